From an optimization exercise on the open Yosys and OpenROAD flow, aimed at small area and a short achievable clock period; shortcuts taken in it are not production practice. At most, simulation tests tie the RTL to the original design; equivalence was not proved. Runs are listed by start time; runs that overlapped did not see each other's results, and the first one shown may already differ from the original design. Some runs may be left out. An edit can pass the tests and still lose a function that they never use. For runs 3 to 13, 19 and 20, only the layout was checked, not whether the RTL still works. Power is estimated from default activity; no workload was simulated.

File: flow/run.sh
#!/bin/bash
# synth_recipe.tcl (not shown) runs the flow's synth.tcl, then flattens the netlist and writes it again
# the make line also repeats each setting of config.mk as NAME=value (left out here)
make -C /OpenROAD-flow-scripts/flow DESIGN_CONFIG=/design/flow/config.mk WORK_HOME=/design/flow/orfs CLKGATE_MAP_FILE= SYNTH_SCRIPT=/design/flow/synth_recipe.tcl finish
File: flow/config.mk
export PLATFORM = sky130hd
export DESIGN_NAME = bist_top
export DESIGN_NICKNAME = bist_top
export VERILOG_FILES = /design/flow/design.v
export SDC_FILE = /design/flow/constraint.sdc
export NUM_CORES = 4
export LEC_CHECK = 0
export CAP_MARGIN = 20
export CORE_MARGIN = 2
export CORE_UTILIZATION = 40
export SLEW_MARGIN = 20
File: flow/constraint.sdc
create_clock -name core_clock -period 6.0 [get_ports {clk}]
set_input_delay 1.2000 -clock core_clock [delete_from_list [all_inputs] [get_ports {clk}]]
set_output_delay 1.2000 -clock core_clock [all_outputs]
set_load 0.01 [all_outputs]
File: flow/design.v
module decoder (
    input  logic [2:0] q,            
    output logic [7:0] data_t        
);
    always_comb begin
        case (q)
            3'b000: data_t = 8'b10101010;
            3'b001: data_t = 8'b01010101;
            3'b010: data_t = 8'b11110000;
            3'b011: data_t = 8'b00001111;
            3'b100: data_t = 8'b00000000;
            3'b101: data_t = 8'b11111111;
            3'b110: data_t = 8'b11001100;
            default: data_t = 8'b00110011;
        endcase
    end
endmodule
module multiplexer #(
    parameter WIDTH = 8   
)(
    input  logic [WIDTH-1:0] normal_in,   
    input  logic [WIDTH-1:0] bist_in,     
    input  logic             NbarT,       
    output logic [WIDTH-1:0] out          
);
    always_comb begin
        if (NbarT)
            out = bist_in;
        else
            out = normal_in;
    end
endmodule
module comparator(
    input  logic [7:0] data_t,        
    input  logic [7:0] ramout,        
    output logic       gt,            
    output logic       eq,            
    output logic       lt             
);
    always_comb begin
        gt = 0;
        eq = 0;
        lt = 0;
        if(data_t > ramout)
            gt = 1;
        else if (data_t < ramout)
            lt = 1;
        else
            eq = 1;
    end
endmodule
module counter #(
    parameter length = 10
)
(
    input logic clk,
    input logic cen,        
    input logic ld,         
    input logic u_d,        
    input logic [length-1:0] d_in,       
    output logic [length-1:0] q,         
    output logic cout        
);
    always_ff @(posedge clk) begin
        if (cen) begin
            if (ld) begin
                q <= d_in;
                cout <= 0;
            end else begin
                if (u_d) begin
                    {cout, q} <= q + 1;
                end else begin
                    {cout, q} <= q - 1;
                    cout <= (q == 0);  
                end
            end
        end
    end
endmodule
module controller
(
    input logic start,       
    input logic rst,         
    input logic clk,         
    input logic cout,        
    output logic NbarT,      
    output logic ld          
);
    typedef enum logic {RESET, TEST} state_t;
    state_t current_state, next_state;
    always_ff @(posedge clk or posedge rst) begin
        if(rst)
            current_state <= RESET;
        else
            current_state <= next_state;
    end
    always_comb begin
        case(current_state)
            RESET: begin
                if (start)
                    next_state = TEST;
                else
                    next_state = RESET;
            end
            TEST: begin
                if(cout)
                    next_state = RESET;
                else
                    next_state = TEST;
            end
            default: next_state = RESET;
        endcase
    end
    always_comb begin
        case(current_state)
            RESET: begin
                NbarT = 0;
                ld = 1;
            end
            TEST: begin
                NbarT = 1;
                ld = 0;
            end
            default: begin
                NbarT = 0;
                ld = 0;
            end
        endcase
    end
endmodule
module single_port_ram(
    input logic [5:0] ramaddr,   
    input logic [7:0] ramin,     
    input logic rwbar,           
    input logic clk,             
    input logic cs,              
    output logic [7:0] ramout    
);
    logic [7:0] ram [0:63];       
    logic [5:0] addr_reg;
    always_ff@(posedge clk) begin
        if(cs) begin
            addr_reg <= ramaddr;
            if(!rwbar) begin
                ram[ramaddr] <= ramin;
            end
        end
    end
    always_comb begin
        if(!cs || !rwbar)begin
            ramout = 8'b0;
        end
        else begin 
            ramout = ram[addr_reg];
        end
    end
endmodule
module bist_top #(
    parameter size   = 6,   
    parameter length = 8    
)(
    input  logic               start,        
    input  logic               rst,
    input  logic               clk,
    input  logic               csin,         
    input  logic               rwbarin,      
    input  logic               opr,          
    input  logic [size-1:0]    address,      
    input  logic [length-1:0]  datain,       
    output logic [length-1:0]  dataout,      
    output logic               fail          
);
    logic               cout, NbarT, ld, counter_en;
    logic [9:0]         q;
    logic [2:0]         decoder_sel;
    logic [size-1:0]    addr_bist, addr_mux_out;
    logic [length-1:0]  data_bist, data_mux_out, ramout;
    logic               rw_mux, eq, gt, lt;
    controller ctrl (
        .start(start),
        .rst(rst),
        .clk(clk),
        .cout(cout),
        .NbarT(NbarT),
        .ld(ld)
    );
    counter #(.length(10)) counter_inst (
        .d_in(10'd0),
        .clk(clk),
        .ld(ld),
        .u_d(1'b1),        
        .cen(counter_en),
        .q(q),
        .cout(cout)
    );
    assign counter_en = NbarT | ld;
    assign decoder_sel = q[2:0];          
    assign addr_bist = q[size-1:0];       
    decoder decoder_inst (
        .q(decoder_sel),
        .data_t(data_bist)
    );
    multiplexer #(.WIDTH(size)) mux_addr (
        .normal_in(address),
        .bist_in(addr_bist),
        .NbarT(NbarT),
        .out(addr_mux_out)
    );
    multiplexer #(.WIDTH(length)) mux_data (
        .normal_in(datain),
        .bist_in(data_bist),
        .NbarT(NbarT),
        .out(data_mux_out)
    );
    assign rw_mux = (NbarT) ? q[6] : rwbarin;
    logic cs;
    assign cs = (NbarT) ? 1'b1 : csin;
    single_port_ram sram_inst (
        .ramaddr(addr_mux_out),
        .ramin(data_mux_out),
        .rwbar(rw_mux),
        .clk(clk),
        .cs(cs),
        .ramout(ramout)
    );
    assign dataout = ramout;
    comparator cmp_inst (
        .data_t(data_bist),
        .ramout(ramout),
        .eq(eq),
        .gt(gt),
        .lt(lt)
    );
    always_comb begin
        if (NbarT && opr) begin
            fail = (!eq) && ((rwbarin && NbarT) || (q[6] && NbarT));
        end else begin
            fail = 1'b0;
        end
    end
endmodule
==> impl_metrics.ini, run 1 <==
[clock_network]
cts_setup_buffers = 0
cts_tree = done
cts_buffer_depth = 3
cts_hold_buf = 0
clkSinkCount = 536
h-tree-depth = 2
worstSkewPairLatency_ps = 590
ctsResizeCount = 0
path_clk_slew_ps = 60
cts_buffers = 53
clockRootBuffer = clkbuf_16

[sta]
hold_viol = 0
setup_viol = 0
slew_viol_final = 0
maxSlewHeadroom_pct = 30.66
setup_tns_ps = 0
period_minus_slack_ps = 5664
max_freq_mhz = 176.5
tightest_slew_ps = 1036
fin_worst_skew_ps = 13.48
fin_crit_sh_pct = 94.41
rsz0062_at_grt = false
hold-worst-slack_ps = 407.4

[drt]
drc = 0
totalWireLength_mm = 49.04
wl_per_cell_um = 25.82
drt_first_iter_violations = 1112
viasPerCell = 5.653
antenna_left = 0
drtPass1Iterations = 5
num_vias = 10735

[logic_synthesis]
synth.yosys.seq_area_share_pct = 73.03
synth-edff-count = 518
avgSynthCellArea_sq_um = 19.76
async_flop_share_pct = 0.1866
ys.flop_type = edfxtp_1
postSynthCellCount = 1103
synthesis.area_sq_um = 21800
ys_ff_latch = 536
ys_warn_count = 8
ys_types = 61

[finish]
layout_commonest_cell = edfxtp_1
final_cell_mix = 518 x edfxtp_1, 97 x nor2_1, 86 x mux4_2
area_growth_syn_to_layout_pct = 12.29
final_cell_area_sq_um = 24480
nets = 1195
antenna-diode-count = 0
utilization_pct = 45.48
drive_above_1_share_pct = 17.62
largest_register_ff_count = 512

[placement]
place_area_sq_um = 22820
hpwl_mm = 30.29
io_buffers = 28
routabilityCongestion = 0.8771

[job]
cap_violations = 0

[floorplan]
fp.dieW_um = 237.4
dieArea_sq_um = 56380
rows = 85
ios = 29
initial_utilization_pct = 40.51
core_area_sq_um = 53810
die_y_um = 237.4

[outcome]
status = timing/DRC/antenna clean

[worst_setup_path]
crit_path_end = fail
cp.required_ps = 4800
reg2reg_slack_ps = 2630
timing.rr.start = ctrl.current_state
r2r_end = sram_inst.ram[32][2]
criticalPathCategory = reg -> out
critical_path.max_fanout = 31
end_kind = output port
crit_path_start_kind = flip-flop
r2r_cells = 6
cp_data_arrival_time_ps = 4460

[global_route]
overflow = 0
grt_max_degree = 65
grt_pass1_wl_mm = 71.70
grt_pass1_vias = 10652
antenna_found_initial = 0
grt_usage_pct = 17.48

[power_and_ir_drop]
p_leak_uw = 0.007856
power.density_nw_per_um2 = 489.5
vdd_drop_max_mv = 0.3261

[hold_path]
hold_class = reg -> reg
==> per-layer routing <==
metal	up-vias	GRT usage, %	part of all wire, %
met3	81	2.915	6.1
li1	4637	-	-
met5	-	0	0
met2	366	27.79	47
met4	0	4.974	2.5
met1	5651	25.04	44
==> cells by family (layout without fill, tap and decap cells) <==
logic type      count (synthesis)  count (layout)  synth area share [%]
fa+ha+maj                      14              14                0.8036
simple gates                  223             223                 4.816
mux                           172             172                 16.04
compound gates                 86              86                 2.709
xor+xnor                        6               6                0.2411
flops                         536             536                 73.03
buf+inv                        66             166                 2.353
==> worst min path at each step <==
stage | depth (start not counted) | from | endpoint | slack (ps)
6_report | 1 | counter_inst.cout | ctrl.current_state | 410
5_1_grt | 1 | counter_inst.cout | ctrl.current_state | 430
4_1_cts | 1 | counter_inst.cout | ctrl.current_state | 410
3_5_place_dp | 1 | counter_inst.cout | ctrl.current_state | 400
3_3_place_gp | 1 | counter_inst.cout | ctrl.current_state | 400
2_1_floorplan | 1 | counter_inst.cout | ctrl.current_state | 390
==> power breakdown <==
part           switching, uW  total [uW]  internal [uW]
logic                   2270        3480           1210
clock network           1370        3200           1830
registers                234        5300           5070
total                   3870       12000           8110
==> stage by stage <==
step | setup WS (ps) | power [uW] | std cells
final | 335.7 | 11980 | 1899
after global routing | 158.6 | 12480 | 1899
after CTS | 265.3 | 12090 | 1899
after detailed placement | 477.1 | 8893 | 1802
after global placement | 419.8 | 8802 | 1802
after floorplan | 1735 | 7518 | 1103
==> cells in the mapped netlist (5+ instances only) <==
library cell,instances,share of area (%)
xnor2_1,6,0.24
nand4_1,7,0.20
nand2b_1,10,0.29
nand2_1,40,0.69
o22ai_1,7,0.20
nor2b_1,16,0.46
a211oi_1,13,0.45
buf_4,12,0.41
a21oi_1,25,0.57
mux4_1,42,5.1
mux2i_1,31,1.4
nor3_1,7,0.16
edfxtp_1,518,71
inv_1,15,0.26
or3_1,5,0.14
a22oi_1,5,0.17
and2_1,8,0.23
mux2_2,13,0.67
mux4_2,86,8.9
nand3_1,17,0.39
o21ai_0,8,0.18
buf_2,9,0.21
ha_1,14,0.80
buf_6,15,0.77
nor2_1,97,1.7
dfxtp_1,17,1.6
==> worst max-delay path: stages, from the launching register on <==
cell and delay (ps):
dfxtp_4 790, buf_12 280, buf_12 220, mux4_1 580, mux2i_1 260, a21oi_1 200
nand3_2 180, o41a_1 190, ha_1 240, nand4_1 80, nor2_1 50, a21oi_1 180
clkdlybuf4s50_1 580
==> area by class of cell <==
class	instances	area, sq um
Clock buffer	64	1368
Clock inverter	33	285.3
Fill cell	4489	29340
Inverter	15	56.30
Multi-Input combinational cell	501	5403
Sequential cell	536	15930
Tap cell	696	870.8
Timing Repair Buffer	54	563.0
==> run 2, diff against run 1 <==
==> flow/design.v (replaced) <==
module bist_top #(
    parameter size   = 6,   
    parameter length = 8    
)(
    input  logic               start,
    input  logic               rst,
    input  logic               clk,
    input  logic               csin,
    input  logic               rwbarin,
    input  logic               opr,
    input  logic [size-1:0]    address,
    input  logic [length-1:0]  datain,
    output logic [length-1:0]  dataout,
    output logic               fail
);
    logic       test;
    logic [9:0] q;
    logic       cout;
    always_ff @(posedge clk or posedge rst) begin
        if (rst)
            test <= 1'b0;
        else if (test)
            test <= !cout;
        else
            test <= start;
    end
    always_ff @(posedge clk) begin
        if (!test)
            {cout, q} <= 11'd0;
        else
            {cout, q} <= {1'b0, q} + 11'd1;
    end
    function automatic logic [7:0] pat(input logic [2:0] s);
        case (s)
            3'd0: pat = 8'hAA;
            3'd1: pat = 8'h55;
            3'd2: pat = 8'hF0;
            3'd3: pat = 8'h0F;
            3'd4: pat = 8'h00;
            3'd5: pat = 8'hFF;
            3'd6: pat = 8'hCC;
            default: pat = 8'h33;
        endcase
    endfunction
    logic [7:0] ptn;
    assign ptn = pat(q[2:0]);
    logic             cs, rw;
    logic [size-1:0]  addr;
    logic [length-1:0] wdata;
    assign cs    = test | csin;
    assign rw    = test ? q[6] : rwbarin;
    assign addr  = test ? q[size-1:0] : address;
    assign wdata = test ? ptn : datain;
    logic [length-1:0] ram [0:63];
    always_ff @(posedge clk) begin
        if (cs && !rw)
            ram[addr] <= wdata;
    end
    logic [length-1:0] rdata;
    always_ff @(posedge clk) begin
        if (cs)
            rdata <= rw ? ram[addr] : wdata;
    end
    assign dataout = (cs && rw) ? rdata : 8'h00;
    logic mm_rd, mm_wr;
    assign mm_rd = (rdata != ptn);         
    assign mm_wr = (q[2:0] != 3'd4);       
    assign fail  = test && opr && (q[6] ? mm_rd : (rwbarin && mm_wr));
endmodule
==> impl_metrics.ini, run 2 <==
[outcome]
status = timing/DRC/antenna clean

[placement]
place_ws_ps = 908.2
hpwl_mm = 38.62
io_buffers = 28
routabilityCongestion = 0.8705

[power_and_ir_drop]
internal_power_uw = 8112
switching_share_pct = 35.92
power.density_nw_per_um2 = 516.9
switchingPower_uw = 4548
p_leak_uw = 0.007899
p_seq_share_pct = 41.1
vdd_drop_max_mv = 0.2926
comb_power_share_pct = 33.3
pwr-share-clk_pct = 25.6

[logic_synthesis]
postSynthCellCount = 1372
ys_ff_latch = 532
yosys.area_share.adder_pct = 0.2940
ys_warn_count = 1
ys.flop_type = edfxtp_1
synth_top_family_by_area = compound AO/OA/AOI/OAI gates
avgSynthCellArea_sq_um = 15.51
ys_types = 69
ys_top_cells_by_area = edfxtp_1 73%, mux2i_1 2.6%, nand2_1 2.3%
yosys.area.top_type_share_pct = 73.39
synth_compound_area_share_pct = 11.50
muxShareOfSynthArea_pct = 4.916
synth-edff-count = 520
yosys.area_share.simple_pct = 6.140
synthXorXnorAreaFrac_pct = 0.5352
yosys.area.top_type = edfxtp_1
synth.yosys.seq_area_share_pct = 74.55
synth_most_common_cell = edfxtp_1
synthesis.area_sq_um = 21280
async_flop_share_pct = 0.1880
synthTopCellsByCount = 520 x edfxtp_1, 131 x nand2_1, 108 x nor2_1

[worst_setup_path]
r2r_end = rdata[3]
criticalPathCategory = reg -> out
end_kind = output port
cp.required_ps = 4800
reg2reg_slack_ps = 1950
r2r_cells = 8
timing.rr.start = test
cp_data_arrival_time_ps = 3630
critical_path.max_fanout = 14
crit_path_start_kind = flip-flop

[sta]
tightest_slew_ps = 1154
hold-worst-slack_ps = 466.1
slew_viol_final = 0
setup_ws_ps = 1173
fin_worst_skew_ps = 23.20
max_freq_mhz = 207.2
setup_tns_ps = 0
period_minus_slack_ps = 4827
maxSlewHeadroom_pct = 23.09
fin_crit_sh_pct = 80.45
rsz0062_at_grt = false
hold_viol = 0
setup_viol = 0

[finish]
antenna-diode-count = 0
layout_commonest_cell = edfxtp_1
final_cell_mix = 520 x edfxtp_1, 131 x nand2_1, 106 x nor2_1
drive_above_1_share_pct = 14.67
largest_register_ff_count = 512
regMostFlops = ram
nets = 1483
area_growth_syn_to_layout_pct = 15.12

[drt]
drc = 0
totalWireLength_mm = 62.22
viasPerCell = 5.986
antenna_left = 0
num_vias = 13098
drtPass1Iterations = 6
wl_per_cell_um = 28.44
drt_first_iter_violations = 1976

[clock_network]
cts_setup_buffers = 0
cts_tree = done
cts_hold_buf = 0
h-tree-depth = 2
clkSinkCount = 532
clockRootBuffer = clkbuf_16
cts_buffers = 55
ctsResizeCount = 0
path_clk_slew_ps = 60
cts_buffer_depth = 3
worstSkewPairLatency_ps = 610

[job]
cap_violations = 0

[global_route]
grt_usage_pct = 22.30
antenna_found_initial = 0
grt_pass1_vias = 12917
overflow = 0
grt_max_degree = 85
grt_pass1_wl_mm = 90.60

[floorplan]
fp.dieW_um = 234.6
initial_utilization_pct = 40.49
ios = 29
dieArea_sq_um = 55050
core_area_sq_um = 52550
die_y_um = 234.6
rows = 84

[hold_path]
hold_start = q[9]
whs_path_depth = 2
hold_class = reg -> reg
holdPathEnd = cout
[run 2: cell count changes after synthesis, sizes merged, moves of 20 or more]
| cell | change |
|---|---|
| o21ai | +25 |
| mux2i | +25 |
| a221oi | +22 |
| mux2 | +20 |
| a222oi | +27 |
| a221o | +20 |
| a21oi | +50 |
| clkbuf | +35 |
| nand2 | +92 |
| a22oi | +23 |
| mux4 | -124 |
[run 2: worst max-delay path by stage]
stage                     from         to  slack, ps
floorplan                 q[2]  ram[0][4]       2320
global placement    address[0]   rdata[3]        910
detailed placement  address[0]   rdata[6]        910
CTS                       q[2]       fail       1150
global route              q[2]       fail        940
finish                    q[2]       fail       1170
[run 2: metrics by stage]
step / util (%) / cells / cell area (sq um) / total power [uW]
finish: 46.61 / 2188 / 24490 / 12660
global route: 46.61 / 2188 / 24490 / 13060
CTS: 46.55 / 2187 / 24460 / 12610
detailed placement: 43.35 / 2088 / 22780 / 9406
global placement: 43.35 / 2088 / 22780 / 9352
floorplan: - / 1372 / 21280 / 7555
[run 2: cell type report]
cell class                      instances  area, sq um
Clock buffer                           70         1475
Inverter                                8        30.03
Multi-Input combinational cell        747         5112
Tap cell                              688        860.8
Sequential cell                       532        15860
Fill cell                            4573        28060
Timing Repair Buffer                  114        945.9
Clock inverter                         29        206.4
[run 2: critical path, cell delays in order, from the launching register on]
cell	delay (ps)
dfxtp_1	650
inv_1	180
ha_1	290
or2_2	320
a21oi_1	340
xor2_1	190
nand4_1	100
nor4_1	300
a311oi_1	140
clkdlybuf4s50_1	500
[run 2: metal layers]
layer	vias up	GRT usage, %	wire length (um)
li1	5630	-	-
met1	6593	31.25	25780
met2	744	33.76	27840
met3	131	5.334	6196
met4	0	8.573	2409
met5	-	0	0
[run 2: cell families after synthesis]
group,Yosys count
xor+xnor,13
flops,532
mux,93
simple gates,307
buf+inv,93
fa+ha+maj,5
compound gates,329
[run 2: power by group through the flow]
stage	registers [uW]	clock network, uW	logic, uW
after floorplan	5260	0	2300
after global placement	5270	0	4080
after detailed placement	5280	0	4130
after CTS	5200	3270	4140
after global routing	5220	3420	4430
final	5200	3240	4220
==> run 3, diff against run 2 <==
==> flow/design.v (replaced) <==
module dec3n (
    input  logic [2:0] a,
    input  logic       en,
    output logic [7:0] yn
);
    always_comb
        for (int i = 0; i < 8; i++)
            yn[i] = !(en && (a == i));
endmodule
module wsel (
    input  logic rn,
    input  logic cn,
    output logic y
);
    assign y = !(rn || cn);
endmodule
module aoi3 (
    input  logic [2:0] d,
    input  logic [2:0] s,
    output logic       yn
);
    assign yn = !(|(d & s));
endmodule
module rdbit64 (
    input  logic [63:0] d,
    input  logic [63:0] s,
    output logic        y
);
    logic [21:0] n;
    genvar g;
    generate
        for (g = 0; g < 21; g++) begin : g_aoi
            aoi3 u (.d(d[3*g+2:3*g]), .s(s[3*g+2:3*g]), .yn(n[g]));
        end
    endgenerate
    assign n[21] = !(d[63] && s[63]);
    assign y = !(&n);
endmodule
module dgate (
    input  logic a, b, c, d,
    output logic y
);
    assign y = (a && b && c) || d;
endmodule
module fgate (
    input  logic a, b, c, d,
    output logic y
);
    assign y = (a && b && c) || (a && d);
endmodule
module bist_top #(
    parameter size   = 6,   
    parameter length = 8    
)(
    input  logic               start,
    input  logic               rst,
    input  logic               clk,
    input  logic               csin,
    input  logic               rwbarin,
    input  logic               opr,
    input  logic [size-1:0]    address,
    input  logic [length-1:0]  datain,
    output logic [length-1:0]  dataout,
    output logic               fail
);
    function automatic logic [7:0] pat(input logic [2:0] s);
        case (s)
            3'd0: pat = 8'hAA;
            3'd1: pat = 8'h55;
            3'd2: pat = 8'hF0;
            3'd3: pat = 8'h0F;
            3'd4: pat = 8'h00;
            3'd5: pat = 8'hFF;
            3'd6: pat = 8'hCC;
            default: pat = 8'h33;
        endcase
    endfunction
    logic       test;
    logic [9:0] q;
    logic       cout;
    logic       test_nx;
    logic [9:0] q_nx;
    logic       cout_nx;
    assign test_nx = test ? !cout : start;
    assign {cout_nx, q_nx} = test ? {1'b0, q} + 11'd1 : 11'd0;
    always_ff @(posedge clk or posedge rst) begin
        if (rst)
            test <= 1'b0;
        else
            test <= test_nx;
    end
    always_ff @(posedge clk) begin
        {cout, q} <= {cout_nx, q_nx};
    end
    logic [7:0] ptn;
    assign ptn = pat(q[2:0]);
    logic              cs, rw, we;
    logic [size-1:0]   addr;
    logic [length-1:0] wdata;
    assign cs    = test | csin;
    assign rw    = test ? q[6] : rwbarin;
    assign we    = cs & !rw;
    assign addr  = test ? q[size-1:0] : address;
    assign wdata = test ? ptn : datain;
    logic [7:0]  row_n, col_n, wrow_n;
    dec3n u_drow  (.a(addr[5:3]), .en(1'b1), .yn(row_n));
    dec3n u_dcol  (.a(addr[2:0]), .en(1'b1), .yn(col_n));
    dec3n u_dwrow (.a(addr[5:3]), .en(we),   .yn(wrow_n));
    logic [63:0] rsel, wsel_w;
    genvar gw;
    generate
        for (gw = 0; gw < 64; gw++) begin : g_sel
            wsel u_r (.rn(row_n[gw/8]),  .cn(col_n[gw%8]), .y(rsel[gw]));
            wsel u_w (.rn(wrow_n[gw/8]), .cn(col_n[gw%8]), .y(wsel_w[gw]));
        end
    endgenerate
    logic [length-1:0] ram [0:63];
    always_ff @(posedge clk) begin
        for (int w = 0; w < 64; w++)
            if (wsel_w[w])
                ram[w] <= wdata;
    end
    logic [length-1:0] rd_word;
    genvar gb, gx;
    generate
        for (gb = 0; gb < length; gb++) begin : g_rd
            logic [63:0] col;
            for (gx = 0; gx < 64; gx++) begin : g_w
                assign col[gx] = ram[gx][gb];
            end
            rdbit64 u_rd (.d(col), .s(rsel), .y(rd_word[gb]));
        end
    endgenerate
    logic [length-1:0] rdata;
    always_ff @(posedge clk) begin
        if (cs)
            rdata <= rw ? rd_word : wdata;
    end
    logic rd_t, fa, fb;
    logic [7:0] rdata_t;
    assign rdata_t = q[6] ? rd_word : ptn;     
    always_ff @(posedge clk or posedge rst) begin
        if (rst) begin
            rd_t <= 1'b0;
            fa   <= 1'b0;
            fb   <= 1'b0;
        end else begin
            rd_t <= test_nx && q_nx[6];
            fa   <= test && !cout && q_nx[6] && (rdata_t != pat(q_nx[2:0]));
            fb   <= test_nx && !q_nx[6] && (q_nx[2:0] != 3'd4);
        end
    end
    genvar go;
    generate
        for (go = 0; go < length; go++) begin : g_out
            logic idle_d, test_d;
            assign idle_d = rdata[go] && !test;
            assign test_d = rdata[go] && rd_t;
            dgate u_d (.a(csin), .b(rwbarin), .c(idle_d), .d(test_d), .y(dataout[go]));
        end
    endgenerate
    fgate u_f (.a(opr), .b(rwbarin), .c(fb), .d(fa), .y(fail));
endmodule
--- a/flow/config.mk
+++ b/flow/config.mk
@@ -8,4 +8,6 @@
 export CAP_MARGIN = 20
 export CORE_MARGIN = 2
 export CORE_UTILIZATION = 40
+export CTS_BUF_LIST = sky130_fd_sc_hd__clkbuf_4 sky130_fd_sc_hd__clkbuf_8
 export SLEW_MARGIN = 20
+export SYNTH_HIERARCHICAL = 1
==> impl_metrics.ini, run 3 <==
[outcome]
status = timing/DRC/antenna clean

[sta]
slew_viol_final = 0
maxSlewHeadroom_pct = 24.84
period_minus_slack_ps = 4691
setup_tns_ps = 0
setup_viol = 0
tightest_slew_ps = 1124
rsz0062_at_grt = false
max_freq_mhz = 213.2
fin_crit_sh_pct = 78.19
hold_viol = 0
fin_worst_skew_ps = 34.08

[worst_setup_path]
cp_num_buf_inv = 2
crit_chain = clkdlybuf4s50_1 -> mux2_2 -> nand4bb_1 -> nor2_1 -> a222oi_1 -> nand4_1 -> a211oi_1 -> buf_4 -> nand2_1 -> o22ai_2 -> xor2_1 -> o2111ai_1 -> a211oi_1 -> a31oi_1
slowest_stage = a222oi_1
crit_top_cell = a211oi_1
cp_data_arrival_time_ps = 5220
criticalPathCategory = in -> reg
critPathMaxStageDelay_ps = 610
cp_top_family = compound AO/OA/AOI/OAI gates
crit_path_start_kind = input pin
end_kind = flip-flop
cp.required_ps = 6530
critical_path.max_fanout = 16

[global_route]
antenna_found_initial = 1
grt_pass1_wl_mm = 75.24
grt_pass1_vias = 11917
grt_usage_pct = 19.16
overflow = 0
grt_max_degree = 66

[logic_synthesis]
ys_types = 57
ys_warn_count = 9
ys_top_cells_by_area = edfxtp_1 78%, a222oi_1 8.4%, nor2_1 2.9%
synth.yosys.seq_area_share_pct = 79.23
synthTopCellsByCount = 520 x edfxtp_1, 168 x a222oi_1, 154 x nor2_1
ys_ff_latch = 535
yosys.area.top_type_share_pct = 77.64
avgSynthCellArea_sq_um = 17.97
ys.flop_type = edfxtp_1
postSynthCellCount = 1119
yosys.area.top_type = edfxtp_1
synthesis.area_sq_um = 20110
synth-edff-count = 520
synth_most_common_cell = edfxtp_1
async_flop_share_pct = 0.7477

[drt]
antenna_left = 0
wl_per_cell_um = 25.31
viasPerCell = 5.978
wl_met1_mm = 20.34
top_layer = met4
totalWireLength_mm = 50.33
num_vias = 11891
drtPass1Iterations = 10
routed-wl-met3_mm = 4.563
wl_met2_mm = 23.89
drt_first_iter_violations = 1903
drc = 0

[floorplan]
initial_utilization_pct = 40.34
core_area_sq_um = 49860
die_y_um = 228.2
rows = 82
dieArea_sq_um = 52090
ios = 29
fp.dieW_um = 228.2

[clock_network]
clkSinkCount = 535
cts_tree = done
cts_setup_buffers = 0
h-tree-depth = 3
cts_buffers = 83
ctsResizeCount = 0
path_clk_slew_ps = 60
cts_buffer_depth = 3
clockRootBuffer = clkbuf_8
worstSkewPairLatency_ps = 660
cts_hold_buf = 0

[finish]
regMostFlops = ram
largest_register_ff_count = 512
final_cell_area_sq_um = 23090
finalNonFillerCells = 1989
final_cell_mix = 520 x edfxtp_1, 168 x a222oi_1, 154 x nor2_1
drive_above_1_share_pct = 13.91
multi_input_area_sq_um = 4156
area_growth_syn_to_layout_pct = 14.79
layout_commonest_cell = edfxtp_1
seqCellArea_sq_um = 15940
nets = 1288
fill_cells = 4319

[hold_path]
hold_class = reg -> reg

[placement]
routabilityCongestion = 0.8693
place_area_sq_um = 21430
placed_cells = 1846
hpwl_mm = 31.52
io_buffers = 28

[power_and_ir_drop]
vdd_drop_max_mv = 0.2027
p_leak_uw = 0.007220
power.density_nw_per_um2 = 445.2

[job]
cap_violations = 0
-- run 3: cell count changes in the layout (fill, tap and decap cells not counted), sizes merged, moves of 20 or more --
cell and change:
mux2i -56, a221o -20, a21oi -65, a222oi +141
a221oi -21, nand2 -105, a22oi -28, o21ai -29
nor2 +45, nand4 +33, o2bb2ai -22, buf -63
clkbuf +36
-- run 3: through the flow --
stage                     utilization, %  setup WS, ps  total power, uW  hold slack [ps]
after CTS                          46.30          1465            10360            473.9
after global placement             42.99         808.6             7265            461.5
final                              46.30          1309            10280            470.8
after detailed placement           42.99         765.4             7323            465.8
after floorplan                        -          2177             6393            436.3
after global routing               46.30          1173            10680            494.3
-- run 3: path summary, 6_finish.rpt --
kind / endpoint / start / slack (ps) / depth (start not counted)
max in group asynchronous: test / rst / 5090 / 2
setup reg to reg: fa / test / 1660 / 12
hold / removal: cout / q[9] / 470 / 2
hold reg to reg: cout / q[9] / 470 / 2
setup / recovery: fa / address[4] / 1310 / 14
min in group asynchronous: fa / rst / 730 / 2
-- run 3: cell type report --
type | count | area share (%)
Sequential cell | 535 | 69.02
Inverter | 13 | 0.2113
Antenna cell | 1 | 0.01084
Clock buffer | 106 | 5.831
Clock inverter | 36 | 1.322
Tap cell | 672 | 3.642
Multi-Input combinational cell | 575 | 18.00
Timing Repair Buffer | 51 | 1.962
-- run 3: layer usage --
metal  track usage, %  vias to the layer above
met1            25.33                     5999
met2            30.95                      650
met5                0                        -
li1                 -                     5153
met3            4.063                       89
met4            7.843                        0
-- run 3: kinds of logic (layout without fill, tap and decap cells) --
family                   count (synthesis)  count (layout)  synth area share [%]
adder cells (fa/ha/maj)                  9               9                0.5599
multiplexers                            18              18                 1.026
flip-flops                             535             535                 79.23
other                                    1              17               0.01864
XOR/XNOR                                14              14                0.6097
buffers and inverters                   24             206                0.7651
AO/OA/AOI/OAI                          222             222                 10.51
AND/OR/NAND/NOR                        296             296                 7.285
-- run 3: worst reg2reg max path: stages, from the launching register on --
cell and delay, ps:
dfrtp_1 520, mux2_2 520, nand4_1 490, nor2_1 280, a222oi_1 470, nand4_1 310, nor4_1 450, nand2_1 240
o22ai_2 200, xor2_1 160, o2111ai_1 140, a211oi_1 300, a31oi_1 150
-- run 3: Yosys stat by module, one instance, submodules excluded --
module | flops+latches | cells inside | area [sq um] | times used
bist_top | 535 | 717 | 17230 | 1
dec3n | 0 | 8 | 76.32 | 3
rdbit64 | 0 | 9 | 51.30 | 8
fgate | 0 | 2 | 11.26 | 1
aoi3 | 0 | 1 | 10.01 | 168
dgate | 0 | 1 | 8.758 | 8
wsel | 0 | 1 | 3.754 | 128
-- run 3: power by group --
group / switching, uW / leakage, uW / internal [uW]
clock: 1360 / 0.000858 / 1680
sequential: 65.9 / 0.00481 / 5050
combinational: 1640 / 0.00155 / 486
total: 3060 / 0.00722 / 7220
==> run 4, diff against run 3 <==
--- a/flow/config.mk
+++ b/flow/config.mk
@@ -9,5 +9,6 @@
 export CORE_MARGIN = 2
 export CORE_UTILIZATION = 40
 export CTS_BUF_LIST = sky130_fd_sc_hd__clkbuf_4 sky130_fd_sc_hd__clkbuf_8
+export SETUP_SLACK_MARGIN = 3.2
 export SLEW_MARGIN = 20
 export SYNTH_HIERARCHICAL = 1
==> impl_metrics.ini, run 4 <==
[outcome]
status = timing/DRC/antenna clean

[logic_synthesis]
synth_most_common_cell = edfxtp_1
ys.flop_type = edfxtp_1
async_flop_share_pct = 0.7477
muxShareOfSynthArea_pct = 1.026
yosys.area.top_type_share_pct = 77.64
synth_compound_area_share_pct = 10.51
ys_warn_count = 9
ys_top_cells_by_area = edfxtp_1 78%, a222oi_1 8.4%, nor2_1 2.9%
synthesis.area_sq_um = 20110
ys_types = 57
synth-edff-count = 520
synthXorXnorAreaFrac_pct = 0.6096
synth.yosys.seq_area_share_pct = 79.23
postSynthCellCount = 1119
yosys.area_share.adder_pct = 0.5599
synthTopCellsByCount = 520 x edfxtp_1, 168 x a222oi_1, 154 x nor2_1
avgSynthCellArea_sq_um = 17.97
yosys.area.top_type = edfxtp_1
ys_ff_latch = 535
synth_top_family_by_area = compound AO/OA/AOI/OAI gates
yosys.area_share.simple_pct = 7.285

[sta]
setup_viol = 0
hold-worst-slack_ps = 497.7
tightest_slew_ps = 1065
period_minus_slack_ps = 3744
setup_tns_ps = 0
max_freq_mhz = 267.1
fin_crit_sh_pct = 62.40
fin_worst_skew_ps = 60.00
slew_viol_final = 0
hold_viol = 0
maxSlewHeadroom_pct = 29.00
rsz0062_at_grt = true

[placement]
io_buffers = 28
hpwl_mm = 32.24
place_area_sq_um = 21550
routabilityCongestion = 0.8439

[finish]
drive_above_1_share_pct = 34.58
area_growth_syn_to_layout_pct = 28.44
antenna-diode-count = 0
final_cell_mix = 520 x edfxtp_1, 168 x a222oi_1, 100 x buf_4
nets = 1438
layout_commonest_cell = edfxtp_1
largest_register_ff_count = 512
regMostFlops = ram
final_cell_area_sq_um = 25830
fill_cells = 3999

[hold_path]
hold_class = reg -> reg

[worst_setup_path]
critical_path.max_fanout = 8
end_kind = flip-flop
criticalPathCategory = in -> reg
cp_data_arrival_time_ps = 4270
crit_path_start_kind = input pin
cp.required_ps = 6520

[power_and_ir_drop]
vdd_drop_max_mv = 0.3112
power.density_nw_per_um2 = 426.6
p_leak_uw = 0.008340

[drt]
viasPerCell = 6.036
drc = 0
totalWireLength_mm = 57.50
drt_first_iter_violations = 2238
wl_per_cell_um = 26.82
drtPass1Iterations = 13
num_vias = 12941
antenna_left = 0

[floorplan]
core_area_sq_um = 49860
initial_utilization_pct = 40.34
dieArea_sq_um = 52090
die_y_um = 228.2
ios = 29
rows = 82
fp.dieW_um = 228.2

[global_route]
grt_usage_pct = 21.43
grt_pass1_vias = 12678
grt_max_degree = 66
overflow = 0
grt_pass1_wl_mm = 82.32
antenna_found_initial = 0

[clock_network]
path_clk_slew_ps = 60
worstSkewPairLatency_ps = 680
cts_buffer_depth = 3
cts_buffers = 85
clockRootBuffer = clkbuf_8
cts_hold_buf = 0
cts_tree = done
h-tree-depth = 3
clkSinkCount = 535

[job]
cap_violations = 0
-- run 4: per-module statistics from Yosys, one instance, submodules excluded --
module / flip-flops and latches / cells / copies in the design
bist_top: 535 / 717 / 1
rdbit64: 0 / 9 / 8
aoi3: 0 / 1 / 168
fgate: 0 / 2 / 1
dec3n: 0 / 8 / 3
dgate: 0 / 1 / 8
wsel: 0 / 1 / 128
-- run 4: through the flow --
| stage | power [uW] | cells | utilization, % | worst slack, ps |
|---|---|---|---|---|
| 2_1_floorplan | 6397 | 1134 | - | 2259 |
| 3_3_place_gp | 7282 | 1849 | 43.21 | 649.6 |
| 3_5_place_dp | 7320 | 1849 | 43.21 | 593.6 |
| 4_1_cts | 10770 | 2094 | 50.07 | 2420 |
| 5_1_grt | 11370 | 2144 | 51.81 | 2192 |
| 6_report | 11020 | 2144 | 51.81 | 2256 |
-- run 4: worst max-delay path: stages --
cell and delay, ps:
buf_4 140, mux2_4 350, nand4_1 160, buf_4 200
buf_4 160, nor2_4 70, a222oi_1 410, nand4_1 330
nor4_4 320, nand2_1 140, nor2b_1 120, a21oi_1 60
xnor2_1 170, o2111ai_1 140, a211oi_1 200, a31oi_1 110
-- run 4: area by class of cell --
cell class | count | area [sq um] | area share [%]
Inverter | 13 | 48.80 | 0.1889
Clock inverter | 38 | 203.9 | 0.7895
Clock buffer | 112 | 1391 | 5.386
Tap cell | 672 | 840.8 | 3.255
Multi-Input combinational cell | 582 | 5355 | 20.73
Sequential cell | 535 | 15940 | 61.70
Timing Repair Buffer | 192 | 2053 | 7.948
-- run 4: cells by family (layout without fill, tap and decap cells) --
logic type,Yosys count,count (layout)
buf+inv,24,355
flops,535,535
xor+xnor,14,14
simple gates,296,296
fa+ha+maj,9,9
mux,18,22
other cells,1,16
compound gates,222,225
-- run 4: final timing paths --
check	from	to	slack, ps	depth (start not counted)
max	address[3]	fa	2260	16
min	q[9]	cout	500	2
max reg2reg	test	fa	2310	13
min reg2reg	q[9]	cout	500	2
max in group asynchronous	rst	test	5070	2
min in group asynchronous	rst	fa	750	2
-- run 4: what timing repair did --
item                                    CTS  global route
buffers inserted                         86            47
endpoints found under the setup margin  743           750
pin swaps                                94            48
gates resized for setup                 293            90
cloned                                    9             2
-- run 4: routing by layer --
metal	GRT usage [%]	part of all wire, %
met1	29.29	40
met3	5.887	10
met5	0	0
met4	9.048	3.3
met2	32.38	46
-- run 4: report_power, final --
group          switching (uW)  internal, uW  leakage (uW)
clock network            1390          1550      0.000853
registers                90.6          5040       0.00481
logic                    2010           941       0.00268
total                    3480          7540       0.00834
==> run 5, diff against run 4 <==
==> flow/design.v (replaced) <==
module predec3n (
    input  logic [2:0] a,
    input  logic [2:0] a_n,
    input  logic       en_a,
    input  logic [7:0] qd,
    output logic [7:0] yn
);
    genvar j;
    generate
        for (j = 0; j < 8; j++) begin : g_j
            g_a41oi u (.a(en_a),
                       .b(j[2] ? a[2] : a_n[2]),
                       .c(j[1] ? a[1] : a_n[1]),
                       .d(j[0] ? a[0] : a_n[0]),
                       .e(qd[j]), .y(yn[j]));
        end
    endgenerate
endmodule
module rdbit (
    input  logic [63:0] d,
    input  logic [63:0] rsel,
    input  logic        wbit,
    input  logic        wsel_d,
    output logic        y
);
    logic [21:0] p;
    logic [5:0]  s;
    logic [2:0]  t;
    genvar k;
    generate
        for (k = 0; k < 21; k++) begin : g_p
            g_aoi222 u (.a0(d[3*k]),   .b0(rsel[3*k]),
                        .a1(d[3*k+1]), .b1(rsel[3*k+1]),
                        .a2(d[3*k+2]), .b2(rsel[3*k+2]), .y(p[k]));
        end
    endgenerate
    g_aoi22 u_p21 (.a0(d[63]), .b0(rsel[63]), .a1(wbit), .b1(wsel_d), .y(p[21]));
    g_nand4 u_s0 (.a(p[0]),  .b(p[1]),  .c(p[2]),  .d(p[3]),  .y(s[0]));
    g_nand4 u_s1 (.a(p[4]),  .b(p[5]),  .c(p[6]),  .d(p[7]),  .y(s[1]));
    g_nand4 u_s2 (.a(p[8]),  .b(p[9]),  .c(p[10]), .d(p[11]), .y(s[2]));
    g_nand4 u_s3 (.a(p[12]), .b(p[13]), .c(p[14]), .d(p[15]), .y(s[3]));
    g_nand3 u_s4 (.a(p[16]), .b(p[17]), .c(p[18]), .y(s[4]));
    g_nand3 u_s5 (.a(p[19]), .b(p[20]), .c(p[21]), .y(s[5]));
    g_nor2  u_t0 (.a(s[0]), .b(s[1]), .y(t[0]));
    g_nor2  u_t1 (.a(s[2]), .b(s[3]), .y(t[1]));
    g_nor2  u_t2 (.a(s[4]), .b(s[5]), .y(t[2]));
    g_nand3 u_y  (.a(t[0]), .b(t[1]), .c(t[2]), .y(y));
endmodule
module g_inv   (input logic a, output logic y);                   assign y = !a;                          endmodule
module g_or2   (input logic a, b, output logic y);                assign y = a || b;                      endmodule
module g_nor2  (input logic a, b, output logic y);                assign y = !(a || b);                   endmodule
module g_nor3  (input logic a, b, c, output logic y);             assign y = !(a || b || c);              endmodule
module g_nand3 (input logic a, b, c, output logic y);             assign y = !(a && b && c);              endmodule
module g_nand4 (input logic a, b, c, d, output logic y);          assign y = !(a && b && c && d);         endmodule
module g_xnor2 (input logic a, b, output logic y);                assign y = !(a ^ b);                    endmodule
module g_aoi22 (input logic a0, b0, a1, b1, output logic y);      assign y = !((a0 && b0) || (a1 && b1)); endmodule
module g_aoi222 (input logic a0, b0, a1, b1, a2, b2, output logic y);
    assign y = !((a0 && b0) || (a1 && b1) || (a2 && b2));
endmodule
module g_a41oi (input logic a, b, c, d, e, output logic y);       assign y = !((a && b && c && d) || e);  endmodule
module g_a31o  (input logic a, b, c, d, output logic y);          assign y = (a && b && c) || d;          endmodule
module g_a32o  (input logic a, b, c, d, e, output logic y);       assign y = (a && b && c) || (d && e);   endmodule
module bist_top #(
    parameter size   = 6,   
    parameter length = 8    
)(
    input  logic               start,
    input  logic               rst,
    input  logic               clk,
    input  logic               csin,
    input  logic               rwbarin,
    input  logic               opr,
    input  logic [size-1:0]    address,
    input  logic [length-1:0]  datain,
    output logic [length-1:0]  dataout,
    output logic               fail
);
    function automatic logic [7:0] pat(input logic [2:0] s);
        case (s)
            3'd0: pat = 8'hAA;
            3'd1: pat = 8'h55;
            3'd2: pat = 8'hF0;
            3'd3: pat = 8'h0F;
            3'd4: pat = 8'h00;
            3'd5: pat = 8'hFF;
            3'd6: pat = 8'hCC;
            default: pat = 8'h33;
        endcase
    endfunction
    logic       test;
    logic [9:0] q;
    logic       cout;
    logic       test_nx;
    logic [9:0] q_nx;
    logic       cout_nx;
    assign test_nx = test ? !cout : start;
    assign {cout_nx, q_nx} = test ? {1'b0, q} + 11'd1 : 11'd0;
    always_ff @(posedge clk or posedge rst) begin
        if (rst)
            test <= 1'b0;
        else
            test <= test_nx;
    end
    always_ff @(posedge clk) begin
        {cout, q} <= {cout_nx, q_nx};
    end
    logic [7:0] ptn;
    assign ptn = pat(q[2:0]);
    logic              cs, we;
    logic [length-1:0] wdata;
    assign cs    = test | csin;
    assign we    = test ? !q[6] : (csin && !rwbarin);
    assign wdata = test ? ptn : datain;
    logic       ntest, en_rd, en_wr;
    logic [5:0] address_n;
    logic [7:0] qd_rrow, qd_wrow, qd_col, rrow_n, wrow_n, col_n;
    assign ntest = !test;
    assign en_rd = ntest && rwbarin;
    assign en_wr = ntest && csin && !rwbarin;
    always_comb
        for (int j = 0; j < 8; j++) begin
            qd_rrow[j] = test &&  q[6] && (q[5:3] == j);
            qd_wrow[j] = test && !q[6] && (q[5:3] == j);
            qd_col[j]  = test && (q[2:0] == j);
        end
    genvar ga;
    generate
        for (ga = 0; ga < size; ga++) begin : g_ainv
            g_inv u (.a(address[ga]), .y(address_n[ga]));
        end
    endgenerate
    predec3n u_prrow (.a(address[5:3]), .a_n(address_n[5:3]), .en_a(en_rd), .qd(qd_rrow), .yn(rrow_n));
    predec3n u_pwrow (.a(address[5:3]), .a_n(address_n[5:3]), .en_a(en_wr), .qd(qd_wrow), .yn(wrow_n));
    predec3n u_pcol  (.a(address[2:0]), .a_n(address_n[2:0]), .en_a(ntest), .qd(qd_col),  .yn(col_n));
    genvar gw;
    logic [63:0] rsel, wsel;
    generate
        for (gw = 0; gw < 64; gw++) begin : g_sel
            g_nor2 u_r (.a(rrow_n[gw/8]), .b(col_n[gw%8]), .y(rsel[gw]));
            g_nor2 u_w (.a(wrow_n[gw/8]), .b(col_n[gw%8]), .y(wsel[gw]));
        end
    endgenerate
    logic [length-1:0] ram [0:63];
    always_ff @(posedge clk) begin
        for (int w = 0; w < 64; w++)
            if (wsel[w])
                ram[w] <= wdata;
    end
    logic [length-1:0] rd;
    genvar gb, gx;
    generate
        for (gb = 0; gb < length; gb++) begin : g_rd
            logic [63:0] col;
            for (gx = 0; gx < 64; gx++) begin : g_w
                assign col[gx] = ram[gx][gb];
            end
            rdbit u_rd (.d(col), .rsel(rsel), .wbit(wdata[gb]), .wsel_d(we), .y(rd[gb]));
        end
    endgenerate
    logic [length-1:0] rdata;
    always_ff @(posedge clk) begin
        if (cs)
            rdata <= rd;
    end
    logic [7:0] ptn_nx, mism_n;
    logic       chk_n, fa_lo_d, fa_hi_d;
    assign ptn_nx = pat(q_nx[2:0]);
    assign chk_n  = !(test && !cout && q_nx[6]);
    generate
        for (gb = 0; gb < length; gb++) begin : g_cmp
            g_xnor2 u (.a(rd[gb]), .b(ptn_nx[gb]), .y(mism_n[gb]));
        end
    endgenerate
    g_a41oi u_falo (.a(mism_n[0]), .b(mism_n[1]), .c(mism_n[2]), .d(mism_n[3]), .e(chk_n), .y(fa_lo_d));
    g_a41oi u_fahi (.a(mism_n[4]), .b(mism_n[5]), .c(mism_n[6]), .d(mism_n[7]), .e(chk_n), .y(fa_hi_d));
    logic rd_t, fa_lo, fa_hi, fb;
    always_ff @(posedge clk or posedge rst) begin
        if (rst) begin
            rd_t  <= 1'b0;
            fa_lo <= 1'b0;
            fa_hi <= 1'b0;
            fb    <= 1'b0;
        end else begin
            rd_t  <= test_nx && q_nx[6];
            fa_lo <= fa_lo_d;
            fa_hi <= fa_hi_d;
            fb    <= test_nx && !q_nx[6] && (q_nx[2:0] != 3'd4);
        end
    end
    genvar go;
    generate
        for (go = 0; go < length; go++) begin : g_out
            logic idle_d, test_d;
            assign idle_d = rdata[go] && ntest;
            assign test_d = rdata[go] && rd_t;
            g_a31o u (.a(csin), .b(rwbarin), .c(idle_d), .d(test_d), .y(dataout[go]));
        end
    endgenerate
    logic fa;
    assign fa = fa_lo || fa_hi;
    g_a32o u_fail (.a(opr), .b(rwbarin), .c(fb), .d(opr), .e(fa), .y(fail));
endmodule
--- a/flow/config.mk
+++ b/flow/config.mk
@@ -8,7 +8,5 @@
 export CAP_MARGIN = 20
 export CORE_MARGIN = 2
 export CORE_UTILIZATION = 40
-export CTS_BUF_LIST = sky130_fd_sc_hd__clkbuf_4 sky130_fd_sc_hd__clkbuf_8
-export SETUP_SLACK_MARGIN = 3.2
 export SLEW_MARGIN = 20
 export SYNTH_HIERARCHICAL = 1
==> impl_metrics.ini, run 5 <==
[job]
cap_violations = 0

[floorplan]
ios = 29
fp.dieW_um = 228.6
initial_utilization_pct = 40.39
dieArea_sq_um = 52260
rows = 82
die_y_um = 228.6
core_area_sq_um = 49970

[logic_synthesis]
async_flop_share_pct = 0.9328
ys_top_cells_by_area = edfxtp_1 77%, a222oi_1 8.3%, nor2_1 3.4%
ys.flop_type = edfxtp_1
yosys.area.top_type = edfxtp_1
ys_ff_latch = 536
postSynthCellCount = 1132
synthTopCellsByCount = 520 x edfxtp_1, 182 x nor2_1, 168 x a222oi_1
yosys.area.top_type_share_pct = 77.38
avgSynthCellArea_sq_um = 17.83
ys_warn_count = 8
synth.yosys.seq_area_share_pct = 79.09
synth_most_common_cell = edfxtp_1
synth-edff-count = 520
synthesis.area_sq_um = 20180
ys_types = 44

[finish]
final_cell_area_sq_um = 23150
drive_above_1_share_pct = 11.92
final_cell_mix = 520 x edfxtp_1, 182 x nor2_1, 168 x a222oi_1
utilization_pct = 46.34
area_growth_syn_to_layout_pct = 14.73
layout_commonest_cell = edfxtp_1
antenna-diode-count = 0
regMostFlops = ram
nets = 1254
largest_register_ff_count = 512

[drt]
drtPass1Iterations = 11
antenna_left = 0
drc = 0
wl_per_cell_um = 27.01
num_vias = 11965
totalWireLength_mm = 52.38
viasPerCell = 6.171
drt_first_iter_violations = 2104

[placement]
place_area_sq_um = 21500
routabilityCongestion = 0.9327
place_ws_ps = 925.2
io_buffers = 28
hpwl_mm = 33.13

[clock_network]
clockRootBuffer = clkbuf_16
h-tree-depth = 2
cts_buffers = 53
ctsResizeCount = 0
worstSkewPairLatency_ps = 600
cts_setup_buffers = 0
cts_hold_buf = 0
cts_tree = done
path_clk_slew_ps = 70
clkSinkCount = 536
cts_buffer_depth = 3

[worst_setup_path]
criticalPathCategory = reg -> reg
crit_path_start_kind = flip-flop
cp_num_buf_inv = 3
crit_path_end = fa_hi
cp_data_arrival_time_ps = 5070
critical_path.max_fanout = 40
cp.depth = 11
cp-startpoint = test
end_kind = flip-flop
r2r_end = fa_hi
cp_top_family = compound AO/OA/AOI/OAI gates
critPathMaxStageDelay_ps = 910
r2r_cells = 11
crit_chain = buf_4 -> inv_1 -> a41oi_2 -> buf_4 -> nor2_1 -> a222oi_1 -> nand4_1 -> nor2_1 -> nand3_1 -> xnor2_1 -> a41oi_2
cp.required_ps = 6470
reg2reg_slack_ps = 1400
slowest_stage = a41oi_2
timing.rr.start = test

[sta]
maxSlewHeadroom_pct = 30.52
tightest_slew_ps = 1040
fin_crit_sh_pct = 76.65
setup_viol = 0
max_freq_mhz = 217.4
setup_ws_ps = 1401
rsz0062_at_grt = false
slew_viol_final = 0
period_minus_slack_ps = 4599
setup_tns_ps = 0
fin_worst_skew_ps = 18.61
hold_viol = 0

[global_route]
grt_pass1_vias = 11560
antenna_found_initial = 0
grt_max_degree = 66
grt_pass1_wl_mm = 77.54
overflow = 0
grt_usage_pct = 19.93

[outcome]
status = timing/DRC/antenna clean

[power_and_ir_drop]
power.density_nw_per_um2 = 445.7
vdd_drop_max_mv = 0.3892
p_leak_uw = 0.007066

[hold_path]
hold_class = reg -> reg
run 5: cell types whose count changed in the layout (fill, tap and decap cells not counted), moves of 17 or more:
cell / previous run / this run
buf_12: 27 / 1
nand3_1: 12 / 31
nor2_2: 34 / 0
clkbuf_8: 89 / 0
buf_6: 32 / 0
nor2_1: 37 / 182
clkbuf_16: 2 / 55
nor2_4: 83 / 0
mux2_4: 17 / 0
buf_4: 100 / 19
clkbuf_4: 24 / 0
a41oi_2: 1 / 26
clkdlybuf4s50_1: 10 / 28
run 5: where the power goes:
group / switching [uW] / internal (uW)
Combinational: 1590 / 403
Clock: 1400 / 1720
Sequential: 95.9 / 5110
Total: 3080 / 7240
run 5: Yosys stat by module (local to each module, per instance), excerpt:
| module | cells | cell area, sq um |
|---|---|---|
| bist_top | 699 | 16910 |
| g_a31o | 1 | 8.758 |
| g_a32o | 1 | 10.01 |
| g_a41oi | 1 | 16.27 |
| g_aoi222 | 1 | 10.01 |
| g_inv | 1 | 3.754 |
| g_nand3 | 1 | 5.005 |
| g_nand4 | 1 | 6.256 |
| g_xnor2 | 1 | 8.758 |
run 5: layer usage:
| metal | vias up | part of all wire [%] | track usage (%) |
|---|---|---|---|
| met5 | - | 0 | 0 |
| met4 | 0 | 3.1 | 7.394 |
| met3 | 91 | 8.5 | 3.743 |
| met2 | 643 | 47 | 31.12 |
| met1 | 6113 | 41 | 27.94 |
| li1 | 5118 | - | - |
run 5: layout make-up:
cell class	instances	area, sq um
fill	4258	26810
sequential	536	15960
multi-input combinational	570	4194
clock buffer	57	1384
tap	672	840.8
timing repair buffer	48	442.9
clock inverter	40	269.0
inverter	16	60.06
run 5: tightest hold or removal path, stage by stage, from the launching register on:
cell and delay, ps:
dfxtp_1 330, nand3_1 70, nor2_1 30
run 5: stage by stage:
step | total power, uW | instances | hold slack (ps)
4_1_cts | 10400 | 1939 | 464.2
2_1_floorplan | 6319 | 1132 | 432.7
6_report | 10320 | 1939 | 466.6
3_3_place_gp | 7269 | 1842 | 451.5
3_5_place_dp | 7297 | 1842 | 449.8
5_1_grt | 10700 | 1939 | 490.7
run 5: cell families after synthesis:
group | share of synthesized area, %
multiplexers | 0.05580
buffers and inverters | 0.5332
AO/OA/AOI/OAI | 12.20
flip-flops | 79.09
AND/OR/NAND/NOR | 6.913
adder cells (fa/ha/maj) | 0.5580
XOR/XNOR | 0.6510
run 5: how the worst min path moves through the flow:
stage	start	endpoint	slack, ps	depth (start not counted)
detailed placement	q[9]	cout	450	2
global route	q[9]	cout	490	2
finish	q[9]	cout	470	2
global placement	q[9]	cout	450	2
floorplan	cout	rd_t	430	1
CTS	q[9]	cout	460	2
==> run 6, diff against run 5 <==
--- a/flow/config.mk
+++ b/flow/config.mk
@@ -7,6 +7,10 @@
 export LEC_CHECK = 0
 export CAP_MARGIN = 20
 export CORE_MARGIN = 2
-export CORE_UTILIZATION = 40
+export CORE_UTILIZATION = 60
+export CTS_BUF_LIST = sky130_fd_sc_hd__clkbuf_8
+export CTS_CLUSTER_DIAMETER = 80
+export CTS_CLUSTER_SIZE = 18
+export SETUP_SLACK_MARGIN = 2.8
 export SLEW_MARGIN = 20
 export SYNTH_HIERARCHICAL = 1
==> impl_metrics.ini, run 6 <==
[outcome]
status = timing/DRC/antenna clean

[sta]
slew_viol_final = 0
period_minus_slack_ps = 3303
hold_viol = 0
max_freq_mhz = 302.8
maxSlewHeadroom_pct = 29.04
fin_worst_skew_ps = 17.45
rsz0062_at_grt = true
setup_tns_ps = 0
setup_viol = 0
tightest_slew_ps = 1062
fin_crit_sh_pct = 55.05

[finish]
drive_above_1_share_pct = 24.54
nets = 1324
fill_cells = 2249
regMostFlops = ram
largest_register_ff_count = 512
area_growth_syn_to_layout_pct = 15.28
utilization_pct = 69.73
final_cell_mix = 520 x edfxtp_1, 168 x a222oi_1, 110 x nor2_1
layout_commonest_cell = edfxtp_1

[logic_synthesis]
synthXorXnorAreaFrac_pct = 0.6510
synthTopCellsByCount = 520 x edfxtp_1, 182 x nor2_1, 168 x a222oi_1
postSynthCellCount = 1132
synth-edff-count = 520
yosys.area.top_type_share_pct = 77.38
synthesis.area_sq_um = 20180
ys_types = 44
avgSynthCellArea_sq_um = 17.83
ys.flop_type = edfxtp_1
yosys.area.top_type = edfxtp_1
ys_ff_latch = 536
synth_compound_area_share_pct = 12.20
async_flop_share_pct = 0.9328
yosys.area_share.adder_pct = 0.5580
synth.yosys.seq_area_share_pct = 79.09
ys_top_cells_by_area = edfxtp_1 77%, a222oi_1 8.3%, nor2_1 3.4%
synth_top_family_by_area = compound AO/OA/AOI/OAI gates
synth_most_common_cell = edfxtp_1
ys_warn_count = 8
yosys.area_share.simple_pct = 6.913
muxShareOfSynthArea_pct = 0.05580

[drt]
drtPass1Iterations = 10
num_vias = 12356
drc = 0
antenna_left = 0
wl_per_cell_um = 30.39
viasPerCell = 7.032
drt_first_iter_violations = 1894
totalWireLength_mm = 53.40

[clock_network]
cts_tree = done
clkSinkCount = 536
h-tree-depth = 2
cts_hold_buf = 0
clockRootBuffer = clkbuf_8
cts_buffers = 35
path_clk_slew_ps = 110
worstSkewPairLatency_ps = 580
cts_buffer_depth = 3

[power_and_ir_drop]
power.density_nw_per_um2 = 393.9
vdd_drop_max_mv = 0.4375
p_leak_uw = 0.007247

[global_route]
grt_pass1_vias = 11804
grt_usage_pct = 30.42
grt_use_met2_pct = 45.84
grt_pass1_wl_mm = 77.83
antenna_found_initial = 2
top_usage_layer = met2
grt_use_met3_pct = 6.548
grt_max_degree = 66
grtUsageMet1_pct = 45.33
overflow = 0

[floorplan]
die_y_um = 187.4
core_area_sq_um = 33360
initial_utilization_pct = 60.49
ios = 29
rows = 67
fp.dieW_um = 187.4
dieArea_sq_um = 35120

[placement]
io_buffers = 28
hpwl_mm = 32.22
routabilityCongestion = 0.8593

[worst_setup_path]
criticalPathCategory = in -> reg
slowest_stage = nor2_1
cp_num_buf_inv = 1
critPathMaxStageDelay_ps = 760
cp_top_family = simple AND/OR/NAND/NOR gates
end_kind = flip-flop
cp_data_arrival_time_ps = 3510
crit_chain = buf_2 -> nor3b_4 -> a41oi_2 -> nor2_1
cp.required_ps = 6200
crit_path_start_kind = input pin
critical_path.max_fanout = 10

[job]
cap_violations = 0

[hold_path]
hold_class = reg -> reg
[run 6: where the power goes]
part / switching (uW) / internal [uW]
Sequential: 89.8 / 5110
Combinational: 1710 / 623
Clock: 1070 / 559
Total: 2870 / 6290
[run 6: path summary, 6_finish.rpt]
| path | startpoint | depth (start not counted) | endpoint | slack [ps] |
|---|---|---|---|---|
| setup / recovery | csin | 4 | ram[57][2] | 2700 |
| hold / removal | q[9] | 2 | cout | 480 |
| setup reg to reg | test | 11 | fa_hi | 2710 |
| hold reg to reg | q[9] | 2 | cout | 480 |
| max in group asynchronous | rst | 2 | test | 4900 |
| min in group asynchronous | rst | 2 | fa_lo | 850 |
[run 6: final cells by class]
| cell class | instances | area [sq um] | area share [%] |
|---|---|---|---|
| inverters | 16 | 75.07 | 0.3227 |
| clock inverters | 14 | 61.31 | 0.2635 |
| well taps | 448 | 560.5 | 2.410 |
| repair buffers | 136 | 1370 | 5.889 |
| multi-input cells | 570 | 4722 | 20.30 |
| flip-flops and latches | 536 | 15980 | 68.68 |
| clock buffers | 36 | 495.5 | 2.130 |
| diodes | 1 | 2.502 | 0.01076 |
[run 6: layer usage]
| layer | vias up | wire, um |
|---|---|---|
| met1 | 6252 | 20820 |
| met2 | 784 | 24490 |
| li1 | 5219 | - |
| met4 | 0 | 1763 |
| met5 | - | 0 |
| met3 | 101 | 6322 |
[run 6: worst reg2reg max path: stages, from the launching register on]
cell      delay [ps]
dfrtp_4          530
buf_4            160
and3_1           200
a41oi_2          150
buf_4            360
nor2_1           280
a222oi_1         660
nand4_1          260
nor2_2           170
nand3_2          120
xnor2_2          150
a41oi_2          180
[run 6: modules after synthesis, one instance, submodules excluded, excerpt]
module / flops+latches / cells
bist_top: 536 / 699
g_a31o: 0 / 1
g_a32o: 0 / 1
g_a41oi: 0 / 1
g_aoi22: 0 / 1
g_aoi222: 0 / 1
g_inv: 0 / 1
g_nand3: 0 / 1
g_nand4: 0 / 1
g_xnor2: 0 / 1
[run 6: cells by family after synthesis]
group / after synthesis
AOI/OAI and AO/OA: 239
xor gates and xnor gates: 15
adders and majority gates: 9
buffers and inverters: 26
DFF: 536
muxes: 1
and+or+nand+nor: 306
[run 6: what timing repair did]
item	in CTS	in global routing
pin swaps	68	42
buffers inserted	73	11
hold endpoints to repair	0	0
endpoints found under the setup margin	531	111
resized for setup	195	47
[run 6: per-stage QoR]
stage | power, uW | instance area [sq um] | std cells | hold WS, ps | setup slack, ps
global route | 9465 | 23260 | 1757 | 526.9 | 2619
floorplan | 6286 | 20220 | 1132 | 432.7 | 2837
finish | 9163 | 23260 | 1757 | 482.5 | 2697
CTS | 9056 | 23000 | 1745 | 472.7 | 2656
global placement | 7195 | 21240 | 1622 | 466.0 | 1145
detailed placement | 7245 | 21240 | 1622 | 465.8 | 1168
==> run 7, diff against run 6 <==
--- a/flow/config.mk
+++ b/flow/config.mk
@@ -11,6 +11,5 @@
 export CTS_BUF_LIST = sky130_fd_sc_hd__clkbuf_8
 export CTS_CLUSTER_DIAMETER = 80
 export CTS_CLUSTER_SIZE = 18
-export SETUP_SLACK_MARGIN = 2.8
 export SLEW_MARGIN = 20
 export SYNTH_HIERARCHICAL = 1
==> impl_metrics.ini, run 7 <==
[outcome]
status = timing/DRC/antenna clean

[logic_synthesis]
yosys.area_share.simple_pct = 6.913
synth_top_family_by_area = compound AO/OA/AOI/OAI gates
yosys.area.top_type_share_pct = 77.38
yosys.area_share.adder_pct = 0.5580
ys.flop_type = edfxtp_1
synth_most_common_cell = edfxtp_1
ys_warn_count = 8
synthXorXnorAreaFrac_pct = 0.6510
async_flop_share_pct = 0.9328
ys_types = 44
synthesis.area_sq_um = 20180
synth_compound_area_share_pct = 12.20
synth.yosys.seq_area_share_pct = 79.09
synthTopCellsByCount = 520 x edfxtp_1, 182 x nor2_1, 168 x a222oi_1
postSynthCellCount = 1132
muxShareOfSynthArea_pct = 0.05580
ys_top_cells_by_area = edfxtp_1 77%, a222oi_1 8.3%, nor2_1 3.4%
synth-edff-count = 520
ys_ff_latch = 536
avgSynthCellArea_sq_um = 17.83
yosys.area.top_type = edfxtp_1

[drt]
num_vias = 11761
totalWireLength_mm = 49.37
drt_first_iter_violations = 2339
wl_per_cell_um = 29.40
drc = 0
drtPass1Iterations = 12
viasPerCell = 7.005
antenna_left = 0

[global_route]
antenna_found_initial = 0
grt_max_degree = 65
grt_usage_pct = 28.14
grtUsageMet1_pct = 45.41
top_usage_layer = met1
grt_use_met2_pct = 40.79
grt_use_met3_pct = 5.141
grt_pass1_vias = 11068
grt_pass1_wl_mm = 72.33
overflow = 0

[worst_setup_path]
cp-startpoint = address[1]
criticalPathCategory = in -> reg
crit_chain = clkdlybuf4s50_1 -> inv_1 -> a41oi_2 -> nor2_1 -> a222oi_1 -> nand4_1 -> nor2_1 -> nand3_1 -> xnor2_1 -> a41oi_2
cp.depth = 10
timing.rr.start = q[1]
critPathMaxStageDelay_ps = 900
crit_path_start_kind = input pin
critical_path.max_fanout = 10
r2r_cells = 12
cp_data_arrival_time_ps = 4980
cp_top_family = compound AO/OA/AOI/OAI gates
cp.required_ps = 6470
slowest_stage = a41oi_2
end_kind = flip-flop
cp_num_buf_inv = 2

[finish]
largest_register_ff_count = 512
regMostFlops = ram
seqCellArea_sq_um = 15960
antenna-diode-count = 0
drive_above_1_share_pct = 9.667
fill_cells = 2373
final_cell_mix = 520 x edfxtp_1, 182 x nor2_1, 168 x a222oi_1
nets = 1248
area_growth_syn_to_layout_pct = 8.327
layout_commonest_cell = edfxtp_1
multi_input_area_sq_um = 4194

[clock_network]
path_clk_slew_ps = 120
cts_hold_buf = 0
cts_buffers = 35
clkSinkCount = 536
cts_buffer_depth = 3
worstSkewPairLatency_ps = 590
cts_tree = done
h-tree-depth = 2
ctsResizeCount = 0
clockRootBuffer = clkbuf_8
cts_setup_buffers = 0

[placement]
hpwl_mm = 31.72
place_ws_ps = 894.4
io_buffers = 28
routabilityCongestion = 0.8408

[floorplan]
die_y_um = 187.4
initial_utilization_pct = 60.49
core_area_sq_um = 33360
fp.dieW_um = 187.4
rows = 67
dieArea_sq_um = 35120
ios = 29

[sta]
maxSlewHeadroom_pct = 29.77
tightest_slew_ps = 1053
fin_crit_sh_pct = 75.20
max_freq_mhz = 221.6
fin_worst_skew_ps = 15.75
rsz0062_at_grt = false
setup_ws_ps = 1488
slew_viol_final = 0
setup_tns_ps = 0
period_minus_slack_ps = 4512
setup_viol = 0
hold_viol = 0

[power_and_ir_drop]
power.density_nw_per_um2 = 403.0
p_leak_uw = 0.006650
vdd_drop_max_mv = 0.4573

[hold_path]
hold_class = reg -> reg
whs_path_depth = 2
hold_start = q[9]

[job]
cap_violations = 0
run 7: metal layers:
metal  part of all wire (%)  vias to the layer above
met5                      0                        -
met4                    1.7                        0
met3                     11                       56
met2                     45                      662
met1                     43                     5993
li1                       -                     5050
run 7: area by class of cell:
cell class | instances | share of cell area (%)
repair buffers | 60 | 2.381
multi-input cells | 570 | 19.18
inverters | 16 | 0.2747
well taps | 448 | 2.564
clock inverters | 14 | 0.3777
clock buffers | 35 | 2.204
flip-flops and latches | 536 | 73.01
run 7: path summary, 6_finish.rpt:
kind	slack [ps]	to
setup / recovery	1490	fa_lo
hold / removal	480	cout
setup reg to reg	1810	fa_lo
hold reg to reg	480	cout
max in group asynchronous	4950	test
min in group asynchronous	820	fa_lo
run 7: through the flow:
stage / utilization [%] / cells / cell area (sq um) / hold WS [ps] / power, uW
after floorplan: - / 1132 / 20180 / 432.7 / 6319
after global routing: 65.52 / 1679 / 21860 / 517.7 / 9120
after CTS: 65.52 / 1679 / 21860 / 476.5 / 8835
after global placement: 63.83 / 1630 / 21300 / 450.0 / 7205
final: 65.52 / 1679 / 21860 / 481.3 / 8809
after detailed placement: 63.83 / 1630 / 21300 / 456.7 / 7242
run 7: logic make-up after synthesis:
kind of cell | after synthesis
xor+xnor | 15
simple gates | 306
mux | 1
fa+ha+maj | 9
buf+inv | 26
compound gates | 239
flops | 536
run 7: worst reg2reg max path: cells and delay by family (launching register included):
family          cells  cell delay, ps
buf+inv             1             100
compound gates      3            1540
simple gates        6            1440
fa+ha+maj           1             310
flops               1             470
xor+xnor            1             210
run 7: where the power goes:
group / internal [uW] / switching [uW] / total, uW
sequential: 5100 / 100 / 5200
clock: 586 / 1060 / 1640
combinational: 423 / 1540 / 1960
run 7: per-module statistics from Yosys (local to each module, per instance), a selection:
module	cells inside	copies in the design
bist_top	699	1
g_a41oi	1	26
g_aoi22	1	8
g_a32o	1	1
g_aoi222	1	168
g_a31o	1	8
g_xnor2	1	8
g_nand4	1	32
g_nand3	1	24
g_inv	1	6
g_nor2	1	152
==> run 8, diff against run 7 <==
--- a/flow/design.v
+++ b/flow/design.v
@@ -58,6 +58,8 @@
     assign y = !((a0 && b0) || (a1 && b1) || (a2 && b2));
 endmodule
 module g_a41oi (input logic a, b, c, d, e, output logic y);       assign y = !((a && b && c && d) || e);  endmodule
+module g_and2  (input logic a, b, output logic y);                assign y = a && b;                      endmodule
+module g_a21o  (input logic a, b, c, output logic y);             assign y = (a && b) || c;               endmodule
 module g_a31o  (input logic a, b, c, d, output logic y);          assign y = (a && b && c) || d;          endmodule
 module g_a32o  (input logic a, b, c, d, e, output logic y);       assign y = (a && b && c) || (d && e);   endmodule
 module bist_top #(
@@ -187,13 +189,15 @@
             fb    <= test_nx && !q_nx[6] && (q_nx[2:0] != 3'd4);
         end
     end
+    logic idle_rd;
+    g_and2 u_ird (.a(csin), .b(rwbarin), .y(idle_rd));
     genvar go;
     generate
         for (go = 0; go < length; go++) begin : g_out
             logic idle_d, test_d;
             assign idle_d = rdata[go] && ntest;
             assign test_d = rdata[go] && rd_t;
-            g_a31o u (.a(csin), .b(rwbarin), .c(idle_d), .d(test_d), .y(dataout[go]));
+            g_a21o u (.a(idle_rd), .b(idle_d), .c(test_d), .y(dataout[go]));
         end
     endgenerate
     logic fa;
--- a/flow/config.mk
+++ b/flow/config.mk
@@ -10,6 +10,7 @@
 export CORE_UTILIZATION = 60
 export CTS_BUF_LIST = sky130_fd_sc_hd__clkbuf_8
 export CTS_CLUSTER_DIAMETER = 80
-export CTS_CLUSTER_SIZE = 18
+export CTS_CLUSTER_SIZE = 14
+export SETUP_SLACK_MARGIN = 3.5
 export SLEW_MARGIN = 20
 export SYNTH_HIERARCHICAL = 1
==> impl_metrics.ini, run 8 <==
[outcome]
status = timing/DRC/antenna clean

[sta]
fin_crit_sh_pct = 54.19
fin_worst_skew_ps = 41.34
maxSlewHeadroom_pct = 29.97
setup_ws_ps = 2749
slew_viol_final = 0
tightest_slew_ps = 1048
max_freq_mhz = 307.6
setup_tns_ps = 0
hold-worst-slack_ps = 467.5
setup_viol = 0
period_minus_slack_ps = 3251
rsz0062_at_grt = true
hold_viol = 0

[finish]
utilization_pct = 74.71
final_cell_mix = 520 x edfxtp_1, 168 x a222oi_1, 112 x buf_4
antenna-diode-count = 0
area_growth_syn_to_layout_pct = 23.55
finalNonFillerCells = 1842
regMostFlops = ram
drive_above_1_share_pct = 33.57
largest_register_ff_count = 512
fill_cells = 1995
nets = 1405
layout_commonest_cell = edfxtp_1

[clock_network]
cts_tree = done
clockRootBuffer = clkbuf_8
cts_buffers = 44
worstSkewPairLatency_ps = 650
clkSinkCount = 536
cts_buffer_depth = 3
path_clk_slew_ps = 110
h-tree-depth = 2

[worst_setup_path]
r2r_cells = 13
crit_chain = buf_12 -> clkinvlp_4 -> buf_6 -> a41oi_4 -> buf_12 -> buf_6 -> nor2_2 -> a222oi_1 -> nand4_1 -> nor2_2 -> nand3_2 -> xnor2_2 -> a41oi_2
crit_path_start_kind = input pin
reg2reg_slack_ps = 2750
crit_path_end = fa_hi
cp_data_arrival_time_ps = 3780
cp.depth = 13
criticalPathCategory = in -> reg
end_kind = flip-flop
cp_num_buf_inv = 5
slowest_stage = a222oi_1
r2r_end = fa_hi
critPathMaxStageDelay_ps = 630
cp_top_family = compound AO/OA/AOI/OAI gates
cp-startpoint = address[1]
cp.required_ps = 6530
timing.rr.start = q[0]
critical_path.max_fanout = 8

[logic_synthesis]
synth-edff-count = 520
yosys.area.top_type_share_pct = 77.39
synthXorXnorAreaFrac_pct = 0.6511
avgSynthCellArea_sq_um = 17.81
async_flop_share_pct = 0.9328
yosys.area.top_type = edfxtp_1
synth_compound_area_share_pct = 12.15
synthesis.area_sq_um = 20180
yosys.area_share.simple_pct = 6.945
yosys.area_share.adder_pct = 0.5581
synth.yosys.seq_area_share_pct = 79.10
muxShareOfSynthArea_pct = 0.05581
synth_top_family_by_area = compound AO/OA/AOI/OAI gates
synth_most_common_cell = edfxtp_1
ys_top_cells_by_area = edfxtp_1 77%, a222oi_1 8.3%, nor2_1 3.4%
postSynthCellCount = 1133
ys_ff_latch = 536
ys_warn_count = 8
ys.flop_type = edfxtp_1
ys_types = 43
synthTopCellsByCount = 520 x edfxtp_1, 182 x nor2_1, 168 x a222oi_1

[hold_path]
hold_class = reg -> reg
whs_path_depth = 1

[power_and_ir_drop]
vdd_drop_max_mv = 0.5488
power.density_nw_per_um2 = 391.8
p_leak_uw = 0.007879

[global_route]
grt_pass1_wl_mm = 80.09
grt_usage_pct = 31.19
grt_pass1_vias = 12254
overflow = 0
grt_max_degree = 66
antenna_found_initial = 0

[floorplan]
initial_utilization_pct = 60.47
dieArea_sq_um = 35110
core_area_sq_um = 33360
die_y_um = 187.4
fp.dieW_um = 187.4
rows = 67
ios = 29

[placement]
place_ws_ps = 775.0
placed_cells = 1616
routabilityCongestion = 0.8444
hpwl_mm = 30.89
io_buffers = 28

[drt]
num_vias = 12745
totalWireLength_mm = 54.72
antenna_left = 0
drt_first_iter_violations = 2105
drc = 0
drtPass1Iterations = 11
viasPerCell = 6.919
wl_per_cell_um = 29.71

[job]
cap_violations = 0
run 8: Yosys stat by module, one instance, submodules excluded, excerpt:
module / area, sq um / cells inside
g_nand4: 6.256 / 1
g_inv: 3.754 / 1
g_and2: 6.256 / 1
g_a21o: 7.507 / 1
g_nand3: 5.005 / 1
g_nor2: 3.754 / 1
g_aoi222: 10.01 / 1
bist_top: 16910 / 699
g_a41oi: 16.27 / 1
g_xnor2: 8.758 / 1
g_a32o: 10.01 / 1
g_aoi22: 12.51 / 1
run 8: timing repair:
action                                  in CTS  in global routing
gates resized for setup                    346                 72
buffers inserted                           115                 44
pin swaps                                   93                 60
endpoints found under the setup margin     570                371
cloned                                       3                  0
hold buffers                                 0                  0
run 8: area by class of cell:
class | count | area, sq um | area share, %
Clock inverter | 19 | 86.33 | 0.3463
Clock buffer | 45 | 619.3 | 2.485
Sequential cell | 536 | 15970 | 64.08
Multi-Input combinational cell | 572 | 5385 | 21.60
Tap cell | 448 | 560.5 | 2.249
Timing Repair Buffer | 206 | 2216 | 8.889
Inverter | 16 | 86.33 | 0.3463
run 8: metal layers:
layer,global-route usage (%),vias to the layer above,wire length (um)
li1,-,5388,-
met1,46.85,6531,22150
met2,47.47,753,25550
met3,5.310,73,5537
met4,10.12,0,1481
met5,0,-,0
run 8: per-stage QoR:
step / cell area [sq um] / power (uW)
6_report: 24930 / 9768
5_1_grt: 24930 / 10060
4_1_cts: 24130 / 9540
3_5_place_dp: 21330 / 7224
3_3_place_gp: 21330 / 7188
2_1_floorplan: 20410 / 6337
run 8: cell families after synthesis:
logic type / after synthesis
flip-flops: 536
adder cells (fa/ha/maj): 9
buffers and inverters: 26
XOR/XNOR: 15
AO/OA/AOI/OAI: 239
multiplexers: 1
AND/OR/NAND/NOR: 307
run 8: how the worst min path moves through the flow:
stage / start / to / slack (ps)
2_1_floorplan: cout / rd_t / 430
3_3_place_gp: q[9] / cout / 450
3_5_place_dp: q[9] / cout / 450
4_1_cts: q[9] / cout / 470
5_1_grt: q[9] / cout / 490
6_report: cout / rd_t / 470
run 8: power by group:
part,internal [uW],switching [uW]
clock network,693,1140
registers,5110,101
logic,830,1900
total,6630,3140
==> run 9, diff against run 8 <==
--- a/flow/config.mk
+++ b/flow/config.mk
@@ -11,6 +11,6 @@
 export CTS_BUF_LIST = sky130_fd_sc_hd__clkbuf_8
 export CTS_CLUSTER_DIAMETER = 80
 export CTS_CLUSTER_SIZE = 14
-export SETUP_SLACK_MARGIN = 3.5
+export SETUP_SLACK_MARGIN = 3.0
 export SLEW_MARGIN = 20
 export SYNTH_HIERARCHICAL = 1
==> impl_metrics.ini, run 9 <==
[sta]
setup_viol = 0
slew_viol_final = 0
maxSlewHeadroom_pct = 31.62
hold_viol = 0
max_freq_mhz = 309.0
fin_crit_sh_pct = 53.94
fin_worst_skew_ps = 28.46
setup_ws_ps = 2764
rsz0062_at_grt = true
setup_tns_ps = 0
tightest_slew_ps = 1024
period_minus_slack_ps = 3236

[floorplan]
fp.dieW_um = 187.4
dieArea_sq_um = 35110
core_area_sq_um = 33360
ios = 29
die_y_um = 187.4
initial_utilization_pct = 60.47
rows = 67

[logic_synthesis]
synthesis.area_sq_um = 20180
ys.flop_type = edfxtp_1
avgSynthCellArea_sq_um = 17.81
ys_top_cells_by_area = edfxtp_1 77%, a222oi_1 8.3%, nor2_1 3.4%
yosys.area.top_type = edfxtp_1
async_flop_share_pct = 0.9328
synthTopCellsByCount = 520 x edfxtp_1, 182 x nor2_1, 168 x a222oi_1
ys_types = 43
synth_most_common_cell = edfxtp_1
ys_warn_count = 8
postSynthCellCount = 1133
synth.yosys.seq_area_share_pct = 79.10
yosys.area.top_type_share_pct = 77.39
synth-edff-count = 520
ys_ff_latch = 536

[finish]
regMostFlops = ram
drive_above_1_share_pct = 27.93
fill_cells = 2122
nets = 1359
final_cell_mix = 520 x edfxtp_1, 168 x a222oi_1, 91 x nor2_1
layout_commonest_cell = edfxtp_1
utilization_pct = 71.81
area_growth_syn_to_layout_pct = 18.75
largest_register_ff_count = 512
antenna-diode-count = 0

[worst_setup_path]
critical_path.max_fanout = 8
r2r_cells = 13
cp_data_arrival_time_ps = 3710
cp.required_ps = 6470
timing.rr.start = q[0]
criticalPathCategory = in -> reg
reg2reg_slack_ps = 2780
r2r_end = fa_hi
end_kind = flip-flop
crit_path_start_kind = input pin

[clock_network]
cts_buffers = 44
clockRootBuffer = clkbuf_8
cts_buffer_depth = 3
path_clk_slew_ps = 100
worstSkewPairLatency_ps = 620
cts_hold_buf = 0
h-tree-depth = 2
cts_tree = done
clkSinkCount = 536

[power_and_ir_drop]
vdd_drop_max_mv = 0.4550
p_leak_uw = 0.007579
power.density_nw_per_um2 = 403.1
total_power_uw = 9658

[placement]
routabilityCongestion = 0.9106
io_buffers = 28
place_ws_ps = 846.5
hpwl_mm = 32.28

[global_route]
overflow = 0
grt_pass1_vias = 11939
grt_pass1_wl_mm = 78.47
grt_usage_pct = 30.52
grt_max_degree = 66
antenna_found_initial = 0

[hold_path]
hold_start = q[9]
hold_class = reg -> reg
holdPathEnd = cout
whs_path_depth = 2

[drt]
drt_first_iter_violations = 2312
viasPerCell = 7.017
totalWireLength_mm = 54.51
drtPass1Iterations = 14
drc = 0
wl_per_cell_um = 30.39
antenna_left = 0
num_vias = 12589

[outcome]
status = timing/DRC/antenna clean

[job]
cap_violations = 0
[run 9: cell counts after synthesis]
Identical to the previous run, type by type.
[run 9: worst max-delay path by stage]
stage	start	to	depth (start not counted)
finish	address[2]	fa_hi	12
detailed placement	address[1]	fa_hi	10
global placement	address[0]	fa_hi	11
CTS	address[2]	fa_hi	12
floorplan	datain[2]	fa_lo	8
global route	q[0]	fa_lo	13
[run 9: critical path, cell delays in order]
cell        delay [ps]
buf_12              80
clkinvlp_4         170
a41oi_4            280
buf_12             160
buf_8              130
nor2_4              60
a222oi_1           560
nand4_1            360
nor2_1             210
nand3_2            130
xnor2_2            210
a41oi_2            140
[run 9: what timing repair did]
item,in CTS,in global routing
setup endpoints to repair,531,25
buffers inserted,83,29
pin swaps,57,61
gates cloned,0,2
gates resized for setup,241,81
[run 9: where the power goes]
group          switching [uW]  internal (uW)
combinational            1840            784
sequential                107           5110
clock                    1140            680
total                    3080           6570
[run 9: metal layers]
layer / up-vias / track usage (%) / wire length [um]
li1: 5283 / - / -
met2: 806 / 48.50 / 25960
met5: - / 0 / 0
met4: 0 / 8.752 / 1665
met1: 6392 / 44.84 / 21320
met3: 108 / 4.597 / 5571
[run 9: cell type report]
cell class	count	area (sq um)	share of cell area, %
timing repair buffer	161	1754	7.322
clock inverter	18	83.83	0.3499
tap	448	560.5	2.340
clock buffer	44	605.6	2.528
multi-input combinational	571	4891	20.41
sequential	536	15970	66.67
inverter	16	90.09	0.3760
[run 9: cell families (layout without fill, tap and decap cells)]
logic type	after synthesis	in the layout	synth area share [%]
DFF	536	536	79.10
AOI/OAI and AO/OA	239	239	12.15
buffers and inverters	26	239	0.5333
muxes	1	1	0.05581
and+or+nand+nor	307	307	6.945
adders and majority gates	9	9	0.5581
xor gates and xnor gates	15	15	0.6511
[run 9: modules after synthesis (local to each module, per instance), a selection]
module | flip-flops and latches | cell area [sq um] | times used
bist_top | 536 | 16910 | 1
g_a41oi | 0 | 16.27 | 26
g_aoi22 | 0 | 12.51 | 8
g_a32o | 0 | 10.01 | 1
g_xnor2 | 0 | 8.758 | 8
g_a21o | 0 | 7.507 | 8
g_nand4 | 0 | 6.256 | 32
g_and2 | 0 | 6.256 | 1
g_nand3 | 0 | 5.005 | 24
g_nor2 | 0 | 3.754 | 152
g_inv | 0 | 3.754 | 6
[run 9: stage by stage]
step,std cells,cell area (sq um),hold slack [ps]
after CTS,1763,23340,478.5
after global placement,1618,21300,454.5
final,1794,23960,479.5
after global routing,1794,23960,526.0
after floorplan,1133,20310,432.7
after detailed placement,1618,21300,453.2
==> run 10, diff against run 9 <==
==> flow/flow/run.sh (new file) <==
#!/bin/bash
# Layout flow: the standard synthesis and layout (standard.sh), with all
# signal ports constrained to one edge of the die (io.tcl) and the port
# buffers made from buf_4 cells. Each step's full output goes to its own log.
set -euo pipefail
work=$(pwd)
bash standard.sh synth > "$work/synth.log" 2>&1
bash standard.sh \
    IO_CONSTRAINTS="$work/flow/io.tcl" \
    "BUFFER_PORTS_ARGS=-buffer_cell sky130_fd_sc_hd__buf_4" \
    finish > "$work/layout.log" 2>&1
==> flow/flow/io.tcl (new file) <==
# All ports on the right edge of the die, kept together.
set_io_pin_constraint -group -region right:* -pin_names {
    clk rst start csin rwbarin opr
    address[0] address[1] address[2] address[3] address[4] address[5]
    datain[0] datain[1] datain[2] datain[3] datain[4] datain[5] datain[6] datain[7]
    dataout[0] dataout[1] dataout[2] dataout[3] dataout[4] dataout[5] dataout[6] dataout[7]
    fail
}
==> flow/standard.sh (new file) <==
#!/bin/bash
# synth_recipe.tcl (not shown) runs the flow's synth.tcl, then flattens the netlist and writes it again
# the make line also repeats each setting of config.mk as NAME=value (left out here)
make -C /OpenROAD-flow-scripts/flow DESIGN_CONFIG=/design/flow/config.mk WORK_HOME=/design/flow/orfs CLKGATE_MAP_FILE= SYNTH_SCRIPT=/design/flow/synth_recipe.tcl "${@:-finish}"
removed: flow/run.sh
==> impl_metrics.ini, run 10 <==
[placement]
hpwl_mm = 30.70
routabilityCongestion = 0.8920
io_buffers = 28
place_ws_ps = 1563
placed_cells = 1614

[drt]
wl_per_cell_um = 29.01
drt_first_iter_violations = 2060
drtPass1Iterations = 10
num_vias = 12223
antenna_left = 0
drc = 0
viasPerCell = 6.859
totalWireLength_mm = 51.70

[power_and_ir_drop]
p_leak_uw = 0.007534
total_power_uw = 9570
vdd_drop_max_mv = 0.4020
power.density_nw_per_um2 = 402.8

[logic_synthesis]
avgSynthCellArea_sq_um = 17.81
synth-edff-count = 520
ys_warn_count = 8
yosys.area.top_type_share_pct = 77.39
synthTopCellsByCount = 520 x edfxtp_1, 182 x nor2_1, 168 x a222oi_1
async_flop_share_pct = 0.9328
synth_most_common_cell = edfxtp_1
postSynthCellCount = 1133
synth.yosys.seq_area_share_pct = 79.10
yosys.area.top_type = edfxtp_1
ys_types = 43
synthesis.area_sq_um = 20180
ys.flop_type = edfxtp_1
ys_top_cells_by_area = edfxtp_1 77%, a222oi_1 8.3%, nor2_1 3.4%
ys_ff_latch = 536

[clock_network]
clkSinkCount = 536
cts_buffer_depth = 3
h-tree-depth = 2
worstSkewPairLatency_ps = 660
cts_buffers = 44
cts_tree = done
path_clk_slew_ps = 90
clockRootBuffer = clkbuf_8

[finish]
drive_above_1_share_pct = 28.11
regMostFlops = ram
finalNonFillerCells = 1782
utilization_pct = 71.22
nets = 1347
layout_commonest_cell = edfxtp_1
antenna-diode-count = 0
area_growth_syn_to_layout_pct = 17.77
largest_register_ff_count = 512
final_cell_mix = 520 x edfxtp_1, 168 x a222oi_1, 101 x buf_4
fill_cells = 2168

[hold_path]
hold_class = reg -> reg
whs_path_depth = 2

[sta]
fin_worst_skew_ps = 51.08
maxSlewHeadroom_pct = 32.90
rsz0062_at_grt = true
max_freq_mhz = 310.1
hold_viol = 0
period_minus_slack_ps = 3225
setup_ws_ps = 2775
setup_viol = 0
fin_crit_sh_pct = 53.74
slew_viol_final = 0
setup_tns_ps = 0
tightest_slew_ps = 1004

[floorplan]
fp.dieW_um = 187.4
initial_utilization_pct = 60.47
dieArea_sq_um = 35110
rows = 67
die_y_um = 187.4
ios = 29
core_area_sq_um = 33360

[worst_setup_path]
criticalPathCategory = in -> reg
cp.required_ps = 6490
end_kind = flip-flop
crit_chain = buf_8 -> clkinvlp_4 -> buf_4 -> a41oi_4 -> buf_12 -> buf_4 -> nor2_1 -> a222oi_1 -> nand4_1 -> nor2_2 -> nand3_2 -> xnor2_2 -> a41oi_2
slowest_stage = a222oi_1
crit_top_cell = buf_4
r2r_cells = 13
crit_path_start_kind = input pin
critPathMaxStageDelay_ps = 340
critical_path.max_fanout = 8
cp_data_arrival_time_ps = 3720

[outcome]
status = timing/DRC/antenna clean

[job]
cap_violations = 0

[global_route]
overflow = 0
grt_max_degree = 66
grt_pass1_vias = 11671
grt_pass1_wl_mm = 75.40
grt_usage_pct = 29.23
antenna_found_initial = 0
run 10: worst max-delay path, delay by kind of cell:
kind            cells  cell delay, ps
xor+xnor            1             190
compound gates      3             720
simple gates        4             770
buf+inv             5             830
run 10: layout make-up:
cell class,instances,area [sq um],area share (%)
flip-flops and latches,536,15970,67.23
multi-input cells,571,4902,20.63
repair buffers,149,1528,6.429
clock buffers,45,619.3,2.607
well taps,448,560.5,2.359
clock inverters,17,88.84,0.3739
inverters,16,88.84,0.3739
run 10: path summary, 6_finish.rpt:
path / endpoint / slack (ps) / from
min in group asynchronous: fa_lo / 530 / rst
max reg2reg: fa_hi / 2830 / q[0]
max in group asynchronous: test / 5210 / rst
max: fa_hi / 2780 / address[0]
min reg2reg: cout / 480 / q[9]
min: cout / 480 / q[9]
run 10: timing repair:
action / CTS / global route
pin swaps: 85 / 60
gates resized for setup: 171 / 51
endpoints found under the setup margin: 223 / 445
hold buffers: 0 / 0
cloned: 1 / 0
buffers inserted: 71 / 34
run 10: power by group:
part	internal, uW	leakage (uW)	switching [uW]
clock	695	0.000416	1120
sequential	5110	0.00483	118
combinational	756	0.00229	1770
total	6570	0.00753	3000
run 10: kinds of logic (layout without fill, tap and decap cells):
family	count (synthesis)	after routing	synth area share, %
muxes	1	1	0.05581
xor gates and xnor gates	15	15	0.6511
and+or+nand+nor	307	307	6.945
DFF	536	536	79.10
adders and majority gates	9	9	0.5581
AOI/OAI and AO/OA	239	239	12.15
buffers and inverters	26	227	0.5333
run 10: metal layers:
layer	track usage, %	part of all wire (%)	up-vias
met5	0	0	-
met4	6.511	2.2	0
met3	6.548	9.9	82
met2	44.01	46	677
li1	-	-	5259
met1	44.55	42	6205
run 10: Yosys stat by module (local to each module, per instance), a selection:
module / cell area [sq um] / cells inside / flip-flops and latches
g_xnor2: 8.758 / 1 / 0
g_a41oi: 16.27 / 1 / 0
g_nor2: 3.754 / 1 / 0
g_inv: 3.754 / 1 / 0
bist_top: 16910 / 699 / 536
g_aoi222: 10.01 / 1 / 0
g_nand3: 5.005 / 1 / 0
g_nand4: 6.256 / 1 / 0
g_aoi22: 12.51 / 1 / 0
g_and2: 6.256 / 1 / 0
g_a32o: 10.01 / 1 / 0
run 10: metrics by stage:
step                hold WS [ps]  instance area, sq um
detailed placement         448.6                 21180
CTS                        470.1                 23290
floorplan                  432.7                 20310
global route               492.5                 23760
global placement           452.9                 21180
finish                     476.8                 23760
==> run 11, diff against run 10 <==
--- a/flow/design.v
+++ b/flow/design.v
@@ -16,6 +16,13 @@
         end
     endgenerate
 endmodule
+module ao8 (
+    input  logic [7:0] d,
+    input  logic [7:0] s,
+    output logic       y
+);
+    assign y = |(d & s);
+endmodule
 module rdbit (
     input  logic [63:0] d,
     input  logic [63:0] rsel,
@@ -23,32 +30,25 @@
     input  logic        wsel_d,
     output logic        y
 );
-    logic [21:0] p;
-    logic [5:0]  s;
-    logic [2:0]  t;
+    logic [7:0] s;
+    logic [2:0] t;
+    logic       byp_n;
     genvar k;
     generate
-        for (k = 0; k < 21; k++) begin : g_p
-            g_aoi222 u (.a0(d[3*k]),   .b0(rsel[3*k]),
-                        .a1(d[3*k+1]), .b1(rsel[3*k+1]),
-                        .a2(d[3*k+2]), .b2(rsel[3*k+2]), .y(p[k]));
-        end
-    endgenerate
-    g_aoi22 u_p21 (.a0(d[63]), .b0(rsel[63]), .a1(wbit), .b1(wsel_d), .y(p[21]));
-    g_nand4 u_s0 (.a(p[0]),  .b(p[1]),  .c(p[2]),  .d(p[3]),  .y(s[0]));
-    g_nand4 u_s1 (.a(p[4]),  .b(p[5]),  .c(p[6]),  .d(p[7]),  .y(s[1]));
-    g_nand4 u_s2 (.a(p[8]),  .b(p[9]),  .c(p[10]), .d(p[11]), .y(s[2]));
-    g_nand4 u_s3 (.a(p[12]), .b(p[13]), .c(p[14]), .d(p[15]), .y(s[3]));
-    g_nand3 u_s4 (.a(p[16]), .b(p[17]), .c(p[18]), .y(s[4]));
-    g_nand3 u_s5 (.a(p[19]), .b(p[20]), .c(p[21]), .y(s[5]));
-    g_nor2  u_t0 (.a(s[0]), .b(s[1]), .y(t[0]));
-    g_nor2  u_t1 (.a(s[2]), .b(s[3]), .y(t[1]));
-    g_nor2  u_t2 (.a(s[4]), .b(s[5]), .y(t[2]));
-    g_nand3 u_y  (.a(t[0]), .b(t[1]), .c(t[2]), .y(y));
+        for (k = 0; k < 8; k++) begin : g_s
+            ao8 u (.d(d[8*k+7:8*k]), .s(rsel[8*k+7:8*k]), .y(s[k]));
+        end
+    endgenerate
+    g_nor3  u_t0 (.a(s[0]), .b(s[1]), .c(s[2]), .y(t[0]));
+    g_nor3  u_t1 (.a(s[3]), .b(s[4]), .c(s[5]), .y(t[1]));
+    g_nor2  u_t2 (.a(s[6]), .b(s[7]), .y(t[2]));
+    g_nand2 u_b  (.a(wbit), .b(wsel_d), .y(byp_n));
+    g_nand4 u_y  (.a(t[0]), .b(t[1]), .c(t[2]), .d(byp_n), .y(y));
 endmodule
 module g_inv   (input logic a, output logic y);                   assign y = !a;                          endmodule
 module g_or2   (input logic a, b, output logic y);                assign y = a || b;                      endmodule
 module g_nor2  (input logic a, b, output logic y);                assign y = !(a || b);                   endmodule
+module g_nand2 (input logic a, b, output logic y);                assign y = !(a && b);                   endmodule
 module g_nor3  (input logic a, b, c, output logic y);             assign y = !(a || b || c);              endmodule
 module g_nand3 (input logic a, b, c, output logic y);             assign y = !(a && b && c);              endmodule
 module g_nand4 (input logic a, b, c, d, output logic y);          assign y = !(a && b && c && d);         endmodule
==> flow/run.sh (new file) <==
#!/bin/bash
# synth_recipe.tcl (not shown) runs the flow's synth.tcl, then flattens the netlist and writes it again
# the make line also repeats each setting of config.mk as NAME=value (left out here)
make -C /OpenROAD-flow-scripts/flow DESIGN_CONFIG=/design/flow/config.mk WORK_HOME=/design/flow/orfs CLKGATE_MAP_FILE= SYNTH_SCRIPT=/design/flow/synth_recipe.tcl finish
removed: flow/flow/run.sh
removed: flow/flow/io.tcl
removed: flow/standard.sh
==> impl_metrics.ini, run 11 <==
[floorplan]
core_area_sq_um = 33620
initial_utilization_pct = 61.21
rows = 67
ios = 29
die_y_um = 189.2
fp.dieW_um = 189.2
dieArea_sq_um = 35790

[placement]
placed_cells = 1720
place_ws_ps = 1084
hpwl_mm = 32.47
io_buffers = 28
routabilityCongestion = 0.9066

[power_and_ir_drop]
comb_power_share_pct = 25.7
internal_power_uw = 6522
p_leak_uw = 0.007425
switchingPower_uw = 2997
switching_share_pct = 31.49
total_power_uw = 9519
p_seq_share_pct = 54.8
power.density_nw_per_um2 = 392.1
vdd_drop_max_mv = 0.2974
pwr-share-clk_pct = 19.5

[logic_synthesis]
synth-edff-count = 520
ys_top_cells_by_area = edfxtp_1 76%, a22oi_1 9.3%, nor2_1 3.0%
yosys.area.top_type = edfxtp_1
yosys.area.top_type_share_pct = 75.88
ys_warn_count = 8
synth_most_common_cell = edfxtp_1
synthesis.area_sq_um = 20580
synth.yosys.seq_area_share_pct = 77.56
ys.flop_type = edfxtp_1
ys_ff_latch = 536
async_flop_share_pct = 0.9328
postSynthCellCount = 1237
synthTopCellsByCount = 520 x edfxtp_1, 256 x a22oi_1, 166 x nor2_1
avgSynthCellArea_sq_um = 16.63
ys_types = 43

[worst_setup_path]
cp.required_ps = 4800
r2r_end = fa_hi
criticalPathCategory = in -> out
cp-startpoint = csin
crit_path_start_kind = input pin
timing.rr.start = test
reg2reg_slack_ps = 3010
critical_path.max_fanout = 7
crit_path_end = dataout[6]
cp_data_arrival_time_ps = 1890
r2r_cells = 11
end_kind = output port

[job]
cap_violations = 0

[sta]
max_freq_mhz = 323.8
fin_worst_skew_ps = 45.52
rsz0062_at_grt = true
hold_viol = 0
setup_tns_ps = 0
fin_crit_sh_pct = 51.47
maxSlewHeadroom_pct = 40.82
slew_viol_final = 0
tightest_slew_ps = 887.7
setup_ws_ps = 2912
setup_viol = 0
period_minus_slack_ps = 3088

[finish]
finalNonFillerCells = 1873
largest_register_ff_count = 512
layout_commonest_cell = edfxtp_1
drive_above_1_share_pct = 27.81
nets = 1435
area_growth_syn_to_layout_pct = 17.99
final_cell_mix = 520 x edfxtp_1, 203 x a22oi_1, 74 x nor2_2
regMostFlops = ram

[clock_network]
cts_buffer_depth = 3
h-tree-depth = 2
path_clk_slew_ps = 110
clkSinkCount = 536
cts_hold_buf = 0
clockRootBuffer = clkbuf_8
cts_tree = done
cts_buffers = 44
worstSkewPairLatency_ps = 630

[drt]
drc = 0
viasPerCell = 6.684
drt_first_iter_violations = 1642
wl_per_cell_um = 28.28
antenna_left = 0
totalWireLength_mm = 52.97
drtPass1Iterations = 7
num_vias = 12520

[outcome]
status = timing/DRC/antenna clean

[hold_path]
hold_class = reg -> reg

[global_route]
overflow = 0
grt_pass1_wl_mm = 74.64
antenna_found_initial = 0
grt_max_degree = 46
grt_pass1_vias = 11795
grt_usage_pct = 28.63
==> run 11: worst min-delay path by stage <==
| stage | start | to | slack (ps) | cells after the start |
|---|---|---|---|---|
| detailed placement | q[9] | cout | 460 | 2 |
| global placement | q[9] | cout | 460 | 2 |
| finish | cout | rd_t | 490 | 1 |
| CTS | q[9] | cout | 480 | 2 |
| floorplan | cout | rd_t | 430 | 1 |
| global route | q[9] | cout | 520 | 2 |
==> run 11: cell families after synthesis <==
kind of cell    share of synthesized area [%]
flops                                   77.56
simple gates                            8.075
compound gates                          12.60
buf+inv                                0.5229
xor+xnor                               0.6385
fa+ha+maj                              0.5473
mux                                   0.05472
==> run 11: layout make-up <==
class | count | area [sq um]
Tap cell | 448 | 560.5
Inverter | 16 | 82.58
Multi-Input combinational cell | 675 | 5431
Sequential cell | 536 | 15970
Clock buffer | 45 | 619.3
Timing Repair Buffer | 133 | 1499
Antenna cell | 1 | 2.502
Clock inverter | 19 | 110.1
Fill cell | 2100 | 9338
==> run 11: metal layers <==
metal  vias up  share of wire [%]  global-route usage (%)
met4         0                2.8                   7.752
met3        90                8.4                   4.708
met2       644                 46                   43.36
li1       5432                  -                       -
met5         -                  0                       0
met1      6354                 43                   43.81
==> run 11: Yosys stat by module (local to each module, per instance), a selection <==
module / cell area (sq um) / copies in the design
g_a41oi: 16.27 / 26
g_and2: 6.256 / 1
g_nand2: 3.754 / 8
g_nand4: 6.256 / 8
g_xnor2: 8.758 / 8
g_a21o: 7.507 / 8
g_inv: 3.754 / 6
g_nor2: 3.754 / 136
g_nor3: 10.01 / 16
g_a32o: 10.01 / 1
ao8: 36.28 / 64
bist_top: 16910 / 1
==> run 11: worst max-delay path: stages <==
cell and delay, ps:
buf_2 130, and2_4 170, buf_6 110, a21o_1 150, buf_2 130
==> run 11: timing repair <==
action	4_1_cts	5_1_grt
setup buffers	40	42
pin swaps	33	65
endpoints found under the setup margin	531	480
cloned	0	5
gates resized for setup	172	158
==> run 11: per-stage QoR <==
stage	hold WS (ps)	utilization [%]	area, sq um
3_3_place_gp	459.4	64.44	21660
4_1_cts	478.6	68.88	23150
3_5_place_dp	458.2	64.44	21660
5_1_grt	515.2	72.21	24280
6_report	488.2	72.22	24280
2_1_floorplan	432.7	-	20710
==> run 11: power groups by stage <==
| stage | clock [uW] | sequential (uW) | combinational, uW |
|---|---|---|---|
| after floorplan | 0 | 5250 | 1000 |
| after global routing | 2030 | 5230 | 2570 |
| after CTS | 1890 | 5210 | 2100 |
| after detailed placement | 0 | 5290 | 1930 |
| final | 1860 | 5210 | 2450 |
| after global placement | 0 | 5290 | 1880 |
==> run 12, diff against run 11 <==
==> flow/flow/run.sh (new file) <==
#!/bin/bash
# Layout flow: the standard synthesis and layout (standard.sh), with all
# signal ports constrained to one edge of the die (io.tcl) and the port
# buffers made from buf_4 cells. Each step's full output goes to its own log.
set -euo pipefail
work=$(pwd)
bash standard.sh synth > "$work/synth.log" 2>&1
bash standard.sh \
    IO_CONSTRAINTS="$work/flow/io.tcl" \
    "BUFFER_PORTS_ARGS=-buffer_cell sky130_fd_sc_hd__buf_4" \
    finish > "$work/layout.log" 2>&1
==> flow/flow/io.tcl (new file) <==
# All ports on the right edge of the die, kept together.
set_io_pin_constraint -group -region right:* -pin_names {
    clk rst start csin rwbarin opr
    address[0] address[1] address[2] address[3] address[4] address[5]
    datain[0] datain[1] datain[2] datain[3] datain[4] datain[5] datain[6] datain[7]
    dataout[0] dataout[1] dataout[2] dataout[3] dataout[4] dataout[5] dataout[6] dataout[7]
    fail
}
==> flow/standard.sh (new file) <==
#!/bin/bash
# synth_recipe.tcl (not shown) runs the flow's synth.tcl, then flattens the netlist and writes it again
# the make line also repeats each setting of config.mk as NAME=value (left out here)
make -C /OpenROAD-flow-scripts/flow DESIGN_CONFIG=/design/flow/config.mk WORK_HOME=/design/flow/orfs CLKGATE_MAP_FILE= SYNTH_SCRIPT=/design/flow/synth_recipe.tcl "${@:-finish}"
--- a/flow/config.mk
+++ b/flow/config.mk
@@ -11,6 +11,6 @@
 export CTS_BUF_LIST = sky130_fd_sc_hd__clkbuf_8
 export CTS_CLUSTER_DIAMETER = 80
 export CTS_CLUSTER_SIZE = 14
-export SETUP_SLACK_MARGIN = 3.0
+export SETUP_SLACK_MARGIN = 3.3
 export SLEW_MARGIN = 20
 export SYNTH_HIERARCHICAL = 1
removed: flow/run.sh
==> impl_metrics.ini, run 12 <==
[placement]
routabilityCongestion = 0.8685
hpwl_mm = 32.44
placed_cells = 1718
io_buffers = 28

[global_route]
grt_usage_pct = 31.21
grt_pass1_vias = 12519
grt_pass1_wl_mm = 81.42
grt_use_met2_pct = 46.93
grt_use_met3_pct = 5.987
grtUsageMet1_pct = 47.17
grt_max_degree = 61
antenna_found_initial = 0
top_usage_layer = met1
overflow = 0

[sta]
slew_viol_final = 0
setup_tns_ps = 0
tightest_slew_ps = 1062
hold_viol = 0
period_minus_slack_ps = 3142
rsz0062_at_grt = true
maxSlewHeadroom_pct = 29.18
max_freq_mhz = 318.3
fin_crit_sh_pct = 52.37
fin_worst_skew_ps = 40.18
setup_viol = 0

[drt]
drc = 0
drtPass1Iterations = 6
wl_per_cell_um = 29.45
totalWireLength_mm = 56.45
drt_first_iter_violations = 1682
num_vias = 12979
viasPerCell = 6.770
antenna_left = 0

[logic_synthesis]
synthesis.area_sq_um = 20580
muxShareOfSynthArea_pct = 0.05472
yosys.area.top_type = edfxtp_1
synth_compound_area_share_pct = 12.60
ys_warn_count = 8
synthTopCellsByCount = 520 x edfxtp_1, 256 x a22oi_1, 166 x nor2_1
ys.flop_type = edfxtp_1
yosys.area_share.adder_pct = 0.5472
synth_top_family_by_area = compound AO/OA/AOI/OAI gates
ys_types = 43
yosys.area.top_type_share_pct = 75.88
async_flop_share_pct = 0.9328
synth.yosys.seq_area_share_pct = 77.56
synth_most_common_cell = edfxtp_1
postSynthCellCount = 1237
synth-edff-count = 520
yosys.area_share.simple_pct = 8.075
ys_ff_latch = 536
synthXorXnorAreaFrac_pct = 0.6385
ys_top_cells_by_area = edfxtp_1 76%, a22oi_1 9.3%, nor2_1 3.0%
avgSynthCellArea_sq_um = 16.63

[clock_network]
h-tree-depth = 2
clkSinkCount = 536
cts_buffers = 44
cts_buffer_depth = 3
clockRootBuffer = clkbuf_8
cts_tree = done
path_clk_slew_ps = 110
worstSkewPairLatency_ps = 620

[floorplan]
dieArea_sq_um = 35790
die_y_um = 189.2
rows = 67
initial_utilization_pct = 61.21
core_area_sq_um = 33620
ios = 29
fp.dieW_um = 189.2

[power_and_ir_drop]
comb_power_share_pct = 27.3
p_leak_uw = 0.007770
vdd_drop_max_mv = 0.5596
switchingPower_uw = 3144
p_seq_share_pct = 53.6
switching_share_pct = 32.26
internal_power_uw = 6602
pwr-share-clk_pct = 19.0
power.density_nw_per_um2 = 387.6

[finish]
drive_above_1_share_pct = 35.06
nets = 1482
fill_cells = 1990
antenna-diode-count = 0
largest_register_ff_count = 512
layout_commonest_cell = edfxtp_1
regMostFlops = ram
area_growth_syn_to_layout_pct = 22.19
finalNonFillerCells = 1917
final_cell_mix = 520 x edfxtp_1, 184 x a22oi_1, 113 x buf_4

[worst_setup_path]
crit_chain = buf_12 -> clkinvlp_4 -> buf_4 -> a41oi_4 -> buf_6 -> buf_4 -> nor2_4 -> a22oi_1 -> nand4_1 -> nor3_2 -> nand4_1 -> xnor2_1 -> a41oi_2
end_kind = flip-flop
critical_path.max_fanout = 8
cp_num_buf_inv = 5
cp_data_arrival_time_ps = 3610
crit_path_start_kind = input pin
criticalPathCategory = in -> reg
cp-startpoint = address[2]
timing.rr.start = test
critPathMaxStageDelay_ps = 320
slowest_stage = nor3_2
cp_top_family = simple AND/OR/NAND/NOR gates
cp.required_ps = 6460

[hold_path]
hold_class = reg -> reg
hold_start = q[9]

[outcome]
status = timing/DRC/antenna clean

[job]
cap_violations = 0
-- run 12: routing by layer --
layer | routed length [um] | share of wire, %
met2 | 25550 | 45
met4 | 1751 | 3.1
met1 | 23350 | 41
met3 | 5803 | 10
met5 | 0 | 0
-- run 12: tightest hold or removal path: stages (launching register included) --
cell     delay (ps)
dfxtp_1         340
nand3_1          60
nor2_1           30
-- run 12: cell type report --
class | count | area, sq um | share of cell area [%]
tap | 448 | 560.5 | 2.229
sequential | 536 | 15970 | 63.53
timing repair buffer | 178 | 1996 | 7.937
clock buffer | 44 | 605.6 | 2.408
multi-input combinational | 677 | 5816 | 23.13
clock inverter | 18 | 107.6 | 0.4279
inverter | 16 | 86.33 | 0.3434
-- run 12: path summary, 6_finish.rpt --
check / end / slack [ps] / depth (start not counted)
max in group asynchronous: test / 5190 / 2
max reg2reg: fa_hi / 2870 / 14
min: cout / 460 / 2
max: fa_hi / 2860 / 13
min in group asynchronous: rd_t / 540 / 2
min reg2reg: cout / 460 / 2
-- run 12: timing repair --
action | 4_1_cts | 5_1_grt
endpoints found under the setup margin | 627 | 623
hold endpoints to repair | 0 | 0
setup buffers | 107 | 22
hold buffers | 0 | 0
pin swaps | 91 | 53
cloned | 7 | 1
resized for setup | 278 | 64
-- run 12: cells by family after synthesis --
logic type | count (synthesis)
xor gates and xnor gates | 15
AOI/OAI and AO/OA | 319
and+or+nand+nor | 331
buffers and inverters | 26
muxes | 1
adders and majority gates | 9
DFF | 536
-- run 12: per-stage QoR --
stage | util [%] | total power [uW] | hold slack, ps | setup WS [ps] | cell area [sq um]
after floorplan | - | 6265 | 432.7 | 3027 | 20810
after global placement | 64.45 | 7148 | 447.4 | 1715 | 21670
after global routing | 74.80 | 10030 | 487.3 | 2750 | 25140
after CTS | 73.45 | 9512 | 461.6 | 2985 | 24690
after detailed placement | 64.45 | 7199 | 454.0 | 1635 | 21670
final | 74.80 | 9745 | 464.8 | 2858 | 25140
-- run 12: power groups by stage --
stage | Combinational (uW) | Clock (uW) | Sequential [uW]
global placement | 1870 | 0 | 5270
CTS | 2430 | 1870 | 5210
floorplan | 1020 | 0 | 5250
detailed placement | 1920 | 0 | 5280
finish | 2660 | 1860 | 5230
global route | 2770 | 2010 | 5240
-- run 12: Yosys stat by module (local to each module, per instance), a selection --
module    copies in the design  flip-flops and latches  cell area, sq um
g_inv                        6                       0             3.754
g_a32o                       1                       0             10.01
g_and2                       1                       0             6.256
g_a21o                       8                       0             7.507
ao8                         64                       0             36.28
g_nor3                      16                       0             10.01
bist_top                     1                     536             16910
g_nor2                     136                       0             3.754
g_a41oi                     26                       0             16.27
g_xnor2                      8                       0             8.758
g_nand4                      8                       0             6.256
g_nand2                      8                       0             3.754
==> run 13, diff against run 12 <==
--- a/flow/config.mk
+++ b/flow/config.mk
@@ -11,6 +11,6 @@
 export CTS_BUF_LIST = sky130_fd_sc_hd__clkbuf_8
 export CTS_CLUSTER_DIAMETER = 80
 export CTS_CLUSTER_SIZE = 14
-export SETUP_SLACK_MARGIN = 3.3
+export SETUP_SLACK_MARGIN = 3.0
 export SLEW_MARGIN = 20
 export SYNTH_HIERARCHICAL = 1
==> impl_metrics.ini, run 13 <==
[finish]
finalNonFillerCells = 1889
largest_register_ff_count = 512
antenna-diode-count = 0
final_cell_mix = 520 x edfxtp_1, 174 x a22oi_1, 88 x nor2_2
layout_commonest_cell = edfxtp_1
utilization_pct = 73.65
area_growth_syn_to_layout_pct = 20.32
drive_above_1_share_pct = 33.80
regMostFlops = ram
nets = 1452

[global_route]
grt_pass1_wl_mm = 77.29
antenna_found_initial = 0
overflow = 0
grt_pass1_vias = 11818
grt_usage_pct = 29.95
grt_max_degree = 66

[drt]
antenna_left = 0
viasPerCell = 6.713
totalWireLength_mm = 54.34
drt_first_iter_violations = 1494
drc = 0
drtPass1Iterations = 6
wl_per_cell_um = 28.77
num_vias = 12680

[power_and_ir_drop]
p_leak_uw = 0.007557
comb_power_share_pct = 26.2
power.density_nw_per_um2 = 384.7
vdd_drop_max_mv = 0.3860
switchingPower_uw = 3028
internal_power_uw = 6496
p_seq_share_pct = 54.9
switching_share_pct = 31.79
pwr-share-clk_pct = 19.0

[logic_synthesis]
yosys.area.top_type = edfxtp_1
ys_types = 43
yosys.area.top_type_share_pct = 75.88
synth-edff-count = 520
synthesis.area_sq_um = 20580
synth_most_common_cell = edfxtp_1
postSynthCellCount = 1237
ys.flop_type = edfxtp_1
ys_ff_latch = 536
ys_warn_count = 8
synthTopCellsByCount = 520 x edfxtp_1, 256 x a22oi_1, 166 x nor2_1
ys_top_cells_by_area = edfxtp_1 76%, a22oi_1 9.3%, nor2_1 3.0%
async_flop_share_pct = 0.9328
avgSynthCellArea_sq_um = 16.63
synth.yosys.seq_area_share_pct = 77.56

[worst_setup_path]
critPathMaxStageDelay_ps = 350
timing.rr.start = test
cp.depth = 13
reg2reg_slack_ps = 2910
crit_path_start_kind = input pin
criticalPathCategory = in -> reg
critical_path.max_fanout = 8
crit_chain = buf_8 -> clkinvlp_4 -> buf_6 -> a41oi_4 -> buf_12 -> buf_12 -> nor2_4 -> a22oi_1 -> nand4_1 -> nor3_2 -> nand4_1 -> xnor2_1 -> a41oi_2
crit_path_end = fa_hi
cp_top_family = simple AND/OR/NAND/NOR gates
cp_data_arrival_time_ps = 3610
end_kind = flip-flop
r2r_end = fa_hi
slowest_stage = nor3_2
cp-startpoint = address[2]
cp.required_ps = 6510
r2r_cells = 14
cp_num_buf_inv = 5

[clock_network]
worstSkewPairLatency_ps = 650
cts_buffers = 44
cts_buffer_depth = 3
cts_tree = done
path_clk_slew_ps = 100
h-tree-depth = 2
clockRootBuffer = clkbuf_8
clkSinkCount = 536
cts_hold_buf = 0

[floorplan]
die_y_um = 189.2
ios = 29
dieArea_sq_um = 35790
core_area_sq_um = 33620
initial_utilization_pct = 61.21
rows = 67
fp.dieW_um = 189.2

[sta]
period_minus_slack_ps = 3095
rsz0062_at_grt = true
max_freq_mhz = 323.1
slew_viol_final = 0
maxSlewHeadroom_pct = 43.28
hold_viol = 0
tightest_slew_ps = 850.9
setup_tns_ps = 0
fin_crit_sh_pct = 51.58
setup_viol = 0
fin_worst_skew_ps = 50.77

[hold_path]
hold_class = in -> async

[placement]
hpwl_mm = 32.96
placed_cells = 1719
routabilityCongestion = 0.8856
io_buffers = 28

[job]
cap_violations = 0

[outcome]
status = timing/DRC/antenna clean
==> run 13: cell types whose count changed in the layout (fill, tap and decap cells not counted), sizes merged <==
cell / before / now
bufbuf: 4 / 1
bufinv: 1 / 0
clkinvlp: 8 / 7
inv: 24 / 28
a21oi: 9 / 8
clkbuf: 44 / 46
buf: 174 / 147
clkinv: 1 / 0
==> run 13: final cells by class <==
class / count / area (sq um)
clock buffers: 45 / 619.3
multi-input cells: 676 / 5774
fillers: 2061 / 8857
repair buffers: 149 / 1665
flip-flops and latches: 536 / 15970
clock inverters: 19 / 78.83
well taps: 448 / 560.5
inverters: 16 / 86.33
==> run 13: worst min-delay path by stage <==
stage,end,slack (ps),startpoint
2_1_floorplan,rd_t,430,cout
3_3_place_gp,cout,470,q[9]
3_5_place_dp,cout,470,q[9]
4_1_cts,fb,460,rst
5_1_grt,fa_hi,480,rst
6_report,fb,470,rst
==> run 13: per-layer routing <==
layer	share of wire, %	routed length (um)	GRT usage [%]	vias up
met2	47	25310	45.01	685
met4	3.5	1908	10.40	0
met5	0	0	0	-
met1	41	22290	44.14	6404
met3	8.9	4826	6.413	119
li1	-	-	-	5472
==> run 13: kinds of logic after synthesis <==
group	synth area share, %
XOR/XNOR	0.6385
multiplexers	0.05472
AO/OA/AOI/OAI	12.60
adder cells (fa/ha/maj)	0.5473
buffers and inverters	0.5229
AND/OR/NAND/NOR	8.075
flip-flops	77.56
==> run 13: power by group through the flow <==
| stage | sequential, uW | clock, uW | combinational (uW) |
|---|---|---|---|
| 6_report | 5230 | 1810 | 2490 |
| 5_1_grt | 5240 | 1980 | 2620 |
| 4_1_cts | 5200 | 1840 | 2170 |
| 3_5_place_dp | 5290 | 0 | 1930 |
| 3_3_place_gp | 5290 | 0 | 1890 |
| 2_1_floorplan | 5250 | 0 | 1000 |
==> run 13: what timing repair did <==
action,CTS,global route
setup endpoints to repair,227,525
cloned,2,1
resized for setup,135,222
pin swaps,34,95
setup buffers,56,47
==> run 13: per-module statistics from Yosys (local to each module, per instance), a selection <==
module / flops+latches / area (sq um) / times used
g_and2: 0 / 6.256 / 1
g_a32o: 0 / 10.01 / 1
g_nor2: 0 / 3.754 / 136
bist_top: 536 / 16910 / 1
g_nand2: 0 / 3.754 / 8
ao8: 0 / 36.28 / 64
g_a41oi: 0 / 16.27 / 26
g_xnor2: 0 / 8.758 / 8
g_a21o: 0 / 7.507 / 8
g_nand4: 0 / 6.256 / 8
g_nor3: 0 / 10.01 / 16
g_inv: 0 / 3.754 / 6
==> run 13: through the flow <==
| step | total power, uW | hold slack [ps] | setup slack [ps] | cell area [sq um] |
|---|---|---|---|---|
| 5_1_grt | 9842 | 477.6 | 2854 | 24760 |
| 3_5_place_dp | 7214 | 465.3 | 1768 | 21580 |
| 4_1_cts | 9217 | 457.3 | 2938 | 23440 |
| 6_report | 9524 | 471.2 | 2905 | 24760 |
| 3_3_place_gp | 7176 | 466.5 | 1863 | 21580 |
| 2_1_floorplan | 6252 | 432.7 | 2926 | 20710 |
==> run 14, diff against run 13 <==
--- a/flow/design.v
+++ b/flow/design.v
@@ -26,24 +26,20 @@
 module rdbit (
     input  logic [63:0] d,
     input  logic [63:0] rsel,
-    input  logic        wbit,
-    input  logic        wsel_d,
     output logic        y
 );
     logic [7:0] s;
-    logic [2:0] t;
-    logic       byp_n;
+    logic [3:0] t;
     genvar k;
     generate
         for (k = 0; k < 8; k++) begin : g_s
             ao8 u (.d(d[8*k+7:8*k]), .s(rsel[8*k+7:8*k]), .y(s[k]));
         end
-    endgenerate
-    g_nor3  u_t0 (.a(s[0]), .b(s[1]), .c(s[2]), .y(t[0]));
-    g_nor3  u_t1 (.a(s[3]), .b(s[4]), .c(s[5]), .y(t[1]));
-    g_nor2  u_t2 (.a(s[6]), .b(s[7]), .y(t[2]));
-    g_nand2 u_b  (.a(wbit), .b(wsel_d), .y(byp_n));
-    g_nand4 u_y  (.a(t[0]), .b(t[1]), .c(t[2]), .d(byp_n), .y(y));
+        for (k = 0; k < 4; k++) begin : g_t
+            g_nor2 u (.a(s[2*k]), .b(s[2*k+1]), .y(t[k]));
+        end
+    endgenerate
+    g_nand4 u_y (.a(t[0]), .b(t[1]), .c(t[2]), .d(t[3]), .y(y));
 endmodule
 module g_inv   (input logic a, output logic y);                   assign y = !a;                          endmodule
 module g_or2   (input logic a, b, output logic y);                assign y = a || b;                      endmodule
@@ -60,6 +56,7 @@
 module g_a41oi (input logic a, b, c, d, e, output logic y);       assign y = !((a && b && c && d) || e);  endmodule
 module g_and2  (input logic a, b, output logic y);                assign y = a && b;                      endmodule
 module g_a21o  (input logic a, b, c, output logic y);             assign y = (a && b) || c;               endmodule
+module g_o21ai (input logic a, b, c, output logic y);             assign y = !((a || b) && c);            endmodule
 module g_a31o  (input logic a, b, c, d, output logic y);          assign y = (a && b && c) || d;          endmodule
 module g_a32o  (input logic a, b, c, d, e, output logic y);       assign y = (a && b && c) || (d && e);   endmodule
 module bist_top #(
@@ -113,15 +110,14 @@
     assign cs    = test | csin;
     assign we    = test ? !q[6] : (csin && !rwbarin);
     assign wdata = test ? ptn : datain;
-    logic       ntest, en_rd, en_wr;
+    logic       ntest, en_wr;
     logic [5:0] address_n;
     logic [7:0] qd_rrow, qd_wrow, qd_col, rrow_n, wrow_n, col_n;
     assign ntest = !test;
-    assign en_rd = ntest && rwbarin;
     assign en_wr = ntest && csin && !rwbarin;
     always_comb
         for (int j = 0; j < 8; j++) begin
-            qd_rrow[j] = test &&  q[6] && (q[5:3] == j);
+            qd_rrow[j] = test && (q[5:3] == j);
             qd_wrow[j] = test && !q[6] && (q[5:3] == j);
             qd_col[j]  = test && (q[2:0] == j);
         end
@@ -131,7 +127,7 @@
             g_inv u (.a(address[ga]), .y(address_n[ga]));
         end
     endgenerate
-    predec3n u_prrow (.a(address[5:3]), .a_n(address_n[5:3]), .en_a(en_rd), .qd(qd_rrow), .yn(rrow_n));
+    predec3n u_prrow (.a(address[5:3]), .a_n(address_n[5:3]), .en_a(ntest), .qd(qd_rrow), .yn(rrow_n));
     predec3n u_pwrow (.a(address[5:3]), .a_n(address_n[5:3]), .en_a(en_wr), .qd(qd_wrow), .yn(wrow_n));
     predec3n u_pcol  (.a(address[2:0]), .a_n(address_n[2:0]), .en_a(ntest), .qd(qd_col),  .yn(col_n));
     genvar gw;
@@ -156,18 +152,18 @@
             for (gx = 0; gx < 64; gx++) begin : g_w
                 assign col[gx] = ram[gx][gb];
             end
-            rdbit u_rd (.d(col), .rsel(rsel), .wbit(wdata[gb]), .wsel_d(we), .y(rd[gb]));
+            rdbit u_rd (.d(col), .rsel(rsel), .y(rd[gb]));
         end
     endgenerate
     logic [length-1:0] rdata;
     always_ff @(posedge clk) begin
         if (cs)
-            rdata <= rd;
+            rdata <= we ? wdata : rd;
     end
     logic [7:0] ptn_nx, mism_n;
     logic       chk_n, fa_lo_d, fa_hi_d;
     assign ptn_nx = pat(q_nx[2:0]);
-    assign chk_n  = !(test && !cout && q_nx[6]);
+    assign chk_n  = !(test && !cout && q[6] && q_nx[6]);
     generate
         for (gb = 0; gb < length; gb++) begin : g_cmp
             g_xnor2 u (.a(rd[gb]), .b(ptn_nx[gb]), .y(mism_n[gb]));
@@ -175,32 +171,34 @@
     endgenerate
     g_a41oi u_falo (.a(mism_n[0]), .b(mism_n[1]), .c(mism_n[2]), .d(mism_n[3]), .e(chk_n), .y(fa_lo_d));
     g_a41oi u_fahi (.a(mism_n[4]), .b(mism_n[5]), .c(mism_n[6]), .d(mism_n[7]), .e(chk_n), .y(fa_hi_d));
-    logic rd_t, fa_lo, fa_hi, fb;
+    logic rd_t, fa_lo, fa_hi, fa_t, fb;
     always_ff @(posedge clk or posedge rst) begin
         if (rst) begin
             rd_t  <= 1'b0;
             fa_lo <= 1'b0;
             fa_hi <= 1'b0;
+            fa_t  <= 1'b0;
             fb    <= 1'b0;
         end else begin
             rd_t  <= test_nx && q_nx[6];
             fa_lo <= fa_lo_d;
             fa_hi <= fa_hi_d;
+            fa_t  <= test && !cout && !q[6] && q_nx[6];
             fb    <= test_nx && !q_nx[6] && (q_nx[2:0] != 3'd4);
         end
     end
-    logic idle_rd;
-    g_and2 u_ird (.a(csin), .b(rwbarin), .y(idle_rd));
+    logic idle_rd_n;
+    g_nand2 u_ird (.a(csin), .b(rwbarin), .y(idle_rd_n));
     genvar go;
     generate
         for (go = 0; go < length; go++) begin : g_out
-            logic idle_d, test_d;
-            assign idle_d = rdata[go] && ntest;
-            assign test_d = rdata[go] && rd_t;
-            g_a21o u (.a(idle_rd), .b(idle_d), .c(test_d), .y(dataout[go]));
+            logic idle_dn, test_dn;
+            assign idle_dn = !(rdata[go] && ntest);
+            assign test_dn = !(rdata[go] && rd_t);
+            g_o21ai u (.a(idle_rd_n), .b(idle_dn), .c(test_dn), .y(dataout[go]));
         end
     endgenerate
     logic fa;
-    assign fa = fa_lo || fa_hi;
+    assign fa = fa_lo || fa_hi || fa_t;
     g_a32o u_fail (.a(opr), .b(rwbarin), .c(fb), .d(opr), .e(fa), .y(fail));
 endmodule
==> impl_metrics.ini, run 14 <==
[floorplan]
initial_utilization_pct = 61.07
rows = 67
dieArea_sq_um = 35710
core_area_sq_um = 33620
ios = 29
die_y_um = 189.0
fp.dieW_um = 189.0

[finish]
regMostFlops = ram
drive_above_1_share_pct = 35.50
utilization_pct = 73.31
area_growth_syn_to_layout_pct = 20.04
finalNonFillerCells = 1882
antenna-diode-count = 0
layout_commonest_cell = edfxtp_1
final_cell_mix = 520 x edfxtp_1, 140 x a22oi_1, 116 x a22oi_2
nets = 1445
largest_register_ff_count = 512

[hold_path]
whs_path_depth = 2
hold_class = reg -> reg

[global_route]
grt_max_degree = 65
grt_usage_pct = 29.58
overflow = 0
grt_pass1_vias = 12057
antenna_found_initial = 0
grt_pass1_wl_mm = 77.49

[clock_network]
path_clk_slew_ps = 100
clockRootBuffer = clkbuf_8
h-tree-depth = 2
cts_buffers = 44
clkSinkCount = 537
worstSkewPairLatency_ps = 590
cts_buffer_depth = 3
cts_tree = done

[logic_synthesis]
ys_types = 46
synth_most_common_cell = edfxtp_1
synth-edff-count = 520
yosys.area.top_type_share_pct = 76.07
postSynthCellCount = 1247
synth.yosys.seq_area_share_pct = 77.87
muxShareOfSynthArea_pct = 0.4388
synthesis.area_sq_um = 20530
ys_warn_count = 8
yosys.area_share.adder_pct = 0.5485
yosys.area_share.simple_pct = 7.320
synth_top_family_by_area = compound AO/OA/AOI/OAI gates
synthTopCellsByCount = 520 x edfxtp_1, 256 x a22oi_1, 184 x nor2_1
async_flop_share_pct = 1.117
synth_compound_area_share_pct = 12.67
ys.flop_type = edfxtp_1
ys_top_cells_by_area = edfxtp_1 76%, a22oi_1 9.4%, nor2_1 3.4%
yosys.area.top_type = edfxtp_1
avgSynthCellArea_sq_um = 16.46
synthXorXnorAreaFrac_pct = 0.5973
ys_ff_latch = 537

[sta]
period_minus_slack_ps = 3082
fin_crit_sh_pct = 51.36
rsz0062_at_grt = true
maxSlewHeadroom_pct = 27.79
max_freq_mhz = 324.5
tightest_slew_ps = 1083
setup_viol = 0
hold_viol = 0
setup_tns_ps = 0
fin_worst_skew_ps = 32.09
slew_viol_final = 0

[worst_setup_path]
cp.required_ps = 6350
criticalPathCategory = reg -> reg
critical_path.max_fanout = 8
crit_path_start_kind = flip-flop
cp_data_arrival_time_ps = 3430
r2r_cells = 13
end_kind = flip-flop

[placement]
io_buffers = 28
placed_cells = 1725
routabilityCongestion = 0.9222
hpwl_mm = 32.20

[power_and_ir_drop]
p_leak_uw = 0.007421
vdd_drop_max_mv = 0.3313
power.density_nw_per_um2 = 408.3

[drt]
wl_per_cell_um = 28.74
drtPass1Iterations = 7
antenna_left = 0
drc = 0
totalWireLength_mm = 54.09
drt_first_iter_violations = 1501
num_vias = 12712
viasPerCell = 6.755

[job]
cap_violations = 0

[outcome]
status = timing/DRC/antenna clean
-- run 14: cell count changes in the layout (fill, tap and decap cells not counted), moves of 10 or more --
| cell | previous run | this run |
|---|---|---|
| a22oi_1 | 174 | 140 |
| a22oi_2 | 82 | 116 |
| buf_6 | 33 | 10 |
| nor2_2 | 88 | 108 |
| nor3_2 | 16 | 0 |
| nor2_4 | 36 | 24 |
| buf_4 | 82 | 93 |
| nand2_1 | 17 | 28 |
| nor2_1 | 42 | 52 |
-- run 14: repair_timing --
action | CTS | global route
hold buffers | 0 | 0
pin swaps | 39 | 93
buffers inserted | 56 | 34
cloned | 0 | 3
gates resized for setup | 141 | 218
hold endpoints to repair | 0 | 0
endpoints found under the setup margin | 508 | 531
-- run 14: Yosys stat by module (local to each module, per instance), excerpt --
module    flip-flops and latches  cells  copies in the design  cell area, sq um
g_nand4                        0      1                     8             6.256
g_a41oi                        0      1                    26             16.27
g_nor2                         0      1                   160             3.754
bist_top                     537    709                     1             16990
ao8                            0      5                    64             36.28
g_inv                          0      1                     6             3.754
g_nand2                        0      1                     1             3.754
g_a32o                         0      1                     1             10.01
g_o21ai                        0      1                     8             5.005
-- run 14: path summary, 6_finish.rpt --
kind                       start  endpoint  slack (ps)
max in group asynchronous    rst      test        5190
max                         test  rdata[0]        2920
min in group asynchronous    rst      test         550
max reg2reg                 test  rdata[0]        2920
min reg2reg                 q[9]      cout         480
min                         q[9]      cout         480
-- run 14: routing by layer --
| layer | track usage (%) | up-vias | wire length, um |
|---|---|---|---|
| li1 | - | 5464 | - |
| met1 | 44.40 | 6462 | 22450 |
| met2 | 45.46 | 683 | 25360 |
| met3 | 5.171 | 103 | 4743 |
| met4 | 8.173 | 0 | 1536 |
| met5 | 0 | - | 0 |
-- run 14: worst max-delay path, stage by stage (launching register included) --
cell	delay (ps)
dfrtp_2	400
buf_12	130
clkinvlp_4	190
buf_12	200
buf_12	140
a41oi_4	280
buf_12	160
buf_12	150
nor2_4	90
a22oi_2	190
nand4_1	230
nor2_4	210
nand4_1	150
mux2_2	290
-- run 14: through the flow --
step                total power (uW)  area (sq um)  hold slack, ps  setup slack, ps
global route                   10380         24640           486.7             2850
floorplan                       6570         20660           426.7             3009
CTS                             9732         23420           471.9             2857
detailed placement              7697         21530           450.0             1775
global placement                7661         21530           444.4             1818
finish                         10060         24640           476.7             2918
-- run 14: layout make-up --
type,count,area [sq um]
sequential,537,16000
fill,2097,8974
multi-input combinational,681,5838
timing repair buffer,136,1455
clock buffer,45,619.3
tap,448,560.5
clock inverter,19,86.33
inverter,16,86.33
-- run 14: cell families (layout without fill, tap and decap cells) --
kind of cell             count (synthesis)  in the layout
AO/OA/AOI/OAI                          320            320
multiplexers                             8              8
flip-flops                             537            537
XOR/XNOR                                14             14
AND/OR/NAND/NOR                        330            330
adder cells (fa/ha/maj)                  9              9
buffers and inverters                   29            216
-- run 14: power breakdown --
part	switching [uW]	leakage [uW]	internal [uW]	total (uW)
Combinational	2130	0.00217	856	2980
Clock	1120	0.000415	693	1810
Sequential	133	0.00484	5140	5270
Total	3380	0.00742	6690	10100
==> run 15, diff against run 14 <==
==> flow/run.sh (new file) <==
#!/bin/bash
# synth_recipe.tcl (not shown) runs the flow's synth.tcl, then flattens the netlist and writes it again
# the make line also repeats each setting of config.mk as NAME=value (left out here)
make -C /OpenROAD-flow-scripts/flow DESIGN_CONFIG=/design/flow/config.mk WORK_HOME=/design/flow/orfs CLKGATE_MAP_FILE= SYNTH_SCRIPT=/design/flow/synth_recipe.tcl finish
removed: flow/flow/run.sh
removed: flow/flow/io.tcl
removed: flow/standard.sh
==> impl_metrics.ini, run 15 <==
[outcome]
status = timing/DRC/antenna clean

[global_route]
antenna_found_initial = 0
grtUsageMet1_pct = 46.23
top_usage_layer = met1
grt_max_degree = 66
overflow = 0
grt_usage_pct = 30.94
grt_use_met2_pct = 46.18
grt_pass1_wl_mm = 79.63
grt_pass1_vias = 12050
grt_use_met3_pct = 5.264

[worst_setup_path]
critPathMaxStageDelay_ps = 280
crit_path_start_kind = input pin
criticalPathCategory = in -> reg
slowest_stage = mux2_2
cp_data_arrival_time_ps = 3420
end_kind = flip-flop
crit_chain = buf_6 -> clkinvlp_4 -> buf_4 -> a41oi_4 -> buf_12 -> buf_4 -> nor2_1 -> a22oi_1 -> nand4_1 -> nor2_2 -> nand4_1 -> mux2_2
r2r_cells = 11
cp.required_ps = 6370
critical_path.max_fanout = 8

[finish]
final_cell_mix = 520 x edfxtp_1, 176 x a22oi_1, 112 x nor2_1
largest_register_ff_count = 512
nets = 1445
utilization_pct = 72.44
multi_input_area_sq_um = 5448
seqCellArea_sq_um = 16000
fill_cells = 2091
regMostFlops = ram
drive_above_1_share_pct = 27.86
layout_commonest_cell = edfxtp_1
antenna-diode-count = 0
area_growth_syn_to_layout_pct = 18.62

[clock_network]
clkSinkCount = 537
cts_buffer_depth = 3
clockRootBuffer = clkbuf_8
cts_buffers = 44
path_clk_slew_ps = 100
cts_tree = done
worstSkewPairLatency_ps = 650
h-tree-depth = 2

[sta]
tightest_slew_ps = 1139
fin_crit_sh_pct = 50.72
setup_tns_ps = 0
slew_viol_final = 0
rsz0062_at_grt = true
hold_viol = 0
period_minus_slack_ps = 3043
maxSlewHeadroom_pct = 24.04
max_freq_mhz = 328.6
setup_viol = 0
fin_worst_skew_ps = 51.12

[logic_synthesis]
ys_top_cells_by_area = edfxtp_1 76%, a22oi_1 9.4%, nor2_1 3.4%
postSynthCellCount = 1247
synthTopCellsByCount = 520 x edfxtp_1, 256 x a22oi_1, 184 x nor2_1
ys_types = 46
synthesis.area_sq_um = 20530
avgSynthCellArea_sq_um = 16.46
ys.flop_type = edfxtp_1
yosys.area.top_type_share_pct = 76.07
synth.yosys.seq_area_share_pct = 77.87
synth-edff-count = 520
yosys.area.top_type = edfxtp_1
ys_ff_latch = 537
ys_warn_count = 8
async_flop_share_pct = 1.117
synth_most_common_cell = edfxtp_1

[drt]
drt_first_iter_violations = 1791
viasPerCell = 6.829
totalWireLength_mm = 55.45
wl_per_cell_um = 29.49
drtPass1Iterations = 6
num_vias = 12838
drc = 0
antenna_left = 0

[floorplan]
core_area_sq_um = 33620
rows = 67
fp.dieW_um = 189.0
die_y_um = 189.0
dieArea_sq_um = 35710
ios = 29
initial_utilization_pct = 61.07

[power_and_ir_drop]
vdd_drop_max_mv = 0.5524
p_leak_uw = 0.007379
power.density_nw_per_um2 = 411.7

[hold_path]
whs_path_depth = 2
hold_class = reg -> reg

[placement]
hpwl_mm = 32.65
io_buffers = 28
routabilityCongestion = 0.9075

[job]
cap_violations = 0
[run 15: changes by cell type in the layout (fill, tap and decap cells not counted), moves of 4 or more]
cell | previous run | this run
o21ai_4 | 0 | 5
a22oi_2 | 116 | 80
buf_4 | 93 | 68
buf_6 | 10 | 19
mux2_4 | 5 | 1
mux2_2 | 3 | 7
clkdlybuf4s50_1 | 0 | 10
nor2_4 | 24 | 13
a22oi_1 | 140 | 176
nand2_4 | 5 | 0
nor2_2 | 108 | 59
nor2_1 | 52 | 112
o21ai_2 | 8 | 3
[run 15: stage by stage]
| step | setup WS [ps] | instances | cell area, sq um | hold WS, ps | power [uW] |
|---|---|---|---|---|---|
| global route | 2912 | 1880 | 24350 | 502.8 | 10330 |
| finish | 2957 | 1880 | 24350 | 470.2 | 10020 |
| CTS | 2935 | 1857 | 23690 | 468.3 | 9830 |
| global placement | 856.3 | 1722 | 21570 | 445.9 | 7641 |
| floorplan | 3009 | 1247 | 20660 | 426.7 | 6570 |
| detailed placement | 823.4 | 1722 | 21570 | 443.1 | 7673 |
[run 15: what timing repair did]
item / CTS / global route
pin swaps: 42 / 56
setup buffers: 71 / 21
gates resized for setup: 229 / 109
endpoints found under the setup margin: 531 / 19
cloned: 2 / 2
hold buffers: 0 / 0
[run 15: critical path, delay by kind of cell]
family | cells | cell delay [ps]
mux | 1 | 280
simple gates | 4 | 740
compound gates | 2 | 400
buf+inv | 5 | 790
[run 15: Yosys stat by module, one instance, submodules excluded, a selection]
module	cells inside	copies in the design
g_xnor2	1	8
bist_top	709	1
g_o21ai	1	8
g_nand2	1	1
g_a41oi	1	26
g_nand4	1	8
g_inv	1	6
[run 15: power by group]
group          switching (uW)  internal (uW)  leakage (uW)  total [uW]
clock network            1130            696      0.000416        1830
registers                 120           5140       0.00484        5260
logic                    2100            837       0.00212        2930
[run 15: path summary, 6_finish.rpt]
kind	slack, ps	end	start
max	2960	rdata[1]	address[1]
min	470	cout	q[9]
max reg2reg	3020	rdata[1]	q[0]
min reg2reg	470	cout	q[9]
max in group asynchronous	4960	test	rst
min in group asynchronous	770	fa_hi	rst
[run 15: logic make-up (layout without fill, tap and decap cells)]
group           after synthesis  in the layout  synth area share [%]
flops                       537            537                 77.87
fa+ha+maj                     9              9                0.5486
compound gates              320            320                 12.67
buf+inv                      29            214                0.5607
mux                           8              8                0.4389
xor+xnor                     14             14                0.5973
simple gates                330            330                 7.320
[run 15: cell type report]
class / instances / share of cell area [%]
flip-flops and latches: 537 / 65.71
multi-input cells: 681 / 22.37
repair buffers: 135 / 6.253
clock buffers: 45 / 2.543
well taps: 448 / 2.302
inverters: 16 / 0.4213
clock inverters: 17 / 0.3648
repair inverters: 1 / 0.03597
[run 15: routing by layer]
metal	up-vias	routed length, um
met4	0	2079
met3	142	5816
met2	787	25450
met1	6449	22100
met5	-	0
li1	5460	-
==> run 16, diff against run 15 <==
--- a/flow/config.mk
+++ b/flow/config.mk
@@ -7,10 +7,11 @@
 export LEC_CHECK = 0
 export CAP_MARGIN = 20
 export CORE_MARGIN = 2
-export CORE_UTILIZATION = 60
+export CORE_UTILIZATION = 70
 export CTS_BUF_LIST = sky130_fd_sc_hd__clkbuf_8
 export CTS_CLUSTER_DIAMETER = 80
 export CTS_CLUSTER_SIZE = 14
+export PLACE_DENSITY = 0.78
 export SETUP_SLACK_MARGIN = 3.0
 export SLEW_MARGIN = 20
 export SYNTH_HIERARCHICAL = 1
==> impl_metrics.ini, run 16 <==
[global_route]
top_usage_layer = met2
grtUsageMet1_pct = 50.85
overflow = 0
grt_pass1_vias = 12527
grt_usage_pct = 35.03
grt_use_met3_pct = 6.602
grt_use_met2_pct = 54.40
antenna_found_initial = 0
grt_max_degree = 66
grt_pass1_wl_mm = 78.83

[logic_synthesis]
synth_most_common_cell = edfxtp_1
synthTopCellsByCount = 520 x edfxtp_1, 256 x a22oi_1, 184 x nor2_1
synth.yosys.seq_area_share_pct = 77.87
avgSynthCellArea_sq_um = 16.46
synthesis.area_sq_um = 20530
ys_top_cells_by_area = edfxtp_1 76%, a22oi_1 9.4%, nor2_1 3.4%
ys.flop_type = edfxtp_1
synth-edff-count = 520
yosys.area.top_type_share_pct = 76.07
ys_ff_latch = 537
ys_types = 46
postSynthCellCount = 1247
ys_warn_count = 8
yosys.area.top_type = edfxtp_1
async_flop_share_pct = 1.117

[job]
cap_violations = 0

[clock_network]
h-tree-depth = 2
cts_tree = done
worstSkewPairLatency_ps = 610
clockRootBuffer = clkbuf_8
cts_hold_buf = 0
path_clk_slew_ps = 100
cts_buffers = 44
clkSinkCount = 537
cts_buffer_depth = 3

[finish]
final_cell_mix = 520 x edfxtp_1, 151 x a22oi_1, 105 x a22oi_2
regMostFlops = ram
antenna-diode-count = 0
layout_commonest_cell = edfxtp_1
area_growth_syn_to_layout_pct = 19.22
fill_cells = 1224
final_cell_area_sq_um = 24470
nets = 1443
largest_register_ff_count = 512
drive_above_1_share_pct = 30.46

[power_and_ir_drop]
vdd_drop_max_mv = 0.3490
total_power_uw = 10100
power.density_nw_per_um2 = 412.7
p_leak_uw = 0.007421

[drt]
drc = 0
wl_per_cell_um = 30.81
antenna_left = 0
totalWireLength_mm = 56.23
drt_first_iter_violations = 2208
viasPerCell = 7.353
drtPass1Iterations = 6
num_vias = 13419

[worst_setup_path]
timing.rr.start = q[1]
reg2reg_slack_ps = 2660
cp.required_ps = 6480
cp_data_arrival_time_ps = 3820
crit_path_start_kind = flip-flop
r2r_cells = 14
criticalPathCategory = reg -> reg
end_kind = flip-flop
r2r_end = fa_lo
critical_path.max_fanout = 8

[sta]
slew_viol_final = 0
setup_tns_ps = 0
period_minus_slack_ps = 3342
maxSlewHeadroom_pct = 22.19
tightest_slew_ps = 1167
rsz0062_at_grt = true
hold_viol = 0
fin_worst_skew_ps = 19.56
fin_crit_sh_pct = 55.70
setup_viol = 0
max_freq_mhz = 299.2

[hold_path]
hold_start = q[8]
holdPathEnd = q[8]
whs_path_depth = 2
hold_class = reg -> reg

[floorplan]
die_y_um = 175.3
fp.dieW_um = 175.3
dieArea_sq_um = 30710
rows = 62
ios = 29
initial_utilization_pct = 71.33
core_area_sq_um = 28780

[placement]
place_area_sq_um = 21530
hpwl_mm = 31.75
routabilityCongestion = 0.9125
io_buffers = 28

[outcome]
status = timing/DRC/antenna clean
run 16: cell counts after synthesis:
No cell type changed its count.
run 16: layer usage:
layer / share of wire [%] / vias to the layer above / routed length, um
met1: 35 / 6609 / 19860
met5: 0 / - / 0
met4: 5.2 / 0 / 2918
met2: 46 / 1132 / 26110
li1: - / 5460 / -
met3: 13 / 218 / 7349
run 16: cell families after synthesis:
family,Yosys count,share of synthesized area (%)
XOR/XNOR,14,0.5973
buffers and inverters,29,0.5607
multiplexers,8,0.4389
adder cells (fa/ha/maj),9,0.5486
flip-flops,537,77.87
AO/OA/AOI/OAI,320,12.67
AND/OR/NAND/NOR,330,7.320
run 16: cell type report:
type                            instances  area [sq um]  share of cell area, %
Clock inverter                         28         120.1                 0.4908
Clock buffer                           45         619.3                  2.531
Inverter                               16         98.84                 0.4039
Timing Repair Buffer                  134          1493                  6.099
Sequential cell                       537         15990                  65.34
Tap cell                              384         480.5                  1.963
Multi-Input combinational cell        681          5670                  23.17
run 16: timing repair:
item	CTS	global route
hold endpoints to repair	0	0
pin swaps	52	77
resized for setup	243	161
endpoints found under the setup margin	595	34
setup buffers	63	22
gates cloned	1	2
run 16: how the worst max path moves through the flow:
stage	start	end	slack, ps	cells after the start
5_1_grt	q[1]	fa_hi	2620	14
6_report	q[1]	fa_lo	2660	14
3_3_place_gp	address[2]	rdata[4]	1140	10
3_5_place_dp	address[1]	rdata[6]	1050	9
2_1_floorplan	address[1]	rdata[2]	3010	8
4_1_cts	test	dataout[5]	2880	6
run 16: worst max-delay path: stages (launching register included):
cell and delay, ps:
dfxtp_2 360, inv_1 100, ha_2 310, nand2_2 130, nor2_1 540, a41oi_4 160
buf_12 220, buf_4 160, nor2_2 360, a22oi_1 180, nand4_1 190, nor2_2 80
nand4_1 130, xnor2_1 150, a41oi_2 140
run 16: where the power goes:
| group | total, uW | internal (uW) | switching [uW] |
|---|---|---|---|
| registers | 5250 | 5130 | 113 |
| clock network | 1860 | 701 | 1160 |
| logic | 3000 | 831 | 2170 |
| total | 10100 | 6670 | 3430 |
run 16: stage by stage:
step                hold WS, ps  instances  worst slack (ps)  util, %
CTS                       473.3       1800              2878    81.95
floorplan                 426.7       1247              3009        -
detailed placement        471.0       1663              1051    74.82
finish                    527.5       1825              2658    85.04
global route              551.7       1825              2615    85.04
global placement          453.8       1663              1140    74.82
run 16: Yosys stat by module (local to each module, per instance), excerpt:
module | area (sq um) | cells | flops+latches
g_nor2 | 3.754 | 1 | 0
bist_top | 16990 | 709 | 537
g_a32o | 10.01 | 1 | 0
g_inv | 3.754 | 1 | 0
g_xnor2 | 8.758 | 1 | 0
g_nand4 | 6.256 | 1 | 0
g_nand2 | 3.754 | 1 | 0
ao8 | 36.28 | 5 | 0
g_a41oi | 16.27 | 1 | 0
g_o21ai | 5.005 | 1 | 0
==> run 17, diff against run 16 <==
--- a/flow/config.mk
+++ b/flow/config.mk
@@ -7,11 +7,10 @@
 export LEC_CHECK = 0
 export CAP_MARGIN = 20
 export CORE_MARGIN = 2
-export CORE_UTILIZATION = 70
+export CORE_UTILIZATION = 50
 export CTS_BUF_LIST = sky130_fd_sc_hd__clkbuf_8
 export CTS_CLUSTER_DIAMETER = 80
 export CTS_CLUSTER_SIZE = 14
-export PLACE_DENSITY = 0.78
 export SETUP_SLACK_MARGIN = 3.0
 export SLEW_MARGIN = 20
 export SYNTH_HIERARCHICAL = 1
==> impl_metrics.ini, run 17 <==
[power_and_ir_drop]
power.density_nw_per_um2 = 413.9
p_seq_share_pct = 52.4
pwr-share-clk_pct = 18.2
switchingPower_uw = 3314
vdd_drop_max_mv = 0.3606
internal_power_uw = 6678
p_leak_uw = 0.007259
comb_power_share_pct = 29.4
switching_share_pct = 33.17

[drt]
totalWireLength_mm = 53.78
viasPerCell = 6.311
num_vias = 12281
antenna_left = 0
drc = 0
drt_first_iter_violations = 1287
drtPass1Iterations = 5
wl_per_cell_um = 27.63

[worst_setup_path]
critPathMaxStageDelay_ps = 390
end_kind = flip-flop
critical_path.max_fanout = 9
crit_chain = inv_1 -> ha_4 -> and3_1 -> a41oi_4 -> buf_12 -> nor2_2 -> a22oi_1 -> nand4_1 -> nor2_2 -> nand4_1 -> mux2_2
cp_num_buf_inv = 2
crit_path_start_kind = flip-flop
slowest_stage = dfxtp_4
criticalPathCategory = reg -> reg
cp_top_family = simple AND/OR/NAND/NOR gates
cp_data_arrival_time_ps = 3470
cp.required_ps = 6390

[global_route]
grt_max_degree = 66
grt_usage_pct = 24.92
grt_pass1_vias = 11792
overflow = 0
antenna_found_initial = 0
grt_pass1_wl_mm = 77.02

[logic_synthesis]
async_flop_share_pct = 1.117
postSynthCellCount = 1247
synthesis.area_sq_um = 20530
ys_warn_count = 8
yosys.area.top_type = edfxtp_1
ys_top_cells_by_area = edfxtp_1 76%, a22oi_1 9.4%, nor2_1 3.4%
ys.flop_type = edfxtp_1
synthTopCellsByCount = 520 x edfxtp_1, 256 x a22oi_1, 184 x nor2_1
synth-edff-count = 520
yosys.area.top_type_share_pct = 76.07
synth_most_common_cell = edfxtp_1
ys_ff_latch = 537
ys_types = 46
synth.yosys.seq_area_share_pct = 77.87
avgSynthCellArea_sq_um = 16.46

[hold_path]
hold_class = reg -> reg

[finish]
final_cell_area_sq_um = 24140
regMostFlops = ram
final_cell_mix = 520 x edfxtp_1, 213 x a22oi_1, 89 x nor2_2
antenna-diode-count = 0
drive_above_1_share_pct = 26.24
area_growth_syn_to_layout_pct = 17.59
nets = 1426
layout_commonest_cell = edfxtp_1
largest_register_ff_count = 512

[sta]
setup_viol = 0
tightest_slew_ps = 1128
rsz0062_at_grt = true
setup_tns_ps = 0
fin_worst_skew_ps = 19.28
max_freq_mhz = 324.4
hold_viol = 0
fin_crit_sh_pct = 51.38
slew_viol_final = 0
period_minus_slack_ps = 3083
maxSlewHeadroom_pct = 24.78

[placement]
io_buffers = 28
place_area_sq_um = 21680
hpwl_mm = 32.64
routabilityCongestion = 0.8499

[clock_network]
cts_buffer_depth = 3
worstSkewPairLatency_ps = 630
cts_tree = done
cts_hold_buf = 0
cts_buffers = 44
path_clk_slew_ps = 100
h-tree-depth = 2
clockRootBuffer = clkbuf_8
clkSinkCount = 537

[floorplan]
fp.dieW_um = 206.6
ios = 29
rows = 74
dieArea_sq_um = 42690
initial_utilization_pct = 50.50
core_area_sq_um = 40650
die_y_um = 206.6

[outcome]
status = timing/DRC/antenna clean

[job]
cap_violations = 0
==> run 17: cell counts after synthesis <==
No cell type changed its count.
==> run 17: timing repair <==
action | CTS | global route
setup buffers | 52 | 18
pin swaps | 36 | 43
setup endpoints to repair | 531 | 312
gates resized for setup | 193 | 130
gates cloned | 1 | 4
==> run 17: path summary, 6_finish.rpt <==
check                                 to  cells after the start  start  slack [ps]
worst max-delay path            rdata[6]                     11   q[0]        2920
worst min-delay path                cout                      2   q[9]         470
worst max register to register  rdata[6]                     11   q[0]        2920
worst min register to register      cout                      2   q[9]         470
max in group asynchronous           test                      2    rst        4990
min in group asynchronous           rd_t                      2    rst         790
==> run 17: metrics by stage <==
step | hold WS, ps | instances | setup slack, ps | total power, uW | util [%]
floorplan | 426.7 | 1247 | 3009 | 6570 | -
global placement | 452.8 | 1806 | 899.1 | 7633 | 53.34
detailed placement | 454.3 | 1806 | 925.1 | 7676 | 53.34
CTS | 464.0 | 1922 | 2937 | 9716 | 57.44
global route | 523.2 | 1946 | 2888 | 10350 | 59.39
finish | 468.4 | 1946 | 2917 | 9992 | 59.39
==> run 17: kinds of logic (layout without fill, tap and decap cells) <==
family / count (synthesis) / in the layout / synth area share (%)
compound gates: 320 / 320 / 12.67
xor+xnor: 14 / 14 / 0.5973
fa+ha+maj: 9 / 9 / 0.5486
buf+inv: 29 / 196 / 0.5607
flops: 537 / 537 / 77.87
mux: 8 / 8 / 0.4389
simple gates: 330 / 330 / 7.320
==> run 17: worst min-delay path, cell delays in order (launching register included) <==
cell	delay (ps)
dfxtp_1	330
nand2_1	60
nor3_1	50
==> run 17: power by group through the flow <==
stage	sequential, uW	clock, uW	combinational [uW]
2_1_floorplan	5290	0	1280
5_1_grt	5260	1990	3100
3_3_place_gp	5300	0	2330
6_report	5240	1820	2940
4_1_cts	5220	1870	2630
3_5_place_dp	5310	0	2370
==> run 17: cell type report <==
type                       instances  area (sq um)
fill                            3000         16510
sequential                       537         16000
multi-input combinational        681          5353
timing repair buffer             116          1320
tap                              532         665.6
clock buffer                      45         619.3
inverter                          16         102.6
clock inverter                    18         72.57
timing repair inverter             1         8.758
==> run 17: routing by layer <==
metal	wire length, um	track usage (%)	part of all wire (%)	vias up
met5	0	0	0	-
met4	1401	6.327	2.6	0
met3	4162	4.710	7.7	86
met2	25610	39.82	48	469
met1	22600	35.61	42	6303
li1	-	-	-	5423
==> run 17: Yosys stat by module, one instance, submodules excluded, excerpt <==
module / area [sq um] / flip-flops and latches / cells inside
ao8: 36.28 / 0 / 5
g_a32o: 10.01 / 0 / 1
g_inv: 3.754 / 0 / 1
g_nand2: 3.754 / 0 / 1
g_nand4: 6.256 / 0 / 1
g_nor2: 3.754 / 0 / 1
g_o21ai: 5.005 / 0 / 1
==> run 18, diff against run 17 <==
--- a/flow/config.mk
+++ b/flow/config.mk
@@ -7,10 +7,10 @@
 export LEC_CHECK = 0
 export CAP_MARGIN = 20
 export CORE_MARGIN = 2
-export CORE_UTILIZATION = 50
+export CORE_UTILIZATION = 55
 export CTS_BUF_LIST = sky130_fd_sc_hd__clkbuf_8
 export CTS_CLUSTER_DIAMETER = 80
-export CTS_CLUSTER_SIZE = 14
+export CTS_CLUSTER_SIZE = 16
 export SETUP_SLACK_MARGIN = 3.0
 export SLEW_MARGIN = 20
 export SYNTH_HIERARCHICAL = 1
==> impl_metrics.ini, run 18 <==
[logic_synthesis]
yosys.area.top_type = edfxtp_1
ys.flop_type = edfxtp_1
synth_most_common_cell = edfxtp_1
synthTopCellsByCount = 520 x edfxtp_1, 256 x a22oi_1, 184 x nor2_1
synth-edff-count = 520
ys_warn_count = 8
synthesis.area_sq_um = 20530
ys_ff_latch = 537
synth.yosys.seq_area_share_pct = 77.87
postSynthCellCount = 1247
yosys.area.top_type_share_pct = 76.07
avgSynthCellArea_sq_um = 16.46
async_flop_share_pct = 1.117
ys_top_cells_by_area = edfxtp_1 76%, a22oi_1 9.4%, nor2_1 3.4%
ys_types = 46

[worst_setup_path]
critPathMaxStageDelay_ps = 720
criticalPathCategory = in -> reg
reg2reg_slack_ps = 2960
end_kind = flip-flop
slowest_stage = nor2_1
crit_path_start_kind = input pin
critical_path.max_fanout = 9
cp.required_ps = 6230
cp_data_arrival_time_ps = 3340
crit_chain = buf_12 -> buf_6 -> nor3b_4 -> a41oi_2 -> nor2_1

[outcome]
status = timing/DRC/antenna clean

[floorplan]
die_y_um = 197.2
fp.dieW_um = 197.2
ios = 29
dieArea_sq_um = 38890
initial_utilization_pct = 55.94
rows = 70
core_area_sq_um = 36700

[power_and_ir_drop]
vdd_drop_max_mv = 0.3117
p_leak_uw = 0.007285
power.density_nw_per_um2 = 405.8
switchingPower_uw = 3316
switching_share_pct = 33.52
internal_power_uw = 6576
pwr-share-clk_pct = 17.4
p_seq_share_pct = 52.9
comb_power_share_pct = 29.6

[finish]
area_growth_syn_to_layout_pct = 18.75
largest_register_ff_count = 512
layout_commonest_cell = edfxtp_1
antenna-diode-count = 0
nets = 1433
regMostFlops = ram
final_cell_mix = 520 x edfxtp_1, 167 x a22oi_1, 89 x a22oi_2
fill_cells = 2530
drive_above_1_share_pct = 30.37

[drt]
antenna_left = 0
drt_first_iter_violations = 1303
drtPass1Iterations = 6
viasPerCell = 6.627
totalWireLength_mm = 54.58
drc = 0
num_vias = 12505
wl_per_cell_um = 28.92

[clock_network]
cts_buffer_depth = 3
cts_tree = done
clockRootBuffer = clkbuf_8
path_clk_slew_ps = 110
cts_buffers = 39
worstSkewPairLatency_ps = 610
h-tree-depth = 2
clkSinkCount = 537

[global_route]
grt_max_degree = 66
antenna_found_initial = 0
grt_pass1_wl_mm = 79.01
overflow = 0
grt_usage_pct = 28.20
grt_pass1_vias = 12142

[sta]
period_minus_slack_ps = 3110
setup_tns_ps = 0
hold_viol = 0
maxSlewHeadroom_pct = 33.57
fin_crit_sh_pct = 51.83
tightest_slew_ps = 996.4
fin_worst_skew_ps = 22.21
setup_viol = 0
rsz0062_at_grt = true
setup_ws_ps = 2890
max_freq_mhz = 321.6
slew_viol_final = 0

[placement]
place_ws_ps = 1050
io_buffers = 28
hpwl_mm = 33.78
routabilityCongestion = 0.8642

[job]
cap_violations = 0

[hold_path]
hold_class = reg -> reg
[run 18: critical path: cells and delay by family]
kind                   cells  cell delay (ps)
AOI/OAI and AO/OA          1              580
and+or+nand+nor            2             1310
buffers and inverters      2              230
[run 18: timing repair]
action / in CTS / in global routing
buffers inserted: 67 / 14
pin swaps: 56 / 66
endpoints found under the setup margin: 534 / 267
hold buffers: 0 / 0
gates cloned: 2 / 0
gates resized for setup: 232 / 165
[run 18: cell families after synthesis]
kind of cell	count (synthesis)	share of synthesized area [%]
fa+ha+maj	9	0.5486
compound gates	320	12.67
buf+inv	29	0.5607
simple gates	330	7.320
mux	8	0.4389
xor+xnor	14	0.5973
flops	537	77.87
[run 18: area by class of cell]
type	count	area (sq um)	area share (%)
repair buffers	128	1413	5.794
flip-flops and latches	537	16000	65.62
multi-input cells	681	5640	23.14
inverters	16	112.6	0.4619
well taps	468	585.6	2.402
repair inverters	1	8.758	0.03593
clock inverters	16	71.32	0.2925
clock buffers	40	550.5	2.258
[run 18: path summary, 6_finish.rpt]
kind                         start         end  cells past startpoint
setup / recovery           rwbarin  ram[31][5]                      5
hold / removal                q[9]        cout                      2
setup reg to reg              test  ram[31][5]                      5
hold reg to reg               q[9]        cout                      2
max in group asynchronous      rst        rd_t                      2
min in group asynchronous      rst          fb                      2
[run 18: power groups by stage]
| stage | combinational [uW] | clock, uW | sequential, uW |
|---|---|---|---|
| global route | 3090 | 1880 | 5260 |
| global placement | 2400 | 0 | 5300 |
| CTS | 2780 | 1750 | 5220 |
| detailed placement | 2450 | 0 | 5300 |
| floorplan | 1280 | 0 | 5290 |
| finish | 2930 | 1720 | 5240 |
[run 18: Yosys stat by module, one instance, submodules excluded, excerpt]
module    flops+latches  area [sq um]  cells inside
g_a32o                0         10.01             1
g_a41oi               0         16.27             1
g_nand4               0         6.256             1
g_nor2                0         3.754             1
bist_top            537         16990           709
g_inv                 0         3.754             1
[run 18: routing by layer]
metal	up-vias	wire length [um]	global-route usage [%]	share of wire, %
met5	-	0	0	0
met4	0	1577	8.883	2.9
met3	96	4228	4.798	7.7
met2	534	25600	43.69	47
met1	6445	23170	41.39	42
li1	5430	-	-	-
[run 18: per-stage QoR]
stage	util, %	std cells	power, uW	hold slack, ps	area (sq um)
finish	66.43	1887	9892	478.8	24380
global route	66.43	1887	10230	503.5	24380
CTS	64.32	1873	9757	477.5	23610
detailed placement	59.04	1748	7755	461.9	21660
global placement	58.96	1747	7696	462.9	21640
floorplan	-	1247	6570	426.7	20660
==> run 19, diff against run 18 <==
--- a/flow/design.v
+++ b/flow/design.v
@@ -187,15 +187,13 @@
             fb    <= test_nx && !q_nx[6] && (q_nx[2:0] != 3'd4);
         end
     end
-    logic idle_rd_n;
-    g_nand2 u_ird (.a(csin), .b(rwbarin), .y(idle_rd_n));
     genvar go;
     generate
         for (go = 0; go < length; go++) begin : g_out
-            logic idle_dn, test_dn;
-            assign idle_dn = !(rdata[go] && ntest);
-            assign test_dn = !(rdata[go] && rd_t);
-            g_o21ai u (.a(idle_rd_n), .b(idle_dn), .c(test_dn), .y(dataout[go]));
+            logic idle_d, test_d;
+            assign idle_d = rdata[go] && ntest;
+            assign test_d = rdata[go] && rd_t;
+            g_a31o u (.a(csin), .b(rwbarin), .c(idle_d), .d(test_d), .y(dataout[go]));
         end
     endgenerate
     logic fa;
--- a/flow/config.mk
+++ b/flow/config.mk
@@ -7,10 +7,10 @@
 export LEC_CHECK = 0
 export CAP_MARGIN = 20
 export CORE_MARGIN = 2
-export CORE_UTILIZATION = 55
+export CORE_UTILIZATION = 60
 export CTS_BUF_LIST = sky130_fd_sc_hd__clkbuf_8
 export CTS_CLUSTER_DIAMETER = 80
-export CTS_CLUSTER_SIZE = 16
+export CTS_CLUSTER_SIZE = 14
 export SETUP_SLACK_MARGIN = 3.0
 export SLEW_MARGIN = 20
 export SYNTH_HIERARCHICAL = 1
==> impl_metrics.ini, run 19 <==
[outcome]
status = timing/DRC/antenna clean

[sta]
fin_crit_sh_pct = 51.36
setup_ws_ps = 2919
tightest_slew_ps = 1166
rsz0062_at_grt = true
setup_tns_ps = 0
fin_worst_skew_ps = 31.82
hold_viol = 0
maxSlewHeadroom_pct = 22.11
setup_viol = 0
period_minus_slack_ps = 3081
max_freq_mhz = 324.5
slew_viol_final = 0

[drt]
drc = 0
drtPass1Iterations = 5
wl_per_cell_um = 28.53
viasPerCell = 6.810
num_vias = 12659
drt_first_iter_violations = 1440
antenna_left = 0
totalWireLength_mm = 53.04

[clock_network]
h-tree-depth = 2
cts_buffers = 44
worstSkewPairLatency_ps = 610
cts_tree = done
clkSinkCount = 537
path_clk_slew_ps = 100
cts_hold_buf = 0
clockRootBuffer = clkbuf_8
cts_buffer_depth = 3

[worst_setup_path]
criticalPathCategory = in -> reg
crit_path_start_kind = input pin
cp_data_arrival_time_ps = 3460
crit_chain = buf_12 -> clkinvlp_4 -> buf_6 -> a41oi_4 -> buf_6 -> nor2_4 -> a22oi_2 -> nand4_1 -> nor2_4 -> nand4_1 -> mux2_4
cp_top_family = simple AND/OR/NAND/NOR gates
critPathMaxStageDelay_ps = 380
cp_num_buf_inv = 4
end_kind = flip-flop
slowest_stage = a41oi_4
critical_path.max_fanout = 8
cp.required_ps = 6380

[logic_synthesis]
postSynthCellCount = 1245
yosys.area.top_type = edfxtp_1
async_flop_share_pct = 1.117
synth-edff-count = 520
ys_types = 46
synthTopCellsByCount = 520 x edfxtp_1, 256 x a22oi_1, 184 x nor2_1
yosys.area.top_type_share_pct = 75.83
ys_warn_count = 8
synth_most_common_cell = edfxtp_1
ys_top_cells_by_area = edfxtp_1 76%, a22oi_1 9.3%, nor2_1 3.4%
synth.yosys.seq_area_share_pct = 77.63
ys_ff_latch = 537
synthesis.area_sq_um = 20590
ys.flop_type = edfxtp_1
avgSynthCellArea_sq_um = 16.54

[finish]
largest_register_ff_count = 512
final_cell_mix = 520 x edfxtp_1, 147 x a22oi_1, 109 x a22oi_2
drive_above_1_share_pct = 29.98
area_growth_syn_to_layout_pct = 18.00
regMostFlops = ram
nets = 1423
layout_commonest_cell = edfxtp_1
antenna-diode-count = 0

[floorplan]
rows = 67
fp.dieW_um = 189.3
ios = 29
core_area_sq_um = 33700
initial_utilization_pct = 61.10
dieArea_sq_um = 35820
die_y_um = 189.3

[global_route]
grt_max_degree = 66
grt_pass1_wl_mm = 76.40
grt_usage_pct = 29.13
overflow = 0
antenna_found_initial = 0
grt_pass1_vias = 11999

[placement]
io_buffers = 28
hpwl_mm = 31.93
routabilityCongestion = 0.8724
place_ws_ps = 1055

[power_and_ir_drop]
p_leak_uw = 0.007281
power.density_nw_per_um2 = 410.1
vdd_drop_max_mv = 0.6002

[job]
cap_violations = 0

[hold_path]
hold_class = reg -> reg
## run 19: changes by cell type after synthesis
cell      before  now
buf_1          1    0
nor2b_1        1    9
buf_2          5    6
and2_1         0    8
o21ai_1        8    0
nand2_1       34   17
clkbuf_1       7    6
a31o_1         0    8
## run 19: repair_timing
item                                    4_1_cts  5_1_grt
gates cloned                                  1        1
setup buffers                                45       22
pin swaps                                    53       81
endpoints found under the setup margin      531       54
resized for setup                           226      150
## run 19: per-module statistics from Yosys, one instance, submodules excluded, a selection
| module | cells | area (sq um) |
|---|---|---|
| g_a32o | 1 | 10.01 |
| g_a31o | 1 | 8.758 |
| g_inv | 1 | 3.754 |
| bist_top | 708 | 17020 |
| g_nand4 | 1 | 6.256 |
| g_a41oi | 1 | 16.27 |
| ao8 | 5 | 36.28 |
| g_xnor2 | 1 | 8.758 |
| g_nor2 | 1 | 3.754 |
## run 19: stage by stage
stage / hold WS, ps / total power [uW] / instances / area, sq um / utilization, %
floorplan: 426.7 / 6575 / 1245 / 20690 / -
global placement: 444.1 / 7640 / 1725 / 21660 / 64.27
detailed placement: 444.1 / 7666 / 1725 / 21660 / 64.27
CTS: 463.1 / 9666 / 1834 / 23440 / 69.56
global route: 491.0 / 10280 / 1859 / 24300 / 72.10
finish: 462.2 / 9966 / 1859 / 24300 / 72.10
## run 19: report_power, final
part	internal (uW)	total [uW]	switching, uW
clock	680	1800	1120
combinational	850	2930	2080
sequential	5130	5240	107
## run 19: logic make-up after synthesis
kind of cell,Yosys count,share of synthesized area (%)
simple gates,329,7.474
compound gates,320,12.77
fa+ha+maj,9,0.5469
flops,537,77.63
buf+inv,28,0.5469
mux,8,0.4375
xor+xnor,14,0.5955
## run 19: final cells by class
| type | instances | area [sq um] |
|---|---|---|
| flip-flops and latches | 537 | 16000 |
| fillers | 2113 | 9402 |
| multi-input cells | 680 | 5700 |
| repair buffers | 115 | 1257 |
| clock buffers | 44 | 605.6 |
| well taps | 448 | 560.5 |
| inverters | 16 | 90.09 |
| clock inverters | 19 | 86.33 |
## run 19: worst paths after layout
check,start,end,slack (ps),cells past startpoint
setup / recovery,address[1],rdata[0],2920,11
hold / removal,q[9],cout,460,2
setup reg to reg,test,rdata[0],2930,12
hold reg to reg,q[9],cout,460,2
max in group asynchronous,rst,test,4940,2
min in group asynchronous,rst,fb,830,2
## run 19: metal layers
layer,vias to the layer above,part of all wire [%],GRT usage [%]
met5,-,0,0
met1,6465,41,43.67
met3,99,8.5,3.967
met2,672,48,45.75
li1,5423,-,-
met4,0,2.7,8.020
## run 19: worst reg2reg max path, delay by kind of cell (launching register included)
kind                   cells  cell delay, ps
AO/OA/AOI/OAI              2             610
buffers and inverters      5             780
flip-flops                 1             410
multiplexers               1             300
AND/OR/NAND/NOR            4             740
==> run 20, diff against run 19 <==
--- a/flow/design.v
+++ b/flow/design.v
@@ -26,10 +26,14 @@
 module rdbit (
     input  logic [63:0] d,
     input  logic [63:0] rsel,
+    input  logic        wbit,
+    input  logic        byp,
+    output logic        y_rd,
     output logic        y
 );
     logic [7:0] s;
     logic [3:0] t;
+    logic       all_t, byp_n;
     genvar k;
     generate
         for (k = 0; k < 8; k++) begin : g_s
@@ -39,7 +43,10 @@
             g_nor2 u (.a(s[2*k]), .b(s[2*k+1]), .y(t[k]));
         end
     endgenerate
-    g_nand4 u_y (.a(t[0]), .b(t[1]), .c(t[2]), .d(t[3]), .y(y));
+    g_nand4 u_rd  (.a(t[0]), .b(t[1]), .c(t[2]), .d(t[3]), .y(y_rd));
+    g_and4  u_all (.a(t[0]), .b(t[1]), .c(t[2]), .d(t[3]), .y(all_t));
+    g_nand2 u_b   (.a(wbit), .b(byp), .y(byp_n));
+    g_nand2 u_y   (.a(all_t), .b(byp_n), .y(y));
 endmodule
 module g_inv   (input logic a, output logic y);                   assign y = !a;                          endmodule
 module g_or2   (input logic a, b, output logic y);                assign y = a || b;                      endmodule
@@ -47,6 +54,7 @@
 module g_nand2 (input logic a, b, output logic y);                assign y = !(a && b);                   endmodule
 module g_nor3  (input logic a, b, c, output logic y);             assign y = !(a || b || c);              endmodule
 module g_nand3 (input logic a, b, c, output logic y);             assign y = !(a && b && c);              endmodule
+module g_and4  (input logic a, b, c, d, output logic y);          assign y = a && b && c && d;            endmodule
 module g_nand4 (input logic a, b, c, d, output logic y);          assign y = !(a && b && c && d);         endmodule
 module g_xnor2 (input logic a, b, output logic y);                assign y = !(a ^ b);                    endmodule
 module g_aoi22 (input logic a0, b0, a1, b1, output logic y);      assign y = !((a0 && b0) || (a1 && b1)); endmodule
@@ -110,14 +118,15 @@
     assign cs    = test | csin;
     assign we    = test ? !q[6] : (csin && !rwbarin);
     assign wdata = test ? ptn : datain;
-    logic       ntest, en_wr;
+    logic       ntest, en_rd, en_wr;
     logic [5:0] address_n;
     logic [7:0] qd_rrow, qd_wrow, qd_col, rrow_n, wrow_n, col_n;
     assign ntest = !test;
+    assign en_rd = ntest && rwbarin;
     assign en_wr = ntest && csin && !rwbarin;
     always_comb
         for (int j = 0; j < 8; j++) begin
-            qd_rrow[j] = test && (q[5:3] == j);
+            qd_rrow[j] = test && q[6] && (q[5:3] == j);
             qd_wrow[j] = test && !q[6] && (q[5:3] == j);
             qd_col[j]  = test && (q[2:0] == j);
         end
@@ -127,7 +136,7 @@
             g_inv u (.a(address[ga]), .y(address_n[ga]));
         end
     endgenerate
-    predec3n u_prrow (.a(address[5:3]), .a_n(address_n[5:3]), .en_a(ntest), .qd(qd_rrow), .yn(rrow_n));
+    predec3n u_prrow (.a(address[5:3]), .a_n(address_n[5:3]), .en_a(en_rd), .qd(qd_rrow), .yn(rrow_n));
     predec3n u_pwrow (.a(address[5:3]), .a_n(address_n[5:3]), .en_a(en_wr), .qd(qd_wrow), .yn(wrow_n));
     predec3n u_pcol  (.a(address[2:0]), .a_n(address_n[2:0]), .en_a(ntest), .qd(qd_col),  .yn(col_n));
     genvar gw;
@@ -144,7 +153,7 @@
             if (wsel[w])
                 ram[w] <= wdata;
     end
-    logic [length-1:0] rd;
+    logic [length-1:0] rd, rd_w;
     genvar gb, gx;
     generate
         for (gb = 0; gb < length; gb++) begin : g_rd
@@ -152,13 +161,13 @@
             for (gx = 0; gx < 64; gx++) begin : g_w
                 assign col[gx] = ram[gx][gb];
             end
-            rdbit u_rd (.d(col), .rsel(rsel), .y(rd[gb]));
+            rdbit u_rd (.d(col), .rsel(rsel), .wbit(wdata[gb]), .byp(we), .y_rd(rd[gb]), .y(rd_w[gb]));
         end
     endgenerate
     logic [length-1:0] rdata;
     always_ff @(posedge clk) begin
         if (cs)
-            rdata <= we ? wdata : rd;
+            rdata <= rd_w;
     end
     logic [7:0] ptn_nx, mism_n;
     logic       chk_n, fa_lo_d, fa_hi_d;
==> impl_metrics.ini, run 20 <==
[outcome]
status = timing/DRC/antenna clean

[sta]
hold-worst-slack_ps = 475.7
hold_viol = 0
fin_worst_skew_ps = 21.87
rsz0062_at_grt = true
period_minus_slack_ps = 3109
tightest_slew_ps = 1132
setup_viol = 0
slew_viol_final = 0
setup_tns_ps = 0
fin_crit_sh_pct = 51.82
max_freq_mhz = 321.6
maxSlewHeadroom_pct = 24.34

[logic_synthesis]
ys_top_cells_by_area = edfxtp_1 75%, a22oi_1 9.3%, nor2_1 3.4%
synth-edff-count = 520
yosys.area.top_type_share_pct = 75.31
synthTopCellsByCount = 520 x edfxtp_1, 257 x a22oi_1, 188 x nor2_1
yosys.area.top_type = edfxtp_1
ys.flop_type = edfxtp_1
synth.yosys.seq_area_share_pct = 77.09
avgSynthCellArea_sq_um = 16.29
postSynthCellCount = 1273
ys_types = 50
ys_ff_latch = 537
ys_warn_count = 8
async_flop_share_pct = 1.117
synthesis.area_sq_um = 20730
synth_most_common_cell = edfxtp_1

[clock_network]
cts_tree = done
h-tree-depth = 2
cts_buffer_depth = 3
clockRootBuffer = clkbuf_8
worstSkewPairLatency_ps = 650
clkSinkCount = 537
path_clk_slew_ps = 90
cts_buffers = 44
cts_hold_buf = 0

[finish]
regMostFlops = ram
nets = 1420
layout_commonest_cell = edfxtp_1
antenna-diode-count = 0
drive_above_1_share_pct = 21.04
largest_register_ff_count = 512
area_growth_syn_to_layout_pct = 13.08
final_cell_mix = 520 x edfxtp_1, 241 x a22oi_1, 89 x nor2_1

[global_route]
overflow = 0
grt_max_degree = 66
grt_pass1_vias = 11819
grt_usage_pct = 28.84
grt_pass1_wl_mm = 74.47
antenna_found_initial = 0

[hold_path]
hold_class = reg -> reg
hold_start = q[9]
whs_path_depth = 2
holdPathEnd = cout

[drt]
routed-wl-met3_mm = 4.133
antenna_left = 0
wl_per_cell_um = 27.74
drc = 0
wl_met1_mm = 21.59
drtPass1Iterations = 5
totalWireLength_mm = 51.65
viasPerCell = 6.646
drt_first_iter_violations = 1423
num_vias = 12374
top_layer = met4
wl_met2_mm = 24.19

[worst_setup_path]
cp_data_arrival_time_ps = 3630
r2r_end = fa_hi
r2r_cells = 11
criticalPathCategory = in -> reg
timing.rr.start = test
crit_path_start_kind = input pin
end_kind = flip-flop
critical_path.max_fanout = 8
reg2reg_slack_ps = 2960
cp.required_ps = 6520

[placement]
io_buffers = 28
hpwl_mm = 32.86
routabilityCongestion = 0.8835

[floorplan]
core_area_sq_um = 34290
rows = 68
die_y_um = 189.9
ios = 29
dieArea_sq_um = 36060
initial_utilization_pct = 60.47
fp.dieW_um = 189.9

[job]
cap_violations = 0

[power_and_ir_drop]
p_leak_uw = 0.007102
vdd_drop_max_mv = 0.4073
power.density_nw_per_um2 = 395.0
==> run 20: changes by cell type in the layout (fill, tap and decap cells not counted), sizes merged, moves of 4 or more <==
cell	before	now
a21oi	7	13
and4	0	9
buf	100	70
clkinvlp	9	5
inv	24	29
mux2	8	1
nand2	17	29
nor2	184	188
==> run 20: how the worst max path moves through the flow <==
stage                          start         end  slack (ps)  cells past startpoint
after global routing            test       fa_hi        2790                     13
after detailed placement  address[3]       fa_lo        1340                     10
after global placement          test       fa_lo        1420                     10
after floorplan            datain[0]   ram[0][0]        2410                      2
after CTS                    rwbarin  dataout[7]        2870                      5
final                        rwbarin       fa_hi        2890                     12
==> run 20: Yosys stat by module, one instance, submodules excluded, a selection <==
module    area, sq um  times used  flip-flops and latches  cells inside
g_a32o          10.01           1                       0             1
ao8             36.28          64                       0             5
g_a41oi         16.27          26                       0             1
g_nand4         6.256           8                       0             1
g_nand2         3.754          16                       0             1
g_nor2          3.754         160                       0             1
bist_top        17040           1                     537           712
g_and4          8.758           8                       0             1
g_a31o          8.758           8                       0             1
g_inv           3.754           6                       0             1
g_xnor2         8.758           8                       0             1
==> run 20: layout make-up <==
type / instances / area, sq um
sequential: 537 / 15990
fill: 2351 / 10840
multi-input combinational: 707 / 5238
timing repair buffer: 84 / 873.3
clock buffer: 44 / 605.6
tap: 455 / 569.3
clock inverter: 18 / 83.83
inverter: 17 / 83.83
==> run 20: kinds of logic (layout without fill, tap and decap cells) <==
logic type,count (synthesis),count (layout),share of synthesized area (%)
AOI/OAI and AO/OA,324,324,12.73
xor gates and xnor gates,11,11,0.5009
adders and majority gates,9,9,0.5431
buffers and inverters,29,163,0.6396
DFF,537,537,77.09
muxes,3,3,0.1509
and+or+nand+nor,360,360,8.345
==> run 20: through the flow <==
step / area [sq um] / util (%) / total power, uW / std cells / worst slack, ps
final: 23450 / 68.38 / 9262 / 1862 / 2891
after global routing: 23450 / 68.38 / 9578 / 1862 / 2787
after CTS: 23080 / 67.30 / 9214 / 1853 / 2874
after detailed placement: 21830 / 63.66 / 7367 / 1767 / 1335
after global placement: 21770 / 63.50 / 7285 / 1765 / 1420
after floorplan: 20760 / - / 6318 / 1273 / 2412
==> run 20: power breakdown <==
group	leakage (uW)	total (uW)	internal [uW]	switching [uW]
sequential	0.00484	5280	5160	120
combinational	0.00185	2190	515	1680
clock	0.000407	1790	680	1110
==> run 20: metal layers <==
metal | track usage (%) | vias to the layer above
met5 | 0 | -
met4 | 11.39 | 0
met3 | 5.386 | 93
met2 | 44.48 | 555
met1 | 41.37 | 6259
li1 | - | 5467
==> run 20: worst max-delay path, stage by stage <==
cell and delay, ps:
buf_6 70, buf_8 120, nor2b_4 450, a41oi_4 200, buf_12 180, nor2_1 460, a22oi_1 240, nand4_1 240
nor2_2 80, nand4_1 90, xnor2_1 150, a41oi_2 140
==> run 20: what timing repair did <==
item,CTS,global route
setup buffers,24,9
setup endpoints to repair,694,467
pin swaps,10,12
endpoints found under the hold margin,0,0
resized for setup,163,94
==> run 21, diff against run 20 <==
--- a/flow/design.v
+++ b/flow/design.v
@@ -33,7 +33,7 @@
 );
     logic [7:0] s;
     logic [3:0] t;
-    logic       all_t, byp_n;
+    logic       keep, wb_n;
     genvar k;
     generate
         for (k = 0; k < 8; k++) begin : g_s
@@ -43,10 +43,10 @@
             g_nor2 u (.a(s[2*k]), .b(s[2*k+1]), .y(t[k]));
         end
     endgenerate
-    g_nand4 u_rd  (.a(t[0]), .b(t[1]), .c(t[2]), .d(t[3]), .y(y_rd));
-    g_and4  u_all (.a(t[0]), .b(t[1]), .c(t[2]), .d(t[3]), .y(all_t));
-    g_nand2 u_b   (.a(wbit), .b(byp), .y(byp_n));
-    g_nand2 u_y   (.a(all_t), .b(byp_n), .y(y));
+    g_nand4 u_rd (.a(t[0]), .b(t[1]), .c(t[2]), .d(t[3]), .y(y_rd));
+    g_a41o  u_k  (.a(t[0]), .b(t[1]), .c(t[2]), .d(t[3]), .e(byp), .y(keep));
+    g_nand2 u_wb (.a(wbit), .b(byp), .y(wb_n));
+    g_nand2 u_y  (.a(keep), .b(wb_n), .y(y));
 endmodule
 module g_inv   (input logic a, output logic y);                   assign y = !a;                          endmodule
 module g_or2   (input logic a, b, output logic y);                assign y = a || b;                      endmodule
@@ -65,6 +65,7 @@
 module g_and2  (input logic a, b, output logic y);                assign y = a && b;                      endmodule
 module g_a21o  (input logic a, b, c, output logic y);             assign y = (a && b) || c;               endmodule
 module g_o21ai (input logic a, b, c, output logic y);             assign y = !((a || b) && c);            endmodule
+module g_a41o  (input logic a, b, c, d, e, output logic y);       assign y = (a && b && c && d) || e;     endmodule
 module g_a31o  (input logic a, b, c, d, output logic y);          assign y = (a && b && c) || d;          endmodule
 module g_a32o  (input logic a, b, c, d, e, output logic y);       assign y = (a && b && c) || (d && e);   endmodule
 module bist_top #(
@@ -118,15 +119,14 @@
     assign cs    = test | csin;
     assign we    = test ? !q[6] : (csin && !rwbarin);
     assign wdata = test ? ptn : datain;
-    logic       ntest, en_rd, en_wr;
+    logic       ntest, en_wr;
     logic [5:0] address_n;
     logic [7:0] qd_rrow, qd_wrow, qd_col, rrow_n, wrow_n, col_n;
     assign ntest = !test;
-    assign en_rd = ntest && rwbarin;
     assign en_wr = ntest && csin && !rwbarin;
     always_comb
         for (int j = 0; j < 8; j++) begin
-            qd_rrow[j] = test && q[6] && (q[5:3] == j);
+            qd_rrow[j] = test && (q[5:3] == j);
             qd_wrow[j] = test && !q[6] && (q[5:3] == j);
             qd_col[j]  = test && (q[2:0] == j);
         end
@@ -136,7 +136,7 @@
             g_inv u (.a(address[ga]), .y(address_n[ga]));
         end
     endgenerate
-    predec3n u_prrow (.a(address[5:3]), .a_n(address_n[5:3]), .en_a(en_rd), .qd(qd_rrow), .yn(rrow_n));
+    predec3n u_prrow (.a(address[5:3]), .a_n(address_n[5:3]), .en_a(ntest), .qd(qd_rrow), .yn(rrow_n));
     predec3n u_pwrow (.a(address[5:3]), .a_n(address_n[5:3]), .en_a(en_wr), .qd(qd_wrow), .yn(wrow_n));
     predec3n u_pcol  (.a(address[2:0]), .a_n(address_n[2:0]), .en_a(ntest), .qd(qd_col),  .yn(col_n));
     genvar gw;
@@ -196,13 +196,15 @@
             fb    <= test_nx && !q_nx[6] && (q_nx[2:0] != 3'd4);
         end
     end
+    logic idle_rd_n;
+    g_nand2 u_ird (.a(csin), .b(rwbarin), .y(idle_rd_n));
     genvar go;
     generate
         for (go = 0; go < length; go++) begin : g_out
-            logic idle_d, test_d;
-            assign idle_d = rdata[go] && ntest;
-            assign test_d = rdata[go] && rd_t;
-            g_a31o u (.a(csin), .b(rwbarin), .c(idle_d), .d(test_d), .y(dataout[go]));
+            logic idle_dn, test_dn;
+            assign idle_dn = !(rdata[go] && ntest);
+            assign test_dn = !(rdata[go] && rd_t);
+            g_o21ai u (.a(idle_rd_n), .b(idle_dn), .c(test_dn), .y(dataout[go]));
         end
     endgenerate
     logic fa;
--- a/flow/config.mk
+++ b/flow/config.mk
@@ -7,7 +7,7 @@
 export LEC_CHECK = 0
 export CAP_MARGIN = 20
 export CORE_MARGIN = 2
-export CORE_UTILIZATION = 60
+export CORE_UTILIZATION = 50
 export CTS_BUF_LIST = sky130_fd_sc_hd__clkbuf_8
 export CTS_CLUSTER_DIAMETER = 80
 export CTS_CLUSTER_SIZE = 14
==> impl_metrics.ini, run 21 <==
[drt]
drt_first_iter_violations = 1400
antenna_left = 0
totalWireLength_mm = 55.36
num_vias = 12586
drtPass1Iterations = 5
drc = 0
wl_per_cell_um = 28.16
viasPerCell = 6.402

[global_route]
grt_max_degree = 66
overflow = 0
antenna_found_initial = 0
grt_usage_pct = 25.22
grt_pass1_vias = 12021
grt_pass1_wl_mm = 78.23

[outcome]
status = timing/DRC/antenna clean

[placement]
hpwl_mm = 33.75
place_area_sq_um = 21720
placed_cells = 1834
routabilityCongestion = 0.9364
io_buffers = 28

[logic_synthesis]
yosys.area_share.simple_pct = 7.585
ys_types = 45
muxShareOfSynthArea_pct = 0.05470
yosys.area.top_type_share_pct = 75.85
avgSynthCellArea_sq_um = 16.27
synth_most_common_cell = edfxtp_1
postSynthCellCount = 1265
synthesis.area_sq_um = 20590
synth_top_family_by_area = compound AO/OA/AOI/OAI gates
synth_compound_area_share_pct = 12.88
synthXorXnorAreaFrac_pct = 0.6746
ys.flop_type = edfxtp_1
yosys.area.top_type = edfxtp_1
ys_top_cells_by_area = edfxtp_1 76%, a22oi_1 9.3%, nor2_1 3.4%
async_flop_share_pct = 1.117
yosys.area_share.adder_pct = 0.5470
synth.yosys.seq_area_share_pct = 77.65
synthTopCellsByCount = 520 x edfxtp_1, 256 x a22oi_1, 186 x nor2_1
ys_ff_latch = 537
synth-edff-count = 520
ys_warn_count = 8

[sta]
tightest_slew_ps = 1053
fin_worst_skew_ps = 25.39
slew_viol_final = 0
fin_crit_sh_pct = 50.76
rsz0062_at_grt = true
setup_tns_ps = 0
max_freq_mhz = 328.4
hold_viol = 0
period_minus_slack_ps = 3045
maxSlewHeadroom_pct = 29.61
setup_viol = 0

[finish]
final_cell_area_sq_um = 23840
finalNonFillerCells = 1966
nets = 1436
largest_register_ff_count = 512
antenna-diode-count = 0
area_growth_syn_to_layout_pct = 15.78
regMostFlops = ram
drive_above_1_share_pct = 21.41
final_cell_mix = 520 x edfxtp_1, 239 x a22oi_1, 108 x nor2_1
layout_commonest_cell = edfxtp_1

[worst_setup_path]
critPathMaxStageDelay_ps = 420
cp_data_arrival_time_ps = 3570
slowest_stage = dfrtp_1
cp-startpoint = test
crit_chain = buf_12 -> buf_4 -> nand2_1 -> nor2_1 -> a41oi_4 -> buf_12 -> nor2_2 -> a22oi_1 -> nand4_1 -> nor2_4 -> nand4_1 -> xnor2_1 -> a41oi_2
end_kind = flip-flop
cp.required_ps = 6530
cp_top_family = simple AND/OR/NAND/NOR gates
crit_path_start_kind = flip-flop
criticalPathCategory = reg -> reg
timing.rr.start = test
critical_path.max_fanout = 15
cp_num_buf_inv = 3

[floorplan]
fp.dieW_um = 206.9
initial_utilization_pct = 50.53
rows = 74
core_area_sq_um = 40740
ios = 29
die_y_um = 206.9
dieArea_sq_um = 42810

[power_and_ir_drop]
p_leak_uw = 0.007296
power.density_nw_per_um2 = 418.8
vdd_drop_max_mv = 0.2768
total_power_uw = 9982

[clock_network]
h-tree-depth = 2
worstSkewPairLatency_ps = 650
cts_buffers = 45
path_clk_slew_ps = 100
cts_hold_buf = 0
clockRootBuffer = clkbuf_8
cts_buffer_depth = 3
clkSinkCount = 537
cts_tree = done

[hold_path]
hold_start = q[9]
hold_class = reg -> reg

[job]
cap_violations = 0
==> run 21: cell types whose count changed in the layout (fill, tap and decap cells not counted), moves of 8 or more <==
| cell | previous run | this run |
|---|---|---|
| nor2_2 | 86 | 50 |
| nor2_1 | 89 | 108 |
| nor2_4 | 13 | 28 |
| nand2_1 | 28 | 42 |
| inv_1 | 25 | 35 |
| buf_4 | 40 | 49 |
| a21oi_1 | 11 | 3 |
| a41o_1 | 0 | 8 |
==> run 21: kinds of logic (layout without fill, tap and decap cells) <==
kind of cell | count (synthesis) | after routing
DFF | 537 | 537
and+or+nand+nor | 346 | 346
AOI/OAI and AO/OA | 326 | 326
buffers and inverters | 31 | 200
xor gates and xnor gates | 15 | 15
adders and majority gates | 9 | 9
muxes | 1 | 1
==> run 21: worst reg2reg max path, stage by stage, from the launching register on <==
cell,delay [ps]
dfrtp_1,420
buf_12,140
buf_4,210
nand2_1,220
nor2_1,120
a41oi_4,210
buf_12,160
nor2_2,90
a22oi_1,340
nand4_1,280
nor2_4,260
nand4_1,140
xnor2_1,210
a41oi_2,130
==> run 21: final timing paths <==
| path | endpoint | slack [ps] | cells past startpoint |
|---|---|---|---|
| setup reg to reg | fa_lo | 2950 | 13 |
| hold reg to reg | cout | 470 | 2 |
| min in group asynchronous | fa_lo | 790 | 2 |
| max in group asynchronous | rd_t | 4950 | 2 |
| setup / recovery | fa_lo | 2950 | 13 |
| hold / removal | cout | 470 | 2 |
==> run 21: what timing repair did <==
item	in CTS	in global routing
gates cloned	1	5
buffers inserted	21	31
endpoints found under the setup margin	556	54
gates resized for setup	178	94
pin swaps	17	33
==> run 21: area by class of cell <==
type                       count  area [sq um]
tap                          532         665.6
clock buffer                  45         619.3
clock inverter                29         130.1
multi-input combinational    697          5177
fill                        3120         16900
inverter                      19         86.33
timing repair buffer         107          1167
sequential                   537         15990
==> run 21: metal layers <==
layer	global-route usage [%]	wire (um)
met4	10.16	2082
met2	40.33	26210
met5	0	0
met1	35.25	23290
met3	3.501	3782
==> run 21: per-stage QoR <==
| stage | worst slack [ps] | util [%] | hold slack (ps) |
|---|---|---|---|
| detailed placement | 1296 | 53.31 | 451.5 |
| CTS | 2959 | 56.65 | 466.4 |
| global placement | 1348 | 53.31 | 440.4 |
| finish | 2955 | 58.51 | 468.8 |
| floorplan | 3029 | - | 426.7 |
| global route | 2865 | 58.51 | 469.9 |
==> run 21: per-module statistics from Yosys (local to each module, per instance), excerpt <==
module | cells | flip-flops and latches | copies in the design | area, sq um
g_nor2 | 1 | 0 | 160 | 3.754
g_inv | 1 | 0 | 6 | 3.754
g_o21ai | 1 | 0 | 8 | 5.005
g_nand2 | 1 | 0 | 17 | 3.754
g_nand4 | 1 | 0 | 8 | 6.256
g_a32o | 1 | 0 | 1 | 10.01
==> run 21: power breakdown <==
part | internal, uW | total [uW] | leakage, uW | switching (uW)
Sequential | 5110 | 5220 | 0.00484 | 110
Combinational | 754 | 2870 | 0.00199 | 2120
Clock | 706 | 1890 | 0.000464 | 1180
Total | 6570 | 9980 | 0.00730 | 3410
==> run 22, diff against run 21 <==
--- a/flow/config.mk
+++ b/flow/config.mk
@@ -7,7 +7,7 @@
 export LEC_CHECK = 0
 export CAP_MARGIN = 20
 export CORE_MARGIN = 2
-export CORE_UTILIZATION = 50
+export CORE_UTILIZATION = 60
 export CTS_BUF_LIST = sky130_fd_sc_hd__clkbuf_8
 export CTS_CLUSTER_DIAMETER = 80
 export CTS_CLUSTER_SIZE = 14
==> impl_metrics.ini, run 22 <==
[logic_synthesis]
avgSynthCellArea_sq_um = 16.27
ys_ff_latch = 537
synth_most_common_cell = edfxtp_1
synthesis.area_sq_um = 20590
ys_top_cells_by_area = edfxtp_1 76%, a22oi_1 9.3%, nor2_1 3.4%
postSynthCellCount = 1265
synth.yosys.seq_area_share_pct = 77.65
synthTopCellsByCount = 520 x edfxtp_1, 256 x a22oi_1, 186 x nor2_1
ys_warn_count = 8
yosys.area.top_type_share_pct = 75.85
yosys.area.top_type = edfxtp_1
ys.flop_type = edfxtp_1
async_flop_share_pct = 1.117
ys_types = 45
synth-edff-count = 520

[drt]
viasPerCell = 6.692
totalWireLength_mm = 51.28
drc = 0
num_vias = 12447
wl_per_cell_um = 27.57
drtPass1Iterations = 6
antenna_left = 0
drt_first_iter_violations = 1360

[floorplan]
rows = 67
core_area_sq_um = 33700
fp.dieW_um = 189.2
initial_utilization_pct = 61.09
dieArea_sq_um = 35810
ios = 29
die_y_um = 189.2

[sta]
fin_worst_skew_ps = 28.71
period_minus_slack_ps = 3040
slew_viol_final = 0
max_freq_mhz = 328.9
maxSlewHeadroom_pct = 26.97
tightest_slew_ps = 1095
hold-worst-slack_ps = 458.1
hold_viol = 0
rsz0062_at_grt = true
setup_tns_ps = 0
setup_viol = 0
fin_crit_sh_pct = 50.67

[worst_setup_path]
critical_path.max_fanout = 8
r2r_end = fa_hi
end_kind = output port
criticalPathCategory = in -> out
cp.required_ps = 4800
reg2reg_slack_ps = 3040
cp_data_arrival_time_ps = 1840
timing.rr.start = test
r2r_cells = 11
crit_path_end = dataout[0]
cp-startpoint = csin
crit_path_start_kind = input pin

[clock_network]
worstSkewPairLatency_ps = 610
cts_hold_buf = 0
clockRootBuffer = clkbuf_8
cts_buffers = 44
cts_tree = done
path_clk_slew_ps = 90
clkSinkCount = 537
cts_buffer_depth = 3
h-tree-depth = 2

[finish]
nets = 1423
largest_register_ff_count = 512
area_growth_syn_to_layout_pct = 15.56
drive_above_1_share_pct = 24.01
finalNonFillerCells = 1860
utilization_pct = 70.59
antenna-diode-count = 0
fill_cells = 2187
regMostFlops = ram
seqCellArea_sq_um = 15990
layout_commonest_cell = edfxtp_1
final_cell_mix = 520 x edfxtp_1, 212 x a22oi_1, 87 x nor2_1
multi_input_area_sq_um = 5369

[placement]
hpwl_mm = 31.95
routabilityCongestion = 0.8990
io_buffers = 28
placed_cells = 1750

[global_route]
overflow = 0
grt_pass1_wl_mm = 74.87
grt_usage_pct = 28.50
grt_pass1_vias = 11777
antenna_found_initial = 0
grt_max_degree = 44

[hold_path]
hold_class = reg -> reg

[power_and_ir_drop]
vdd_drop_max_mv = 0.4828
power.density_nw_per_um2 = 410.8
total_power_uw = 9774
p_leak_uw = 0.007202

[outcome]
status = timing/DRC/antenna clean

[job]
cap_violations = 0
## run 22: worst max-delay path, cell delays in order
cell and delay, ps:
buf_12 90, nand2_8 90, buf_6 130, o21ai_4 190
buf_6 130
## run 22: modules after synthesis, one instance, submodules excluded, excerpt
module | area, sq um | flip-flops and latches
ao8 | 36.28 | 0
bist_top | 16900 | 537
g_a32o | 10.01 | 0
g_a41o | 10.01 | 0
g_a41oi | 16.27 | 0
g_inv | 3.754 | 0
g_nand2 | 3.754 | 0
g_nand4 | 6.256 | 0
g_nor2 | 3.754 | 0
g_o21ai | 5.005 | 0
g_xnor2 | 8.758 | 0
## run 22: timing repair
| item | 4_1_cts | 5_1_grt |
|---|---|---|
| resized for setup | 182 | 140 |
| endpoints found under the setup margin | 531 | 136 |
| gates cloned | 1 | 1 |
| setup buffers | 31 | 11 |
| pin swaps | 16 | 27 |
## run 22: worst min path at each step
stage | end | cells past startpoint | start
2_1_floorplan | cout | 2 | q[9]
3_3_place_gp | cout | 2 | q[9]
3_5_place_dp | cout | 2 | q[9]
4_1_cts | cout | 2 | q[9]
5_1_grt | cout | 2 | q[9]
6_report | cout | 2 | q[9]
## run 22: logic make-up (layout without fill, tap and decap cells)
logic type               Yosys count  in the layout  share of synthesized area, %
flip-flops                       537            537                         77.65
AND/OR/NAND/NOR                  346            346                         7.585
AO/OA/AOI/OAI                    326            326                         12.88
buffers and inverters             31            178                        0.6077
XOR/XNOR                          15             15                        0.6747
adder cells (fa/ha/maj)            9              9                        0.5470
multiplexers                       1              1                       0.05470
## run 22: final cells by class
cell class / count / area share, %
timing repair buffer: 95 / 4.534
sequential: 537 / 67.22
tap: 448 / 2.356
multi-input combinational: 697 / 22.57
inverter: 19 / 0.3576
clock inverter: 19 / 0.3629
clock buffer: 45 / 2.603
## run 22: stage by stage
stage	setup WS [ps]	area, sq um
detailed placement	1169	21610
floorplan	3029	20620
finish	2960	23790
CTS	2934	23120
global route	2913	23790
global placement	1230	21610
## run 22: power breakdown
| group | leakage (uW) | internal [uW] | switching (uW) |
|---|---|---|---|
| Combinational | 0.00195 | 740 | 2010 |
| Sequential | 0.00484 | 5110 | 103 |
| Clock | 0.000415 | 693 | 1120 |
## run 22: per-layer routing
metal | share of wire (%) | track usage (%)
met1 | 42 | 42.72
met2 | 46 | 44.31
met3 | 8.5 | 4.115
met4 | 3.1 | 8.527
met5 | 0 | 0
==> run 23, diff against run 22 <==
==> flow/flow/run.sh (new file) <==
#!/bin/bash
# Layout flow: the standard synthesis and layout (standard.sh), with the
# port buffers made from buf_4 cells. Each step's full output goes to its own log.
set -euo pipefail
work=$(pwd)
bash standard.sh synth > "$work/synth.log" 2>&1
bash standard.sh \
    "BUFFER_PORTS_ARGS=-buffer_cell sky130_fd_sc_hd__buf_4" \
    finish > "$work/layout.log" 2>&1
==> flow/standard.sh (new file) <==
#!/bin/bash
# synth_recipe.tcl (not shown) runs the flow's synth.tcl, then flattens the netlist and writes it again
# the make line also repeats each setting of config.mk as NAME=value (left out here)
make -C /OpenROAD-flow-scripts/flow DESIGN_CONFIG=/design/flow/config.mk WORK_HOME=/design/flow/orfs CLKGATE_MAP_FILE= SYNTH_SCRIPT=/design/flow/synth_recipe.tcl "${@:-finish}"
removed: flow/run.sh
==> impl_metrics.ini, run 23 <==
[logic_synthesis]
ys_ff_latch = 537
postSynthCellCount = 1265
yosys.area.top_type = edfxtp_1
muxShareOfSynthArea_pct = 0.05470
yosys.area.top_type_share_pct = 75.85
synthTopCellsByCount = 520 x edfxtp_1, 256 x a22oi_1, 186 x nor2_1
yosys.area_share.simple_pct = 7.585
synth-edff-count = 520
synthesis.area_sq_um = 20590
synth_compound_area_share_pct = 12.88
ys.flop_type = edfxtp_1
synthXorXnorAreaFrac_pct = 0.6746
yosys.area_share.adder_pct = 0.5470
synth.yosys.seq_area_share_pct = 77.65
ys_types = 45
ys_warn_count = 8
async_flop_share_pct = 1.117
synth_most_common_cell = edfxtp_1
avgSynthCellArea_sq_um = 16.27
ys_top_cells_by_area = edfxtp_1 76%, a22oi_1 9.3%, nor2_1 3.4%
synth_top_family_by_area = compound AO/OA/AOI/OAI gates

[clock_network]
cts_buffers = 44
cts_buffer_depth = 3
path_clk_slew_ps = 100
worstSkewPairLatency_ps = 630
cts_tree = done
h-tree-depth = 2
clockRootBuffer = clkbuf_8
clkSinkCount = 537

[drt]
wl_per_cell_um = 27.29
drt_first_iter_violations = 1317
totalWireLength_mm = 51.17
drc = 0
drtPass1Iterations = 5
antenna_left = 0
num_vias = 12345
viasPerCell = 6.584

[finish]
regMostFlops = ram
area_growth_syn_to_layout_pct = 15.85
antenna-diode-count = 0
multi_input_area_sq_um = 5400
nets = 1428
seqCellArea_sq_um = 15990
final_cell_mix = 520 x edfxtp_1, 219 x a22oi_1, 101 x nor2_1
finalNonFillerCells = 1875
drive_above_1_share_pct = 23.41
layout_commonest_cell = edfxtp_1
largest_register_ff_count = 512
utilization_pct = 70.77
fill_cells = 2227

[hold_path]
hold_class = reg -> reg

[worst_setup_path]
slowest_stage = a22oi_1
cp.required_ps = 6480
cp_data_arrival_time_ps = 3530
crit_path_start_kind = input pin
criticalPathCategory = in -> reg
end_kind = flip-flop
critPathMaxStageDelay_ps = 320
crit_chain = buf_6 -> clkinvlp_4 -> buf_4 -> a41oi_4 -> buf_12 -> nor2_2 -> a22oi_1 -> nand4_1 -> nor2_2 -> nand4_1 -> xnor2_1 -> a41oi_2
critical_path.max_fanout = 9

[placement]
routabilityCongestion = 0.8465
io_buffers = 28
hpwl_mm = 31.71
placed_cells = 1746

[sta]
setup_tns_ps = 0
fin_worst_skew_ps = 32.56
setup_viol = 0
period_minus_slack_ps = 3052
maxSlewHeadroom_pct = 31.68
rsz0062_at_grt = true
fin_crit_sh_pct = 50.87
tightest_slew_ps = 1025
hold_viol = 0
slew_viol_final = 0
max_freq_mhz = 327.6

[floorplan]
rows = 67
initial_utilization_pct = 61.09
core_area_sq_um = 33700
ios = 29
die_y_um = 189.2
fp.dieW_um = 189.2
dieArea_sq_um = 35810

[global_route]
overflow = 0
grt_usage_pct = 28.63
grt_max_degree = 66
grt_pass1_vias = 11747
top_usage_layer = met2
antenna_found_initial = 0
grt_use_met3_pct = 6.265
grt_pass1_wl_mm = 74.87
grtUsageMet1_pct = 42.44
grt_use_met2_pct = 43.73

[power_and_ir_drop]
power.density_nw_per_um2 = 409.3
total_power_uw = 9760
p_leak_uw = 0.007284
vdd_drop_max_mv = 0.5824

[job]
cap_violations = 0

[outcome]
status = timing/DRC/antenna clean
## run 23: cell counts after synthesis
Identical to the previous run, type by type.
## run 23: timing repair
action	4_1_cts	5_1_grt
pin swaps	12	45
gates resized for setup	72	158
hold buffers	0	0
buffers inserted	18	36
endpoints found under the setup margin	484	121
cloned	1	0
## run 23: cell type report
class	count	area share [%]
Clock buffer	46	2.655
Clock inverter	28	0.4879
Inverter	19	0.3620
Multi-Input combinational cell	697	22.64
Sequential cell	537	67.06
Tap cell	448	2.350
Timing Repair Buffer	100	4.438
## run 23: through the flow
stage	worst slack, ps	hold WS, ps	cell area [sq um]
3_5_place_dp	1670	443.5	21510
3_3_place_gp	1765	442.3	21510
4_1_cts	2858	422.1	22850
2_1_floorplan	3029	426.7	20620
6_report	2948	424.5	23850
5_1_grt	2961	444.8	23850
## run 23: worst paths after layout
path | startpoint | to | slack [ps] | cells past startpoint
setup / recovery | address[3] | fa_lo | 2950 | 12
hold / removal | q[9] | cout | 420 | 2
setup reg to reg | q[0] | fa_lo | 3020 | 13
hold reg to reg | q[9] | cout | 420 | 2
max in group asynchronous | rst | fa_lo | 5190 | 2
min in group asynchronous | rst | rd_t | 520 | 2
## run 23: routing by layer
layer | part of all wire [%] | wire length, um | vias up
li1 | - | - | 5452
met1 | 43 | 21830 | 6295
met2 | 47 | 24300 | 534
met3 | 7.8 | 4016 | 64
met4 | 2.0 | 1028 | 0
met5 | 0 | 0 | -
## run 23: logic make-up after synthesis
logic type / count (synthesis)
AO/OA/AOI/OAI: 326
AND/OR/NAND/NOR: 346
multiplexers: 1
buffers and inverters: 31
adder cells (fa/ha/maj): 9
XOR/XNOR: 15
flip-flops: 537
## run 23: where the power goes
group / leakage (uW) / internal (uW) / total (uW) / switching, uW
clock: 0.000476 / 714 / 1850 / 1130
combinational: 0.00197 / 713 / 2690 / 1980
sequential: 0.00484 / 5120 / 5220 / 101
## run 23: modules after synthesis, one instance, submodules excluded, a selection
module	copies in the design	flip-flops and latches	cells
g_a32o	1	0	1
g_nor2	160	0	1
g_xnor2	8	0	1
bist_top	1	537	703
g_nand4	8	0	1
g_a41o	8	0	1
g_inv	6	0	1
g_o21ai	8	0	1
## run 23: worst max-delay path: cells and delay by family
family | cells | cell delay [ps]
AND/OR/NAND/NOR | 4 | 680
buffers and inverters | 4 | 770
XOR/XNOR | 1 | 230
AO/OA/AOI/OAI | 3 | 630
==> run 24, diff against run 23 <==
==> flow/run.sh (new file) <==
#!/bin/bash
# synth_recipe.tcl (not shown) runs the flow's synth.tcl, then flattens the netlist and writes it again
# the make line also repeats each setting of config.mk as NAME=value (left out here)
make -C /OpenROAD-flow-scripts/flow DESIGN_CONFIG=/design/flow/config.mk WORK_HOME=/design/flow/orfs CLKGATE_MAP_FILE= SYNTH_SCRIPT=/design/flow/synth_recipe.tcl finish
--- a/flow/config.mk
+++ b/flow/config.mk
@@ -10,7 +10,7 @@
 export CORE_UTILIZATION = 60
 export CTS_BUF_LIST = sky130_fd_sc_hd__clkbuf_8
 export CTS_CLUSTER_DIAMETER = 80
-export CTS_CLUSTER_SIZE = 14
+export CTS_CLUSTER_SIZE = 18
 export SETUP_SLACK_MARGIN = 3.0
 export SLEW_MARGIN = 20
 export SYNTH_HIERARCHICAL = 1
removed: flow/flow/run.sh
removed: flow/standard.sh
==> impl_metrics.ini, run 24 <==
[clock_network]
cts_buffer_depth = 3
worstSkewPairLatency_ps = 590
cts_tree = done
h-tree-depth = 2
cts_buffers = 35
cts_hold_buf = 0
clkSinkCount = 537
clockRootBuffer = clkbuf_8
path_clk_slew_ps = 110

[placement]
placed_cells = 1750
routabilityCongestion = 0.8990
hpwl_mm = 31.95
io_buffers = 28

[finish]
area_growth_syn_to_layout_pct = 15.22
layout_commonest_cell = edfxtp_1
nets = 1422
drive_above_1_share_pct = 23.26
antenna-diode-count = 0
largest_register_ff_count = 512
final_cell_mix = 520 x edfxtp_1, 220 x a22oi_1, 91 x nor2_1
regMostFlops = ram
finalNonFillerCells = 1854

[power_and_ir_drop]
vdd_drop_max_mv = 0.4855
p_leak_uw = 0.007160
internal_power_uw = 6420
switching_share_pct = 33.39
switchingPower_uw = 3218
power.density_nw_per_um2 = 406.3
pwr-share-clk_pct = 17.0
comb_power_share_pct = 28.9
p_seq_share_pct = 54.1
total_power_uw = 9638

[logic_synthesis]
synth-edff-count = 520
yosys.area.top_type = edfxtp_1
postSynthCellCount = 1265
avgSynthCellArea_sq_um = 16.27
synthesis.area_sq_um = 20590
ys_ff_latch = 537
async_flop_share_pct = 1.117
synth_most_common_cell = edfxtp_1
ys_types = 45
ys_warn_count = 8
ys.flop_type = edfxtp_1
synthTopCellsByCount = 520 x edfxtp_1, 256 x a22oi_1, 186 x nor2_1
ys_top_cells_by_area = edfxtp_1 76%, a22oi_1 9.3%, nor2_1 3.4%
synth.yosys.seq_area_share_pct = 77.65
yosys.area.top_type_share_pct = 75.85

[global_route]
grt_use_met2_pct = 44.98
grt_usage_pct = 28.33
overflow = 0
grtUsageMet1_pct = 42.62
top_usage_layer = met2
antenna_found_initial = 0
grt_pass1_vias = 11631
grt_pass1_wl_mm = 74.61
grt_max_degree = 44
grt_use_met3_pct = 3.448

[sta]
setup_viol = 0
period_minus_slack_ps = 3046
max_freq_mhz = 328.3
tightest_slew_ps = 1096
hold_viol = 0
rsz0062_at_grt = true
setup_tns_ps = 0
maxSlewHeadroom_pct = 26.92
slew_viol_final = 0
fin_worst_skew_ps = 20.37
fin_crit_sh_pct = 50.76

[worst_setup_path]
cp_data_arrival_time_ps = 1850
slowest_stage = o21ai_4
critPathMaxStageDelay_ps = 190
crit_path_start_kind = input pin
critical_path.max_fanout = 8
crit_chain = buf_12 -> nand2_8 -> buf_6 -> o21ai_4 -> buf_6
cp.required_ps = 4800
crit_top_cell = buf_6
end_kind = output port
criticalPathCategory = in -> out

[job]
cap_violations = 0

[drt]
drtPass1Iterations = 5
totalWireLength_mm = 51.83
drt_first_iter_violations = 1295
num_vias = 12348
viasPerCell = 6.660
antenna_left = 0
wl_per_cell_um = 27.95
drc = 0

[floorplan]
ios = 29
initial_utilization_pct = 61.09
core_area_sq_um = 33700
dieArea_sq_um = 35810
rows = 67
fp.dieW_um = 189.2
die_y_um = 189.2

[hold_path]
hold_class = reg -> reg

[outcome]
status = timing/DRC/antenna clean
run 24: repair_timing:
item	4_1_cts	5_1_grt
gates resized for setup	195	129
endpoints found under the setup margin	531	41
pin swaps	23	29
setup buffers	30	20
cloned	1	2
run 24: kinds of logic (layout without fill, tap and decap cells):
kind of cell | after synthesis | in the layout | share of synthesized area [%]
simple gates | 346 | 346 | 7.585
fa+ha+maj | 9 | 9 | 0.5470
compound gates | 326 | 326 | 12.88
flops | 537 | 537 | 77.65
xor+xnor | 15 | 15 | 0.6747
buf+inv | 31 | 172 | 0.6077
mux | 1 | 1 | 0.05470
run 24: per-module statistics from Yosys, one instance, submodules excluded, excerpt:
module	flops+latches	cells
ao8	0	5
g_nand4	0	1
g_a41o	0	1
g_o21ai	0	1
g_a32o	0	1
g_nor2	0	1
g_xnor2	0	1
g_nand2	0	1
run 24: power groups by stage:
stage / registers (uW) / logic, uW / clock network, uW
floorplan: 5260 / 1250 / 0
global placement: 5280 / 2320 / 0
detailed placement: 5280 / 2330 / 0
CTS: 5200 / 2550 / 1660
global route: 5230 / 2950 / 1780
finish: 5210 / 2790 / 1640
run 24: final timing paths:
| path | to | slack, ps | depth (start not counted) | startpoint |
|---|---|---|---|---|
| max | dataout[0] | 2950 | 5 | rwbarin |
| min | cout | 460 | 2 | q[9] |
| max reg2reg | fa_lo | 3040 | 12 | q[0] |
| min reg2reg | cout | 460 | 2 | q[9] |
| max in group asynchronous | test | 4910 | 2 | rst |
| min in group asynchronous | fa_t | 840 | 2 | rst |
run 24: stage by stage:
stage | setup WS [ps] | hold WS (ps) | util [%] | cell area (sq um)
global route | 2941 | 515.1 | 70.38 | 23720
finish | 2954 | 457.1 | 70.38 | 23720
floorplan | 3029 | 426.7 | - | 20620
global placement | 1230 | 440.2 | 64.13 | 21610
detailed placement | 1169 | 440.5 | 64.13 | 21610
CTS | 2947 | 456.6 | 68.29 | 23010
run 24: routing by layer:
layer	up-vias	wire length [um]
li1	5441	-
met1	6282	21850
met2	550	24350
met3	75	4171
met4	0	1463
met5	-	0
run 24: area by class of cell:
type	instances	area [sq um]
well taps	448	560.5
repair buffers	103	1167
flip-flops and latches	537	15990
inverters	19	85.08
fillers	2196	9981
multi-input cells	697	5355
clock inverters	14	62.56
clock buffers	36	495.5
run 24: worst max-delay path, delay by kind of cell:
kind            cells  cell delay, ps
buf+inv             3             360
compound gates      1             190
simple gates        1              80
==> run 25, diff against run 24 <==
--- a/flow/config.mk
+++ b/flow/config.mk
@@ -10,7 +10,7 @@
 export CORE_UTILIZATION = 60
 export CTS_BUF_LIST = sky130_fd_sc_hd__clkbuf_8
 export CTS_CLUSTER_DIAMETER = 80
-export CTS_CLUSTER_SIZE = 18
-export SETUP_SLACK_MARGIN = 3.0
+export CTS_CLUSTER_SIZE = 14
+export SETUP_SLACK_MARGIN = 3.1
 export SLEW_MARGIN = 20
 export SYNTH_HIERARCHICAL = 1
==> impl_metrics.ini, run 25 <==
[floorplan]
core_area_sq_um = 33700
ios = 29
initial_utilization_pct = 61.09
dieArea_sq_um = 35810
die_y_um = 189.2
fp.dieW_um = 189.2
rows = 67

[clock_network]
clkSinkCount = 537
cts_buffers = 44
path_clk_slew_ps = 110
cts_buffer_depth = 3
worstSkewPairLatency_ps = 590
h-tree-depth = 2
cts_hold_buf = 0
cts_tree = done
clockRootBuffer = clkbuf_8

[global_route]
overflow = 0
antenna_found_initial = 0
grt_usage_pct = 29.88
grt_max_degree = 66
grt_pass1_wl_mm = 78.15
grt_pass1_vias = 12161

[drt]
totalWireLength_mm = 54.57
viasPerCell = 6.771
drtPass1Iterations = 5
drc = 0
wl_per_cell_um = 28.77
num_vias = 12844
antenna_left = 0
drt_first_iter_violations = 1644

[sta]
period_minus_slack_ps = 3049
setup_viol = 0
rsz0062_at_grt = true
tightest_slew_ps = 924.8
max_freq_mhz = 328.0
slew_viol_final = 0
setup_tns_ps = 0
maxSlewHeadroom_pct = 38.34
fin_crit_sh_pct = 50.81
hold_viol = 0
fin_worst_skew_ps = 26.56
hold-worst-slack_ps = 479.7

[worst_setup_path]
critical_path.max_fanout = 7
crit_path_start_kind = flip-flop
end_kind = output port
reg2reg_slack_ps = 3000
cp_data_arrival_time_ps = 1850
timing.rr.start = test
crit_path_end = dataout[2]
r2r_end = fa_hi
cp-startpoint = test
r2r_cells = 13
criticalPathCategory = reg -> out
cp.required_ps = 4800

[hold_path]
hold_class = reg -> reg

[logic_synthesis]
synth-edff-count = 520
yosys.area.top_type = edfxtp_1
ys_types = 45
ys_warn_count = 8
postSynthCellCount = 1265
synthesis.area_sq_um = 20590
synthTopCellsByCount = 520 x edfxtp_1, 256 x a22oi_1, 186 x nor2_1
synth_most_common_cell = edfxtp_1
avgSynthCellArea_sq_um = 16.27
synth.yosys.seq_area_share_pct = 77.65
async_flop_share_pct = 1.117
ys_top_cells_by_area = edfxtp_1 76%, a22oi_1 9.3%, nor2_1 3.4%
yosys.area.top_type_share_pct = 75.85
ys.flop_type = edfxtp_1
ys_ff_latch = 537

[outcome]
status = timing/DRC/antenna clean

[finish]
final_cell_mix = 520 x edfxtp_1, 194 x a22oi_1, 115 x nor2_2
largest_register_ff_count = 512
antenna-diode-count = 0
final_cell_area_sq_um = 24660
layout_commonest_cell = edfxtp_1
regMostFlops = ram
drive_above_1_share_pct = 31.82
nets = 1460
fill_cells = 2073
area_growth_syn_to_layout_pct = 19.77

[placement]
io_buffers = 28
place_area_sq_um = 21680
hpwl_mm = 32.46
routabilityCongestion = 0.8962

[power_and_ir_drop]
power.density_nw_per_um2 = 408.5
p_leak_uw = 0.007462
vdd_drop_max_mv = 0.7182
total_power_uw = 10070

[job]
cap_violations = 0
run 25: repair_timing:
action / CTS / global route
setup buffers: 59 / 22
cloned: 3 / 3
resized for setup: 266 / 188
endpoints found under the setup margin: 571 / 534
pin swaps: 37 / 54
run 25: area by class of cell:
type / instances / area, sq um / area share, %
Timing Repair Buffer: 131 / 1480 / 6.003
Sequential cell: 537 / 15990 / 64.86
Tap cell: 448 / 560.5 / 2.273
Clock buffer: 46 / 633.1 / 2.568
Clock inverter: 18 / 80.08 / 0.3248
Inverter: 19 / 86.33 / 0.3501
Multi-Input combinational cell: 698 / 5824 / 23.62
run 25: per-stage QoR:
stage | utilization (%) | worst slack, ps | cells
after detailed placement | 64.34 | 989.4 | 1746
after global placement | 64.25 | 1051 | 1745
final | 73.16 | 2951 | 1897
after global routing | 73.16 | 2918 | 1897
after floorplan | - | 3092 | 1265
after CTS | 70.34 | 2950 | 1872
run 25: cells by family after synthesis:
logic type | after synthesis | synth area share [%]
adders and majority gates | 9 | 0.5470
AOI/OAI and AO/OA | 326 | 12.88
muxes | 1 | 0.05470
xor gates and xnor gates | 15 | 0.6747
DFF | 537 | 77.65
and+or+nand+nor | 346 | 7.585
buffers and inverters | 31 | 0.6077
run 25: worst min path at each step:
stage	to	slack [ps]	from	cells after the start
finish	cout	480	q[9]	2
global route	cout	500	q[9]	2
CTS	cout	470	q[9]	2
detailed placement	cout	440	q[9]	2
global placement	cout	440	q[9]	2
floorplan	cout	430	q[9]	2
run 25: report_power, final:
group	internal, uW	total (uW)	switching (uW)
combinational	862	3040	2170
sequential	5110	5220	110
clock	706	1810	1110
run 25: per-layer routing:
| layer | routed length, um | track usage (%) | share of wire [%] |
|---|---|---|---|
| met1 | 22020 | 45.64 | 40 |
| met2 | 25220 | 45.82 | 46 |
| met3 | 5466 | 4.041 | 10 |
| met4 | 1864 | 8.766 | 3.4 |
| met5 | 0 | 0 | 0 |
run 25: Yosys stat by module, one instance, submodules excluded, a selection:
module	times used	cells inside	flip-flops and latches
bist_top	1	703	537
g_a32o	1	1	0
g_xnor2	8	1	0
g_nand4	8	1	0
g_inv	6	1	0
g_nand2	17	1	0
run 25: worst max-delay path, cell delays in order (launching register included):
cell and delay (ps):
dfrtp_1 430, buf_12 150, clkinvlp_4 80, buf_6 100
buf_12 120, nand2_1 90, o21ai_4 170, buf_6 130
==> run 26, diff against run 25 <==
==> flow/flow/run.sh (new file) <==
#!/bin/bash
# Layout flow: the standard synthesis (standard.sh synth), then its
# standard layout with two changes for the steps after synthesis: the port
# buffers are buf_4 cells, and the slow low-power inverters and delay cells
# are added to the platform's don't-use list so that the resizer does not
# pick them. Each step's full output goes to its own log.
set -euo pipefail
work=$(pwd)
bash standard.sh synth > "$work/synth.log" 2>&1
bash standard.sh \
    "DONT_USE_CELLS=sky130_fd_sc_hd__probe_p_8 sky130_fd_sc_hd__probec_p_8 sky130_fd_sc_hd__lpflow_bleeder_1 sky130_fd_sc_hd__lpflow_clkbufkapwr_1 sky130_fd_sc_hd__lpflow_clkbufkapwr_16 sky130_fd_sc_hd__lpflow_clkbufkapwr_2 sky130_fd_sc_hd__lpflow_clkbufkapwr_4 sky130_fd_sc_hd__lpflow_clkbufkapwr_8 sky130_fd_sc_hd__lpflow_clkinvkapwr_1 sky130_fd_sc_hd__lpflow_clkinvkapwr_16 sky130_fd_sc_hd__lpflow_clkinvkapwr_2 sky130_fd_sc_hd__lpflow_clkinvkapwr_4 sky130_fd_sc_hd__lpflow_clkinvkapwr_8 sky130_fd_sc_hd__lpflow_decapkapwr_12 sky130_fd_sc_hd__lpflow_decapkapwr_3 sky130_fd_sc_hd__lpflow_decapkapwr_4 sky130_fd_sc_hd__lpflow_decapkapwr_6 sky130_fd_sc_hd__lpflow_decapkapwr_8 sky130_fd_sc_hd__lpflow_inputiso0n_1 sky130_fd_sc_hd__lpflow_inputiso0p_1 sky130_fd_sc_hd__lpflow_inputiso1n_1 sky130_fd_sc_hd__lpflow_inputiso1p_1 sky130_fd_sc_hd__lpflow_inputisolatch_1 sky130_fd_sc_hd__lpflow_isobufsrc_1 sky130_fd_sc_hd__lpflow_isobufsrc_16 sky130_fd_sc_hd__lpflow_isobufsrc_2 sky130_fd_sc_hd__lpflow_isobufsrc_4 sky130_fd_sc_hd__lpflow_isobufsrc_8 sky130_fd_sc_hd__lpflow_isobufsrckapwr_16 sky130_fd_sc_hd__lpflow_lsbuf_lh_hl_isowell_tap_1 sky130_fd_sc_hd__lpflow_lsbuf_lh_hl_isowell_tap_2 sky130_fd_sc_hd__lpflow_lsbuf_lh_hl_isowell_tap_4 sky130_fd_sc_hd__lpflow_lsbuf_lh_isowell_4 sky130_fd_sc_hd__lpflow_lsbuf_lh_isowell_tap_1 sky130_fd_sc_hd__lpflow_lsbuf_lh_isowell_tap_2 sky130_fd_sc_hd__lpflow_lsbuf_lh_isowell_tap_4 sky130_fd_sc_hd__fill_1 sky130_fd_sc_hd__fill_2 sky130_fd_sc_hd__fill_4 sky130_fd_sc_hd__fill_8 sky130_fd_sc_hd__conb_1 sky130_fd_sc_hd__clkinvlp_2 sky130_fd_sc_hd__clkinvlp_4 sky130_fd_sc_hd__clkdlybuf4s15_1 sky130_fd_sc_hd__clkdlybuf4s15_2 sky130_fd_sc_hd__clkdlybuf4s18_1 sky130_fd_sc_hd__clkdlybuf4s18_2 sky130_fd_sc_hd__clkdlybuf4s25_1 sky130_fd_sc_hd__clkdlybuf4s25_2 sky130_fd_sc_hd__clkdlybuf4s50_1 sky130_fd_sc_hd__clkdlybuf4s50_2 sky130_fd_sc_hd__dlygate4sd1_1 sky130_fd_sc_hd__dlygate4sd2_1 sky130_fd_sc_hd__dlygate4sd3_1 sky130_fd_sc_hd__dlymetal6s2s_1 sky130_fd_sc_hd__dlymetal6s4s_1 sky130_fd_sc_hd__dlymetal6s6s_1" \
    "BUFFER_PORTS_ARGS=-buffer_cell sky130_fd_sc_hd__buf_4" \
    finish > "$work/layout.log" 2>&1
==> flow/standard.sh (new file) <==
#!/bin/bash
# synth_recipe.tcl (not shown) runs the flow's synth.tcl, then flattens the netlist and writes it again
# the make line also repeats each setting of config.mk as NAME=value (left out here)
make -C /OpenROAD-flow-scripts/flow DESIGN_CONFIG=/design/flow/config.mk WORK_HOME=/design/flow/orfs CLKGATE_MAP_FILE= SYNTH_SCRIPT=/design/flow/synth_recipe.tcl "${@:-finish}"
--- a/flow/config.mk
+++ b/flow/config.mk
@@ -11,6 +11,6 @@
 export CTS_BUF_LIST = sky130_fd_sc_hd__clkbuf_8
 export CTS_CLUSTER_DIAMETER = 80
 export CTS_CLUSTER_SIZE = 14
-export SETUP_SLACK_MARGIN = 3.1
+export SETUP_SLACK_MARGIN = 3.0
 export SLEW_MARGIN = 20
 export SYNTH_HIERARCHICAL = 1
removed: flow/run.sh
==> impl_metrics.ini, run 26 <==
[outcome]
status = timing/DRC/antenna clean

[drt]
drc = 0
drt_first_iter_violations = 1408
wl_per_cell_um = 28.10
antenna_left = 0
totalWireLength_mm = 51.97
drtPass1Iterations = 5
viasPerCell = 6.651
num_vias = 12298

[logic_synthesis]
yosys.area.top_type_share_pct = 75.85
synth-edff-count = 520
ys_ff_latch = 537
muxShareOfSynthArea_pct = 0.05470
synthXorXnorAreaFrac_pct = 0.6746
ys_warn_count = 8
ys_top_cells_by_area = edfxtp_1 76%, a22oi_1 9.3%, nor2_1 3.4%
synth_top_family_by_area = compound AO/OA/AOI/OAI gates
synth_most_common_cell = edfxtp_1
postSynthCellCount = 1265
synthesis.area_sq_um = 20590
async_flop_share_pct = 1.117
yosys.area.top_type = edfxtp_1
yosys.area_share.simple_pct = 7.585
yosys.area_share.adder_pct = 0.5470
avgSynthCellArea_sq_um = 16.27
ys_types = 45
ys.flop_type = edfxtp_1
synth.yosys.seq_area_share_pct = 77.65
synth_compound_area_share_pct = 12.88
synthTopCellsByCount = 520 x edfxtp_1, 256 x a22oi_1, 186 x nor2_1

[worst_setup_path]
r2r_cells = 11
reg2reg_slack_ps = 2980
critical_path.max_fanout = 33
cp_data_arrival_time_ps = 3540
crit_path_start_kind = flip-flop
cp.required_ps = 6520
end_kind = flip-flop
r2r_end = fa_lo
criticalPathCategory = reg -> reg
timing.rr.start = test

[floorplan]
initial_utilization_pct = 61.09
die_y_um = 189.2
fp.dieW_um = 189.2
dieArea_sq_um = 35810
rows = 67
ios = 29
core_area_sq_um = 33700

[sta]
period_minus_slack_ps = 3018
setup_tns_ps = 0
fin_crit_sh_pct = 50.30
tightest_slew_ps = 1142
hold_viol = 0
rsz0062_at_grt = true
maxSlewHeadroom_pct = 23.87
setup_viol = 0
fin_worst_skew_ps = 32.56
hold-worst-slack_ps = 443.5
slew_viol_final = 0
max_freq_mhz = 331.4

[global_route]
overflow = 0
top_usage_layer = met1
grt_pass1_vias = 11739
grt_use_met2_pct = 43.73
grtUsageMet1_pct = 43.92
grt_pass1_wl_mm = 75.12
grt_use_met3_pct = 4.949
antenna_found_initial = 2
grt_usage_pct = 29.22
grt_max_degree = 49

[placement]
hpwl_mm = 32.85
routabilityCongestion = 0.8836
io_buffers = 28
place_area_sq_um = 21520

[power_and_ir_drop]
vdd_drop_max_mv = 0.5396
power.density_nw_per_um2 = 417.5
p_leak_uw = 0.006998

[clock_network]
worstSkewPairLatency_ps = 640
clockRootBuffer = clkbuf_8
clkSinkCount = 537
cts_hold_buf = 0
path_clk_slew_ps = 100
cts_buffer_depth = 3
cts_tree = done
h-tree-depth = 2
cts_buffers = 44

[hold_path]
holdPathEnd = cout
hold_class = reg -> reg
hold_start = q[9]
whs_path_depth = 2

[finish]
final_cell_area_sq_um = 23280
utilization_pct = 69.08
area_growth_syn_to_layout_pct = 13.09
drive_above_1_share_pct = 20.94
fill_cells = 2300
regMostFlops = ram
final_cell_mix = 520 x edfxtp_1, 228 x a22oi_1, 97 x nor2_1
largest_register_ff_count = 512
nets = 1412
layout_commonest_cell = edfxtp_1

[job]
cap_violations = 0
==> run 26: changes by cell type in the layout (fill, tap and decap cells not counted), sizes merged <==
| cell | before | now |
|---|---|---|
| buf | 115 | 80 |
| clkdlybuf4s50 | 10 | 0 |
| inv | 33 | 38 |
| clkinvlp | 4 | 0 |
| clkbuf | 50 | 47 |
| diode | 0 | 2 |
| bufbuf | 1 | 0 |
| clkdlybuf4s15 | 1 | 0 |
| o21ai | 17 | 16 |
==> run 26: worst max-delay path by stage <==
stage	cells past startpoint	end	slack, ps	from
after global routing	11	fa_lo	2870	test
after floorplan	9	fa_lo	3030	address[1]
after global placement	12	fa_lo	1840	test
after CTS	11	fa_lo	2910	address[4]
final	11	fa_lo	2980	test
after detailed placement	11	fa_lo	1840	address[1]
==> run 26: cell families (layout without fill, tap and decap cells) <==
kind of cell / Yosys count / in the layout
other cells: 0 / 2
mux: 1 / 1
simple gates: 346 / 346
flops: 537 / 537
xor+xnor: 15 / 15
buf+inv: 31 / 165
fa+ha+maj: 9 / 9
compound gates: 326 / 326
==> run 26: area by class of cell <==
cell class              instances  area (sq um)  area share (%)
flip-flops and latches        537         16000           68.71
repair buffers                 83         689.4           2.961
clock inverters                18         82.58          0.3547
well taps                     448         560.5           2.408
clock buffers                  44         605.6           2.601
repair inverters                1         6.256         0.02687
diodes                          2         5.005         0.02150
multi-input cells             697          5256           22.58
inverters                      19         78.83          0.3386
==> run 26: worst max-delay path, cell delays in order (launching register included) <==
cell and delay, ps:
dfrtp_2 470, buf_8 220, and3_1 240, a41oi_4 220
buf_4 260, nor2_2 130, a22oi_1 310, nand4_1 270
nor2_4 270, nand4_1 150, xnor2_1 200, a41oi_2 130
==> run 26: timing repair <==
action	4_1_cts	5_1_grt
hold endpoints to repair	0	0
cloned	0	1
resized for setup	116	96
setup buffers	14	18
setup endpoints to repair	531	90
pin swaps	14	19
==> run 26: modules after synthesis (local to each module, per instance), a selection <==
module | cell area, sq um | flip-flops and latches
g_a32o | 10.01 | 0
bist_top | 16900 | 537
g_inv | 3.754 | 0
g_a41o | 10.01 | 0
g_o21ai | 5.005 | 0
g_nand2 | 3.754 | 0
g_a41oi | 16.27 | 0
==> run 26: metrics by stage <==
step                      cells  total power (uW)  worst slack (ps)
after floorplan            1265              6518              3029
after detailed placement   1751              7643              1839
final                      1849              9718              2982
after CTS                  1827              9577              2910
after global routing       1849             10070              2872
after global placement     1751              7613              1840
==> run 26: where the power goes <==
| part | switching, uW | leakage [uW] | total, uW | internal (uW) |
|---|---|---|---|---|
| logic | 2050 | 0.00175 | 2700 | 656 |
| clock network | 1130 | 0.000411 | 1810 | 680 |
| registers | 91.8 | 0.00484 | 5210 | 5110 |
| total | 3270 | 0.00700 | 9720 | 6450 |
==> run 26: routing by layer <==
layer	wire [um]	up-vias
li1	-	5426
met1	21820	6163
met2	23970	618
met3	4483	91
met4	1699	0
met5	0	-
==> run 27, diff against run 26 <==
==> flow/flow/run.sh (replaced) <==
#!/bin/bash
# Layout flow: the standard synthesis (standard.sh synth), then its
# standard layout with two changes for the steps after synthesis: the port
# buffers are buf_4 cells, and the slow low-power inverters and delay cells
# are added to the platform's don't-use list so that the resizer does not
# pick them. The timing repair after global routing aims at a larger
# setup margin than the earlier steps. Each step's full output goes to its own log.
set -euo pipefail
work=$(pwd)
bash standard.sh synth > "$work/synth.log" 2>&1
DU="sky130_fd_sc_hd__probe_p_8 sky130_fd_sc_hd__probec_p_8 sky130_fd_sc_hd__lpflow_bleeder_1 sky130_fd_sc_hd__lpflow_clkbufkapwr_1 sky130_fd_sc_hd__lpflow_clkbufkapwr_16 sky130_fd_sc_hd__lpflow_clkbufkapwr_2 sky130_fd_sc_hd__lpflow_clkbufkapwr_4 sky130_fd_sc_hd__lpflow_clkbufkapwr_8 sky130_fd_sc_hd__lpflow_clkinvkapwr_1 sky130_fd_sc_hd__lpflow_clkinvkapwr_16 sky130_fd_sc_hd__lpflow_clkinvkapwr_2 sky130_fd_sc_hd__lpflow_clkinvkapwr_4 sky130_fd_sc_hd__lpflow_clkinvkapwr_8 sky130_fd_sc_hd__lpflow_decapkapwr_12 sky130_fd_sc_hd__lpflow_decapkapwr_3 sky130_fd_sc_hd__lpflow_decapkapwr_4 sky130_fd_sc_hd__lpflow_decapkapwr_6 sky130_fd_sc_hd__lpflow_decapkapwr_8 sky130_fd_sc_hd__lpflow_inputiso0n_1 sky130_fd_sc_hd__lpflow_inputiso0p_1 sky130_fd_sc_hd__lpflow_inputiso1n_1 sky130_fd_sc_hd__lpflow_inputiso1p_1 sky130_fd_sc_hd__lpflow_inputisolatch_1 sky130_fd_sc_hd__lpflow_isobufsrc_1 sky130_fd_sc_hd__lpflow_isobufsrc_16 sky130_fd_sc_hd__lpflow_isobufsrc_2 sky130_fd_sc_hd__lpflow_isobufsrc_4 sky130_fd_sc_hd__lpflow_isobufsrc_8 sky130_fd_sc_hd__lpflow_isobufsrckapwr_16 sky130_fd_sc_hd__lpflow_lsbuf_lh_hl_isowell_tap_1 sky130_fd_sc_hd__lpflow_lsbuf_lh_hl_isowell_tap_2 sky130_fd_sc_hd__lpflow_lsbuf_lh_hl_isowell_tap_4 sky130_fd_sc_hd__lpflow_lsbuf_lh_isowell_4 sky130_fd_sc_hd__lpflow_lsbuf_lh_isowell_tap_1 sky130_fd_sc_hd__lpflow_lsbuf_lh_isowell_tap_2 sky130_fd_sc_hd__lpflow_lsbuf_lh_isowell_tap_4 sky130_fd_sc_hd__fill_1 sky130_fd_sc_hd__fill_2 sky130_fd_sc_hd__fill_4 sky130_fd_sc_hd__fill_8 sky130_fd_sc_hd__conb_1 sky130_fd_sc_hd__clkinvlp_2 sky130_fd_sc_hd__clkinvlp_4 sky130_fd_sc_hd__clkdlybuf4s15_1 sky130_fd_sc_hd__clkdlybuf4s15_2 sky130_fd_sc_hd__clkdlybuf4s18_1 sky130_fd_sc_hd__clkdlybuf4s18_2 sky130_fd_sc_hd__clkdlybuf4s25_1 sky130_fd_sc_hd__clkdlybuf4s25_2 sky130_fd_sc_hd__clkdlybuf4s50_1 sky130_fd_sc_hd__clkdlybuf4s50_2 sky130_fd_sc_hd__dlygate4sd1_1 sky130_fd_sc_hd__dlygate4sd2_1 sky130_fd_sc_hd__dlygate4sd3_1 sky130_fd_sc_hd__dlymetal6s2s_1 sky130_fd_sc_hd__dlymetal6s4s_1 sky130_fd_sc_hd__dlymetal6s6s_1"
bash standard.sh "DONT_USE_CELLS=$DU" \
    "BUFFER_PORTS_ARGS=-buffer_cell sky130_fd_sc_hd__buf_4" \
    cts > "$work/layout_cts.log" 2>&1
bash standard.sh "DONT_USE_CELLS=$DU" \
    "BUFFER_PORTS_ARGS=-buffer_cell sky130_fd_sc_hd__buf_4" \
    SETUP_SLACK_MARGIN=3.3 \
    finish > "$work/layout.log" 2>&1
==> impl_metrics.ini, run 27 <==
[placement]
place_ws_ps = 1839
io_buffers = 28
routabilityCongestion = 0.8836
hpwl_mm = 32.85

[clock_network]
clkSinkCount = 537
cts_buffers = 44
h-tree-depth = 2
cts_hold_buf = 0
cts_tree = done
path_clk_slew_ps = 100
clockRootBuffer = clkbuf_8
cts_buffer_depth = 3
worstSkewPairLatency_ps = 640

[logic_synthesis]
synthTopCellsByCount = 520 x edfxtp_1, 256 x a22oi_1, 186 x nor2_1
ys_warn_count = 8
synthesis.area_sq_um = 20590
synth_most_common_cell = edfxtp_1
ys_top_cells_by_area = edfxtp_1 76%, a22oi_1 9.3%, nor2_1 3.4%
postSynthCellCount = 1265
yosys.area.top_type = edfxtp_1
ys_types = 45
ys.flop_type = edfxtp_1
yosys.area.top_type_share_pct = 75.85
ys_ff_latch = 537
synth.yosys.seq_area_share_pct = 77.65
avgSynthCellArea_sq_um = 16.27
synth-edff-count = 520
async_flop_share_pct = 1.117

[floorplan]
initial_utilization_pct = 61.09
rows = 67
fp.dieW_um = 189.2
dieArea_sq_um = 35810
core_area_sq_um = 33700
ios = 29
die_y_um = 189.2

[global_route]
grt_usage_pct = 29.22
overflow = 0
grt_pass1_vias = 11739
antenna_found_initial = 0
grt_max_degree = 49
grt_pass1_wl_mm = 75.12

[finish]
antenna-diode-count = 0
drive_above_1_share_pct = 32.01
fill_cells = 2104
area_growth_syn_to_layout_pct = 20.93
regMostFlops = ram
final_cell_mix = 520 x edfxtp_1, 161 x a22oi_1, 95 x a22oi_2
largest_register_ff_count = 512
nets = 1497
layout_commonest_cell = edfxtp_1

[sta]
hold-worst-slack_ps = 453.8
rsz0062_at_grt = true
maxSlewHeadroom_pct = 28.50
hold_viol = 0
setup_ws_ps = 2984
setup_tns_ps = 0
tightest_slew_ps = 1072
max_freq_mhz = 331.5
period_minus_slack_ps = 3016
setup_viol = 0
fin_crit_sh_pct = 50.27
fin_worst_skew_ps = 36.01
slew_viol_final = 0

[power_and_ir_drop]
vdd_drop_max_mv = 0.6762
power.density_nw_per_um2 = 415.6
total_power_uw = 10350
p_leak_uw = 0.007434

[worst_setup_path]
r2r_end = ram[44][0]
crit_path_start_kind = flip-flop
reg2reg_slack_ps = 2980
cp.required_ps = 6270
end_kind = flip-flop
critical_path.max_fanout = 9
cp_data_arrival_time_ps = 3290
criticalPathCategory = reg -> reg
r2r_cells = 4
timing.rr.start = test

[hold_path]
hold_class = reg -> reg
whs_path_depth = 2
holdPathEnd = cout
hold_start = q[9]

[outcome]
status = timing/DRC/antenna clean

[drt]
viasPerCell = 6.786
num_vias = 13111
antenna_left = 0
drt_first_iter_violations = 1528
totalWireLength_mm = 58.05
wl_per_cell_um = 30.05
drtPass1Iterations = 5
drc = 0

[job]
cap_violations = 0
[run 27: cell counts after synthesis]
No cell type changed its count.
[run 27: per-module statistics from Yosys (local to each module, per instance), a selection]
module / cells / cell area, sq um
g_xnor2: 1 / 8.758
g_nor2: 1 / 3.754
g_o21ai: 1 / 5.005
g_a41o: 1 / 10.01
ao8: 5 / 36.28
bist_top: 703 / 16900
g_inv: 1 / 3.754
[run 27: metal layers]
metal	routed length [um]	GRT usage, %
met5	0	0
met4	1815	10.85
met3	5985	4.949
met2	26990	43.73
met1	23260	43.92
[run 27: worst max path at each step]
stage	startpoint	to	slack (ps)
after floorplan	address[1]	fa_lo	3030
after global placement	test	fa_lo	1840
after detailed placement	address[1]	fa_lo	1840
after CTS	address[4]	fa_lo	2910
after global routing	test	ram[9][1]	2900
final	test	ram[44][0]	2980
[run 27: cell type report]
class	instances	area, sq um	area share (%)
flip-flops and latches	537	16000	64.27
well taps	448	560.5	2.252
clock buffers	44	605.6	2.433
repair inverters	3	28.78	0.1156
inverters	19	91.34	0.3669
repair buffers	161	1340	5.383
clock inverters	18	82.58	0.3317
multi-input cells	702	6186	24.85
[run 27: what timing repair did]
item                                    in CTS  in global routing
resized for setup                          116                355
pin swaps                                   14                 96
cloned                                       0                 13
endpoints found under the setup margin     531                731
setup buffers                               14                 91
[run 27: logic make-up (layout without fill, tap and decap cells)]
family | count (synthesis) | in the layout | synth area share (%)
buffers and inverters | 31 | 245 | 0.6077
XOR/XNOR | 15 | 15 | 0.6747
adder cells (fa/ha/maj) | 9 | 9 | 0.5470
AO/OA/AOI/OAI | 326 | 331 | 12.88
multiplexers | 1 | 1 | 0.05470
flip-flops | 537 | 537 | 77.65
AND/OR/NAND/NOR | 346 | 346 | 7.585
[run 27: through the flow]
stage	instance area [sq um]	cells	util, %
final	24900	1932	73.87
after global placement	21520	1751	63.85
after global routing	24900	1932	73.87
after floorplan	20620	1265	-
after detailed placement	21520	1751	63.85
after CTS	22820	1827	67.71
[run 27: critical path, cell delays in order, from the launching register on]
cell and delay, ps:
dfrtp_2 520, buf_12 180, nor3b_4 610, a41oi_2 600, nor2_1 720
[run 27: power by group]
group	internal, uW	switching [uW]	leakage (uW)
combinational	904	2420	0.00218
sequential	5110	103	0.00484
clock	680	1130	0.000411
total	6700	3650	0.00743
==> run 28, diff against run 27 <==
==> flow/flow/run.sh: back to that of run 26 <==
--- a/flow/config.mk
+++ b/flow/config.mk
@@ -10,7 +10,7 @@
 export CORE_UTILIZATION = 60
 export CTS_BUF_LIST = sky130_fd_sc_hd__clkbuf_8
 export CTS_CLUSTER_DIAMETER = 80
-export CTS_CLUSTER_SIZE = 14
+export CTS_CLUSTER_SIZE = 16
 export SETUP_SLACK_MARGIN = 3.0
 export SLEW_MARGIN = 20
 export SYNTH_HIERARCHICAL = 1
==> impl_metrics.ini, run 28 <==
[finish]
final_cell_area_sq_um = 23380
final_cell_mix = 520 x edfxtp_1, 217 x a22oi_1, 97 x nor2_1
area_growth_syn_to_layout_pct = 13.58
nets = 1416
fill_cells = 2285
drive_above_1_share_pct = 21.90
largest_register_ff_count = 512
layout_commonest_cell = edfxtp_1
regMostFlops = ram
utilization_pct = 69.38

[worst_setup_path]
cp_num_buf_inv = 3
end_kind = flip-flop
cp_data_arrival_time_ps = 3490
crit_top_cell = nand4_1
cp_top_family = compound AO/OA/AOI/OAI gates
crit_chain = buf_4 -> inv_1 -> a41oi_4 -> buf_2 -> nor2_2 -> a22oi_1 -> nand4_1 -> nor2_4 -> nand4_1 -> xnor2_1 -> a41oi_2
critical_path.max_fanout = 8
crit_path_start_kind = input pin
cp.required_ps = 6470
criticalPathCategory = in -> reg
critPathMaxStageDelay_ps = 410
slowest_stage = a41oi_4

[power_and_ir_drop]
total_power_uw = 9653
switching_share_pct = 33.37
p_leak_uw = 0.007007
p_seq_share_pct = 53.9
power.density_nw_per_um2 = 412.9
vdd_drop_max_mv = 0.5472
pwr-share-clk_pct = 17.7
switchingPower_uw = 3221
comb_power_share_pct = 28.4
internal_power_uw = 6432

[global_route]
antenna_found_initial = 1
grt_pass1_wl_mm = 74.44
grt_usage_pct = 28.76
grt_max_degree = 49
grt_pass1_vias = 11648
overflow = 0

[sta]
fin_worst_skew_ps = 22.22
setup_tns_ps = 0
hold_viol = 0
rsz0062_at_grt = true
hold-worst-slack_ps = 476.2
period_minus_slack_ps = 3020
slew_viol_final = 0
fin_crit_sh_pct = 50.34
tightest_slew_ps = 1097
maxSlewHeadroom_pct = 26.84
setup_viol = 0
max_freq_mhz = 331.1

[logic_synthesis]
yosys.area.top_type_share_pct = 75.85
synth_most_common_cell = edfxtp_1
synthesis.area_sq_um = 20590
ys.flop_type = edfxtp_1
ys_warn_count = 8
ys_top_cells_by_area = edfxtp_1 76%, a22oi_1 9.3%, nor2_1 3.4%
postSynthCellCount = 1265
ys_types = 45
ys_ff_latch = 537
synth-edff-count = 520
async_flop_share_pct = 1.117
yosys.area.top_type = edfxtp_1
synthTopCellsByCount = 520 x edfxtp_1, 256 x a22oi_1, 186 x nor2_1
synth.yosys.seq_area_share_pct = 77.65
avgSynthCellArea_sq_um = 16.27

[floorplan]
dieArea_sq_um = 35810
rows = 67
fp.dieW_um = 189.2
ios = 29
core_area_sq_um = 33700
initial_utilization_pct = 61.09
die_y_um = 189.2

[placement]
io_buffers = 28
routabilityCongestion = 0.8836
hpwl_mm = 32.85
place_area_sq_um = 21520

[clock_network]
h-tree-depth = 2
path_clk_slew_ps = 110
worstSkewPairLatency_ps = 590
cts_buffers = 39
cts_tree = done
cts_buffer_depth = 3
clkSinkCount = 537
clockRootBuffer = clkbuf_8

[job]
cap_violations = 0

[drt]
drc = 0
viasPerCell = 6.638
drtPass1Iterations = 5
totalWireLength_mm = 51.60
drt_first_iter_violations = 1394
wl_per_cell_um = 27.88
num_vias = 12287
antenna_left = 0

[outcome]
status = timing/DRC/antenna clean

[hold_path]
hold_class = reg -> reg
## run 28: cell counts after synthesis
No cell type changed its count.
## run 28: final timing paths
check / slack [ps] / endpoint / cells past startpoint / startpoint
max in group asynchronous: 5220 / test / 2 / rst
min in group asynchronous: 540 / fa_hi / 2 / rst
worst min register to register: 480 / cout / 2 / q[9]
worst max-delay path: 2980 / fa_hi / 11 / address[2]
worst min-delay path: 480 / cout / 2 / q[9]
worst max register to register: 3010 / fa_hi / 11 / test
## run 28: layout make-up
class	count	area (sq um)	share of cell area (%)
clock buffer	41	564.3	2.413
sequential	537	15990	68.40
timing repair inverter	1	6.256	0.02676
antenna	1	2.502	0.01070
clock inverter	15	61.31	0.2622
timing repair buffer	92	782.0	3.345
inverter	19	78.83	0.3371
tap	448	560.5	2.397
multi-input combinational	697	5333	22.81
## run 28: worst min-delay path, delay by kind of cell, from the launching register on
kind             cells  cell delay, ps
flip-flops           1             330
AND/OR/NAND/NOR      2             100
## run 28: repair_timing
action | CTS | global route
gates cloned | 0 | 2
resized for setup | 101 | 135
hold buffers | 0 | 0
pin swaps | 8 | 32
endpoints found under the hold margin | 0 | 0
setup buffers | 14 | 26
setup endpoints to repair | 530 | 107
## run 28: cell families (layout without fill, tap and decap cells)
| logic type | after synthesis | count (layout) | share of synthesized area (%) |
|---|---|---|---|
| other cells | 0 | 1 | 0 |
| simple gates | 346 | 346 | 7.585 |
| buf+inv | 31 | 168 | 0.6077 |
| xor+xnor | 15 | 15 | 0.6747 |
| mux | 1 | 1 | 0.05470 |
| compound gates | 326 | 326 | 12.88 |
| fa+ha+maj | 9 | 9 | 0.5470 |
| flops | 537 | 537 | 77.65 |
## run 28: through the flow
stage | worst slack, ps | std cells
global route | 2901 | 1851
global placement | 1840 | 1751
detailed placement | 1839 | 1751
floorplan | 3029 | 1265
finish | 2980 | 1851
CTS | 2902 | 1821
## run 28: per-layer routing
layer | part of all wire, % | global-route usage (%) | up-vias
met5 | 0 | 0 | -
met4 | 3.3 | 9.779 | 0
met3 | 8.7 | 4.430 | 82
met2 | 46 | 43.73 | 582
met1 | 42 | 43.32 | 6195
li1 | - | - | 5428
## run 28: Yosys stat by module, one instance, submodules excluded, a selection
module	copies in the design	area (sq um)	flops+latches
bist_top	1	16900	537
g_xnor2	8	8.758	0
g_nor2	160	3.754	0
g_a41oi	26	16.27	0
g_nand2	17	3.754	0
g_a32o	1	10.01	0
ao8	64	36.28	0
g_inv	6	3.754	0
g_o21ai	8	5.005	0
g_a41o	8	10.01	0
g_nand4	8	6.256	0
## run 28: power groups by stage
stage	Sequential [uW]	Clock (uW)	Combinational [uW]
2_1_floorplan	5260	0	1250
3_3_place_gp	5280	0	2330
3_5_place_dp	5290	0	2360
4_1_cts	5200	1740	2520
5_1_grt	5230	1860	2920
6_report	5210	1710	2740
==> run 29, diff against run 28 <==
--- a/flow/config.mk
+++ b/flow/config.mk
@@ -10,7 +10,7 @@
 export CORE_UTILIZATION = 60
 export CTS_BUF_LIST = sky130_fd_sc_hd__clkbuf_8
 export CTS_CLUSTER_DIAMETER = 80
-export CTS_CLUSTER_SIZE = 16
-export SETUP_SLACK_MARGIN = 3.0
+export CTS_CLUSTER_SIZE = 14
+export SETUP_SLACK_MARGIN = 3.15
 export SLEW_MARGIN = 20
 export SYNTH_HIERARCHICAL = 1
==> impl_metrics.ini, run 29 <==
[outcome]
status = timing/DRC/antenna clean

[global_route]
grt_pass1_wl_mm = 76.62
antenna_found_initial = 0
grt_usage_pct = 29.38
grt_pass1_vias = 11974
overflow = 0
grt_max_degree = 66

[power_and_ir_drop]
comb_power_share_pct = 28.7
switching_share_pct = 33.57
p_leak_uw = 0.007262
p_seq_share_pct = 52.8
internal_power_uw = 6591
vdd_drop_max_mv = 0.4829
power.density_nw_per_um2 = 412.4
pwr-share-clk_pct = 18.5
switchingPower_uw = 3331

[finish]
nets = 1451
utilization_pct = 71.39
layout_commonest_cell = edfxtp_1
antenna-diode-count = 0
final_cell_mix = 520 x edfxtp_1, 206 x a22oi_1, 110 x nor2_2
largest_register_ff_count = 512
final_cell_area_sq_um = 24060
regMostFlops = ram
fill_cells = 2172
area_growth_syn_to_layout_pct = 16.87
drive_above_1_share_pct = 28.47

[drt]
num_vias = 12617
wl_per_cell_um = 27.89
antenna_left = 0
drc = 0
drt_first_iter_violations = 1641
viasPerCell = 6.683
totalWireLength_mm = 52.66
drtPass1Iterations = 6

[logic_synthesis]
synth-edff-count = 520
synth.yosys.seq_area_share_pct = 77.65
postSynthCellCount = 1265
ys_types = 45
synth_most_common_cell = edfxtp_1
synthTopCellsByCount = 520 x edfxtp_1, 256 x a22oi_1, 186 x nor2_1
async_flop_share_pct = 1.117
ys_warn_count = 8
ys.flop_type = edfxtp_1
yosys.area.top_type_share_pct = 75.85
ys_ff_latch = 537
synthesis.area_sq_um = 20590
avgSynthCellArea_sq_um = 16.27
ys_top_cells_by_area = edfxtp_1 76%, a22oi_1 9.3%, nor2_1 3.4%
yosys.area.top_type = edfxtp_1

[placement]
place_ws_ps = 1757
routabilityCongestion = 0.8856
io_buffers = 28
place_area_sq_um = 21590
hpwl_mm = 32.44

[sta]
slew_viol_final = 0
fin_worst_skew_ps = 32.54
rsz0062_at_grt = true
setup_ws_ps = 3051
hold-worst-slack_ps = 459.1
period_minus_slack_ps = 2949
tightest_slew_ps = 1078
hold_viol = 0
maxSlewHeadroom_pct = 28.11
max_freq_mhz = 339.1
fin_crit_sh_pct = 49.15
setup_viol = 0
setup_tns_ps = 0

[floorplan]
core_area_sq_um = 33700
ios = 29
dieArea_sq_um = 35810
fp.dieW_um = 189.2
die_y_um = 189.2
rows = 67
initial_utilization_pct = 61.09

[worst_setup_path]
reg2reg_slack_ps = 3120
cp.required_ps = 4800
end_kind = output port
criticalPathCategory = reg -> out
timing.rr.start = test
crit_path_start_kind = flip-flop
r2r_cells = 12
critical_path.max_fanout = 1
r2r_end = fa_lo
cp_data_arrival_time_ps = 1750

[clock_network]
cts_tree = done
clkSinkCount = 537
clockRootBuffer = clkbuf_8
path_clk_slew_ps = 110
cts_buffer_depth = 3
cts_hold_buf = 0
worstSkewPairLatency_ps = 610
h-tree-depth = 2
cts_buffers = 44

[job]
cap_violations = 0

[hold_path]
hold_start = q[9]
hold_class = reg -> reg
holdPathEnd = cout
whs_path_depth = 2
-- run 29: changes by cell type in the layout (fill, tap and decap cells not counted), sizes merged --
| cell | previous run | this run |
|---|---|---|
| buf | 89 | 116 |
| diode | 1 | 0 |
| clkbuf | 44 | 52 |
| a21oi | 5 | 6 |
| a31oi | 2 | 3 |
| inv | 35 | 36 |
-- run 29: metrics by stage --
step,std cells,power (uW)
2_1_floorplan,1265,6546
3_3_place_gp,1746,7560
3_5_place_dp,1746,7612
4_1_cts,1867,9695
5_1_grt,1888,10280
6_report,1888,9923
-- run 29: what timing repair did --
item | in CTS | in global routing
pin swaps | 23 | 55
cloned | 2 | 1
gates resized for setup | 179 | 148
buffers inserted | 55 | 20
endpoints found under the setup margin | 963 | 219
-- run 29: layer usage --
metal	vias up	part of all wire, %	track usage [%]
met5	-	0	0
met4	0	2.0	6.142
met3	75	9.1	4.393
met2	654	47	45.79
met1	6377	42	45.02
li1	5511	-	-
-- run 29: layout make-up --
type | count | area (sq um) | area share [%]
Sequential cell | 537 | 16000 | 66.51
Multi-Input combinational cell | 699 | 5687 | 23.64
Clock buffer | 47 | 646.9 | 2.689
Inverter | 19 | 88.84 | 0.3693
Timing Repair Buffer | 121 | 1001 | 4.161
Tap cell | 448 | 560.5 | 2.330
Clock inverter | 17 | 73.82 | 0.3068
-- run 29: cell families (layout without fill, tap and decap cells) --
| family | Yosys count | in the layout | share of synthesized area [%] |
|---|---|---|---|
| DFF | 537 | 537 | 77.65 |
| xor gates and xnor gates | 15 | 15 | 0.6747 |
| buffers and inverters | 31 | 204 | 0.6077 |
| AOI/OAI and AO/OA | 326 | 328 | 12.88 |
| and+or+nand+nor | 346 | 346 | 7.585 |
| adders and majority gates | 9 | 9 | 0.5470 |
| muxes | 1 | 1 | 0.05470 |
-- run 29: critical path: stages (launching register included) --
cell	delay, ps
dfrtp_1	440
or3_4	340
a32o_2	230
buf_6	120
-- run 29: power by group through the flow --
| stage | clock network (uW) | logic (uW) | registers [uW] |
|---|---|---|---|
| 2_1_floorplan | 0 | 1280 | 5260 |
| 3_3_place_gp | 0 | 2270 | 5290 |
| 3_5_place_dp | 0 | 2310 | 5300 |
| 4_1_cts | 1860 | 2620 | 5210 |
| 5_1_grt | 2000 | 3020 | 5250 |
| 6_report | 1840 | 2850 | 5230 |
-- run 29: modules after synthesis, one instance, submodules excluded, a selection --
module	flip-flops and latches	cells inside	area [sq um]	times used
bist_top	537	703	16900	1
ao8	0	5	36.28	64
g_a41oi	0	1	16.27	26
g_a32o	0	1	10.01	1
g_a41o	0	1	10.01	8
g_xnor2	0	1	8.758	8
g_nand4	0	1	6.256	8
g_o21ai	0	1	5.005	8
g_inv	0	1	3.754	6
g_nand2	0	1	3.754	17
g_nor2	0	1	3.754	160
-- run 29: how the worst max path moves through the flow --
stage / cells past startpoint / to / start
2_1_floorplan: 9 / fa_lo / address[2]
3_3_place_gp: 10 / fa_hi / address[1]
3_5_place_dp: 10 / fa_hi / address[1]
4_1_cts: 4 / dataout[1] / rwbarin
5_1_grt: 5 / dataout[7] / test
6_report: 3 / fail / fa_hi
==> run 30, diff against run 29 <==
--- a/flow/config.mk
+++ b/flow/config.mk
@@ -10,7 +10,7 @@
 export CORE_UTILIZATION = 60
 export CTS_BUF_LIST = sky130_fd_sc_hd__clkbuf_8
 export CTS_CLUSTER_DIAMETER = 80
-export CTS_CLUSTER_SIZE = 14
+export CTS_CLUSTER_SIZE = 16
 export SETUP_SLACK_MARGIN = 3.15
 export SLEW_MARGIN = 20
 export SYNTH_HIERARCHICAL = 1
==> impl_metrics.ini, run 30 <==
[outcome]
status = timing/DRC/antenna clean

[sta]
tightest_slew_ps = 1044
fin_worst_skew_ps = 22.35
fin_crit_sh_pct = 50.14
maxSlewHeadroom_pct = 30.42
max_freq_mhz = 332.4
setup_viol = 0
hold_viol = 0
rsz0062_at_grt = true
setup_ws_ps = 2992
period_minus_slack_ps = 3008
setup_tns_ps = 0
slew_viol_final = 0

[global_route]
antenna_found_initial = 0
grt_pass1_wl_mm = 75.87
grt_max_degree = 66
overflow = 0
grt_pass1_vias = 11898
grt_usage_pct = 28.99

[logic_synthesis]
synthesis.area_sq_um = 20590
ys_ff_latch = 537
async_flop_share_pct = 1.117
yosys.area.top_type_share_pct = 75.85
synth_most_common_cell = edfxtp_1
synth.yosys.seq_area_share_pct = 77.65
avgSynthCellArea_sq_um = 16.27
ys.flop_type = edfxtp_1
ys_warn_count = 8
ys_top_cells_by_area = edfxtp_1 76%, a22oi_1 9.3%, nor2_1 3.4%
ys_types = 45
yosys.area.top_type = edfxtp_1
postSynthCellCount = 1265
synth-edff-count = 520
synthTopCellsByCount = 520 x edfxtp_1, 256 x a22oi_1, 186 x nor2_1

[floorplan]
fp.dieW_um = 189.2
rows = 67
core_area_sq_um = 33700
initial_utilization_pct = 61.09
dieArea_sq_um = 35810
ios = 29
die_y_um = 189.2

[worst_setup_path]
cp_data_arrival_time_ps = 3220
timing.rr.start = test
r2r_end = fa_hi
criticalPathCategory = in -> reg
r2r_cells = 12
reg2reg_slack_ps = 3000
crit_path_start_kind = input pin
cp.required_ps = 6210
end_kind = flip-flop
critical_path.max_fanout = 9

[drt]
totalWireLength_mm = 53.60
drc = 0
drt_first_iter_violations = 1586
wl_per_cell_um = 28.02
num_vias = 12802
viasPerCell = 6.692
drtPass1Iterations = 18
antenna_left = 0

[power_and_ir_drop]
vdd_drop_max_mv = 0.5290
p_leak_uw = 0.007354
total_power_uw = 9967
power.density_nw_per_um2 = 406.6

[finish]
finalNonFillerCells = 1913
largest_register_ff_count = 512
seqCellArea_sq_um = 16000
multi_input_area_sq_um = 5974
drive_above_1_share_pct = 32.35
regMostFlops = ram
final_cell_mix = 520 x edfxtp_1, 175 x a22oi_1, 103 x nor2_2
antenna-diode-count = 0
fill_cells = 2108
nets = 1470
area_growth_syn_to_layout_pct = 19.08
layout_commonest_cell = edfxtp_1
utilization_pct = 72.74

[hold_path]
hold_start = q[9]
hold_class = reg -> reg
holdPathEnd = cout
whs_path_depth = 2

[clock_network]
clockRootBuffer = clkbuf_8
cts_buffers = 39
h-tree-depth = 2
clkSinkCount = 537
cts_buffer_depth = 3
cts_tree = done
path_clk_slew_ps = 90
worstSkewPairLatency_ps = 580

[placement]
routabilityCongestion = 0.8856
io_buffers = 28
place_ws_ps = 1757
hpwl_mm = 32.44
placed_cells = 1746

[job]
cap_violations = 0
## run 30: cell count changes in the layout (fill, tap and decap cells not counted), sizes merged
cell and change:
clkbuf +2, buf +15, bufinv +1, inv +6, clkinv +1
## run 30: worst max-delay path, stage by stage
cell and delay (ps):
buf_8 100, nor3b_4 650, a41oi_2 610, nor2_2 630
## run 30: logic make-up after synthesis
logic type | synth area share [%]
flops | 77.65
compound gates | 12.88
buf+inv | 0.6077
fa+ha+maj | 0.5470
mux | 0.05470
simple gates | 7.585
xor+xnor | 0.6747
## run 30: worst max path at each step
stage	from	endpoint	slack, ps	cells past startpoint
floorplan	address[2]	fa_lo	3090	9
global placement	address[1]	fa_hi	1760	10
detailed placement	address[1]	fa_hi	1760	10
CTS	test	rdata[7]	2990	7
global route	test	fa_hi	2960	13
finish	csin	ram[12][7]	2990	4
## run 30: where the power goes
part / switching (uW) / leakage [uW] / internal, uW
logic: 2160 / 0.00209 / 809
clock network: 1090 / 0.000426 / 670
registers: 123 / 0.00484 / 5120
## run 30: final cells by class
class	count	share of cell area, %
repair buffers	145	4.920
inverters	19	0.3828
multi-input cells	699	24.37
flip-flops and latches	537	65.27
well taps	448	2.287
clock buffers	40	2.246
clock inverters	25	0.5257
## run 30: stage by stage
step	hold WS, ps	area, sq um
2_1_floorplan	426.7	20740
3_3_place_gp	452.0	21590
3_5_place_dp	446.2	21590
4_1_cts	458.6	23380
5_1_grt	475.0	24510
6_report	472.6	24510
## run 30: per-module statistics from Yosys (local to each module, per instance), a selection
module,flops+latches,cell area [sq um],copies in the design
g_xnor2,0,8.758,8
g_a32o,0,10.01,1
g_inv,0,3.754,6
ao8,0,36.28,64
g_nand2,0,3.754,17
g_nor2,0,3.754,160
g_nand4,0,6.256,8
g_a41oi,0,16.27,26
g_a41o,0,10.01,8
g_o21ai,0,5.005,8
bist_top,537,16900,1
## run 30: layer usage
metal  vias to the layer above  share of wire (%)  track usage, %
met5                         -                  0               0
met4                         0                2.8           6.261
met3                       102                8.6           4.189
met2                       668                 47           45.29
met1                      6474                 41           44.34
li1                       5558                  -               -
## run 30: what timing repair did
action	4_1_cts	5_1_grt
pin swaps	31	74
buffers inserted	63	36
gates resized for setup	184	229
hold buffers	0	0
hold endpoints to repair	0	0
cloned	0	3
setup endpoints to repair	963	493
==> run 31, diff against run 30 <==
==> flow/flow/run.sh (replaced) <==
#!/bin/bash
# Layout flow: the standard synthesis (standard.sh synth), then its
# standard layout with two changes for the steps after synthesis: the port
# buffers are buf_4 cells, and the slow low-power inverters and delay cells
# are added to the platform's don't-use list so that the resizer does not
# pick them. The floorplan step removes synthesis buffers instead of
# repairing timing before placement. Each step's full output goes to its own log.
set -euo pipefail
work=$(pwd)
bash standard.sh synth > "$work/synth.log" 2>&1
bash standard.sh \
    "DONT_USE_CELLS=sky130_fd_sc_hd__probe_p_8 sky130_fd_sc_hd__probec_p_8 sky130_fd_sc_hd__lpflow_bleeder_1 sky130_fd_sc_hd__lpflow_clkbufkapwr_1 sky130_fd_sc_hd__lpflow_clkbufkapwr_16 sky130_fd_sc_hd__lpflow_clkbufkapwr_2 sky130_fd_sc_hd__lpflow_clkbufkapwr_4 sky130_fd_sc_hd__lpflow_clkbufkapwr_8 sky130_fd_sc_hd__lpflow_clkinvkapwr_1 sky130_fd_sc_hd__lpflow_clkinvkapwr_16 sky130_fd_sc_hd__lpflow_clkinvkapwr_2 sky130_fd_sc_hd__lpflow_clkinvkapwr_4 sky130_fd_sc_hd__lpflow_clkinvkapwr_8 sky130_fd_sc_hd__lpflow_decapkapwr_12 sky130_fd_sc_hd__lpflow_decapkapwr_3 sky130_fd_sc_hd__lpflow_decapkapwr_4 sky130_fd_sc_hd__lpflow_decapkapwr_6 sky130_fd_sc_hd__lpflow_decapkapwr_8 sky130_fd_sc_hd__lpflow_inputiso0n_1 sky130_fd_sc_hd__lpflow_inputiso0p_1 sky130_fd_sc_hd__lpflow_inputiso1n_1 sky130_fd_sc_hd__lpflow_inputiso1p_1 sky130_fd_sc_hd__lpflow_inputisolatch_1 sky130_fd_sc_hd__lpflow_isobufsrc_1 sky130_fd_sc_hd__lpflow_isobufsrc_16 sky130_fd_sc_hd__lpflow_isobufsrc_2 sky130_fd_sc_hd__lpflow_isobufsrc_4 sky130_fd_sc_hd__lpflow_isobufsrc_8 sky130_fd_sc_hd__lpflow_isobufsrckapwr_16 sky130_fd_sc_hd__lpflow_lsbuf_lh_hl_isowell_tap_1 sky130_fd_sc_hd__lpflow_lsbuf_lh_hl_isowell_tap_2 sky130_fd_sc_hd__lpflow_lsbuf_lh_hl_isowell_tap_4 sky130_fd_sc_hd__lpflow_lsbuf_lh_isowell_4 sky130_fd_sc_hd__lpflow_lsbuf_lh_isowell_tap_1 sky130_fd_sc_hd__lpflow_lsbuf_lh_isowell_tap_2 sky130_fd_sc_hd__lpflow_lsbuf_lh_isowell_tap_4 sky130_fd_sc_hd__fill_1 sky130_fd_sc_hd__fill_2 sky130_fd_sc_hd__fill_4 sky130_fd_sc_hd__fill_8 sky130_fd_sc_hd__conb_1 sky130_fd_sc_hd__clkinvlp_2 sky130_fd_sc_hd__clkinvlp_4 sky130_fd_sc_hd__clkdlybuf4s15_1 sky130_fd_sc_hd__clkdlybuf4s15_2 sky130_fd_sc_hd__clkdlybuf4s18_1 sky130_fd_sc_hd__clkdlybuf4s18_2 sky130_fd_sc_hd__clkdlybuf4s25_1 sky130_fd_sc_hd__clkdlybuf4s25_2 sky130_fd_sc_hd__clkdlybuf4s50_1 sky130_fd_sc_hd__clkdlybuf4s50_2 sky130_fd_sc_hd__dlygate4sd1_1 sky130_fd_sc_hd__dlygate4sd2_1 sky130_fd_sc_hd__dlygate4sd3_1 sky130_fd_sc_hd__dlymetal6s2s_1 sky130_fd_sc_hd__dlymetal6s4s_1 sky130_fd_sc_hd__dlymetal6s6s_1" \
    "BUFFER_PORTS_ARGS=-buffer_cell sky130_fd_sc_hd__buf_4" \
    REMOVE_ABC_BUFFERS=1 \
    finish > "$work/layout.log" 2>&1
--- a/flow/config.mk
+++ b/flow/config.mk
@@ -10,7 +10,7 @@
 export CORE_UTILIZATION = 60
 export CTS_BUF_LIST = sky130_fd_sc_hd__clkbuf_8
 export CTS_CLUSTER_DIAMETER = 80
-export CTS_CLUSTER_SIZE = 16
-export SETUP_SLACK_MARGIN = 3.15
+export CTS_CLUSTER_SIZE = 14
+export SETUP_SLACK_MARGIN = 3.0
 export SLEW_MARGIN = 20
 export SYNTH_HIERARCHICAL = 1
==> impl_metrics.ini, run 31 <==
[outcome]
status = timing/DRC/antenna clean

[sta]
setup_tns_ps = 0
slew_viol_final = 0
maxSlewHeadroom_pct = 26.15
hold_viol = 0
fin_worst_skew_ps = 54.35
max_freq_mhz = 318.6
setup_viol = 0
setup_ws_ps = 2861
fin_crit_sh_pct = 52.31
tightest_slew_ps = 1104
rsz0062_at_grt = true
period_minus_slack_ps = 3139
hold-worst-slack_ps = 451.1

[logic_synthesis]
ys_types = 45
ys_warn_count = 8
ys.flop_type = edfxtp_1
yosys.area.top_type = edfxtp_1
ys_ff_latch = 537
postSynthCellCount = 1265
yosys.area.top_type_share_pct = 75.85
synth.yosys.seq_area_share_pct = 77.65
async_flop_share_pct = 1.117
synth_most_common_cell = edfxtp_1
synth-edff-count = 520
synthesis.area_sq_um = 20590
avgSynthCellArea_sq_um = 16.27
ys_top_cells_by_area = edfxtp_1 76%, a22oi_1 9.3%, nor2_1 3.4%
synthTopCellsByCount = 520 x edfxtp_1, 256 x a22oi_1, 186 x nor2_1

[clock_network]
worstSkewPairLatency_ps = 620
cts_buffer_depth = 3
clkSinkCount = 537
h-tree-depth = 2
cts_tree = done
cts_hold_buf = 0
cts_buffers = 44
path_clk_slew_ps = 90
clockRootBuffer = clkbuf_8

[power_and_ir_drop]
comb_power_share_pct = 28.6
internal_power_uw = 6573
switching_share_pct = 33.76
pwr-share-clk_pct = 18.8
power.density_nw_per_um2 = 416.1
switchingPower_uw = 3350
p_leak_uw = 0.007240
vdd_drop_max_mv = 0.4389
p_seq_share_pct = 52.7

[worst_setup_path]
reg2reg_slack_ps = 2860
critical_path.max_fanout = 8
timing.rr.start = test
cp.required_ps = 6450
end_kind = flip-flop
crit_path_start_kind = flip-flop
cp_data_arrival_time_ps = 3590
r2r_cells = 13
r2r_end = fa_lo
cp-startpoint = test
criticalPathCategory = reg -> reg
crit_path_end = fa_lo

[global_route]
grt_max_degree = 66
overflow = 0
grt_pass1_wl_mm = 78.78
grt_pass1_vias = 11956
antenna_found_initial = 2
grt_usage_pct = 30.41

[floorplan]
core_area_sq_um = 33700
dieArea_sq_um = 35810
ios = 29
initial_utilization_pct = 61.09
fp.dieW_um = 189.2
die_y_um = 189.2
rows = 67

[drt]
wl_per_cell_um = 28.90
totalWireLength_mm = 54.93
num_vias = 12805
antenna_left = 0
drt_first_iter_violations = 1565
drtPass1Iterations = 6
viasPerCell = 6.736
drc = 0

[finish]
regMostFlops = ram
largest_register_ff_count = 512
final_cell_mix = 520 x edfxtp_1, 217 x a22oi_1, 109 x nor2_2
nets = 1453
utilization_pct = 70.77
drive_above_1_share_pct = 25.79
area_growth_syn_to_layout_pct = 15.85
layout_commonest_cell = edfxtp_1

[placement]
io_buffers = 28
place_ws_ps = 1823
hpwl_mm = 33.55
routabilityCongestion = 0.9491

[job]
cap_violations = 0

[hold_path]
hold_class = reg -> reg
[run 31: cell types whose count changed in the layout (fill, tap and decap cells not counted), sizes merged]
cell,previous run,this run
buf,131,117
clkbuf,54,48
inv,42,46
diode,0,3
a21oi,6,7
a31oi,3,4
clkinv,1,0
[run 31: worst max-delay path, stage by stage (launching register included)]
cell	delay, ps
dfrtp_4	550
buf_6	160
buf_4	150
nand3_1	150
nor2_1	100
a41oi_4	210
buf_8	170
nor2_2	100
a22oi_1	330
nand4_1	260
nor2_2	260
nand4_1	140
xnor2_1	240
a41oi_2	140
[run 31: final cells by class]
type / instances / area, sq um
timing repair inverter: 1 / 6.256
clock inverter: 27 / 130.1
multi-input combinational: 701 / 5490
timing repair buffer: 120 / 954.7
antenna: 3 / 7.507
inverter: 19 / 86.33
tap: 448 / 560.5
fill: 2243 / 9852
clock buffer: 45 / 619.3
sequential: 537 / 15990
[run 31: worst min path at each step]
stage,cells after the start,startpoint,end,slack [ps]
2_1_floorplan,2,q[9],cout,430
3_3_place_gp,2,q[9],cout,440
3_5_place_dp,2,q[9],cout,440
4_1_cts,2,q[9],cout,450
5_1_grt,2,q[9],cout,500
6_report,2,q[9],cout,450
[run 31: power by group through the flow]
stage	sequential [uW]	clock [uW]	combinational [uW]
detailed placement	5300	0	2310
finish	5230	1860	2840
floorplan	5320	0	1220
global placement	5290	0	2270
CTS	5210	1890	2570
global route	5240	2020	2990
[run 31: layer usage]
metal	up-vias	global-route usage, %	share of wire [%]
li1	5523	-	-
met5	-	0	0
met1	6496	45.03	42
met2	682	46.13	46
met4	0	9.243	2.8
met3	104	6.506	8.8
[run 31: cell families after synthesis]
logic type      after synthesis  share of synthesized area (%)
fa+ha+maj                     9                         0.5470
simple gates                346                          7.585
buf+inv                      31                         0.6077
mux                           1                        0.05470
xor+xnor                     15                         0.6747
flops                       537                          77.65
compound gates              326                          12.88
[run 31: timing repair]
action / CTS / global route
gates resized for setup: 132 / 141
gates cloned: 5 / 2
buffers inserted: 33 / 35
pin swaps: 20 / 42
endpoints found under the setup margin: 817 / 441
[run 31: through the flow]
step	total power, uW	cells	cell area, sq um
after detailed placement	7605	1751	21520
after floorplan	6544	1253	20530
final	9924	1901	23850
after global routing	10250	1900	23850
after global placement	7568	1750	21510
after CTS	9666	1861	23110
[run 31: Yosys stat by module (local to each module, per instance), a selection]
module,cell area [sq um],times used,cells
g_xnor2,8.758,8,1
g_a32o,10.01,1,1
g_nand2,3.754,17,1
g_nor2,3.754,160,1
bist_top,16900,1,703
ao8,36.28,64,5
g_o21ai,5.005,8,1
g_a41o,10.01,8,1
g_inv,3.754,6,1
g_nand4,6.256,8,1
g_a41oi,16.27,26,1

[afterwards: timing with drivers on the ports]
How much do the figures lean on ideal ports? The routed layouts below were timed once more, with nothing changed but the port constraints. Step 1: set_driving_cell puts a clkbuf_16 on clk and a buf_2 on each other input, an assumption about the parent block. Step 2 also shifts input and output timing later by t, the mid clock arrival at the registers, as if the neighbouring blocks saw the same clock. a / b / c = ideal ports / drivers / drivers and shift; a / b = the first two.
| run | t (ns) | setup slack, ns | clock arrival spread, ns |
|---|---|---|---|
| run 1 | 0.649 | 0.336 / 0.273 / 0.382 | 0.019 / 0.019 |
| run 2 | 0.655 | 1.173 / 1.118 / 0.879 | 0.023 / 0.024 |
| run 3 | 0.699 | 1.309 / 1.335 / 0.636 | 0.038 / 0.038 |
| run 4 | 0.703 | 2.256 / 2.275 / 1.572 | 0.064 / 0.064 |
| run 5 | 0.643 | 1.401 / 1.401 / 0.807 | 0.019 / 0.019 |
| run 6 | 0.624 | 2.697 / 2.648 / 2.024 | 0.022 / 0.022 |
| run 7 | 0.633 | 1.488 / 1.501 / 0.868 | 0.017 / 0.018 |
| run 8 | 0.681 | 2.749 / 2.719 / 2.050 | 0.041 / 0.041 |
| run 9 | 0.653 | 2.764 / 2.730 / 2.077 | 0.035 / 0.035 |
| run 10 | 0.672 | 2.775 / 2.760 / 2.088 | 0.055 / 0.055 |
| run 11 | 0.657 | 2.912 / 2.873 / 2.325 | 0.047 / 0.046 |
| run 12 | 0.639 | 2.858 / 2.835 / 2.197 | 0.043 / 0.043 |
| run 13 | 0.667 | 2.905 / 2.864 / 2.197 | 0.051 / 0.051 |
| run 14 | 0.620 | 2.918 / 2.890 / 2.281 | 0.032 / 0.032 |
| run 15 | 0.679 | 2.957 / 2.917 / 2.269 | 0.051 / 0.051 |
| run 16 | 0.647 | 2.658 / 2.658 / 2.173 | 0.022 / 0.022 |
| run 17 | 0.674 | 2.917 / 2.917 / 2.263 | 0.020 / 0.020 |
| run 18 | 0.644 | 2.890 / 2.888 / 2.244 | 0.024 / 0.024 |
| run 19 | 0.643 | 2.919 / 2.893 / 2.250 | 0.032 / 0.032 |
| run 20 | 0.689 | 2.891 / 2.858 / 2.217 | 0.023 / 0.023 |
| run 21 | 0.688 | 2.955 / 2.955 / 2.324 | 0.027 / 0.027 |
| run 22 | 0.643 | 2.960 / 2.880 / 2.343 | 0.029 / 0.029 |
| run 23 | 0.669 | 2.948 / 2.922 / 2.253 | 0.033 / 0.032 |
| run 24 | 0.634 | 2.954 / 2.885 / 2.385 | 0.027 / 0.026 |
| run 25 | 0.629 | 2.951 / 2.900 / 2.434 | 0.027 / 0.027 |
| run 26 | 0.675 | 2.982 / 2.963 / 2.326 | 0.034 / 0.034 |
| run 27 | 0.678 | 2.984 / 2.944 / 2.306 | 0.039 / 0.039 |
| run 28 | 0.626 | 2.980 / 2.953 / 2.378 | 0.025 / 0.024 |
| run 29 | 0.639 | 3.051 / 2.988 / 2.467 | 0.035 / 0.035 |
| run 30 | 0.622 | 2.992 / 2.955 / 2.368 | 0.023 / 0.022 |
| run 31 | 0.643 | 2.861 / 2.861 / 2.251 | 0.054 / 0.055 |
After both steps every run listed still meets setup and hold. The setup slack of run 13, which loses most, moves by -0.041 ns with the drivers and by -0.708 ns with both steps.
